This design comes from an exercise in tuning for small area and a short achievable clock period on the open sky130 flow, not from production work. In this exercise RTL edits were held to simulation tests only and were not proved equivalent to the original. The runs stand in the order in which they began. Some may have run side by side, so a run need not build on the results above it, and the first need not be the original design. Some runs may be left out. An edit can pass the tests and still lose a function that they never use. Power and IR drop assume default switching activity.

File: config.mk
export PLATFORM = sky130hd
export DESIGN_NAME = MipsMain
export DESIGN_NICKNAME = MipsMain
export VERILOG_FILES = /design/flow/design.v
export SDC_FILE = /design/flow/constraint.sdc
export NUM_CORES = 4
export LEC_CHECK = 0
export CAP_MARGIN = 20
export CORE_MARGIN = 2
export CORE_UTILIZATION = 40
export SLEW_MARGIN = 20
File: constraint.sdc
create_clock -name core_clock -period 50.0 [get_ports {clk}]
set_input_delay 10.0000 -clock core_clock [delete_from_list [all_inputs] [get_ports {clk}]]
set_output_delay 10.0000 -clock core_clock [all_outputs]
set_load 0.01 [all_outputs]
File: design.v
`timescale 1ns / 1ps
module MUX(
		input [19:0] a,
		input [19:0] b,
		input sel,
		output reg [19:0] x
    );
	always @ (*)
	begin
		if (sel == 0)
			x = a;
		else
			x = b;
	end
endmodule
`timescale 1ns / 1ps
module Extend(
		input [7:0] unextended,
		output reg [19:0] extended
    );
	 always @ (*)
	 begin
		extended[19:0] <= { {12{unextended[7]}}, unextended[7:0] };
	 end
endmodule
`timescale 1ns / 1ps
module ZeroExtend(
		input [7:0] unextended,
		output reg [19:0] extended
    );
		always @ (*)
		begin
			extended[7:0] <= unextended[7:0];
			extended[19:8] <= 12'b0;
		end
endmodule
`timescale 1ns / 1ps
module AluCont(func, aluop, aluctr
    );
	 input [3:0] func;
	 input [2:0] aluop;
	 output reg [2:0]aluctr;
    always@(*)
	 begin
    if(aluop == 3'b 100)
		aluctr = func[2:0];
    else
		aluctr = aluop;    
	 end
endmodule
`timescale 1ns / 1ps
module contUnit(opcode, RegWrite, RegDst, AluSrc, MemToReg, MemWrite, MemRead, branch, extOp, AluOp
    );
		input [3:0]opcode;
		output reg RegWrite;
		output reg RegDst;
		output reg AluSrc;
		output reg MemToReg;
		output reg MemWrite;
		output reg MemRead;
		output reg branch;
		output reg extOp;
		output reg [2:0]AluOp;
		always@(*)
		begin
			case(opcode)
			4'b0000:     
			begin
				RegWrite = 1;
				RegDst = 1;
				AluSrc = 0;
				MemToReg = 0;
				MemWrite = 0;
				MemRead = 0;
				branch = 0;
				extOp = 0;
				AluOp = 3'b100;
			end
			4'b0001:    
			begin
				RegWrite = 1;
				RegDst = 0;
				AluSrc = 1;
				MemToReg = 1;
				MemWrite = 0;
				MemRead = 1;
				branch = 0;
				extOp = 1;
				AluOp = 3'b001;
			end
			4'b0010:    
			begin
				RegWrite = 0;
				RegDst = 0;
				AluSrc = 1;
				MemToReg = 0;
				MemWrite = 1;
				MemRead = 0;
				branch = 0;
				extOp = 1;
				AluOp = 3'b001;
			end
			4'b0011:    
			begin
				RegWrite = 0;
				RegDst = 0;
				AluSrc = 0;
				MemToReg = 0;
				MemWrite = 0;
				MemRead = 0;
				branch = 1;
				extOp = 0;
				AluOp = 3'b010;
			end
			default:    
			begin
				RegWrite = 0;
				RegDst = 0;
				AluSrc = 0;
				MemToReg = 0;
				MemWrite = 0;
				MemRead = 0;
				branch = 0;
				extOp = 0;
				AluOp = 3'b000;
			end
			endcase
		end
endmodule
`timescale 1ns / 1ps
module ALU(a, b, sel, c, zeroCheck
    );
	 input [19:0]a;
	 input [19:0]b;
	 input [2:0]sel;
	 output reg[19:0]c;
	 output reg zeroCheck;
	 always@(*)
	 begin
		case(sel)
		3'b001 : c = a + b;
		3'b010 : c = a - b;
		3'b011 : c = a * b;
		3'b100 : c = (b == 20'b0) ? 20'hFFFFF : a / b;
		3'b101 : c = a & b;
		3'b110 : c = a | b;
		3'b111 : c = a ^ b;
		default : c = 20'b0;
		endcase
		if (c == 0) 
		begin
			zeroCheck = 1;
		end
		else
		begin
			zeroCheck = 0;
		end
	 end
endmodule
`timescale 1ns / 1ps
module RegisterFile(
		reg1,
		reg2,
		regaddress,
		regwrite,
		writedata,
		clk,
		reset,
		reg1out,
		reg2out
    );
	 input [3:0] reg1;
	 input [3:0] reg2;
	 input [3:0] regaddress;
	 input regwrite;
	 input [19:0] writedata;
	 input clk;
	 input reset;
	 output reg [19:0] reg1out;
	 output reg [19:0] reg2out;
	 reg [19:0] register [15:0];
	 integer i;
	 always @ (posedge clk)
	 begin
		if (reset) begin
			for (i = 0; i < 16; i = i + 1) begin
				register[i] <= 20'b0;
			end
			reg1out <= 20'b0;
			reg2out <= 20'b0;
		end
		else begin
			if (regwrite) begin
				register[regaddress] <= writedata;
			end
			reg1out <= (regwrite && regaddress == reg1) ? writedata : register[reg1];
			reg2out <= (regwrite && regaddress == reg2) ? writedata : register[reg2];
		end
	 end
endmodule
`timescale 1ns / 1ps
module DataMemory(
		address, 
		writeData,
		memwrite,
		memread,
		memtoreg,
		clk,
		reset,
		readData
    );
	 input [19:0] address;
	 input wire [19:0] writeData;
	 input memwrite;
    input memread;
	 input memtoreg;
	 input clk;
	 input reset;
	 output reg [19:0] readData;
	 reg [19:0] mem [31:0];
	 integer i;
	 always @ (posedge clk)
	 begin
	 if (reset)
	 begin
		readData <= 20'b0;
		for (i = 0; i < 32; i = i + 1) begin
			mem[i] <= i[19:0];
		end
	 end
	 else
	 begin
	 if (memwrite)
	 begin
		mem[address[4:0]] <= writeData;
	 end
	 if (memread)
	 begin
		readData <= mem[address[4:0]];
	 end
	 if (memtoreg == 0)
	 begin
		readData <= address;
	 end
	 end
	 end
endmodule
`timescale 1ns / 1ps
module IFetch(
		pcSrc,
		clk,
		reset,
		extended,
		pc
    );
	 input pcSrc;
	 input clk;
	 input reset;
	 input [19:0] extended;
	 output reg [19:0] pc;
	 reg [19:0] inpc;
	 reg [19:0] nextpc;
	 reg [19:0] adderOut;
	 reg [19:0] extAdderOut;
	 always @ (*)
	 begin
		if (reset == 1)
		begin
			nextpc = 20'b0;
		end
		else
		begin
			nextpc = inpc;
		end
		adderOut = nextpc + 20'b000000000000000000001;
		extAdderOut = adderOut + extended;
	 end
	 always @ (posedge clk)
	 begin
		pc <= nextpc;
		if (pcSrc == 0) 
		begin
			inpc <= adderOut;
		end
		else
		begin
			inpc <= extAdderOut;
		end
	 end
endmodule
`timescale 1ns / 1ps
module MipsMain(
		clk,
		reset,
		instruction,
		pc,
		writedata
    );
	 input clk;
	 input reset;
	 input [19:0] instruction;
	 output wire [19:0] pc;
	 output wire [19:0] writedata;
	 wire pcSrc;
	 wire [19:0] extended;
	 IFetch ifetch1(pcSrc, clk, reset, extended, pc);
	 wire [3:0] opcode; 
	 wire RegWrite; 
	 wire RegDst;
    wire AluSrc; 
	 wire MemToReg;
	 wire MemWrite;
	 wire MemRead;
	 wire branch;
	 wire extOp; 
	 wire [2:0] AluOp;
	 contUnit controlunit1(instruction[19:16], RegWrite, RegDst, AluSrc, MemToReg, MemWrite, MemRead, branch, extOp, AluOp);
	 wire [3:0] regaddress;
	 assign regaddress = RegDst ? instruction[7:4] : instruction[11:8];
	 wire [19:0] reg1out;
	 wire [19:0] reg2out;
	 RegisterFile registerfile1(instruction[15:12], instruction[11:8], regaddress, RegWrite, writedata, clk, reset, reg1out, reg2out);
	 wire [2:0]aluctr;
	 AluCont alucontrol1(instruction[3:0], AluOp, aluctr);
	 wire [19:0] zeroExtended;
	 wire [19:0] signExtended;
	 ZeroExtend zeroExtend1(instruction[7:0], zeroExtended);
	 Extend extend1(instruction[7:0], signExtended);
	 MUX mux1(zeroExtended, signExtended, extOp, extended);
	 wire [19:0] b;
	 MUX mux2(reg2out, extended, AluSrc, b);
	 wire [19:0] result;
	 wire zeroCheck;
	 ALU alu1(reg1out, b, aluctr, result, zeroCheck);
	 assign pcSrc = zeroCheck & branch;
	 DataMemory dataMemory1(result, reg2out, MemWrite, MemRead, MemToReg, clk, reset, writedata);
endmodule
File: run.sh
#!/bin/bash
# synth_recipe.tcl (not shown) runs the flow's synth.tcl, then flattens the netlist and writes it again
# the make line also repeats each setting of config.mk as NAME=value (left out here)
make -C /OpenROAD-flow-scripts/flow DESIGN_CONFIG=/design/flow/config.mk WORK_HOME=/design/flow/orfs CLKGATE_MAP_FILE= SYNTH_SCRIPT=/design/flow/synth_recipe.tcl finish
==> flow_metrics.env, run 1 <==
export IMPL_cp_data_arrival_time_ns=48.44
export IMPL_yosysUniqueCellTypes=104
export IMPL_netlist_instances=6888
export IMPL_r2r_slack_ns=11.11
export IMPL_met2_usage_pct=42.9
export IMPL_syn2layout_area_growth_pct=11.7
export IMPL_yosysTopAreaCell="edfxtp_1"
export IMPL_ys_top_cells_by_count="960 x edfxtp_1, 902 x nand2_1, 875 x and2_1"
export IMPL_rows=154
export IMPL_final_area_um2=79500
export IMPL_synth_edf_count=960
export IMPL_grt_pass1_wl_um=375000
export IMPL_drc_errors=0
export IMPL_avgSynthCellArea_um2=10.3
export IMPL_cts_buffers=112
export IMPL_synth_top_cell_area_share_pct=40.5
export IMPL_post_synth_top_count_cell="edfxtp_1"
export IMPL_synth_area_leaders="edfxtp_1 41%, and2_1 7.7%, mux4_2 6.3%"
export IMPL_gp_congestion=0.967
export IMPL_min_path_cells=1
export IMPL_slew_headroom_pct=13.9
export IMPL_initial_core_util_pct=40.3
export IMPL_dp_slack_ns=-1.88
export IMPL_max_freq_ghz=0.0209
export IMPL_finalCritPeriodShare_pct=95.6
export IMPL_crit_required_ns=50.63
export IMPL_slew_violations=0
export IMPL_cts_sinks=1060
export IMPL_io_pins=62
export IMPL_wl_um=261000
export IMPL_cp_slowest_cell="clkdlybuf4s50_1"
export IMPL_fill_cells=16600
export IMPL_synth_main_ff_cell="edfxtp_1"
export IMPL_setup_ws_ns=2.19
export IMPL_die_x_um=426
export IMPL_worstSkewPairLatency_ns=0.79
export IMPL_vias=56600
export IMPL_fin_nets=7382
export IMPL_wl_per_cell_um=28.0
export IMPL_cts_root_buf="clkbuf_16"
export IMPL_end_kind="flip-flop"
export IMPL_overflow=0
export IMPL_critPathMaxStageDelay_ns=0.60
export IMPL_grt_max_degree=125
export IMPL_path_clk_slew_ns=0.06
export IMPL_grt_util_met3_pct=5.69
export IMPL_firstDrtPassIters=6
export IMPL_tightest_slew_ns=1.29
export IMPL_placedCellCount=9069
export IMPL_busiest_layer="met2"
export IMPL_ys_seq_area_share_pct=43.3
export IMPL_portBuffers=61
export IMPL_skew_ns=0.102
export IMPL_path_class="in -> reg"
export IMPL_drive_above_1_share_pct=13.2
export IMPL_path_common_cell="ha_1"
export IMPL_dp_hpwl_um=171000
export IMPL_ys_ff_latch=1060
export IMPL_r2r_end="dataMemory1.readData[3]"
export IMPL_start_kind="input port"
export IMPL_outcome="complete, no violations"
export IMPL_die_h_um=426
export IMPL_antenna_left=0
export IMPL_drtIter0Drc=7423
export IMPL_syn_nets=7405
export IMPL_min_to="ifetch1.pc[19]"
export IMPL_vias_per_cell=6.07
export IMPL_min_from="ifetch1.inpc[19]"
export IMPL_setup_viol=0
export IMPL_cts_tree="built"
export IMPL_met1_usage_pct=38.8
export IMPL_worst_r2r_path_depth=171
export IMPL_final_cells=9312
export IMPL_clockBufferDepth=3
export IMPL_maxCapViolations=0
export IMPL_r2r_start="registerfile1.reg2out[17]"
export IMPL_antenna_found_initial=17
export IMPL_ys_warn_count=9
export IMPL_first_global_vias=54200
export IMPL_core_area_um2=176000
export IMPL_hold_viol=0
export IMPL_htreeDepth=3
export IMPL_grtUsageTotal_pct=28.1
export IMPL_cp_max_fo=32
export IMPL_period_minus_slack_ns=47.81
export IMPL_placed_area_um2=74900
export IMPL_hold_ws_ns=0.488
export IMPL_synthArstFlopShare_pct=0
export IMPL_synth_cell_area_um2=71100
export IMPL_hold_class="reg -> reg"
export IMPL_dieArea_um2=181000
-- flip-flops by register name (all words and copies together) (netlist names) --
register and count:
ifetch1.pc 20, registerfile1.reg1out 20, registerfile1.reg2out 20, registerfile1.register 320
dataMemory1.readData 20, dataMemory1.mem 640, ifetch1.inpc 20
-- stage by stage --
stage               setup TNS, ns  utilization, %
global route                -7.01            45.0
global placement          -578.48            42.4
CTS                             0            44.6
detailed placement       -1320.59            42.4
floorplan                       0               -
finish                          0            45.0
-- critical path, delay by kind of cell --
kind            cells  cell delay, ns
compound gates     90           19.92
buf+inv            20            3.60
fa+ha+maj          20            5.86
simple gates       39            7.62
mux                 4            1.09
xor+xnor            1            0.22
-- logic make-up (layout without fill, tap and decap cells) --
group / count (synthesis) / after routing / share of synthesized area, %
compound gates: 980 / 982 / 9.40
xor+xnor: 221 / 221 / 2.77
fa+ha+maj: 495 / 495 / 10.2
buf+inv: 758 / 831 / 4.16
flops: 1060 / 1060 / 43.3
mux: 385 / 385 / 9.09
other cells: 0 / 8 / 0
simple gates: 2989 / 2990 / 21.1
-- cell type report --
type	instances	area (µm²)	area share, %
clock inverters	48	634	0.798
diodes	8	20.0	0.0252
repair buffers	327	2730	3.43
flip-flops and latches	1060	30800	38.8
inverters	291	1090	1.37
clock buffers	165	3180	4.00
well taps	2340	2930	3.68
multi-input cells	5073	38000	47.9
-- worst max path at each step --
stage | end | startpoint | slack, ns | cells after the start
2_1_floorplan | ifetch1.inpc[10] | instruction[16] | 1.92 | 176
3_3_place_gp | ifetch1.inpc[15] | instruction[7] | -1.23 | 170
3_5_place_dp | ifetch1.inpc[17] | instruction[7] | -1.88 | 170
4_1_cts | dataMemory1.mem[5][1] | instruction[19] | 0.001 | 169
5_1_grt | dataMemory1.readData[3] | instruction[17] | -0.14 | 179
6_report | dataMemory1.readData[3] | instruction[17] | 2.19 | 174
-- cell usage in the layout, fill, tap and decap left out, types with 114 or more instances in the layout --
cell type / n
edfxtp_1: 960
nand2_1: 900
and2_1: 874
nor2_1: 379
ha_1: 356
inv_1: 280
nand3_1: 272
buf_4: 252
a21oi_1: 221
mux4_2: 200
o21ai_0: 160
xnor2_1: 147
fa_1: 139
mux2i_1: 123
nor3_1: 121
clkbuf_16: 114
-- routing by layer --
layer / wire [µm] / up-vias
met5: 62 / -
met4: 12200 / 10
met3: 28300 / 630
met2: 116000 / 3209
met1: 105000 / 28200
li1: - / 24500
-- repair_timing --
action,CTS,global route
pin swaps,2,10
setup buffers,1,14
hold buffers,0,0
gates resized for setup,10,106
setup endpoints to repair,984,1320
endpoints found under the hold margin,0,0
cloned,2,3
Power of run 1 is not shown: default switching activity piles up to over one toggle a cycle in this logic, so the estimate is an artifact.
==> inputs of run 2 (changes only) <==
==> design.v (replaced) <==
module Divider #(parameter S1 = 8) (
    input clk,
    input [19:0] an,
    input [19:0] bn,
    input [19:0] a,
    input [19:0] b,
    output [19:0] quo
);
  wire [19:0] rem [0:20];
  wire [19:0] qb;
  reg  [S1-1:0] rem1_r;    
  reg  [S1-1:0] q1_r;
  assign rem[0] = 20'd0;
  genvar k;
  generate
    for (k = 1; k <= 20; k = k + 1) begin : row
      wire [19:0] a_s = (k <= S1) ? an : a;
      wire [19:0] b_s = (k <= S1) ? bn : b;
      wire [19:0] rprev = (k == S1 + 1) ? {{(20-S1){1'b0}}, rem1_r} : rem[k-1];
      wire [k-1:0] r2;
      if (k == 1) begin : r2a
        assign r2 = a_s[19];
      end else begin : r2b
        assign r2 = {rprev[k-2:0], a_s[20-k]};
      end
      wire hz;
      if (k == 20) begin : hza
        assign hz = 1'b1;
      end else begin : hzb
        assign hz = ~|b_s[19:k];
      end
      wire [k:0] diff = {1'b0, r2} - {1'b0, b_s[k-1:0]};
      wire ge = hz & ~diff[k];
      assign qb[20-k] = ge;
      assign rem[k] = ge ? diff[k-1:0] : r2;
    end
  endgenerate
  always @(posedge clk) begin
    rem1_r <= rem[S1][S1-1:0];
    q1_r   <= qb[19:20-S1];
  end
  assign quo = {q1_r, qb[19-S1:0]};
endmodule
module MipsMain(
    input clk,
    input reset,
    input [19:0] instruction,
    output [19:0] pc,
    output [19:0] writedata
);
  localparam S1 = 8;    
  wire [3:0] op  = instruction[19:16];
  wire [3:0] rs  = instruction[15:12];
  wire [3:0] rt  = instruction[11:8];
  wire [3:0] rd  = instruction[7:4];
  wire [2:0] fn  = instruction[2:0];
  wire [7:0] imm = instruction[7:0];
  wire isR   = (op == 4'd0);
  wire isLW  = (op == 4'd1);
  wire isSW  = (op == 4'd2);
  wire isBEQ = (op == 4'd3);
  wire regwrite = isR | isLW;
  wire [3:0] wa = isR ? rd : rt;
  reg [19:0] pc_r, npc, A, B, D;
  reg [19:0] R [0:15];
  reg [19:0] M [0:31];
  assign pc = pc_r;
  assign writedata = D;
  wire [19:0] simm = {{12{imm[7]}}, imm};
  wire [19:0] asum = A + simm;
  wire [19:0] add  = A + B;
  wire [19:0] sub  = A - B;
  wire [19:0] mul  = A * B;
  wire [19:0] quo;
  reg [19:0] rres;
  always @(*) begin
    case (fn)
      3'd1: rres = add;
      3'd2: rres = sub;
      3'd3: rres = mul;
      3'd4: rres = quo;
      3'd5: rres = A & B;
      3'd6: rres = A | B;
      3'd7: rres = A ^ B;
      default: rres = 20'd0;
    endcase
  end
  wire [4:0] maddr = A[4:0] + imm[4:0];
  wire [19:0] mrd = M[maddr];
  reg [19:0] dnext;
  always @(*) begin
    if (isR) dnext = rres;
    else if (isLW) dnext = mrd;
    else if (isSW) dnext = asum;
    else if (isBEQ) dnext = sub;
    else dnext = 20'd0;
  end
  wire taken = isBEQ & (A == B);
  wire [19:0] pcbase = reset ? 20'd0 : npc;
  always @(posedge clk) begin
    pc_r <= pcbase;
    npc  <= pcbase + 20'd1 + (taken ? {12'd0, imm} : 20'd0);
  end
  wire [19:0] rA = R[rs];
  wire [19:0] rB = R[rt];
  wire [19:0] An = reset ? 20'd0 : ((regwrite && wa == rs) ? D : rA);
  wire [19:0] Bn = reset ? 20'd0 : ((regwrite && wa == rt) ? D : rB);
  always @(posedge clk) begin
    A <= An;
    B <= Bn;
    D <= dnext & {20{~reset}};
  end
  wire [19:0] rwd = D & {20{~reset}};
  integer i;
  always @(posedge clk) begin
    for (i = 0; i < 16; i = i + 1)
      if (reset | (regwrite & (wa == i))) R[i] <= rwd;
  end
  wire [19:0] mw0 = B & {20{~reset}};
  wire [19:0] mw1 = B | {20{reset}};
  integer m;
  always @(posedge clk) begin
    for (m = 0; m < 32; m = m + 1)
      if (reset | (isSW & (asum[4:0] == m)))
        M[m] <= (mw1 & m) | (mw0 & ~m);
  end
  Divider #(.S1(S1)) div1 (.clk(clk), .an(An), .bn(Bn), .a(A), .b(B), .quo(quo));
endmodule
==> run 2 against run 1 <==
Effect of this change:
- clock skew down 0.0085 ns
- final cell count down 16%
- non-clock buffer count down 107
- die area down 11%
- register-to-register slack better by 5.9 ns
- critical path type is now reg -> reg
- fmax up 45%
- setup slack better by 15 ns
==> flow_metrics.env, run 2 <==
export IMPL_outcome="complete, no violations"
export IMPL_antenna_left=0
export IMPL_antenna_found_initial=13
export IMPL_dp_hpwl_um=151000
export IMPL_path_class="reg -> reg"
export IMPL_grt_max_degree=139
export IMPL_max_freq_ghz=0.0303
export IMPL_crit_start="B[19]"
export IMPL_skew_ns=0.0936
export IMPL_wl_per_cell_um=30.5
export IMPL_portBuffers=61
export IMPL_rows=146
export IMPL_rsz0062_at_grt="false"
export IMPL_synthArstFlopShare_pct=0
export IMPL_final_cell_mix="960 x edfxtp_1, 377 x nand2_1, 374 x ha_1, 366 x inv_1, 363 x nor2_1"
export IMPL_top_register="M"
export IMPL_synthAdderAreaFrac_pct=12.4
export IMPL_r2r_slack_ns=17.05
export IMPL_synth_main_ff_cell="edfxtp_1"
export IMPL_syn2layout_area_growth_pct=11.4
export IMPL_post_synth_top_count_cell="edfxtp_1"
export IMPL_vias=50000
export IMPL_die_x_um=402
export IMPL_cp_data_arrival_time_ns=33.57
export IMPL_netlist_instances=5602
export IMPL_drc_errors=0
export IMPL_final_area_um2=70500
export IMPL_path_clk_slew_ns=0.06
export IMPL_synth_area_mux_share_pct=3.13
export IMPL_core_area_um2=158000
export IMPL_clockBufferDepth=3
export IMPL_r2r_start="B[19]"
export IMPL_drive_above_1_share_pct=9.72
export IMPL_ys_top_cells_by_count="960 x edfxtp_1, 418 x nor2_1, 377 x nand2_1"
export IMPL_gp_congestion=0.933
export IMPL_synth_xor_area_share_pct=3.25
export IMPL_ys_seq_area_share_pct=49.2
export IMPL_post_cts_resized=0
export IMPL_tightest_slew_ns=1.26
export IMPL_syn_nets=6157
export IMPL_tns_ns=0
export IMPL_final_cells=7828
export IMPL_hold_viol=0
export IMPL_die_h_um=402
export IMPL_synth_area_leaders="edfxtp_1 46%, ha_1 7.4%, fa_1 5.0%"
export IMPL_period_minus_slack_ns=32.95
export IMPL_cp_slowest_cell="a41o_1"
export IMPL_dieArea_um2=162000
export IMPL_avgSynthCellArea_um2=11.3
export IMPL_hold_ws_ns=0.476
export IMPL_htreeDepth=3
export IMPL_crit_required_ns=50.62
export IMPL_synth_top_family_by_area="compound AO/OA/AOI/OAI gates"
export IMPL_setup_viol=0
export IMPL_cp_top_family="compound AO/OA/AOI/OAI gates"
export IMPL_first_global_vias=48100
export IMPL_slew_violations=0
export IMPL_yosys_area_share_simple_pct=10.6
export IMPL_cts_buffers=109
export IMPL_grtUsageTotal_pct=28.8
export IMPL_largest_reg_flops=640
export IMPL_worst_r2r_path_depth=122
export IMPL_cp_depth=122
export IMPL_r2r_end="D[0]"
export IMPL_hold_buffers=0
export IMPL_fin_nets=6215
export IMPL_synth_compound_area_share_pct=17.4
export IMPL_ys_warn_count=4
export IMPL_vias_per_cell=6.39
export IMPL_finalCritPeriodShare_pct=65.9
export IMPL_maxCapViolations=0
export IMPL_postCtsSetupBuffers=0
export IMPL_critPathMaxStageDelay_ns=0.77
export IMPL_cts_sinks=1076
export IMPL_synth_top_cell_area_share_pct=45.5
export IMPL_fill_cells=14600
export IMPL_yosysTopAreaCell="edfxtp_1"
export IMPL_firstDrtPassIters=6
export IMPL_cp_max_fo=23
export IMPL_final_common_cell="edfxtp_1"
export IMPL_slew_headroom_pct=16.1
export IMPL_start_kind="flip-flop"
export IMPL_placedCellCount=7618
export IMPL_cts_root_buf="clkbuf_16"
export IMPL_cp_buffers_inverters=7
export IMPL_path_common_cell="o21ai_0"
export IMPL_top_regs="M (640), R (320)"
export IMPL_ys_ff_latch=1076
export IMPL_overflow=0
export IMPL_initial_core_util_pct=40.1
export IMPL_io_pins=62
export IMPL_min_path_cells=1
export IMPL_synth_cell_area_um2=63300
export IMPL_cts_tree="built"
export IMPL_worstSkewPairLatency_ns=0.78
export IMPL_yosysUniqueCellTypes=94
export IMPL_hold_class="reg -> reg"
export IMPL_placed_area_um2=66800
export IMPL_synth_edf_count=960
export IMPL_wl_um=239000
export IMPL_critPathCapture="D[0]"
export IMPL_drtIter0Drc=7120
export IMPL_end_kind="flip-flop"
export IMPL_grt_pass1_wl_um=341000
[run 2: cell types whose count changed after synthesis, sizes merged, moves of 85 or more]
cell	previous run	this run
a221oi	18	174
a22o	9	155
a22oi	18	218
and2	875	28
clkbuf	349	201
inv	281	367
mux4	200	13
nand2	903	378
nand3	272	106
or3	109	24
[run 2: worst min path at each step]
stage,from,end,slack [ns]
2_1_floorplan,npc[0],pc_r[0],0.42
3_3_place_gp,npc[7],pc_r[7],0.47
3_5_place_dp,npc[3],pc_r[3],0.47
4_1_cts,npc[3],pc_r[3],0.48
5_1_grt,npc[5],pc_r[5],0.49
6_report,npc[3],pc_r[3],0.48
[run 2: cell type report]
cell class                      count  area [µm²]  area share [%]
Sequential cell                  1076       31100            44.2
Multi-Input combinational cell   3881       30000            42.5
Clock buffer                      139        2890            4.10
Tap cell                         2072        2590            3.68
Timing Repair Buffer              220        1790            2.54
Inverter                          372        1400            1.98
Clock inverter                     64         758            1.07
Antenna cell                        4        10.0          0.0142
[run 2: cell families after synthesis]
kind of cell,Yosys count
XOR/XNOR,235
buffers and inverters,645
flip-flops,1076
adder cells (fa/ha/maj),533
AND/OR/NAND/NOR,1412
multiplexers,173
AO/OA/AOI/OAI,1528
[run 2: layer usage]
layer / GRT usage [%] / up-vias / routed length, µm
met2: 44.6 / 3319 / 106000
met5: 0 / - / 103
met3: 5.71 / 679 / 27400
li1: - / 21200 / -
met1: 39.3 / 24800 / 93700
met4: 12.8 / 14 / 11900
[run 2: stage by stage]
stage	utilization (%)	worst slack, ns
3_3_place_gp	42.3	18.45
5_1_grt	44.7	13.84
6_report	44.7	17.05
2_1_floorplan	-	21.92
4_1_cts	44.6	17.47
3_5_place_dp	42.3	17.70
Power of run 2 is left out for the same reason.
==> inputs of run 3 (changes only) <==
--- a/config.mk
+++ b/config.mk
@@ -5,6 +5,7 @@
 export SDC_FILE = /design/flow/constraint.sdc
 export NUM_CORES = 4
 export LEC_CHECK = 0
+export ABC_CLOCK_PERIOD_IN_PS = 10000
 export CAP_MARGIN = 20
 export CORE_MARGIN = 2
 export CORE_UTILIZATION = 40
==> run 3 against run 2 <==
Effect of this change:
- non-clock buffer count unchanged
- utilization did not move
- still clean on timing, DRC and antenna
- setup slack stayed put
- routed wire length did not move
- clock-buffer cell count is the same
==> flow_metrics.env, run 3 <==
export IMPL_hold_viol=0
export IMPL_rows=146
export IMPL_r2r_end="D[0]"
export IMPL_drtIter0Drc=7120
export IMPL_final_cells=7828
export IMPL_outcome="complete, no violations"
export IMPL_placedCellCount=7618
export IMPL_min_from="npc[3]"
export IMPL_first_global_vias=48100
export IMPL_core_area_um2=158000
export IMPL_tns_ns=0
export IMPL_path_class="reg -> reg"
export IMPL_synth_cell_area_um2=63300
export IMPL_cp_top_family="compound AO/OA/AOI/OAI gates"
export IMPL_vias=50000
export IMPL_top_regs="M (640), R (320)"
export IMPL_skew_ns=0.0936
export IMPL_firstDrtPassIters=6
export IMPL_wl_per_cell_um=30.5
export IMPL_setup_viol=0
export IMPL_io_pins=62
export IMPL_drc_errors=0
export IMPL_dp_hpwl_um=151000
export IMPL_hold_buffers=0
export IMPL_largest_reg_flops=640
export IMPL_min_to="pc_r[3]"
export IMPL_vias_per_cell=6.39
export IMPL_grt_max_degree=139
export IMPL_syn2layout_area_growth_pct=11.4
export IMPL_fin_nets=6215
export IMPL_drive_above_1_share_pct=9.72
export IMPL_crit_start="B[19]"
export IMPL_slew_violations=0
export IMPL_rsz0062_at_grt="false"
export IMPL_die_h_um=402
export IMPL_cts_root_buf="clkbuf_16"
export IMPL_syn_nets=6157
export IMPL_cts_sinks=1076
export IMPL_worst_r2r_path_depth=122
export IMPL_cp_slowest_cell="a41o_1"
export IMPL_grtUsageTotal_pct=28.8
export IMPL_yosysUniqueCellTypes=94
export IMPL_synthArstFlopShare_pct=0
export IMPL_die_x_um=402
export IMPL_crit_required_ns=50.62
export IMPL_wl_um=239000
export IMPL_slew_headroom_pct=16.1
export IMPL_antenna_left=0
export IMPL_antenna_found_initial=13
export IMPL_ys_top_cells_by_count="960 x edfxtp_1, 418 x nor2_1, 377 x nand2_1"
export IMPL_synth_top_cell_area_share_pct=45.5
export IMPL_min_path_cells=1
export IMPL_fill_cells=14600
export IMPL_initial_core_util_pct=40.1
export IMPL_ys_warn_count=4
export IMPL_ys_ff_latch=1076
export IMPL_dieArea_um2=162000
export IMPL_end_kind="flip-flop"
export IMPL_cp_buffers_inverters=7
export IMPL_netlist_instances=5602
export IMPL_overflow=0
export IMPL_cts_tree="built"
export IMPL_cp_data_arrival_time_ns=33.57
export IMPL_postCtsSetupBuffers=0
export IMPL_grt_pass1_wl_um=341000
export IMPL_htreeDepth=3
export IMPL_critPathMaxStageDelay_ns=0.77
export IMPL_r2r_slack_ns=17.05
export IMPL_synth_main_ff_cell="edfxtp_1"
export IMPL_hold_class="reg -> reg"
export IMPL_period_minus_slack_ns=32.95
export IMPL_worstSkewPairLatency_ns=0.78
export IMPL_r2r_start="B[19]"
export IMPL_post_synth_top_count_cell="edfxtp_1"
export IMPL_post_cts_resized=0
export IMPL_start_kind="flip-flop"
export IMPL_final_cell_mix="960 x edfxtp_1, 377 x nand2_1, 374 x ha_1, 366 x inv_1, 363 x nor2_1"
export IMPL_cts_buffers=109
export IMPL_clockBufferDepth=3
export IMPL_cp_max_fo=23
export IMPL_maxCapViolations=0
export IMPL_finalCritPeriodShare_pct=65.9
export IMPL_path_common_cell="o21ai_0"
export IMPL_ys_seq_area_share_pct=49.2
export IMPL_avgSynthCellArea_um2=11.3
export IMPL_synth_area_leaders="edfxtp_1 46%, ha_1 7.4%, fa_1 5.0%"
export IMPL_synth_edf_count=960
export IMPL_tightest_slew_ns=1.26
export IMPL_max_freq_ghz=0.0303
export IMPL_yosysTopAreaCell="edfxtp_1"
export IMPL_final_common_cell="edfxtp_1"
export IMPL_top_register="M"
export IMPL_gp_congestion=0.933
export IMPL_portBuffers=61
export IMPL_path_clk_slew_ns=0.06
==> run 3: cell counts in the layout (fill, tap and decap cells not counted) <==
Identical to the previous run, type by type.
==> run 3: layout make-up <==
class	instances	area, µm²	share of cell area (%)
inverter	372	1400	1.98
sequential	1076	31100	44.2
tap	2072	2590	3.68
antenna	4	10.0	0.0142
clock inverter	64	758	1.07
multi-input combinational	3881	30000	42.5
timing repair buffer	220	1790	2.54
clock buffer	139	2890	4.10
==> run 3: cell families after synthesis <==
group,Yosys count,share of synthesized area (%)
simple gates,1412,10.6
compound gates,1528,17.4
fa+ha+maj,533,12.4
xor+xnor,235,3.25
flops,1076,49.2
mux,173,3.13
buf+inv,645,4.01
==> run 3: worst max-delay path by stage <==
stage | end | slack, ns | cells past startpoint
finish | D[0] | 17.05 | 122
CTS | D[0] | 17.47 | 122
detailed placement | D[0] | 17.70 | 122
global placement | D[0] | 18.45 | 121
floorplan | D[0] | 21.92 | 130
global route | D[0] | 13.84 | 121
==> run 3: stage by stage <==
stage	hold WS, ns	setup slack [ns]	area (µm²)	utilization [%]
CTS	0.476	17.47	70500	44.6
global route	0.492	13.84	70500	44.7
finish	0.476	17.05	70500	44.7
floorplan	0.421	21.92	63300	-
global placement	0.471	18.45	66800	42.3
detailed placement	0.468	17.70	66800	42.3
==> run 3: metal layers <==
metal  track usage, %  vias to the layer above  share of wire [%]
li1                 -                    21200                  -
met1             39.3                    24800                 39
met2             44.6                     3319                 44
met3             5.71                      679                 11
met4             12.8                       14                5.0
met5                0                        -              0.043
Power of run 3 is left out for the same reason.
==> inputs of run 4 (changes only) <==
==> design.v (replaced) <==
module Divider #(parameter P1 = 2, parameter P2 = 8) (
    input clk,
    input [19:0] an,
    input [19:0] bn,
    input [19:0] a,
    input [19:0] b,
    output [19:0] quo
);
  wire [19:0] rem [0:10];
  wire [19:0] qb;
  reg  [2*P1-1:0] rem1_r, q1_r;
  reg  [2*P2-1:0] rem2_r, q2_r;
  reg  [19-2*P2:0] alow_r;
  reg  [19:0] b2_r;
  reg  [21:0] b32_r;
  assign rem[0] = 20'd0;
  wire [21:0] bn3 = {2'b0, bn} + {1'b0, bn, 1'b0};
  wire [21:0] b3  = {2'b0, b} + {1'b0, b, 1'b0};
  genvar p;
  generate
    for (p = 1; p <= 10; p = p + 1) begin : pr
      localparam W = 2 * p;
      wire [19:0] a_s = (p <= P1) ? an : (p <= P2) ? a : {{(2*P2){1'b0}}, alow_r};
      wire [21:0] m1 = (p <= P1) ? {2'b0, bn} : (p <= P2) ? {2'b0, b} : {2'b0, b2_r};
      wire [21:0] m3 = (p <= P1) ? bn3 : (p <= P2) ? b3 : b32_r;
      wire [21:0] m2 = {m1[20:0], 1'b0};
      wire [19:0] rprev = (p == P1 + 1) ? {{(20-2*P1){1'b0}}, rem1_r} :
                          (p == P2 + 1) ? {{(20-2*P2){1'b0}}, rem2_r} : rem[p-1];
      wire [W-1:0] r4;
      if (p == 1) begin : ra
        assign r4 = a_s[19:18];
      end else begin : rb
        assign r4 = {rprev[W-3:0], a_s[21-W:20-W]};
      end
      wire [W:0] d1 = {1'b0, r4} - {1'b0, m1[W-1:0]};
      wire [W:0] d2 = {1'b0, r4} - {1'b0, m2[W-1:0]};
      wire [W:0] d3 = {1'b0, r4} - {1'b0, m3[W-1:0]};
      wire g1 = ~|m1[21:W] & ~d1[W];
      wire g2 = ~|m2[21:W] & ~d2[W];
      wire g3 = ~|m3[21:W] & ~d3[W];
      assign qb[21-W] = g2;
      assign qb[20-W] = g3 | (g1 & ~g2);
      assign rem[p] = g3 ? d3[W-1:0] : g2 ? d2[W-1:0] : g1 ? d1[W-1:0] : r4;
    end
  endgenerate
  always @(posedge clk) begin
    rem1_r <= rem[P1][2*P1-1:0];
    q1_r   <= qb[19:20-2*P1];
    rem2_r <= rem[P2][2*P2-1:0];
    q2_r   <= {q1_r, qb[19-2*P1:20-2*P2]};
    alow_r <= a[19-2*P2:0];
    b2_r   <= b;
    b32_r  <= b3;
  end
  assign quo = {q2_r, qb[19-2*P2:0]};
endmodule
module MipsMain(
    input clk,
    input reset,
    input [19:0] instruction,
    output [19:0] pc,
    output [19:0] writedata
);
  wire [3:0] op  = instruction[19:16];
  wire [3:0] rs  = instruction[15:12];
  wire [3:0] rt  = instruction[11:8];
  wire [3:0] rd  = instruction[7:4];
  wire [2:0] fn  = instruction[2:0];
  wire [7:0] imm = instruction[7:0];
  wire isR   = (op == 4'd0);
  wire isLW  = (op == 4'd1);
  wire isSW  = (op == 4'd2);
  wire isBEQ = (op == 4'd3);
  wire regwrite = isR | isLW;
  wire [3:0] wa = isR ? rd : rt;
  reg [19:0] pc_r, npc, A, B, D;
  reg isdiv;          
  wire [19:0] Dv = isdiv ? quo : D;
  reg [19:0] R [0:15];
  reg [19:0] M [0:31];
  assign pc = pc_r;
  assign writedata = Dv;
  wire [19:0] simm = {{12{imm[7]}}, imm};
  wire [19:0] asum = A + simm;
  wire [19:0] add  = A + B;
  wire [19:0] sub  = A - B;
  wire [19:0] mul  = A * B;
  wire [19:0] quo;
  reg [19:0] rres;
  always @(*) begin
    case (fn)
      3'd1: rres = add;
      3'd2: rres = sub;
      3'd3: rres = mul;
      3'd5: rres = A & B;
      3'd6: rres = A | B;
      3'd7: rres = A ^ B;
      default: rres = 20'd0;
    endcase
  end
  wire [4:0] maddr = A[4:0] + imm[4:0];
  wire [19:0] mrd = M[maddr];
  reg [19:0] dnext;
  always @(*) begin
    if (isR) dnext = rres;
    else if (isLW) dnext = mrd;
    else if (isSW) dnext = asum;
    else if (isBEQ) dnext = sub;
    else dnext = 20'd0;
  end
  wire taken = isBEQ & (A == B);
  wire [19:0] pcbase = reset ? 20'd0 : npc;
  always @(posedge clk) begin
    pc_r <= pcbase;
    npc  <= pcbase + 20'd1 + (taken ? {12'd0, imm} : 20'd0);
  end
  wire [19:0] rA = R[rs];
  wire [19:0] rB = R[rt];
  wire [19:0] An = reset ? 20'd0 : ((regwrite && wa == rs) ? Dv : rA);
  wire [19:0] Bn = reset ? 20'd0 : ((regwrite && wa == rt) ? Dv : rB);
  always @(posedge clk) begin
    A <= An;
    B <= Bn;
    D <= dnext & {20{~reset}};
    isdiv <= ~reset & isR & (fn == 3'd4);
  end
  wire [19:0] rwd = Dv & {20{~reset}};
  integer i;
  always @(posedge clk) begin
    for (i = 0; i < 16; i = i + 1)
      if (reset | (regwrite & (wa == i))) R[i] <= rwd;
  end
  wire [19:0] mw0 = B & {20{~reset}};
  wire [19:0] mw1 = B | {20{reset}};
  integer m;
  always @(posedge clk) begin
    for (m = 0; m < 32; m = m + 1)
      if (reset | (isSW & (asum[4:0] == m)))
        M[m] <= (mw1 & m) | (mw0 & ~m);
  end
  Divider div1 (.clk(clk), .an(An), .bn(Bn), .a(A), .b(B), .quo(quo));
endmodule
--- a/config.mk
+++ b/config.mk
@@ -5,7 +5,7 @@
 export SDC_FILE = /design/flow/constraint.sdc
 export NUM_CORES = 4
 export LEC_CHECK = 0
-export ABC_CLOCK_PERIOD_IN_PS = 10000
+export ABC_AREA = 1
 export CAP_MARGIN = 20
 export CORE_MARGIN = 2
 export CORE_UTILIZATION = 40
==> run 4 against run 3 <==
Effect of this change:
- synthesized cell count up 38%
- via count up 19%
- still clean
- global-route usage down 0.39 points
==> flow_metrics.env, run 4 <==
export IMPL_outcome="complete, no violations"
export IMPL_cp_cell_sequence="ha_1, a21o_1, a31oi_1, o21ai_0, nand3_1, o2111ai_1, a21oi_1, o21bai_1, nand2_1, inv_1, o21ai_1, nor2_1, a21oi_1, ha_1, o211ai_1, a21oi_1, a2111oi_0, o221ai_1, a21oi_1, o21ai_0, nand2_1, nand3_1, nand2_1, clkdlybuf4s50_1"
export IMPL_route_met2_wl_um=119000
export IMPL_slew_violations=0
export IMPL_critPathMaxStageDelay_ns=0.74
export IMPL_synth_top_cell_area_share_pct=40.3
export IMPL_die_h_um=427
export IMPL_firstDrtPassIters=7
export IMPL_skew_ns=0.0440
export IMPL_finalCritPeriodShare_pct=36.4
export IMPL_dp_slack_ns=32.33
export IMPL_crit_required_ns=40.00
export IMPL_worst_r2r_path_depth=90
export IMPL_final_cell_mix="1614 x nand2_1, 1056 x inv_1, 960 x edfxtp_1, 553 x ha_1, 515 x a21oi_1"
export IMPL_fin_nets=8647
export IMPL_path_class="reg -> out"
export IMPL_clockBufferDepth=3
export IMPL_netlist_instances=7752
export IMPL_hold_buffers=0
export IMPL_r2r_slack_ns=32.94
export IMPL_r2r_end="div1.rem2_r[6]"
export IMPL_core_area_um2=178000
export IMPL_cp_slowest_cell="o21ai_1"
export IMPL_gp_congestion=0.965
export IMPL_period_minus_slack_ns=18.19
export IMPL_r2r_start="B[9]"
export IMPL_dieArea_um2=182000
export IMPL_setup_viol=0
export IMPL_first_global_vias=57800
export IMPL_portBuffers=61
export IMPL_htreeDepth=4
export IMPL_overflow=0
export IMPL_hold_ws_ns=0.332
export IMPL_initial_core_util_pct=40.2
export IMPL_avgSynthCellArea_um2=9.23
export IMPL_path_clk_slew_ns=0.05
export IMPL_vias=59700
export IMPL_post_cts_resized=0
export IMPL_drive_above_1_share_pct=7.48
export IMPL_die_x_um=427
export IMPL_cts_sinks=1146
export IMPL_min_from="div1.q1_r[3]"
export IMPL_dr_max_layer_used="met5"
export IMPL_hold_class="reg -> reg"
export IMPL_maxCapViolations=0
export IMPL_path_common_cell="a21oi_1"
export IMPL_wl_um=263000
export IMPL_ys_seq_area_share_pct=45.5
export IMPL_rsz0062_at_grt="false"
export IMPL_min_path_cells=0
export IMPL_grt_max_degree=65
export IMPL_yosysUniqueCellTypes=77
export IMPL_yosysTopAreaCell="edfxtp_1"
export IMPL_met1Wirelength_um=107000
export IMPL_top_register="M"
export IMPL_min_to="div1.q2_r[15]"
export IMPL_synth_edf_count=960
export IMPL_synthArstFlopShare_pct=0
export IMPL_dp_hpwl_um=185000
export IMPL_ys_top_cells_by_count="1617 x nand2_1, 1059 x inv_1, 960 x edfxtp_1"
export IMPL_hold_viol=0
export IMPL_cp_data_arrival_time_ns=8.19
export IMPL_top_regs="M (640), R (320), div1.b32_r (22)"
export IMPL_syn2layout_area_growth_pct=11.9
export IMPL_post_synth_top_count_cell="nand2_1"
export IMPL_tightest_slew_ns=1.20
export IMPL_vias_per_cell=5.75
export IMPL_wl_per_cell_um=25.3
export IMPL_cp_max_fo=20
export IMPL_final_common_cell="nand2_1"
export IMPL_end_kind="primary output"
export IMPL_cts_buffers=130
export IMPL_worstSkewPairLatency_ns=0.80
export IMPL_io_pins=62
export IMPL_rows=155
export IMPL_ys_warn_count=4
export IMPL_max_freq_ghz=0.0550
export IMPL_setup_ws_ns=31.81
export IMPL_antenna_left=0
export IMPL_synth_cell_area_um2=71600
export IMPL_cts_root_buf="clkbuf_16"
export IMPL_antenna_found_initial=12
export IMPL_ys_ff_latch=1146
export IMPL_drc_errors=0
export IMPL_synth_area_leaders="edfxtp_1 40%, ha_1 9.7%, nand2_1 8.5%"
export IMPL_syn_nets=8496
export IMPL_grt_pass1_wl_um=383000
export IMPL_dr_wl_met3_um=23600
export IMPL_start_kind="flip-flop"
export IMPL_postCtsSetupBuffers=0
export IMPL_drtIter0Drc=7284
export IMPL_largest_reg_flops=640
export IMPL_tns_ns=0
export IMPL_slew_headroom_pct=19.4
export IMPL_synth_main_ff_cell="edfxtp_1"
export IMPL_grtUsageTotal_pct=28.4
export IMPL_cts_tree="built"
[run 4: logic make-up after synthesis]
group,after synthesis,share of synthesized area [%]
AO/OA/AOI/OAI,1467,12.8
XOR/XNOR,270,3.30
adder cells (fa/ha/maj),722,14.4
buffers and inverters,1326,7.07
flip-flops,1146,45.5
multiplexers,5,0.0699
AND/OR/NAND/NOR,2816,16.9
[run 4: worst max path at each step]
| stage | startpoint | end |
|---|---|---|
| after CTS | div1.rem2_r[1] | writedata[0] |
| after detailed placement | instruction[19] | div1.rem1_r[0] |
| after global routing | B[9] | div1.rem2_r[5] |
| after floorplan | instruction[19] | div1.rem1_r[0] |
| final | div1.rem2_r[1] | writedata[0] |
| after global placement | div1.rem2_r[1] | writedata[0] |
[run 4: per-stage QoR]
step	std cells	util, %	instance area, µm²
final	10400	45.0	80100
after global routing	10400	45.0	80100
after CTS	10400	44.9	80100
after detailed placement	10100	42.6	76000
after global placement	10100	42.6	75900
after floorplan	7752	-	71600
[run 4: layout make-up]
cell class	instances	area [µm²]
inverters	1100	4140
clock buffers	170	3520
well taps	2355	2950
clock inverters	65	617
fillers	16900	98100
flip-flops and latches	1146	32600
repair buffers	245	1990
diodes	7	17.5
multi-input cells	5280	34400
[run 4: critical path: cells and delay by family, from the launching register on]
kind	cells	cell delay, ns
buffers and inverters	2	1.19
and+or+nand+nor	6	1.52
DFF	1	0.48
adders and majority gates	2	0.63
AOI/OAI and AO/OA	14	3.59
[run 4: per-layer routing]
layer	vias to the layer above	GRT usage, %
met5	-	0
met4	4	12.5
met3	645	5.23
met2	2916	45.5
met1	29000	37.6
li1	27100	-
Power of run 4 is not shown: the default activity estimate is doubtful for this run.
==> inputs of run 5 (changes only) <==
--- a/design.v
+++ b/design.v
@@ -1,4 +1,27 @@
-module Divider #(parameter P1 = 2, parameter P2 = 8) (
+module Mul20(
+    input [19:0] a,
+    input [19:0] b,
+    output [19:0] p
+);
+  wire [20:0] bx = {b, 1'b0};
+  reg [19:0] acc;
+  integer i;
+  reg one, two, neg;
+  reg [20:0] m;
+  always @(*) begin
+    acc = 20'd0;
+    for (i = 0; i < 10; i = i + 1) begin
+      one = bx[2*i] ^ bx[2*i+1];
+      two = (bx[2*i+2] & ~bx[2*i+1] & ~bx[2*i]) | (~bx[2*i+2] & bx[2*i+1] & bx[2*i]);
+      neg = bx[2*i+2];
+      m = ({21{one}} & {1'b0, a}) | ({21{two}} & {a, 1'b0});
+      m = m ^ {21{neg}};
+      acc = acc + ((m[19:0] << (2*i)) + ({19'd0, neg} << (2*i)));
+    end
+  end
+  assign p = acc;
+endmodule
+module Divider #(parameter P1 = 1, parameter P2 = 8) (
     input clk,
     input [19:0] an,
     input [19:0] bn,
@@ -12,17 +35,16 @@
   reg  [2*P2-1:0] rem2_r, q2_r;
   reg  [19-2*P2:0] alow_r;
   reg  [19:0] b2_r;
-  reg  [21:0] b32_r;
+  reg  [21:0] b3_r, b32_r;    
   assign rem[0] = 20'd0;
   wire [21:0] bn3 = {2'b0, bn} + {1'b0, bn, 1'b0};
-  wire [21:0] b3  = {2'b0, b} + {1'b0, b, 1'b0};
   genvar p;
   generate
     for (p = 1; p <= 10; p = p + 1) begin : pr
       localparam W = 2 * p;
       wire [19:0] a_s = (p <= P1) ? an : (p <= P2) ? a : {{(2*P2){1'b0}}, alow_r};
       wire [21:0] m1 = (p <= P1) ? {2'b0, bn} : (p <= P2) ? {2'b0, b} : {2'b0, b2_r};
-      wire [21:0] m3 = (p <= P1) ? bn3 : (p <= P2) ? b3 : b32_r;
+      wire [21:0] m3 = (p <= P1) ? bn3 : (p <= P2) ? b3_r : b32_r;
       wire [21:0] m2 = {m1[20:0], 1'b0};
       wire [19:0] rprev = (p == P1 + 1) ? {{(20-2*P1){1'b0}}, rem1_r} :
                           (p == P2 + 1) ? {{(20-2*P2){1'b0}}, rem2_r} : rem[p-1];
@@ -37,7 +59,9 @@
       wire [W:0] d3 = {1'b0, r4} - {1'b0, m3[W-1:0]};
       wire g1 = ~|m1[21:W] & ~d1[W];
       wire g2 = ~|m2[21:W] & ~d2[W];
-      wire g3 = ~|m3[21:W] & ~d3[W];
+      wire [W+1:0] t3 = {2'b0, m1[W-1:0]} + {1'b0, m1[W-1:0], 1'b0};
+      wire h3 = (p <= P1) ? (~|m1[21:W] & ~|t3[W+1:W]) : ~|m3[21:W];
+      wire g3 = h3 & ~d3[W];
       assign qb[21-W] = g2;
       assign qb[20-W] = g3 | (g1 & ~g2);
       assign rem[p] = g3 ? d3[W-1:0] : g2 ? d2[W-1:0] : g1 ? d1[W-1:0] : r4;
@@ -50,7 +74,8 @@
     q2_r   <= {q1_r, qb[19-2*P1:20-2*P2]};
     alow_r <= a[19-2*P2:0];
     b2_r   <= b;
-    b32_r  <= b3;
+    b3_r   <= bn3;
+    b32_r  <= b3_r;
   end
   assign quo = {q2_r, qb[19-2*P2:0]};
 endmodule
@@ -84,7 +109,8 @@
   wire [19:0] asum = A + simm;
   wire [19:0] add  = A + B;
   wire [19:0] sub  = A - B;
-  wire [19:0] mul  = A * B;
+  wire [19:0] mul;
+  Mul20 mul1 (.a(A), .b(B), .p(mul));
   wire [19:0] quo;
   reg [19:0] rres;
   always @(*) begin
@@ -99,7 +125,14 @@
     endcase
   end
   wire [4:0] maddr = A[4:0] + imm[4:0];
-  wire [19:0] mrd = M[maddr];
+  wire [31:0] msel = 32'd1 << maddr;
+  reg [19:0] mrd;
+  integer j;
+  always @(*) begin
+    mrd = 20'd0;
+    for (j = 0; j < 32; j = j + 1)
+      mrd = mrd | (M[j] & {20{msel[j]}});
+  end
   reg [19:0] dnext;
   always @(*) begin
     if (isR) dnext = rres;
@@ -109,13 +142,26 @@
     else dnext = 20'd0;
   end
   wire taken = isBEQ & (A == B);
-  wire [19:0] pcbase = reset ? 20'd0 : npc;
+  wire [19:0] npc1 = npc + 20'd1;
+  wire [19:0] npcb = npc1 + {12'd0, imm};
+  wire [8:0]  rstb = {1'b0, imm} + 9'd1;
   always @(posedge clk) begin
-    pc_r <= pcbase;
-    npc  <= pcbase + 20'd1 + (taken ? {12'd0, imm} : 20'd0);
+    pc_r <= reset ? 20'd0 : npc;
+    if (reset) npc <= taken ? {11'd0, rstb} : 20'd1;
+    else       npc <= taken ? npcb : npc1;
   end
-  wire [19:0] rA = R[rs];
-  wire [19:0] rB = R[rt];
+  wire [15:0] sa = 16'd1 << rs;
+  wire [15:0] sb = 16'd1 << rt;
+  reg [19:0] rA, rB;
+  integer n;
+  always @(*) begin
+    rA = 20'd0;
+    rB = 20'd0;
+    for (n = 0; n < 16; n = n + 1) begin
+      rA = rA | (R[n] & {20{sa[n]}});
+      rB = rB | (R[n] & {20{sb[n]}});
+    end
+  end
   wire [19:0] An = reset ? 20'd0 : ((regwrite && wa == rs) ? Dv : rA);
   wire [19:0] Bn = reset ? 20'd0 : ((regwrite && wa == rt) ? Dv : rB);
   always @(posedge clk) begin
@@ -135,7 +181,7 @@
   integer m;
   always @(posedge clk) begin
     for (m = 0; m < 32; m = m + 1)
-      if (reset | (isSW & (asum[4:0] == m)))
+      if (reset | (isSW & msel[m]))
         M[m] <= (mw1 & m) | (mw0 & ~m);
   end
   Divider div1 (.clk(clk), .an(An), .bn(Bn), .a(A), .b(B), .quo(quo));
--- a/config.mk
+++ b/config.mk
@@ -9,4 +9,7 @@
 export CAP_MARGIN = 20
 export CORE_MARGIN = 2
 export CORE_UTILIZATION = 40
+export CTS_BUF_LIST = sky130_fd_sc_hd__clkbuf_8
+export CTS_CLUSTER_DIAMETER = 60
+export CTS_CLUSTER_SIZE = 20
 export SLEW_MARGIN = 20
==> run 5 against run 4 <==
Effect of this change:
- still clean on timing, DRC and antenna
- die area fell by 4.2%
- critical path depth increased by 65
- utilization shrank 0.80 points
- sequential share of layout area up 3.2 points
- non-clock buffer count fell by 9
- hold slack got worse by 0.0039 ns
- final cell count down 8.1%
- clock-buffer cell count decreased by 71
- fmax is 1.0% lower
- clock skew up 0.072 ns
==> flow_metrics.env, run 5 <==
export IMPL_outcome="complete, no violations"
export IMPL_hold_viol=0
export IMPL_htreeDepth=3
export IMPL_tns_ns=0
export IMPL_initial_core_util_pct=40.4
export IMPL_cts_root_buf="clkbuf_8"
export IMPL_grtUsageTotal_pct=28.4
export IMPL_maxCapViolations=0
export IMPL_synth_area_leaders="edfxtp_1 42%, ha_1 9.4%, nand2_1 6.7%"
export IMPL_post_cts_resized=0
export IMPL_slew_headroom_pct=14.2
export IMPL_finalCritPeriodShare_pct=36.7
export IMPL_start_kind="flip-flop"
export IMPL_postCtsSetupBuffers=0
export IMPL_dieArea_um2=175000
export IMPL_cp_buffers_inverters=9
export IMPL_synth_main_ff_cell="edfxtp_1"
export IMPL_avgSynthCellArea_um2=9.64
export IMPL_tightest_slew_ns=1.27
export IMPL_portBuffers=61
export IMPL_r2r_slack_ns=31.63
export IMPL_first_global_vias=53700
export IMPL_synth_cell_area_um2=68500
export IMPL_crit_required_ns=50.63
export IMPL_final_common_cell="nand2_1"
export IMPL_max_freq_ghz=0.0544
export IMPL_drc_errors=0
export IMPL_gp_congestion=0.994
export IMPL_hold_buffers=0
export IMPL_r2r_start="B[13]"
export IMPL_worst_r2r_path_depth=89
export IMPL_end_kind="flip-flop"
export IMPL_yosysUniqueCellTypes=73
export IMPL_syn_nets=7747
export IMPL_hold_ws_ns=0.328
export IMPL_setup_viol=0
export IMPL_ys_warn_count=5
export IMPL_worstSkewPairLatency_ns=0.93
export IMPL_cp_data_arrival_time_ns=19.00
export IMPL_syn2layout_area_growth_pct=9.44
export IMPL_cp_max_fo=16
export IMPL_r2r_end="div1.rem2_r[1]"
export IMPL_cts_tree="built"
export IMPL_ys_seq_area_share_pct=48.0
export IMPL_die_h_um=418
export IMPL_path_clk_slew_ns=0.10
export IMPL_path_class="reg -> reg"
export IMPL_vias_per_cell=5.94
export IMPL_synth_top_cell_area_share_pct=42.1
export IMPL_fin_nets=7862
export IMPL_critPathMaxStageDelay_ns=0.84
export IMPL_period_minus_slack_ns=18.37
export IMPL_final_cell_mix="1224 x nand2_1, 960 x edfxtp_1, 830 x inv_1, 514 x ha_1, 513 x a21oi_1"
export IMPL_antenna_left=0
export IMPL_overflow=0
export IMPL_firstDrtPassIters=7
export IMPL_grt_pass1_wl_um=366000
export IMPL_path_common_cell="nand2_1"
export IMPL_antenna_found_initial=13
export IMPL_netlist_instances=7113
export IMPL_slew_violations=0
export IMPL_rsz0062_at_grt="false"
export IMPL_cp_depth=89
export IMPL_skew_ns=0.116
export IMPL_min_from="div1.b3_r[18]"
export IMPL_synthArstFlopShare_pct=0
export IMPL_cts_sinks=1163
export IMPL_hold_class="reg -> reg"
export IMPL_core_area_um2=170000
export IMPL_dp_hpwl_um=178000
export IMPL_die_x_um=418
export IMPL_cp_top_family="simple AND/OR/NAND/NOR gates"
export IMPL_io_pins=62
export IMPL_top_register="M"
export IMPL_clockBufferDepth=3
export IMPL_min_path_cells=0
export IMPL_post_synth_top_count_cell="nand2_1"
export IMPL_drive_above_1_share_pct=6.98
export IMPL_cp_slowest_cell="inv_1"
export IMPL_wl_per_cell_um=26.7
export IMPL_largest_reg_flops=640
export IMPL_fill_cells=16300
export IMPL_wl_um=254000
export IMPL_drtIter0Drc=6450
export IMPL_min_to="div1.b32_r[18]"
export IMPL_yosysTopAreaCell="edfxtp_1"
export IMPL_ys_ff_latch=1163
export IMPL_grt_max_degree=47
export IMPL_top_regs="M (640), R (320)"
export IMPL_vias=56600
export IMPL_synth_edf_count=960
export IMPL_ys_top_cells_by_count="1225 x nand2_1, 960 x edfxtp_1, 824 x inv_1"
export IMPL_cts_buffers=95
export IMPL_rows=151
## run 5: final cells by class
class                      count  area [µm²]  share of cell area (%)
antenna                        8        20.0                  0.0267
clock buffer                  99        1360                    1.82
clock inverter                72         850                    1.13
inverter                     874        3290                    4.38
multi-input combinational   4858       31900                    42.5
sequential                  1163       32900                    43.9
tap                         2218        2780                    3.70
timing repair buffer         236        1940                    2.59
## run 5: layer usage
| metal | share of wire (%) | vias up | track usage (%) |
|---|---|---|---|
| met1 | 41 | 27600 | 38.5 |
| met4 | 5.0 | 6 | 12.7 |
| met2 | 44 | 2892 | 44.2 |
| li1 | - | 25500 | - |
| met5 | 0.016 | - | 0 |
| met3 | 9.5 | 607 | 5.49 |
## run 5: worst max path at each step
stage | slack (ns) | end | from
2_1_floorplan | 35.82 | div1.b3_r[19] | instruction[19]
3_3_place_gp | 32.22 | div1.rem2_r[1] | B[13]
3_5_place_dp | 31.86 | div1.rem2_r[1] | B[13]
4_1_cts | 31.84 | div1.rem2_r[1] | B[13]
5_1_grt | 29.85 | div1.rem2_r[1] | B[13]
6_report | 31.63 | div1.rem2_r[1] | B[13]
## run 5: metrics by stage
stage	setup slack (ns)	area (µm²)	util, %	std cells
finish	31.63	75000	44.2	9528
global route	29.85	75000	44.2	9526
global placement	32.22	72700	42.8	9346
detailed placement	31.86	72700	42.8	9347
CTS	31.84	74900	44.1	9518
floorplan	35.82	68500	-	7113
## run 5: cells by family after synthesis
logic type / Yosys count / share of synthesized area, %
fa+ha+maj: 612 / 12.2
flops: 1163 / 48.0
buf+inv: 1092 / 6.06
simple gates: 2215 / 13.7
mux: 2 / 0.0310
compound gates: 1700 / 15.7
xor+xnor: 329 / 4.20
Power of run 5 is not shown: the default activity estimate is doubtful for this run.
==> inputs of run 6 (changes only) <==
--- a/design.v
+++ b/design.v
@@ -21,7 +21,7 @@
   end
   assign p = acc;
 endmodule
-module Divider #(parameter P1 = 1, parameter P2 = 8) (
+module Divider #(parameter P1 = 1) (
     input clk,
     input [19:0] an,
     input [19:0] bn,
@@ -32,52 +32,83 @@
   wire [19:0] rem [0:10];
   wire [19:0] qb;
   reg  [2*P1-1:0] rem1_r, q1_r;
-  reg  [2*P2-1:0] rem2_r, q2_r;
-  reg  [19-2*P2:0] alow_r;
-  reg  [19:0] b2_r;
-  reg  [21:0] b3_r, b32_r;    
+  reg  [21:0] b3_r;           
   assign rem[0] = 20'd0;
   wire [21:0] bn3 = {2'b0, bn} + {1'b0, bn, 1'b0};
   genvar p;
   generate
     for (p = 1; p <= 10; p = p + 1) begin : pr
       localparam W = 2 * p;
-      wire [19:0] a_s = (p <= P1) ? an : (p <= P2) ? a : {{(2*P2){1'b0}}, alow_r};
-      wire [21:0] m1 = (p <= P1) ? {2'b0, bn} : (p <= P2) ? {2'b0, b} : {2'b0, b2_r};
-      wire [21:0] m3 = (p <= P1) ? bn3 : (p <= P2) ? b3_r : b32_r;
+      wire [19:0] a_s = (p <= P1) ? an : a;
+      wire [21:0] m1 = (p <= P1) ? {2'b0, bn} : {2'b0, b};
+      wire [21:0] m3 = (p <= P1) ? bn3 : b3_r;
       wire [21:0] m2 = {m1[20:0], 1'b0};
-      wire [19:0] rprev = (p == P1 + 1) ? {{(20-2*P1){1'b0}}, rem1_r} :
-                          (p == P2 + 1) ? {{(20-2*P2){1'b0}}, rem2_r} : rem[p-1];
+      wire [19:0] rprev = (p == P1 + 1) ? {{(20-2*P1){1'b0}}, rem1_r} : rem[p-1];
       wire [W-1:0] r4;
       if (p == 1) begin : ra
         assign r4 = a_s[19:18];
       end else begin : rb
         assign r4 = {rprev[W-3:0], a_s[21-W:20-W]};
       end
-      wire [W:0] d1 = {1'b0, r4} - {1'b0, m1[W-1:0]};
-      wire [W:0] d2 = {1'b0, r4} - {1'b0, m2[W-1:0]};
-      wire [W:0] d3 = {1'b0, r4} - {1'b0, m3[W-1:0]};
-      wire g1 = ~|m1[21:W] & ~d1[W];
-      wire g2 = ~|m2[21:W] & ~d2[W];
+      wire c1, c2, c3;
+      wire [W-1:0] d1, d2, d3;
+      Cmp #(.K(W)) cmp1 (.r(r4), .m(m1[W-1:0]), .ge(c1), .d(d1));
+      Cmp #(.K(W)) cmp2 (.r(r4), .m(m2[W-1:0]), .ge(c2), .d(d2));
+      Cmp #(.K(W)) cmp3 (.r(r4), .m(m3[W-1:0]), .ge(c3), .d(d3));
+      wire g1 = ~|m1[21:W] & c1;
+      wire g2 = ~|m2[21:W] & c2;
       wire [W+1:0] t3 = {2'b0, m1[W-1:0]} + {1'b0, m1[W-1:0], 1'b0};
       wire h3 = (p <= P1) ? (~|m1[21:W] & ~|t3[W+1:W]) : ~|m3[21:W];
-      wire g3 = h3 & ~d3[W];
+      wire g3 = h3 & c3;
       assign qb[21-W] = g2;
       assign qb[20-W] = g3 | (g1 & ~g2);
-      assign rem[p] = g3 ? d3[W-1:0] : g2 ? d2[W-1:0] : g1 ? d1[W-1:0] : r4;
+      assign rem[p] = g3 ? d3 : g2 ? d2 : g1 ? d1 : r4;
     end
   endgenerate
   always @(posedge clk) begin
     rem1_r <= rem[P1][2*P1-1:0];
     q1_r   <= qb[19:20-2*P1];
-    rem2_r <= rem[P2][2*P2-1:0];
-    q2_r   <= {q1_r, qb[19-2*P1:20-2*P2]};
-    alow_r <= a[19-2*P2:0];
-    b2_r   <= b;
     b3_r   <= bn3;
-    b32_r  <= b3_r;
-  end
-  assign quo = {q2_r, qb[19-2*P2:0]};
+  end
+  assign quo = {q1_r, qb[19-2*P1:0]};
+endmodule
+module Cmp #(parameter K = 4) (
+    input [K-1:0] r,
+    input [K-1:0] m,
+    output ge,
+    output [K-1:0] d
+);
+  localparam L = (K <= 2) ? 1 : (K <= 4) ? 2 : (K <= 8) ? 3 : (K <= 16) ? 4 : 5;
+  wire [K-1:0] G [0:L];
+  wire [K-1:0] P [0:L];
+  genvar i, l;
+  generate
+    for (i = 0; i < K; i = i + 1) begin : pg
+      if (i == 0) begin : c
+        assign G[0][i] = r[i] | ~m[i];    
+      end else begin : n
+        assign G[0][i] = r[i] & ~m[i];
+      end
+      assign P[0][i] = r[i] | ~m[i];
+    end
+    for (l = 0; l < L; l = l + 1) begin : lv
+      for (i = 0; i < K; i = i + 1) begin : bt
+        if ((i >> l) & 1) begin : cmb
+          localparam integer J = ((i >> l) << l) - 1;
+          assign G[l+1][i] = G[l][i] | (P[l][i] & G[l][J]);
+          assign P[l+1][i] = P[l][i] & P[l][J];
+        end else begin : pass
+          assign G[l+1][i] = G[l][i];
+          assign P[l+1][i] = P[l][i];
+        end
+      end
+    end
+    wire [K:0] C = {G[L], 1'b1};
+    assign ge = C[K];
+    for (i = 0; i < K; i = i + 1) begin : o
+      assign d[i] = r[i] ^ (~m[i] ^ C[i]);
+    end
+  endgenerate
 endmodule
 module MipsMain(
     input clk,
@@ -99,8 +130,7 @@
   wire regwrite = isR | isLW;
   wire [3:0] wa = isR ? rd : rt;
   reg [19:0] pc_r, npc, A, B, D;
-  reg isdiv;          
-  wire [19:0] Dv = isdiv ? quo : D;
+  wire [19:0] Dv = D;
   reg [19:0] R [0:15];
   reg [19:0] M [0:31];
   assign pc = pc_r;
@@ -118,6 +148,7 @@
       3'd1: rres = add;
       3'd2: rres = sub;
       3'd3: rres = mul;
+      3'd4: rres = quo;
       3'd5: rres = A & B;
       3'd6: rres = A | B;
       3'd7: rres = A ^ B;
@@ -168,7 +199,6 @@
     A <= An;
     B <= Bn;
     D <= dnext & {20{~reset}};
-    isdiv <= ~reset & isR & (fn == 3'd4);
   end
   wire [19:0] rwd = Dv & {20{~reset}};
   integer i;
--- a/config.mk
+++ b/config.mk
@@ -9,7 +9,7 @@
 export CAP_MARGIN = 20
 export CORE_MARGIN = 2
 export CORE_UTILIZATION = 40
-export CTS_BUF_LIST = sky130_fd_sc_hd__clkbuf_8
-export CTS_CLUSTER_DIAMETER = 60
-export CTS_CLUSTER_SIZE = 20
+export CTS_BUF_LIST = sky130_fd_sc_hd__clkbuf_16
+export CTS_CLUSTER_DIAMETER = 80
+export CTS_CLUSTER_SIZE = 24
 export SLEW_MARGIN = 20
==> run 6 against run 5 <==
Effect of this change:
- cell area down 3.3%
- non-clock buffer count shrank 21
- synthesized area fell by 1.5%
- hold slack gained 0.13 ns
- clock-buffer cell count shrank 46
- register-to-register slack improved by 1.6 ns
- largest cell class is now multi-input gates
- first-iteration DRC count up 2.7%
==> flow_metrics.env, run 6 <==
export IMPL_clockBufferDepth=3
export IMPL_wl_um=242000
export IMPL_portBuffers=61
export IMPL_rows=150
export IMPL_min_to="pc_r[19]"
export IMPL_crit_required_ns=50.59
export IMPL_cp_data_arrival_time_ns=18.14
export IMPL_tns_ns=0
export IMPL_synth_main_ff_cell="edfxtp_1"
export IMPL_multi_input_area_um2=31900
export IMPL_crit_start="instruction[19]"
export IMPL_fill_cells=16300
export IMPL_avgSynthCellArea_um2=8.79
export IMPL_yosys_area_share_simple_pct=23.4
export IMPL_first_global_vias=53900
export IMPL_utilization_pct=43.3
export IMPL_vias=56900
export IMPL_path_clk_slew_ns=0.11
export IMPL_htreeDepth=2
export IMPL_top_regs="M (640), R (320), div1.b3_r (22)"
export IMPL_hold_viol=0
export IMPL_grt_max_degree=65
export IMPL_p_per_area_nw_per_um2=61.3
export IMPL_io_pins=62
export IMPL_r2r_slack_ns=33.23
export IMPL_p_leak_nw=31.1
export IMPL_synthAdderAreaFrac_pct=7.85
export IMPL_cts_tree="built"
export IMPL_post_synth_top_count_cell="nand2_1"
export IMPL_max_freq_ghz=0.0570
export IMPL_largest_reg_flops=640
export IMPL_synth_area_mux_share_pct=0.0167
export IMPL_slew_violations=0
export IMPL_synth_top_family_by_area="simple AND/OR/NAND/NOR gates"
export IMPL_cp_max_fo=39
export IMPL_yosysUniqueCellTypes=77
export IMPL_die_x_um=415
export IMPL_cp_slowest_cell="a21oi_1"
export IMPL_dp_hpwl_um=169000
export IMPL_cts_buffers=51
export IMPL_critPathMaxStageDelay_ns=0.87
export IMPL_end_kind="flip-flop"
export IMPL_finalCritPeriodShare_pct=35.1
export IMPL_grtUsageTotal_pct=27.2
export IMPL_final_cell_mix="2048 x nand2_1, 960 x edfxtp_1, 789 x inv_1, 579 x nand3_1, 499 x nor2_1"
export IMPL_skew_ns=0.0440
export IMPL_period_minus_slack_ns=17.55
export IMPL_synth_top_cell_area_share_pct=42.7
export IMPL_synth_cell_area_um2=67500
export IMPL_antenna_found_initial=13
export IMPL_maxCapViolations=0
export IMPL_tightest_slew_ns=1.16
export IMPL_min_from="npc[19]"
export IMPL_syn2layout_area_growth_pct=7.47
export IMPL_worstSkewPairLatency_ns=0.68
export IMPL_ys_warn_count=15
export IMPL_syn_nets=8057
export IMPL_synth_edf_count=960
export IMPL_slew_headroom_pct=21.8
export IMPL_path_common_cell="inv_1"
export IMPL_vias_per_cell=5.74
export IMPL_r2r_end="D[1]"
export IMPL_post_cts_resized=0
export IMPL_regArea_um2=31300
export IMPL_drive_above_1_share_pct=8.00
export IMPL_synth_compound_area_share_pct=11.8
export IMPL_hold_buffers=0
export IMPL_rsz0062_at_grt="false"
export IMPL_worst_r2r_path_depth=103
export IMPL_antenna_left=0
export IMPL_min_path_cells=2
export IMPL_netlist_instances=7685
export IMPL_overflow=0
export IMPL_drtIter0Drc=6626
export IMPL_ys_seq_area_share_pct=46.4
export IMPL_start_kind="input port"
export IMPL_path_class="in -> reg"
export IMPL_firstDrtPassIters=6
export IMPL_setup_viol=0
export IMPL_postCtsSetupBuffers=0
export IMPL_die_h_um=415
export IMPL_core_area_um2=167000
export IMPL_ys_ff_latch=1085
export IMPL_synth_area_leaders="edfxtp_1 43%, nand2_1 11%, nand3_1 4.3%"
export IMPL_gp_congestion=0.965
export IMPL_outcome="complete, no violations"
export IMPL_ir_worst_vdd_uv=39.5
export IMPL_p_total_mw=4.45
export IMPL_hold_class="reg -> reg"
export IMPL_wl_per_cell_um=24.4
export IMPL_final_common_cell="nand2_1"
export IMPL_top_register="M"
export IMPL_synthArstFlopShare_pct=0
export IMPL_cts_root_buf="clkbuf_16"
export IMPL_r2r_start="B[17]"
export IMPL_fin_nets=8040
export IMPL_grt_pass1_wl_um=354000
export IMPL_initial_core_util_pct=40.3
export IMPL_dieArea_um2=172000
export IMPL_drc_errors=0
export IMPL_yosysTopAreaCell="edfxtp_1"
export IMPL_synth_xor_area_share_pct=3.81
export IMPL_ys_top_cells_by_count="2058 x nand2_1, 960 x edfxtp_1, 755 x inv_1"
export IMPL_cts_sinks=1085
==> run 6: cell types whose count changed after synthesis, moves of 42 or more <==
cell | previous run | this run
inv_1 | 824 | 755
a22oi_1 | 85 | 18
a221oi_1 | 145 | 238
nor2_1 | 396 | 532
ha_1 | 514 | 227
o21ai_0 | 348 | 230
inv_2 | 31 | 73
nand2_2 | 2 | 125
nand2_1 | 1225 | 2058
a21oi_1 | 514 | 248
nand3_1 | 273 | 579
dfxtp_1 | 203 | 125
==> run 6: cell type report <==
cell class | count | area share (%)
Clock inverter | 41 | 0.297
Antenna cell | 6 | 0.0207
Clock buffer | 53 | 1.83
Sequential cell | 1085 | 43.2
Inverter | 860 | 4.46
Tap cell | 2204 | 3.80
Timing Repair Buffer | 215 | 2.44
Multi-Input combinational cell | 5455 | 44.0
==> run 6: report_power, final <==
| part | switching, mW | internal [mW] |
|---|---|---|
| combinational | 1.94 | 0.930 |
| clock | 0.286 | 0.198 |
| sequential | 0.0446 | 1.05 |
==> run 6: how the worst max path moves through the flow <==
stage                         end  slack, ns
CTS                 div1.b3_r[19]      32.12
global route        div1.b3_r[19]      31.80
detailed placement  div1.b3_r[19]      31.44
finish              div1.b3_r[19]      32.45
global placement    div1.b3_r[19]      31.60
floorplan           div1.b3_r[19]      34.52
==> run 6: layer usage <==
metal	GRT usage (%)	wire, µm	up-vias
met2	43.6	110000	2520
met5	0	31	-
met3	3.48	18500	493
li1	-	-	26300
met1	36.8	101000	27600
met4	12.5	12300	6
==> run 6: per-stage QoR <==
step                      hold WS (ns)  instance area, µm²  worst slack (ns)  instances
after global routing             0.489               72600             31.80       9917
after CTS                        0.458               72500             32.12       9911
final                            0.455               72600             32.45       9919
after global placement           0.446               70900             31.60       9817
after detailed placement         0.439               70900             31.44       9817
after floorplan                  0.427               67500             34.52       7685
==> run 6: logic make-up after synthesis <==
family / count (synthesis)
and+or+nand+nor: 3627
buffers and inverters: 1145
DFF: 1085
AOI/OAI and AO/OA: 1183
xor gates and xnor gates: 294
adders and majority gates: 350
muxes: 1
==> run 6: critical path: cells and delay by family <==
| family | cells | cell delay [ns] |
|---|---|---|
| fa+ha+maj | 2 | 0.63 |
| simple gates | 10 | 1.75 |
| xor+xnor | 1 | 0.16 |
| compound gates | 13 | 3.15 |
| buf+inv | 9 | 2.41 |
==> inputs of run 7 (changes only) <==
==> flow/run.sh (new file) <==
#!/bin/bash
# The standard layout (standard.sh), with its timing repair steps aiming for
# a setup slack margin instead of zero slack.
set -uo pipefail
export SETUP_SLACK_MARGIN=36.5
bash standard.sh > standard.log 2>&1
status=$?
cp -r orfs/logs logs_orfs 2>/dev/null
exit $status
==> standard.sh (new file) <==
#!/bin/bash
# synth_recipe.tcl (not shown) runs the flow's synth.tcl, then flattens the netlist and writes it again
# the make line also repeats each setting of config.mk as NAME=value (left out here)
make -C /OpenROAD-flow-scripts/flow DESIGN_CONFIG=/design/flow/config.mk WORK_HOME=/design/flow/orfs CLKGATE_MAP_FILE= SYNTH_SCRIPT=/design/flow/synth_recipe.tcl "${@:-finish}"
removed: run.sh
==> run 7 against run 6 <==
Effect of this change:
- final cell count up 2.8%
- routed wire length up 4.7%
- sequential power about the same
- setup slack better by 3.1 ns
- register-to-register slack better by 3.3 ns
- sequential cell count unchanged
- cell area up 8.6%
- critical path type unchanged
- highest routed layer unchanged
==> flow_metrics.env, run 7 <==
export IMPL_first_global_vias=55200
export IMPL_top_regs="M (640), R (320), div1.b3_r (22)"
export IMPL_drive_above_1_share_pct=17.2
export IMPL_top_register="M"
export IMPL_firstDrtPassIters=8
export IMPL_end_kind="flip-flop"
export IMPL_hold_buffers=0
export IMPL_fin_nets=8308
export IMPL_drtIter0Drc=6699
export IMPL_grt_max_degree=66
export IMPL_overflow=0
export IMPL_ys_seq_area_share_pct=46.4
export IMPL_min_from="npc[19]"
export IMPL_final_common_cell="nand2_1"
export IMPL_slew_violations=0
export IMPL_placed_area_um2=71600
export IMPL_path_clk_slew_ns=0.09
export IMPL_syn2layout_area_growth_pct=16.7
export IMPL_r2r_start="B[17]"
export IMPL_outcome="complete, no violations"
export IMPL_dp_hpwl_um=170000
export IMPL_finalCritPeriodShare_pct=29.0
export IMPL_ir_worst_vdd_uv=45.8
export IMPL_io_pins=62
export IMPL_p_per_area_nw_per_um2=60.7
export IMPL_core_area_um2=167000
export IMPL_wl_per_cell_um=24.9
export IMPL_yosysTopAreaCell="edfxtp_1"
export IMPL_antenna_left=0
export IMPL_synth_top_cell_area_share_pct=42.7
export IMPL_antenna_found_initial=12
export IMPL_synth_edf_count=960
export IMPL_max_freq_ghz=0.0690
export IMPL_wl_um=253000
export IMPL_cp_buffers_inverters=4
export IMPL_cp_data_arrival_time_ns=15.06
export IMPL_hold_ws_ns=0.465
export IMPL_setup_viol=0
export IMPL_htreeDepth=2
export IMPL_cts_root_buf="clkbuf_16"
export IMPL_ys_top_cells_by_count="2058 x nand2_1, 960 x edfxtp_1, 755 x inv_1"
export IMPL_vias_per_cell=5.82
export IMPL_synth_area_leaders="edfxtp_1 43%, nand2_1 11%, nand3_1 4.3%"
export IMPL_clockBufferDepth=3
export IMPL_final_area_um2=78800
export IMPL_gp_congestion=0.988
export IMPL_portBuffers=61
export IMPL_skew_ns=0.0550
export IMPL_netlist_instances=7685
export IMPL_ys_warn_count=15
export IMPL_path_class="in -> reg"
export IMPL_start_kind="input port"
export IMPL_cts_buffers=53
export IMPL_largest_reg_flops=640
export IMPL_post_synth_top_count_cell="nand2_1"
export IMPL_syn_nets=8057
export IMPL_worstSkewPairLatency_ns=0.71
export IMPL_synth_main_ff_cell="edfxtp_1"
export IMPL_cp_max_fo=9
export IMPL_critPathMaxStageDelay_ns=0.29
export IMPL_p_total_mw=4.78
export IMPL_synth_cell_area_um2=67500
export IMPL_dieArea_um2=172000
export IMPL_utilization_pct=47.1
export IMPL_hold_class="reg -> reg"
export IMPL_crit_start="instruction[2]"
export IMPL_vias=59300
export IMPL_die_h_um=415
export IMPL_cp_slowest_cell="ha_4"
export IMPL_initial_core_util_pct=40.3
export IMPL_crit_required_ns=50.56
export IMPL_die_x_um=415
export IMPL_drc_errors=0
export IMPL_grt_pass1_wl_um=364000
export IMPL_period_minus_slack_ns=14.50
export IMPL_tns_ns=0
export IMPL_maxCapViolations=0
export IMPL_yosysUniqueCellTypes=77
export IMPL_slew_headroom_pct=19.7
export IMPL_cp_top_family="compound AO/OA/AOI/OAI gates"
export IMPL_cts_sinks=1085
export IMPL_path_common_cell="a221oi_2"
export IMPL_rows=150
export IMPL_final_cell_mix="1961 x nand2_1, 960 x edfxtp_1, 757 x inv_1, 524 x nand3_1, 454 x nor2_1"
export IMPL_tightest_slew_ns=1.19
export IMPL_grtUsageTotal_pct=28.0
export IMPL_hold_viol=0
export IMPL_synthArstFlopShare_pct=0
export IMPL_ys_ff_latch=1085
export IMPL_p_leak_nw=33.7
export IMPL_rsz0062_at_grt="true"
export IMPL_avgSynthCellArea_um2=8.79
export IMPL_cts_tree="built"
## run 7: cell counts after synthesis
Identical to the previous run, type by type.
## run 7: what timing repair did
| item | 4_1_cts | 5_1_grt |
|---|---|---|
| pin swaps | 146 | 192 |
| gates cloned | 12 | 11 |
| buffers inserted | 130 | 114 |
| endpoints found under the setup margin | 71 | 34 |
| gates resized for setup | 426 | 342 |
## run 7: routing by layer
| metal | GRT usage (%) | wire [µm] |
|---|---|---|
| met5 | 0 | 14 |
| met4 | 13.9 | 14200 |
| met3 | 3.52 | 21400 |
| met2 | 45.1 | 116000 |
| met1 | 37.2 | 102000 |
## run 7: final timing paths
| kind | endpoint | slack, ns | cells after the start |
|---|---|---|---|
| setup reg to reg | D[0] | 36.55 | 96 |
| setup / recovery | D[7] | 35.50 | 33 |
| hold / removal | pc_r[19] | 0.46 | 2 |
| hold reg to reg | pc_r[19] | 0.46 | 2 |
## run 7: final cells by class
class	count	area, µm²
Timing Repair Buffer	468	4480
Sequential cell	1085	31400
Multi-Input combinational cell	5467	35100
Clock buffer	54	1350
Inverter	860	3460
Fill cell	15700	88600
Timing Repair inverter	1	8.76
Clock inverter	46	274
Tap cell	2204	2760
Antenna cell	8	20.0
## run 7: where the power goes
group	leakage [nW]	switching (mW)	internal, mW
registers	10.9	0.0376	1.05
logic	21.9	2.13	1.07
clock network	0.921	0.297	0.203
total	33.7	2.46	2.32
## run 7: kinds of logic after synthesis
family	share of synthesized area, %
mux	0.0167
simple gates	23.4
fa+ha+maj	7.85
compound gates	11.8
buf+inv	6.78
xor+xnor	3.81
flops	46.4
## run 7: worst min-delay path: stages, from the launching register on
cell and delay (ns):
dfxtp_1 0.31, inv_1 0.08, nor2_1 0.05
## run 7: per-stage QoR
step                setup slack, ns  cells
floorplan                     35.57   7685
global placement              33.29   9813
finish                        35.50  10200
global route                  35.22  10200
CTS                           35.46  10100
detailed placement            33.25   9815
==> inputs of run 8 (changes only) <==
--- a/design.v
+++ b/design.v
@@ -32,16 +32,15 @@
   wire [19:0] rem [0:10];
   wire [19:0] qb;
   reg  [2*P1-1:0] rem1_r, q1_r;
-  reg  [21:0] b3_r;           
   assign rem[0] = 20'd0;
-  wire [21:0] bn3 = {2'b0, bn} + {1'b0, bn, 1'b0};
+  wire [21:0] b3 = {2'b0, b} + {1'b0, b, 1'b0};
   genvar p;
   generate
     for (p = 1; p <= 10; p = p + 1) begin : pr
       localparam W = 2 * p;
       wire [19:0] a_s = (p <= P1) ? an : a;
       wire [21:0] m1 = (p <= P1) ? {2'b0, bn} : {2'b0, b};
-      wire [21:0] m3 = (p <= P1) ? bn3 : b3_r;
+      wire [21:0] m3 = (p <= P1) ? 22'd0 : b3;    
       wire [21:0] m2 = {m1[20:0], 1'b0};
       wire [19:0] rprev = (p == P1 + 1) ? {{(20-2*P1){1'b0}}, rem1_r} : rem[p-1];
       wire [W-1:0] r4;
@@ -50,15 +49,15 @@
       end else begin : rb
         assign r4 = {rprev[W-3:0], a_s[21-W:20-W]};
       end
+      wire [W+1:0] t3 = (p <= P1) ? {2'b0, m1[W-1:0]} + {1'b0, m1[W-1:0], 1'b0} : {(W+2){1'b0}};
       wire c1, c2, c3;
       wire [W-1:0] d1, d2, d3;
       Cmp #(.K(W)) cmp1 (.r(r4), .m(m1[W-1:0]), .ge(c1), .d(d1));
       Cmp #(.K(W)) cmp2 (.r(r4), .m(m2[W-1:0]), .ge(c2), .d(d2));
-      Cmp #(.K(W)) cmp3 (.r(r4), .m(m3[W-1:0]), .ge(c3), .d(d3));
+      Cmp #(.K(W)) cmp3 (.r(r4), .m((p <= P1) ? t3[W-1:0] : m3[W-1:0]), .ge(c3), .d(d3));
       wire g1 = ~|m1[21:W] & c1;
       wire g2 = ~|m2[21:W] & c2;
-      wire [W+1:0] t3 = {2'b0, m1[W-1:0]} + {1'b0, m1[W-1:0], 1'b0};
-      wire h3 = (p <= P1) ? (~|m1[21:W] & ~|t3[W+1:W]) : ~|m3[21:W];
+      wire h3 = (p <= P1) ? (~|m1[21:W] & ~|t3[W+1:W]) : (~|m1[21:W-1] & ~m3[W]);
       wire g3 = h3 & c3;
       assign qb[21-W] = g2;
       assign qb[20-W] = g3 | (g1 & ~g2);
@@ -68,7 +67,6 @@
   always @(posedge clk) begin
     rem1_r <= rem[P1][2*P1-1:0];
     q1_r   <= qb[19:20-2*P1];
-    b3_r   <= bn3;
   end
   assign quo = {q1_r, qb[19-2*P1:0]};
 endmodule
@@ -157,13 +155,17 @@
   end
   wire [4:0] maddr = A[4:0] + imm[4:0];
   wire [31:0] msel = 32'd1 << maddr;
-  reg [19:0] mrd;
-  integer j;
-  always @(*) begin
-    mrd = 20'd0;
-    for (j = 0; j < 32; j = j + 1)
-      mrd = mrd | (M[j] & {20{msel[j]}});
-  end
+  wire [19:0] mrd;
+  genvar gj, gm;
+  generate
+    for (gj = 0; gj < 20; gj = gj + 1) begin : mcol
+      wire [31:0] t;
+      for (gm = 0; gm < 32; gm = gm + 1) begin : w
+        assign t[gm] = M[gm][gj] & msel[gm];
+      end
+      assign mrd[gj] = |t;     
+    end
+  endgenerate
   reg [19:0] dnext;
   always @(*) begin
     if (isR) dnext = rres;
@@ -183,16 +185,18 @@
   end
   wire [15:0] sa = 16'd1 << rs;
   wire [15:0] sb = 16'd1 << rt;
-  reg [19:0] rA, rB;
-  integer n;
-  always @(*) begin
-    rA = 20'd0;
-    rB = 20'd0;
-    for (n = 0; n < 16; n = n + 1) begin
-      rA = rA | (R[n] & {20{sa[n]}});
-      rB = rB | (R[n] & {20{sb[n]}});
-    end
-  end
+  wire [19:0] rA, rB;
+  generate
+    for (gj = 0; gj < 20; gj = gj + 1) begin : rcol
+      wire [15:0] ta, tb;
+      for (gm = 0; gm < 16; gm = gm + 1) begin : w
+        assign ta[gm] = R[gm][gj] & sa[gm];
+        assign tb[gm] = R[gm][gj] & sb[gm];
+      end
+      assign rA[gj] = |ta;
+      assign rB[gj] = |tb;
+    end
+  endgenerate
   wire [19:0] An = reset ? 20'd0 : ((regwrite && wa == rs) ? Dv : rA);
   wire [19:0] Bn = reset ? 20'd0 : ((regwrite && wa == rt) ? Dv : rB);
   always @(posedge clk) begin
==> flow/run.sh (replaced) <==
#!/bin/bash
# The standard layout (standard.sh), with its timing repair steps aiming for
# a setup slack margin instead of zero slack.
set -uo pipefail
export SETUP_SLACK_MARGIN=37
bash standard.sh > standard.log 2>&1
status=$?
cp -r orfs/logs logs_orfs 2>/dev/null
exit $status
--- a/config.mk
+++ b/config.mk
@@ -13,3 +13,4 @@
 export CTS_CLUSTER_DIAMETER = 80
 export CTS_CLUSTER_SIZE = 24
 export SLEW_MARGIN = 20
+export TNS_END_PERCENT = 0
==> run 8 against run 7 <==
Effect of this change:
- still clean on timing, DRC and antenna
- sequential share of layout area down 0.60 points
- cell area up 0.17%
- clock skew down 0.0057 ns
- final cell count down 0.43%
- sequential cell count down 21
==> flow_metrics.env, run 8 <==
export IMPL_clockBufferDepth=3
export IMPL_synth_area_mux_share_pct=0.149
export IMPL_antenna_found_initial=14
export IMPL_maxCapViolations=0
export IMPL_rsz0062_at_grt="true"
export IMPL_crit_required_ns=50.61
export IMPL_drc_errors=0
export IMPL_rows=152
export IMPL_fin_nets=8252
export IMPL_cp_max_fo=10
export IMPL_dp_slack_ns=34.34
export IMPL_syn_nets=7906
export IMPL_period_minus_slack_ns=13.27
export IMPL_r2r_slack_ns=37.14
export IMPL_critPathMaxStageDelay_ns=0.36
export IMPL_finalCritPeriodShare_pct=26.5
export IMPL_synth_edf_count=960
export IMPL_outcome="complete, no violations"
export IMPL_vias=59200
export IMPL_tightest_slew_ns=1.28
export IMPL_slew_headroom_pct=13.7
export IMPL_htreeDepth=2
export IMPL_portBuffers=61
export IMPL_largest_reg_flops=640
export IMPL_drtIter0Drc=6966
export IMPL_tns_ns=0
export IMPL_cts_tree="built"
export IMPL_avgSynthCellArea_um2=9.14
export IMPL_die_x_um=419
export IMPL_synth_area_leaders="edfxtp_1 42%, nand2_1 9.3%, inv_1 4.3%"
export IMPL_grt_pass1_wl_um=372000
export IMPL_antenna_left=0
export IMPL_ys_warn_count=15
export IMPL_worstSkewPairLatency_ns=0.69
export IMPL_yosys_area_share_simple_pct=23.4
export IMPL_cp_slowest_cell="nand4_1"
export IMPL_synth_xor_area_share_pct=3.90
export IMPL_crit_start="instruction[11]"
export IMPL_skew_ns=0.0493
export IMPL_path_class="in -> reg"
export IMPL_r2r_end="D[0]"
export IMPL_synth_top_cell_area_share_pct=41.9
export IMPL_first_global_vias=55500
export IMPL_wl_um=259000
export IMPL_end_kind="flip-flop"
export IMPL_start_kind="input port"
export IMPL_synth_cell_area_um2=68800
export IMPL_io_pins=62
export IMPL_post_synth_top_count_cell="nand2_1"
export IMPL_dieArea_um2=175000
export IMPL_vias_per_cell=5.83
export IMPL_netlist_instances=7527
export IMPL_drive_above_1_share_pct=20.5
export IMPL_synth_compound_area_share_pct=12.3
export IMPL_dp_hpwl_um=177000
export IMPL_grtUsageTotal_pct=28.6
export IMPL_hold_buffers=0
export IMPL_min_path_cells=2
export IMPL_cp_data_arrival_time_ns=13.87
export IMPL_final_common_cell="nand2_1"
export IMPL_grt_max_degree=52
export IMPL_gp_congestion=0.973
export IMPL_ys_ff_latch=1064
export IMPL_cp_cell_sequence="buf_2, inv_2, nand3_1, buf_4, clkinvlp_4, buf_4, buf_4, a221oi_1, nand4_1, o21ai_0, a21oi_1, nor4_2, nand4_1, nor3_2, nand2_1, nor2_2, buf_4, buf_4, buf_4"
export IMPL_overflow=0
export IMPL_cts_buffers=51
export IMPL_synth_top_family_by_area="simple AND/OR/NAND/NOR gates"
export IMPL_yosysUniqueCellTypes=97
export IMPL_setup_ws_ns=36.73
export IMPL_firstDrtPassIters=6
export IMPL_top_regs="M (640), R (320)"
export IMPL_worst_r2r_path_depth=95
export IMPL_yosysTopAreaCell="edfxtp_1"
export IMPL_hold_viol=0
export IMPL_synthAdderAreaFrac_pct=7.83
export IMPL_r2r_start="B[0]"
export IMPL_core_area_um2=171000
export IMPL_path_clk_slew_ns=0.09
export IMPL_synth_main_ff_cell="edfxtp_1"
export IMPL_min_from="npc[14]"
export IMPL_top_register="M"
export IMPL_synthArstFlopShare_pct=0
export IMPL_ys_seq_area_share_pct=44.9
export IMPL_die_h_um=419
export IMPL_syn2layout_area_growth_pct=14.7
export IMPL_final_cell_mix="1611 x nand2_1, 960 x edfxtp_1, 791 x inv_1, 413 x buf_4, 403 x nor2_1"
export IMPL_wl_per_cell_um=25.6
export IMPL_setup_viol=0
export IMPL_cts_sinks=1064
export IMPL_ys_top_cells_by_count="1702 x nand2_1, 960 x edfxtp_1, 784 x inv_1"
export IMPL_hold_class="reg -> reg"
export IMPL_cts_root_buf="clkbuf_16"
export IMPL_fill_cells=16200
export IMPL_min_to="pc_r[14]"
export IMPL_max_freq_ghz=0.0754
export IMPL_initial_core_util_pct=40.2
export IMPL_slew_violations=0
export IMPL_path_common_cell="buf_4"
run 8: cell families (layout without fill, tap and decap cells):
family                   after synthesis  after routing
AO/OA/AOI/OAI                       1241           1242
XOR/XNOR                             306            306
adder cells (fa/ha/maj)              357            357
buffers and inverters               1174           1543
flip-flops                          1064           1064
multiplexers                          10             10
other                                  0              2
AND/OR/NAND/NOR                     3375           3392
run 8: repair_timing:
action	in CTS	in global routing
gates resized for setup	333	312
hold endpoints to repair	0	0
pin swaps	71	151
setup buffers	132	131
endpoints found under the setup margin	826	34
gates cloned	14	8
run 8: critical path, delay by kind of cell:
kind            cells  cell delay [ns]
compound gates      3             0.64
buf+inv             9             1.75
simple gates        7             1.45
run 8: worst max-delay path by stage:
stage	endpoint	cells past startpoint
2_1_floorplan	div1.rem1_r[0]	22
3_3_place_gp	div1.rem1_r[0]	26
3_5_place_dp	div1.rem1_r[0]	26
4_1_cts	D[0]	105
5_1_grt	D[0]	105
6_report	div1.q1_r[1]	19
run 8: per-layer routing:
layer	GRT usage (%)	routed length (µm)
met3	4.88	25100
met5	0	84
met2	44.6	115000
met1	38.5	104000
met4	13.8	15800
run 8: stage by stage:
| stage | instance area (µm²) | cells | hold WS [ns] | util, % |
|---|---|---|---|---|
| global placement | 72400 | 9765 | 0.475 | 42.3 |
| global route | 78900 | 10100 | 0.523 | 46.1 |
| detailed placement | 72400 | 9768 | 0.470 | 42.3 |
| floorplan | 68800 | 7527 | 0.427 | - |
| CTS | 76500 | 10000 | 0.486 | 44.7 |
| finish | 78900 | 10100 | 0.484 | 46.1 |
run 8: final cells by class:
class | instances | area, µm² | area share, %
Clock buffer | 52 | 1300 | 1.65
Timing Repair Buffer | 531 | 4630 | 5.87
Sequential cell | 1064 | 30900 | 39.2
Tap cell | 2233 | 2790 | 3.54
Multi-Input combinational cell | 5307 | 35400 | 44.8
Clock inverter | 42 | 233 | 0.295
Inverter | 918 | 3640 | 4.61
Antenna cell | 2 | 5.00 | 0.00634
Power of run 8 is not shown: the default activity estimate is doubtful for this run.
==> inputs of run 9 (changes only) <==
--- a/config.mk
+++ b/config.mk
@@ -13,4 +13,4 @@
 export CTS_CLUSTER_DIAMETER = 80
 export CTS_CLUSTER_SIZE = 24
 export SLEW_MARGIN = 20
-export TNS_END_PERCENT = 0
+export TNS_END_PERCENT = 10
==> run 9 against run 8 <==
Effect of this change:
- final cell count barely moved
- register-to-register slack got worse by 0.03 ns
- clock skew fell by 0.0038 ns
- highest routed layer unchanged
==> flow_metrics.env, run 9 <==
export IMPL_wl_um=267000
export IMPL_top_register="M"
export IMPL_grt_max_degree=59
export IMPL_regArea_um2=30900
export IMPL_htreeDepth=2
export IMPL_antenna_found_initial=11
export IMPL_drc_errors=0
export IMPL_grtUsageTotal_pct=29.2
export IMPL_hold_class="reg -> reg"
export IMPL_fill_cells=16300
export IMPL_final_cell_mix="1550 x nand2_1, 960 x edfxtp_1, 766 x inv_1, 422 x buf_4, 387 x nor2_1"
export IMPL_cp_slowest_cell="a221o_1"
export IMPL_finalCritPeriodShare_pct=26.6
export IMPL_netlist_instances=7527
export IMPL_die_x_um=419
export IMPL_synth_cell_area_um2=68800
export IMPL_avgSynthCellArea_um2=9.14
export IMPL_overflow=0
export IMPL_core_area_um2=171000
export IMPL_dieArea_um2=175000
export IMPL_syn_nets=7906
export IMPL_start_kind="input port"
export IMPL_final_common_cell="nand2_1"
export IMPL_syn2layout_area_growth_pct=16.2
export IMPL_path_class="in -> reg"
export IMPL_skew_ns=0.0455
export IMPL_cp_cell_sequence="buf_2, inv_2, nand3_1, buf_4, clkinvlp_4, a221o_1, nor4_4, nand4_1, o211ai_1, inv_1, nor4_2, nand4_1, nor3_4, nand2_2, nand2_2, o21ai_2, o211ai_1, o21ai_1"
export IMPL_ys_top_cells_by_count="1702 x nand2_1, 960 x edfxtp_1, 784 x inv_1"
export IMPL_tns_ns=0
export IMPL_drive_above_1_share_pct=22.3
export IMPL_cts_buffers=52
export IMPL_cts_sinks=1064
export IMPL_slew_violations=0
export IMPL_critPathMaxStageDelay_ns=0.44
export IMPL_synthArstFlopShare_pct=0
export IMPL_dp_hpwl_um=179000
export IMPL_crit_required_ns=50.54
export IMPL_rows=152
export IMPL_post_synth_top_count_cell="nand2_1"
export IMPL_top_regs="M (640), R (320)"
export IMPL_first_global_vias=56300
export IMPL_synth_edf_count=960
export IMPL_vias_per_cell=5.94
export IMPL_path_clk_slew_ns=0.09
export IMPL_setup_ws_ns=36.71
export IMPL_ys_warn_count=15
export IMPL_maxCapViolations=0
export IMPL_ys_ff_latch=1064
export IMPL_setup_viol=0
export IMPL_cp_max_fo=10
export IMPL_worstSkewPairLatency_ns=0.70
export IMPL_period_minus_slack_ns=13.29
export IMPL_outcome="complete, no violations"
export IMPL_wl_per_cell_um=26.3
export IMPL_cp_data_arrival_time_ns=13.82
export IMPL_vias=60300
export IMPL_slew_headroom_pct=17.3
export IMPL_portBuffers=61
export IMPL_end_kind="flip-flop"
export IMPL_firstDrtPassIters=6
export IMPL_io_pins=62
export IMPL_max_freq_ghz=0.0753
export IMPL_grt_pass1_wl_um=379000
export IMPL_drtIter0Drc=7132
export IMPL_synth_main_ff_cell="edfxtp_1"
export IMPL_die_h_um=419
export IMPL_fin_nets=8269
export IMPL_clockBufferDepth=3
export IMPL_cts_root_buf="clkbuf_16"
export IMPL_multi_input_area_um2=36000
export IMPL_synth_area_leaders="edfxtp_1 42%, nand2_1 9.3%, inv_1 4.3%"
export IMPL_initial_core_util_pct=40.2
export IMPL_yosysTopAreaCell="edfxtp_1"
export IMPL_tightest_slew_ns=1.24
export IMPL_gp_congestion=0.952
export IMPL_largest_reg_flops=640
export IMPL_synth_top_cell_area_share_pct=41.9
export IMPL_cts_tree="built"
export IMPL_hold_viol=0
export IMPL_dp_slack_ns=34.26
export IMPL_rsz0062_at_grt="true"
export IMPL_yosysUniqueCellTypes=97
export IMPL_ys_seq_area_share_pct=44.9
export IMPL_antenna_left=0
==> run 9: cell counts after synthesis <==
No cell type changed its count.
==> run 9: cells by family after synthesis <==
logic type,after synthesis,share of synthesized area [%]
mux,10,0.149
fa+ha+maj,357,7.83
simple gates,3375,23.4
compound gates,1241,12.3
flops,1064,44.9
buf+inv,1174,7.43
xor+xnor,306,3.90
==> run 9: cell type report <==
cell class                      instances  share of cell area (%)
Tap cell                             2233                    3.49
Timing Repair inverter                  1                  0.0110
Timing Repair Buffer                  551                    6.17
Inverter                              918                    4.57
Sequential cell                      1064                    38.7
Multi-Input combinational cell       5302                    45.0
Clock inverter                         33                   0.374
Antenna cell                            5                  0.0156
Clock buffer                           52                    1.63
==> run 9: final timing paths <==
path	startpoint	end	slack [ns]	depth (start not counted)
worst max-delay path	instruction[11]	div1.rem1_r[1]	36.71	18
worst min-delay path	npc[11]	pc_r[11]	0.46	2
worst min register to register	npc[11]	pc_r[11]	0.46	2
worst max register to register	B[2]	D[0]	37.11	92
==> run 9: per-stage QoR <==
| step | util, % | area [µm²] | hold WS (ns) | instances |
|---|---|---|---|---|
| 3_5_place_dp | 42.3 | 72400 | 0.468 | 9756 |
| 3_3_place_gp | 42.3 | 72300 | 0.485 | 9755 |
| 4_1_cts | 44.6 | 76300 | 0.461 | 9979 |
| 5_1_grt | 46.7 | 80000 | 0.509 | 10200 |
| 6_report | 46.7 | 80000 | 0.457 | 10200 |
| 2_1_floorplan | - | 68800 | 0.427 | 7527 |
==> run 9: critical path, delay by kind of cell <==
kind                   cells  cell delay, ns
AO/OA/AOI/OAI              5            0.94
AND/OR/NAND/NOR            8            1.63
buffers and inverters      5            1.19
==> run 9: repair_timing <==
| action | in CTS | in global routing |
|---|---|---|
| resized for setup | 313 | 543 |
| pin swaps | 64 | 259 |
| hold buffers | 0 | 0 |
| gates cloned | 9 | 13 |
| endpoints found under the setup margin | 969 | 22 |
| setup buffers | 129 | 156 |
==> run 9: per-layer routing <==
layer / GRT usage (%) / vias up / routed length, µm
met5: 0 / - / 71
met4: 15.7 / 10 / 17000
met3: 4.72 / 760 / 26000
met2: 45.3 / 3410 / 118000
met1: 39.1 / 29500 / 106000
li1: - / 26700 / -
Power of run 9 is not shown: the default activity estimate is doubtful for this run.
==> inputs of run 10 (changes only) <==
--- a/design.v
+++ b/design.v
@@ -133,6 +133,7 @@
   reg [19:0] M [0:31];
   assign pc = pc_r;
   assign writedata = Dv;
+  genvar gj, gm;
   wire [19:0] simm = {{12{imm[7]}}, imm};
   wire [19:0] asum = A + simm;
   wire [19:0] add  = A + B;
@@ -140,23 +141,9 @@
   wire [19:0] mul;
   Mul20 mul1 (.a(A), .b(B), .p(mul));
   wire [19:0] quo;
-  reg [19:0] rres;
-  always @(*) begin
-    case (fn)
-      3'd1: rres = add;
-      3'd2: rres = sub;
-      3'd3: rres = mul;
-      3'd4: rres = quo;
-      3'd5: rres = A & B;
-      3'd6: rres = A | B;
-      3'd7: rres = A ^ B;
-      default: rres = 20'd0;
-    endcase
-  end
   wire [4:0] maddr = A[4:0] + imm[4:0];
   wire [31:0] msel = 32'd1 << maddr;
   wire [19:0] mrd;
-  genvar gj, gm;
   generate
     for (gj = 0; gj < 20; gj = gj + 1) begin : mcol
       wire [31:0] t;
@@ -166,14 +153,26 @@
       assign mrd[gj] = |t;     
     end
   endgenerate
-  reg [19:0] dnext;
-  always @(*) begin
-    if (isR) dnext = rres;
-    else if (isLW) dnext = mrd;
-    else if (isSW) dnext = asum;
-    else if (isBEQ) dnext = sub;
-    else dnext = 20'd0;
-  end
+  wire fR = isR & ~reset;
+  wire [8:0] dsel = {
+    isSW & ~reset,                             
+    isLW & ~reset,                             
+    fR & (fn == 3'd7),                         
+    fR & (fn == 3'd6),                         
+    fR & (fn == 3'd5),                         
+    fR & (fn == 3'd4),                         
+    fR & (fn == 3'd3),                         
+    (fR & (fn == 3'd2)) | (isBEQ & ~reset),    
+    fR & (fn == 3'd1)                          
+  };
+  wire [19:0] dnext;
+  generate
+    for (gj = 0; gj < 20; gj = gj + 1) begin : dcol
+      wire [8:0] t = dsel & {asum[gj], mrd[gj], A[gj] ^ B[gj], A[gj] | B[gj],
+                             A[gj] & B[gj], quo[gj], mul[gj], sub[gj], add[gj]};
+      assign dnext[gj] = |t;
+    end
+  endgenerate
   wire taken = isBEQ & (A == B);
   wire [19:0] npc1 = npc + 20'd1;
   wire [19:0] npcb = npc1 + {12'd0, imm};
@@ -197,18 +196,22 @@
       assign rB[gj] = |tb;
     end
   endgenerate
-  wire [19:0] An = reset ? 20'd0 : ((regwrite && wa == rs) ? Dv : rA);
-  wire [19:0] Bn = reset ? 20'd0 : ((regwrite && wa == rt) ? Dv : rB);
+  wire fwdA = (isR & (rd == rs)) | (isLW & (rt == rs));
+  wire fwdB = isR & (rd == rt) | isLW;
+  wire [19:0] An = (fwdA ? Dv : rA) & {20{~reset}};
+  wire [19:0] Bn = (fwdB ? Dv : rB) & {20{~reset}};
   always @(posedge clk) begin
     A <= An;
     B <= Bn;
-    D <= dnext & {20{~reset}};
+    D <= dnext;
   end
   wire [19:0] rwd = Dv & {20{~reset}};
+  wire [15:0] rdh = 16'd1 << rd;
+  wire [15:0] rth = sb;
   integer i;
   always @(posedge clk) begin
     for (i = 0; i < 16; i = i + 1)
-      if (reset | (regwrite & (wa == i))) R[i] <= rwd;
+      if (reset | (isR & rdh[i]) | (isLW & rth[i])) R[i] <= rwd;
   end
   wire [19:0] mw0 = B & {20{~reset}};
   wire [19:0] mw1 = B | {20{reset}};
--- a/config.mk
+++ b/config.mk
@@ -13,4 +13,4 @@
 export CTS_CLUSTER_DIAMETER = 80
 export CTS_CLUSTER_SIZE = 24
 export SLEW_MARGIN = 20
-export TNS_END_PERCENT = 10
+export TNS_END_PERCENT = 0
==> run 10 against run 9 <==
Effect of this change:
- still clean on timing, DRC and antenna
- final cell count fell by 1.8%
- routed wire length fell by 1.2%
- clock-buffer cell count fell by 2
- critical path type unchanged
==> flow_metrics.env, run 10 <==
export IMPL_outcome="complete, no violations"
export IMPL_dieArea_um2=170000
export IMPL_wl_per_cell_um=26.4
export IMPL_cts_tree="built"
export IMPL_multi_input_area_um2=34200
export IMPL_netlist_instances=7474
export IMPL_end_kind="flip-flop"
export IMPL_synth_top_cell_area_share_pct=43.2
export IMPL_antenna_left=0
export IMPL_slew_headroom_pct=13.5
export IMPL_fin_nets=8140
export IMPL_grt_max_degree=52
export IMPL_top_register="M"
export IMPL_setup_ws_ns=36.64
export IMPL_gp_congestion=0.992
export IMPL_min_to="pc_r[19]"
export IMPL_finalCritPeriodShare_pct=26.7
export IMPL_die_h_um=413
export IMPL_synth_edf_count=960
export IMPL_final_cell_mix="1677 x nand2_1, 960 x edfxtp_1, 785 x inv_1, 487 x nand3_1, 368 x nor2_1"
export IMPL_cts_root_buf="clkbuf_16"
export IMPL_regArea_um2=30900
export IMPL_skew_ns=0.0718
export IMPL_grt_pass1_wl_um=376000
export IMPL_start_kind="input port"
export IMPL_clockBufferDepth=3
export IMPL_cts_sinks=1064
export IMPL_synthArstFlopShare_pct=0
export IMPL_vias=59500
export IMPL_io_pins=62
export IMPL_r2r_end="D[0]"
export IMPL_final_area_um2=76900
export IMPL_dp_slack_ns=32.49
export IMPL_dp_hpwl_um=177000
export IMPL_firstDrtPassIters=6
export IMPL_yosysUniqueCellTypes=78
export IMPL_placed_area_um2=70800
export IMPL_ys_ff_latch=1064
export IMPL_critPathMaxStageDelay_ns=0.46
export IMPL_period_minus_slack_ns=13.36
export IMPL_largest_reg_flops=640
export IMPL_portBuffers=61
export IMPL_cts_buffers=50
export IMPL_tightest_slew_ns=1.29
export IMPL_drtIter0Drc=7924
export IMPL_syn2layout_area_growth_pct=15.2
export IMPL_yosysTopAreaCell="edfxtp_1"
export IMPL_hold_class="reg -> reg"
export IMPL_slew_violations=0
export IMPL_worst_r2r_path_depth=98
export IMPL_max_freq_ghz=0.0749
export IMPL_vias_per_cell=5.96
export IMPL_synth_cell_area_um2=66800
export IMPL_hold_ws_ns=0.456
export IMPL_r2r_slack_ns=37.13
export IMPL_synth_main_ff_cell="edfxtp_1"
export IMPL_fill_cells=15600
export IMPL_ys_top_cells_by_count="1852 x nand2_1, 960 x edfxtp_1, 772 x inv_1"
export IMPL_drive_above_1_share_pct=16.8
export IMPL_drc_errors=0
export IMPL_crit_required_ns=50.53
export IMPL_tns_ns=0
export IMPL_path_class="in -> reg"
export IMPL_first_global_vias=55300
export IMPL_overflow=0
export IMPL_ys_seq_area_share_pct=46.3
export IMPL_wl_um=264000
export IMPL_cp_data_arrival_time_ns=13.89
export IMPL_final_common_cell="nand2_1"
export IMPL_syn_nets=7867
export IMPL_post_synth_top_count_cell="nand2_1"
export IMPL_initial_core_util_pct=40.4
export IMPL_hold_viol=0
export IMPL_antenna_found_initial=11
export IMPL_maxCapViolations=0
export IMPL_top_regs="M (640), R (320)"
export IMPL_cp_cell_sequence="clkdlybuf4s50_1, buf_4, clkinv_2, nand3_2, clkinvlp_4, nand2_1, o21ai_0, a221oi_1, nand3_1, nor4_4, nor3_2, buf_4, fa_1, nand3_1, o21ai_0, nor2_1, a21oi_1"
export IMPL_htreeDepth=2
export IMPL_cp_slowest_cell="clkdlybuf4s50_1"
export IMPL_path_clk_slew_ns=0.09
export IMPL_rows=149
export IMPL_min_from="npc[19]"
export IMPL_cp_max_fo=24
export IMPL_worstSkewPairLatency_ns=0.72
export IMPL_min_path_cells=2
export IMPL_rsz0062_at_grt="true"
export IMPL_setup_viol=0
export IMPL_r2r_start="B[4]"
export IMPL_core_area_um2=165000
export IMPL_hold_buffers=0
export IMPL_die_x_um=413
export IMPL_synth_area_leaders="edfxtp_1 43%, nand2_1 10%, ha_1 4.4%"
export IMPL_grtUsageTotal_pct=29.8
export IMPL_ys_warn_count=15
export IMPL_avgSynthCellArea_um2=8.93
-- run 10: per-layer routing --
layer  vias to the layer above  wire, µm  global-route usage (%)  share of wire, %
li1                      26400         -                       -                 -
met1                     28700    105000                    41.1                40
met2                      3713    113000                    45.3                43
met3                       720     32200                    6.45                12
met4                         6     13400                    12.4               5.1
met5                         -        40                       0             0.015
-- run 10: cells by family after synthesis --
group	after synthesis	synth area share [%]
AND/OR/NAND/NOR	3344	22.1
flip-flops	1064	46.3
buffers and inverters	1156	6.85
adder cells (fa/ha/maj)	371	8.47
AO/OA/AOI/OAI	1247	12.5
XOR/XNOR	282	3.72
multiplexers	10	0.154
-- run 10: how the worst max path moves through the flow --
stage / start / end / slack [ns] / depth (start not counted)
after CTS: B[0] / D[0] / 36.81 / 107
final: instruction[15] / div1.rem1_r[0] / 36.64 / 17
after global routing: B[0] / D[0] / 36.36 / 102
after detailed placement: B[1] / D[0] / 32.49 / 106
after floorplan: instruction[0] / M[25][0] / 36.89 / 11
after global placement: B[1] / D[0] / 32.70 / 106
-- run 10: final cells by class --
cell class	count	share of cell area (%)
Clock buffer	50	1.63
Clock inverter	43	0.311
Timing Repair Buffer	463	5.32
Sequential cell	1064	40.2
Inverter	893	4.57
Timing Repair inverter	2	0.0228
Tap cell	2189	3.56
Antenna cell	3	0.00976
Multi-Input combinational cell	5273	44.4
-- run 10: what timing repair did --
item / 4_1_cts / 5_1_grt
pin swaps: 64 / 148
setup buffers: 87 / 113
cloned: 13 / 10
endpoints found under the setup margin: 612 / 44
hold endpoints to repair: 0 / 0
gates resized for setup: 319 / 366
-- run 10: critical path, delay by kind of cell --
kind	cells	cell delay [ns]
buffers and inverters	5	1.46
AO/OA/AOI/OAI	4	0.49
AND/OR/NAND/NOR	7	1.49
adder cells (fa/ha/maj)	1	0.42
-- run 10: stage by stage --
stage	util (%)	std cells
2_1_floorplan	-	7474
3_3_place_gp	42.8	9659
3_5_place_dp	42.8	9661
4_1_cts	45.1	9854
5_1_grt	46.5	9977
6_report	46.5	9980
Power of run 10 is not shown: the default activity estimate is doubtful for this run.
==> inputs of run 11 (changes only) <==
--- a/config.mk
+++ b/config.mk
@@ -8,7 +8,7 @@
 export ABC_AREA = 1
 export CAP_MARGIN = 20
 export CORE_MARGIN = 2
-export CORE_UTILIZATION = 40
+export CORE_UTILIZATION = 55
 export CTS_BUF_LIST = sky130_fd_sc_hd__clkbuf_16
 export CTS_CLUSTER_DIAMETER = 80
 export CTS_CLUSTER_SIZE = 24
==> run 11 against run 10 <==
Effect of this change:
- critical endpoint is now D[3]
- die area decreased by 27%
- first-iteration DRC count decreased by 2.7%
- utilization increased by 17 points
- sequential share of layout area increased by 0.15 points
- synthesized cell count unchanged
- clock-buffer cell count increased by 4
- critical path type unchanged
- critical path depth increased by 3
- still clean on timing, DRC and antenna
- sequential cell count unchanged
- final cell count decreased by 5.8%
==> flow_metrics.env, run 11 <==
export IMPL_min_path_cells=2
export IMPL_first_global_vias=55600
export IMPL_post_synth_top_count_cell="nand2_1"
export IMPL_vias=59300
export IMPL_drc_errors=0
export IMPL_syn_nets=7867
export IMPL_ys_warn_count=15
export IMPL_wl_per_cell_um=27.1
export IMPL_tns_ns=0
export IMPL_io_pins=62
export IMPL_skew_ns=0.0938
export IMPL_finalCritPeriodShare_pct=26.6
export IMPL_r2r_end="D[0]"
export IMPL_crit_required_ns=50.58
export IMPL_grt_pass1_wl_um=365000
export IMPL_die_h_um=352
export IMPL_fill_cells=10200
export IMPL_hold_class="reg -> reg"
export IMPL_final_common_cell="nand2_1"
export IMPL_top_register="M"
export IMPL_met1_usage_pct=52.9
export IMPL_vias_per_cell=6.31
export IMPL_wl_um=255000
export IMPL_end_kind="flip-flop"
export IMPL_cp_buffers_inverters=5
export IMPL_synth_area_leaders="edfxtp_1 43%, nand2_1 10%, ha_1 4.4%"
export IMPL_r2r_start="B[4]"
export IMPL_path_clk_slew_ns=0.10
export IMPL_dp_hpwl_um=173000
export IMPL_synth_top_cell_area_share_pct=43.2
export IMPL_setup_viol=0
export IMPL_ys_top_cells_by_count="1852 x nand2_1, 960 x edfxtp_1, 772 x inv_1"
export IMPL_hold_buffers=0
export IMPL_die_x_um=352
export IMPL_portBuffers=61
export IMPL_r2r_slack_ns=37.11
export IMPL_fin_nets=8140
export IMPL_critPathMaxStageDelay_ns=0.52
export IMPL_worst_r2r_path_depth=93
export IMPL_gp_congestion=0.977
export IMPL_antenna_found_initial=9
export IMPL_period_minus_slack_ns=13.29
export IMPL_cp_max_fo=7
export IMPL_worstSkewPairLatency_ns=0.76
export IMPL_avgSynthCellArea_um2=8.93
export IMPL_yosysUniqueCellTypes=78
export IMPL_grt_max_degree=44
export IMPL_slew_violations=0
export IMPL_final_cell_mix="1681 x nand2_1, 960 x edfxtp_1, 766 x inv_1, 477 x nand3_1, 368 x nor2_1"
export IMPL_outcome="complete, no violations"
export IMPL_drive_above_1_share_pct=17.0
export IMPL_htreeDepth=2
export IMPL_syn2layout_area_growth_pct=14.8
export IMPL_rsz0062_at_grt="true"
export IMPL_cts_tree="built"
export IMPL_ys_seq_area_share_pct=46.3
export IMPL_rows=127
export IMPL_hold_viol=0
export IMPL_synth_edf_count=960
export IMPL_min_from="npc[19]"
export IMPL_maxCapViolations=0
export IMPL_netlist_instances=7474
export IMPL_min_to="pc_r[19]"
export IMPL_grtUsageTotal_pct=39.6
export IMPL_slew_headroom_pct=16.8
export IMPL_regArea_um2=30900
export IMPL_overflow=0
export IMPL_initial_core_util_pct=55.6
export IMPL_tightest_slew_ns=1.24
export IMPL_cp_top_family="compound AO/OA/AOI/OAI gates"
export IMPL_cts_sinks=1064
export IMPL_cp_slowest_cell="nand4_1"
export IMPL_busiest_layer="met2"
export IMPL_met2_usage_pct=59.0
export IMPL_drtIter0Drc=7714
export IMPL_core_area_um2=120000
export IMPL_firstDrtPassIters=7
export IMPL_max_freq_ghz=0.0752
export IMPL_cp_cell_sequence="buf_12, ha_4, fa_2, nand2_2, o21ai_4, xor2_4, buf_6, clkinv_8, nor2_4, buf_12, a22o_1, a221oi_2, nand4_1, nor3_2, buf_4, nand4_1, a221oi_2, o221ai_1, a221oi_1, o21ai_1"
export IMPL_multi_input_area_um2=34100
export IMPL_yosysTopAreaCell="edfxtp_1"
export IMPL_path_class="in -> reg"
export IMPL_cts_buffers=54
export IMPL_cp_data_arrival_time_ns=13.87
export IMPL_grt_util_met3_pct=10.6
export IMPL_largest_reg_flops=640
export IMPL_clockBufferDepth=3
export IMPL_synthArstFlopShare_pct=0
export IMPL_synth_cell_area_um2=66800
export IMPL_synth_main_ff_cell="edfxtp_1"
export IMPL_start_kind="input port"
export IMPL_top_regs="M (640), R (320)"
export IMPL_antenna_left=0
export IMPL_dieArea_um2=124000
export IMPL_cts_root_buf="clkbuf_16"
export IMPL_ys_ff_latch=1064
## run 11: stage by stage
stage / cells / util [%] / cell area [µm²] / setup WS, ns / hold WS (ns)
after global placement: 9071 / 58.2 / 69900 / 33.08 / 0.435
after CTS: 9266 / 61.6 / 74000 / 36.88 / 0.446
after detailed placement: 9073 / 58.3 / 70000 / 32.99 / 0.429
after global routing: 9403 / 63.8 / 76700 / 36.39 / 0.469
final: 9406 / 63.8 / 76700 / 36.71 / 0.448
after floorplan: 7474 / - / 66800 / 36.89 / 0.415
## run 11: layout make-up
type | instances | share of cell area (%)
Antenna cell | 6 | 0.0196
Clock buffer | 54 | 1.76
Clock inverter | 43 | 0.437
Inverter | 893 | 4.67
Multi-Input combinational cell | 5272 | 44.5
Sequential cell | 1064 | 40.3
Tap cell | 1612 | 2.63
Timing Repair Buffer | 459 | 5.65
Timing Repair inverter | 3 | 0.0310
## run 11: worst reg2reg max path: cells and delay by family, from the launching register on
family	cells	cell delay, ns
compound gates	3	0.37
buf+inv	20	2.29
flops	1	0.47
fa+ha+maj	4	1.62
simple gates	62	6.93
xor+xnor	4	1.06
## run 11: per-layer routing
| metal | up-vias | routed length [µm] |
|---|---|---|
| met1 | 28300 | 97400 |
| met4 | 6 | 15900 |
| met2 | 3737 | 109000 |
| met5 | - | 37 |
| li1 | 26400 | - |
| met3 | 795 | 32400 |
## run 11: repair_timing
action | CTS | global route
setup endpoints to repair | 500 | 25
resized for setup | 361 | 381
pin swaps | 44 | 134
setup buffers | 82 | 117
cloned | 14 | 16
## run 11: how the worst max path moves through the flow
stage / start / cells after the start / slack (ns) / to
after detailed placement: B[1] / 107 / 32.99 / D[0]
after floorplan: instruction[0] / 11 / 36.89 / M[25][0]
after CTS: instruction[0] / 20 / 36.88 / D[3]
after global routing: B[1] / 105 / 36.39 / D[0]
after global placement: B[1] / 107 / 33.08 / D[0]
final: instruction[0] / 20 / 36.71 / D[3]
## run 11: logic make-up (layout without fill, tap and decap cells)
logic type	after synthesis	in the layout	synth area share, %
DFF	1064	1064	46.3
xor gates and xnor gates	282	283	3.72
other	0	6	0
buffers and inverters	1156	1452	6.85
AOI/OAI and AO/OA	1247	1248	12.5
adders and majority gates	371	371	8.47
and+or+nand+nor	3344	3360	22.1
muxes	10	10	0.154
Power of run 11 is not shown: the default activity estimate is doubtful for this run.
==> inputs of run 12 (changes only) <==
--- a/design.v
+++ b/design.v
@@ -79,6 +79,8 @@
   localparam L = (K <= 2) ? 1 : (K <= 4) ? 2 : (K <= 8) ? 3 : (K <= 16) ? 4 : 5;
   wire [K-1:0] G [0:L];
   wire [K-1:0] P [0:L];
+  wire [K-1:0] GD [0:L];
+  wire [K-1:0] PD [0:L];
   genvar i, l;
   generate
     for (i = 0; i < K; i = i + 1) begin : pg
@@ -89,19 +91,31 @@
       end
       assign P[0][i] = r[i] | ~m[i];
     end
-    for (l = 0; l < L; l = l + 1) begin : lv
+    for (l = 0; l < L; l = l + 1) begin : up
       for (i = 0; i < K; i = i + 1) begin : bt
-        if ((i >> l) & 1) begin : cmb
-          localparam integer J = ((i >> l) << l) - 1;
-          assign G[l+1][i] = G[l][i] | (P[l][i] & G[l][J]);
-          assign P[l+1][i] = P[l][i] & P[l][J];
+        if (((i + 1) % (2 << l)) == 0) begin : cmb
+          assign G[l+1][i] = G[l][i] | (P[l][i] & G[l][i - (1 << l)]);
+          assign P[l+1][i] = P[l][i] & P[l][i - (1 << l)];
         end else begin : pass
           assign G[l+1][i] = G[l][i];
           assign P[l+1][i] = P[l][i];
         end
       end
     end
-    wire [K:0] C = {G[L], 1'b1};
+    for (l = L - 1; l >= 0; l = l - 1) begin : dn
+      for (i = 0; i < K; i = i + 1) begin : bt
+        if ((((i + 1) % (2 << l)) == (1 << l)) && (i >= (2 << l))) begin : cmb
+          assign GD[l][i] = GD[l+1][i] | (PD[l+1][i] & GD[l+1][i - (1 << l)]);
+          assign PD[l][i] = PD[l+1][i] & PD[l+1][i - (1 << l)];
+        end else begin : pass
+          assign GD[l][i] = GD[l+1][i];
+          assign PD[l][i] = PD[l+1][i];
+        end
+      end
+    end
+    assign GD[L] = G[L];
+    assign PD[L] = P[L];
+    wire [K:0] C = {GD[0], 1'b1};
     assign ge = C[K];
     for (i = 0; i < K; i = i + 1) begin : o
       assign d[i] = r[i] ^ (~m[i] ^ C[i]);
@@ -127,7 +141,8 @@
   wire isBEQ = (op == 4'd3);
   wire regwrite = isR | isLW;
   wire [3:0] wa = isR ? rd : rt;
-  reg [19:0] pc_r, npc, A, B, D;
+  reg [19:0] pc_r, A, B, D;
+  reg [7:0] bofs;       
   wire [19:0] Dv = D;
   reg [19:0] R [0:15];
   reg [19:0] M [0:31];
@@ -174,13 +189,10 @@
     end
   endgenerate
   wire taken = isBEQ & (A == B);
-  wire [19:0] npc1 = npc + 20'd1;
-  wire [19:0] npcb = npc1 + {12'd0, imm};
-  wire [8:0]  rstb = {1'b0, imm} + 9'd1;
+  wire [19:0] npc = pc_r + 20'd1 + {12'd0, bofs};
   always @(posedge clk) begin
     pc_r <= reset ? 20'd0 : npc;
-    if (reset) npc <= taken ? {11'd0, rstb} : 20'd1;
-    else       npc <= taken ? npcb : npc1;
+    bofs <= taken ? imm : 8'd0;
   end
   wire [15:0] sa = 16'd1 << rs;
   wire [15:0] sb = 16'd1 << rt;
--- a/config.mk
+++ b/config.mk
@@ -8,7 +8,7 @@
 export ABC_AREA = 1
 export CAP_MARGIN = 20
 export CORE_MARGIN = 2
-export CORE_UTILIZATION = 55
+export CORE_UTILIZATION = 40
 export CTS_BUF_LIST = sky130_fd_sc_hd__clkbuf_16
 export CTS_CLUSTER_DIAMETER = 80
 export CTS_CLUSTER_SIZE = 24
==> run 12 against run 11 <==
Effect of this change:
- synthesized cell count down 7.2%
- die area increased by 36%
- first-iteration DRC count is 0.38% higher
- hold slack improved by 0.011 ns
- sequential share of layout area decreased by 0.87 points
- clock-buffer cell count fell by 2
- sequential cell count shrank 12
- critical endpoint is now div1.rem1_r[0]
- fmax decreased by 0.70%
- non-clock buffer count up 85
==> flow_metrics.env, run 12 <==
export IMPL_top_register="M"
export IMPL_clockBufferDepth=3
export IMPL_rsz0062_at_grt="true"
export IMPL_wl_per_cell_um=27.3
export IMPL_period_minus_slack_ns=13.39
export IMPL_synth_area_leaders="edfxtp_1 43%, nand2_1 8.2%, fa_1 5.4%"
export IMPL_cp_slowest_cell="a221oi_1"
export IMPL_min_from="pc_r[19]"
export IMPL_cp_buffers_inverters=6
export IMPL_final_cell_mix="1367 x nand2_1, 960 x edfxtp_1, 663 x inv_1, 398 x buf_4, 342 x nand3_1"
export IMPL_synth_main_ff_cell="edfxtp_1"
export IMPL_vias_per_cell=6.05
export IMPL_cts_root_buf="clkbuf_16"
export IMPL_syn_nets=7366
export IMPL_antenna_left=0
export IMPL_hold_buffers=0
export IMPL_diodes=0
export IMPL_crit_required_ns=50.56
export IMPL_cp_max_fo=12
export IMPL_hold_viol=0
export IMPL_tns_ns=0
export IMPL_cts_tree="built"
export IMPL_slew_headroom_pct=9.11
export IMPL_post_synth_top_count_cell="nand2_1"
export IMPL_final_common_cell="nand2_1"
export IMPL_yosysUniqueCellTypes=81
export IMPL_synth_cell_area_um2=66500
export IMPL_path_clk_slew_ns=0.09
export IMPL_finalCritPeriodShare_pct=26.8
export IMPL_synth_top_cell_area_share_pct=43.4
export IMPL_initial_core_util_pct=40.3
export IMPL_critPathMaxStageDelay_ns=0.78
export IMPL_max_freq_ghz=0.0747
export IMPL_path_common_cell="nand4_1"
export IMPL_fin_nets=7718
export IMPL_htreeDepth=2
export IMPL_synth_edf_count=960
export IMPL_core_area_um2=165000
export IMPL_yosysTopAreaCell="edfxtp_1"
export IMPL_vias=57600
export IMPL_firstDrtPassIters=9
export IMPL_grt_max_degree=51
export IMPL_portBuffers=61
export IMPL_die_x_um=412
export IMPL_largest_reg_flops=640
export IMPL_syn2layout_area_growth_pct=17.0
export IMPL_maxCapViolations=0
export IMPL_drc_errors=0
export IMPL_start_kind="input port"
export IMPL_fill_cells=15300
export IMPL_skew_ns=0.0412
export IMPL_cp_data_arrival_time_ns=13.95
export IMPL_top_regs="M (640), R (320)"
export IMPL_cp_cell_sequence="buf_2, clkinv_2, nand2_2, inv_1, buf_4, a221oi_1, nand4_1, nand3_1, nand4_1, nor3_1, nand4_1, buf_4, nor2_1, inv_1, o21ai_1, nor2_1, a21oi_2"
export IMPL_worstSkewPairLatency_ns=0.69
export IMPL_io_pins=62
export IMPL_die_h_um=412
export IMPL_overflow=0
export IMPL_avgSynthCellArea_um2=9.59
export IMPL_cts_buffers=51
export IMPL_first_global_vias=53400
export IMPL_ys_top_cells_by_count="1459 x nand2_1, 960 x edfxtp_1, 663 x inv_1"
export IMPL_grtUsageTotal_pct=29.3
export IMPL_cp_top_family="buffers and inverters"
export IMPL_hold_ws_ns=0.458
export IMPL_setup_viol=0
export IMPL_crit_start="instruction[11]"
export IMPL_tightest_slew_ns=1.35
export IMPL_ys_warn_count=15
export IMPL_synthArstFlopShare_pct=0
export IMPL_r2r_start="B[4]"
export IMPL_wl_um=260000
export IMPL_cts_sinks=1052
export IMPL_end_kind="flip-flop"
export IMPL_rows=149
export IMPL_path_class="in -> reg"
export IMPL_slew_violations=0
export IMPL_netlist_instances=6935
export IMPL_drtIter0Drc=7743
export IMPL_ys_ff_latch=1052
export IMPL_grt_pass1_wl_um=366000
export IMPL_ys_seq_area_share_pct=46.1
export IMPL_antenna_found_initial=12
export IMPL_outcome="complete, no violations"
export IMPL_gp_congestion=0.988
export IMPL_dp_hpwl_um=171000
export IMPL_drive_above_1_share_pct=21.1
export IMPL_hold_class="reg -> reg"
export IMPL_dieArea_um2=169000
-- run 12: cell count changes after synthesis, moves of 49 or more --
cell and delta:
a21oi_1 -63, nand2_1 -393, nand2_2 +56, nand3_2 +49, inv_1 -109, nand3_1 -152
nor2_1 -63, nand2_4 +49
-- run 12: layer usage --
layer / GRT usage, % / wire (µm)
met4: 13.5 / 14400
met1: 39.7 / 100000
met2: 45.1 / 114000
met3: 5.91 / 31400
met5: 0 / 94
-- run 12: final cells by class --
class / count / area, µm² / share of cell area, %
Inverter: 787 / 3240 / 4.16
Tap cell: 2189 / 2740 / 3.52
Clock buffer: 52 / 1300 / 1.67
Timing Repair inverter: 2 / 13.8 / 0.0177
Sequential cell: 1052 / 30700 / 39.5
Clock inverter: 44 / 295 / 0.380
Multi-Input combinational cell: 4849 / 34500 / 44.4
Timing Repair Buffer: 544 / 4960 / 6.37
-- run 12: through the flow --
stage	std cells	setup slack, ns	util, %	cell area, µm²
4_1_cts	9327	36.80	45.4	74900
3_5_place_dp	9111	32.81	42.7	70400
3_3_place_gp	9110	32.71	42.7	70400
5_1_grt	9519	36.28	47.1	77800
6_report	9519	36.61	47.1	77800
2_1_floorplan	6935	36.54	-	66500
-- run 12: path summary, 6_finish.rpt --
kind | end | slack (ns) | cells after the start
worst max register to register | D[0] | 37.09 | 98
worst min register to register | pc_r[19] | 0.46 | 1
worst max-delay path | div1.rem1_r[0] | 36.61 | 17
worst min-delay path | pc_r[19] | 0.46 | 1
-- run 12: repair_timing --
action,in CTS,in global routing
setup buffers,102,175
gates resized for setup,411,328
pin swaps,69,139
setup endpoints to repair,480,24
cloned,18,15
-- run 12: logic make-up after synthesis --
logic type                 count (synthesis)  share of synthesized area [%]
and+or+nand+nor                         2895                           20.8
muxes                                     10                          0.154
xor gates and xnor gates                 274                           3.61
AOI/OAI and AO/OA                       1242                           12.6
adders and majority gates                409                           9.73
buffers and inverters                   1053                           6.98
DFF                                     1052                           46.1
Power of run 12 is not shown: the default activity estimate is doubtful for this run.
==> inputs of run 13 (changes only) <==
--- a/design.v
+++ b/design.v
@@ -61,7 +61,8 @@
       wire g3 = h3 & c3;
       assign qb[21-W] = g2;
       assign qb[20-W] = g3 | (g1 & ~g2);
-      assign rem[p] = g3 ? d3 : g2 ? d2 : g1 ? d1 : r4;
+      wire [W-1:0] fl = ({W{g3}} & d3) | ({W{g2 & ~g3}} & d2) | ({W{g1 & ~g2}} & d1);
+      assign rem[p] = r4 ^ fl;
     end
   endgenerate
   always @(posedge clk) begin
@@ -118,7 +119,7 @@
     wire [K:0] C = {GD[0], 1'b1};
     assign ge = C[K];
     for (i = 0; i < K; i = i + 1) begin : o
-      assign d[i] = r[i] ^ (~m[i] ^ C[i]);
+      assign d[i] = ~m[i] ^ C[i];
     end
   endgenerate
 endmodule
==> run 13 against run 12 <==
Effect of this change:
- still clean on timing, DRC and antenna
- sequential share of layout area up 1.2 points
- hold slack better by 0.021 ns
- clock skew up 0.042 ns
- die area down 4.8%
- final cell count down 0.97%
- synthesized cell count up 1.0%
- utilization up 1.0 points
- via count about the same
- setup slack worse by 0.061 ns
- critical endpoint is now D[13]
- largest cell class unchanged
==> flow_metrics.env, run 13 <==
export IMPL_syn2layout_area_growth_pct=19.2
export IMPL_first_global_vias=52900
export IMPL_die_h_um=402
export IMPL_end_kind="flip-flop"
export IMPL_ys_top_cells_by_count="1665 x nand2_1, 960 x edfxtp_1, 647 x inv_1"
export IMPL_post_synth_top_count_cell="nand2_1"
export IMPL_ys_warn_count=15
export IMPL_drtIter0Drc=6892
export IMPL_synthAdderAreaFrac_pct=6.13
export IMPL_vias_per_cell=6.11
export IMPL_cp_data_arrival_time_ns=13.97
export IMPL_setup_viol=0
export IMPL_switchingPower_mw=2.27
export IMPL_top_register="M"
export IMPL_grtUsageTotal_pct=29.4
export IMPL_largest_reg_flops=640
export IMPL_drc_errors=0
export IMPL_synth_cell_area_um2=63300
export IMPL_synth_area_mux_share_pct=0.162
export IMPL_yosys_area_share_simple_pct=22.9
export IMPL_cts_root_buf="clkbuf_16"
export IMPL_cp_max_fo=21
export IMPL_vias=57600
export IMPL_syn_nets=7294
export IMPL_finalCritPeriodShare_pct=26.9
export IMPL_hold_buffers=0
export IMPL_synth_xor_area_share_pct=3.61
export IMPL_combinationalPowerShare_pct=66.6
export IMPL_synth_area_leaders="edfxtp_1 46%, nand2_1 9.9%, nand3_1 4.5%"
export IMPL_seq_power_share_pct=22.8
export IMPL_synth_top_family_by_area="simple AND/OR/NAND/NOR gates"
export IMPL_worstSkewPairLatency_ns=0.71
export IMPL_hold_viol=0
export IMPL_p_leak_nw=31.0
export IMPL_synth_top_cell_area_share_pct=45.5
export IMPL_p_sw_share_pct=49.4
export IMPL_die_x_um=402
export IMPL_clkPwrFrac_pct=10.6
export IMPL_wl_per_cell_um=26.6
export IMPL_netlist_instances=7005
export IMPL_cts_tree="built"
export IMPL_max_freq_ghz=0.0744
export IMPL_initial_core_util_pct=40.4
export IMPL_clockBufferDepth=3
export IMPL_overflow=0
export IMPL_ys_ff_latch=1052
export IMPL_fin_nets=7623
export IMPL_cts_buffers=52
export IMPL_grt_pass1_wl_um=356000
export IMPL_hold_class="reg -> reg"
export IMPL_firstDrtPassIters=7
export IMPL_antenna_left=0
export IMPL_grt_util_met3_pct=5.60
export IMPL_antenna_found_initial=9
export IMPL_slew_headroom_pct=19.1
export IMPL_yosysUniqueCellTypes=75
export IMPL_met1_usage_pct=39.6
export IMPL_skew_ns=0.0831
export IMPL_grt_max_degree=56
export IMPL_internal_power_mw=2.33
export IMPL_rsz0062_at_grt="true"
export IMPL_utilization_pct=48.1
export IMPL_hold_ws_ns=0.479
export IMPL_htreeDepth=2
export IMPL_wl_um=250000
export IMPL_path_class="in -> reg"
export IMPL_io_pins=62
export IMPL_busiest_layer="met2"
export IMPL_path_clk_slew_ns=0.10
export IMPL_avgSynthCellArea_um2=9.04
export IMPL_dp_hpwl_um=164000
export IMPL_gp_congestion=0.984
export IMPL_tightest_slew_ns=1.21
export IMPL_portBuffers=61
export IMPL_drive_above_1_share_pct=20.1
export IMPL_final_cell_mix="1406 x nand2_1, 960 x edfxtp_1, 630 x inv_1, 434 x nand3_1, 390 x buf_4"
export IMPL_dieArea_um2=161000
export IMPL_start_kind="input port"
export IMPL_crit_required_ns=50.53
export IMPL_fill_cells=14600
export IMPL_top_regs="M (640), R (320)"
export IMPL_period_minus_slack_ns=13.45
export IMPL_tns_ns=0
export IMPL_ys_seq_area_share_pct=48.5
export IMPL_rows=145
export IMPL_final_common_cell="nand2_1"
export IMPL_yosysTopAreaCell="edfxtp_1"
export IMPL_ir_worst_vdd_uv=51.5
export IMPL_met2_usage_pct=45.2
export IMPL_synth_main_ff_cell="edfxtp_1"
export IMPL_outcome="complete, no violations"
export IMPL_cts_sinks=1052
export IMPL_slew_violations=0
export IMPL_maxCapViolations=0
export IMPL_synth_edf_count=960
export IMPL_p_per_area_nw_per_um2=61.1
export IMPL_synthArstFlopShare_pct=0
export IMPL_synth_compound_area_share_pct=12.6
export IMPL_core_area_um2=157000
-- run 13: cell count changes in the layout (fill, tap and decap cells not counted), sizes merged, moves of 41 or more --
cell / previous run / this run
or2: 64 / 23
fa: 180 / 72
nand4: 117 / 261
nand2: 1723 / 1777
inv: 776 / 695
xnor2: 66 / 12
nor2: 408 / 466
nand3: 484 / 593
o21ai: 260 / 200
-- run 13: power by group through the flow --
| stage | Clock (mW) | Sequential, mW | Combinational [mW] |
|---|---|---|---|
| floorplan | 0 | 1.06 | 1.64 |
| global placement | 0 | 1.07 | 2.22 |
| detailed placement | 0 | 1.07 | 2.25 |
| CTS | 0.492 | 1.05 | 2.51 |
| global route | 0.521 | 1.06 | 3.33 |
| finish | 0.490 | 1.05 | 3.07 |
-- run 13: kinds of logic (layout without fill, tap and decap cells) --
logic type | count (synthesis) | count (layout)
DFF | 1052 | 1052
AOI/OAI and AO/OA | 1169 | 1169
xor gates and xnor gates | 259 | 259
muxes | 10 | 10
adders and majority gates | 267 | 267
other | 0 | 2
and+or+nand+nor | 3250 | 3261
buffers and inverters | 998 | 1349
-- run 13: area by class of cell --
cell class | count | area (µm²) | share of cell area [%]
Antenna cell | 2 | 5.00 | 0.00663
Multi-Input combinational cell | 4966 | 32500 | 43.0
Clock inverter | 34 | 279 | 0.370
Clock buffer | 53 | 1330 | 1.76
Tap cell | 2058 | 2570 | 3.41
Inverter | 708 | 2850 | 3.77
Timing Repair Buffer | 554 | 5280 | 6.99
Sequential cell | 1052 | 30700 | 40.7
-- run 13: through the flow --
step	std cells	cell area (µm²)	power, mW	worst slack (ns)
after global routing	9425	75500	4.91	36.30
after CTS	9226	71300	4.05	36.82
after floorplan	7005	63300	2.70	36.89
final	9427	75500	4.61	36.55
after global placement	9024	67100	3.29	32.84
after detailed placement	9027	67200	3.32	32.73
-- run 13: what timing repair did --
item / 4_1_cts / 5_1_grt
setup buffers: 101 / 187
resized for setup: 348 / 690
pin swaps: 78 / 341
gates cloned: 11 / 11
endpoints found under the setup margin: 664 / 26
-- run 13: worst paths after layout --
path                                      from  endpoint  slack [ns]  depth (start not counted)
worst max-delay path            instruction[0]     D[13]       36.55                         15
worst min-delay path              div1.q1_r[0]     D[18]        0.48                          2
worst max register to register           B[10]      D[1]       36.93                        107
worst min register to register    div1.q1_r[0]     D[18]        0.48                          2
-- run 13: worst max-delay path, cell delays in order --
cell     delay, ns
buf_6         0.12
ha_4          0.17
fa_2          0.39
nand2_4       0.09
o21ai_4       0.07
xor2_4        0.49
buf_6         0.21
nor2_1        0.05
buf_4         0.23
a22oi_1       0.21
nand4_1       0.40
nor4_4        0.86
o22ai_1       0.19
nor4_1        0.35
o31ai_1       0.11
-- run 13: metal layers --
layer,vias to the layer above,wire (µm),share of wire (%)
met5,-,26,0.010
met4,4,15800,6.3
met3,738,28300,11
met2,3486,108000,43
met1,27900,97900,39
li1,25400,-,-
==> inputs of run 14 (changes only) <==
--- a/config.mk
+++ b/config.mk
@@ -6,11 +6,11 @@
 export NUM_CORES = 4
 export LEC_CHECK = 0
 export ABC_AREA = 1
-export CAP_MARGIN = 20
+export CAP_MARGIN = 30
 export CORE_MARGIN = 2
 export CORE_UTILIZATION = 40
 export CTS_BUF_LIST = sky130_fd_sc_hd__clkbuf_16
 export CTS_CLUSTER_DIAMETER = 80
 export CTS_CLUSTER_SIZE = 24
-export SLEW_MARGIN = 20
+export SLEW_MARGIN = 30
 export TNS_END_PERCENT = 0
==> run 14 against run 13 <==
Effect of this change:
- still clean on timing, DRC and antenna
- sequential power about the same
- first-iteration DRC count is 5.0% higher
- synthesized area stayed put
- combinational power is 13% lower
- clock skew down 0.027 ns
- clock-buffer cell count decreased by 1
- via count is 1.9% lower
- sequential share of layout area rose by 1.5 points
- utilization shrank 1.8 points
- non-clock buffer count decreased by 118
- highest routed layer unchanged
==> flow_metrics.env, run 14 <==
export IMPL_outcome="complete, no violations"
export IMPL_crit_required_ns=50.53
export IMPL_path_clk_slew_ns=0.09
export IMPL_vias_per_cell=6.07
export IMPL_yosysUniqueCellTypes=75
export IMPL_synth_top_cell_area_share_pct=45.5
export IMPL_dp_slack_ns=32.65
export IMPL_ir_worst_vdd_uv=56.6
export IMPL_core_area_um2=157000
export IMPL_setup_ws_ns=36.63
export IMPL_initial_core_util_pct=40.4
export IMPL_hold_ws_ns=0.484
export IMPL_maxCapViolations=0
export IMPL_top_register="M"
export IMPL_hold_viol=0
export IMPL_firstDrtPassIters=6
export IMPL_ys_top_cells_by_count="1665 x nand2_1, 960 x edfxtp_1, 647 x inv_1"
export IMPL_synth_area_leaders="edfxtp_1 46%, nand2_1 9.9%, nand3_1 4.5%"
export IMPL_hold_class="reg -> reg"
export IMPL_first_global_vias=53200
export IMPL_setup_viol=0
export IMPL_antenna_left=0
export IMPL_grtUsageTotal_pct=29.6
export IMPL_final_common_cell="nand2_1"
export IMPL_top_regs="M (640), R (320)"
export IMPL_avgSynthCellArea_um2=9.04
export IMPL_post_synth_top_count_cell="nand2_1"
export IMPL_final_cell_mix="1575 x nand2_1, 960 x edfxtp_1, 651 x inv_1, 527 x nand3_1, 368 x nor2_1"
export IMPL_antenna_found_initial=4
export IMPL_dieArea_um2=161000
export IMPL_cp_max_fo=21
export IMPL_busiest_layer="met2"
export IMPL_wl_um=247000
export IMPL_utilization_pct=46.4
export IMPL_cts_root_buf="clkbuf_16"
export IMPL_yosysTopAreaCell="edfxtp_1"
export IMPL_worstSkewPairLatency_ns=0.70
export IMPL_placed_area_um2=67400
export IMPL_cp_data_arrival_time_ns=13.90
export IMPL_rows=145
export IMPL_die_x_um=402
export IMPL_p_per_area_nw_per_um2=58.0
export IMPL_period_minus_slack_ns=13.37
export IMPL_final_area_um2=72700
export IMPL_syn2layout_area_growth_pct=14.9
export IMPL_htreeDepth=2
export IMPL_ys_ff_latch=1052
export IMPL_slew_violations=0
export IMPL_drtIter0Drc=7239
export IMPL_drive_above_1_share_pct=14.1
export IMPL_largest_reg_flops=640
export IMPL_synth_cell_area_um2=63300
export IMPL_start_kind="input port"
export IMPL_synth_edf_count=960
export IMPL_ys_seq_area_share_pct=48.5
export IMPL_hold_buffers=0
export IMPL_fin_nets=7501
export IMPL_wl_per_cell_um=26.6
export IMPL_gp_congestion=0.984
export IMPL_netlist_instances=7005
export IMPL_portBuffers=61
export IMPL_finalCritPeriodShare_pct=26.7
export IMPL_grt_max_degree=56
export IMPL_vias=56500
export IMPL_cts_buffers=52
export IMPL_met1_usage_pct=40.0
export IMPL_slew_headroom_pct=25.9
export IMPL_grt_pass1_wl_um=358000
export IMPL_synthArstFlopShare_pct=0
export IMPL_met2_usage_pct=45.6
export IMPL_tightest_slew_ns=1.08
export IMPL_drc_errors=0
export IMPL_die_h_um=402
export IMPL_io_pins=62
export IMPL_end_kind="flip-flop"
export IMPL_dp_hpwl_um=166000
export IMPL_path_class="in -> reg"
export IMPL_synth_main_ff_cell="edfxtp_1"
export IMPL_clockBufferDepth=3
export IMPL_cts_tree="built"
export IMPL_grt_util_met3_pct=5.54
export IMPL_rsz0062_at_grt="true"
export IMPL_placedCellCount=9037
export IMPL_fill_cells=14900
export IMPL_skew_ns=0.0565
export IMPL_p_total_mw=4.22
export IMPL_ys_warn_count=15
export IMPL_max_freq_ghz=0.0748
export IMPL_overflow=0
export IMPL_tns_ns=0
export IMPL_final_cells=9306
export IMPL_p_leak_nw=30.0
export IMPL_cts_sinks=1052
export IMPL_syn_nets=7294
## run 14: cell counts after synthesis
No cell type changed its count.
## run 14: cell families (layout without fill, tap and decap cells)
group | after synthesis | in the layout | share of synthesized area (%)
adders and majority gates | 267 | 267 | 6.13
xor gates and xnor gates | 259 | 260 | 3.61
muxes | 10 | 10 | 0.162
DFF | 1052 | 1052 | 48.5
other | 0 | 2 | 0
AOI/OAI and AO/OA | 1169 | 1169 | 12.6
buffers and inverters | 998 | 1233 | 6.15
and+or+nand+nor | 3250 | 3255 | 22.9
## run 14: final timing paths
kind	from	cells after the start	slack (ns)	endpoint
setup / recovery	instruction[0]	17	36.63	D[13]
hold / removal	pc_r[19]	1	0.48	pc_r[19]
setup reg to reg	B[15]	109	36.67	D[0]
hold reg to reg	pc_r[19]	1	0.48	pc_r[19]
## run 14: layout make-up
class | count | area [µm²] | share of cell area, %
Inverter | 708 | 2770 | 3.81
Sequential cell | 1052 | 30700 | 42.2
Clock buffer | 52 | 1300 | 1.79
Clock inverter | 36 | 273 | 0.375
Tap cell | 2058 | 2570 | 3.54
Timing Repair inverter | 1 | 5.00 | 0.00688
Antenna cell | 2 | 5.00 | 0.00688
Timing Repair Buffer | 436 | 4300 | 5.92
Multi-Input combinational cell | 4961 | 30800 | 42.3
## run 14: report_power, final
part / switching, mW / internal [mW] / total, mW
Sequential: 0.0285 / 1.02 / 1.05
Combinational: 1.78 / 0.905 / 2.68
Clock: 0.286 / 0.198 / 0.484
## run 14: worst max-delay path, stage by stage
cell and delay [ns]:
buf_4 0.15, ha_2 0.20, fa_2 0.35, nand2_2 0.11, o21ai_4 0.08, buf_12 0.15
xor2_4 0.21, clkinv_2 0.15, buf_4 0.16, nor2_2 0.04, buf_4 0.24, a221oi_1 0.35
nand4_1 0.33, nor4_4 0.69, o22ai_1 0.19, nor4_1 0.33, o31ai_1 0.13
## run 14: what timing repair did
| item | in CTS | in global routing |
|---|---|---|
| gates resized for setup | 409 | 86 |
| pin swaps | 109 | 67 |
| setup endpoints to repair | 658 | 35 |
| setup buffers | 126 | 36 |
| cloned | 15 | 0 |
## run 14: per-layer routing
layer / wire length [µm] / share of wire, % / vias to the layer above
met5: 36 / 0.015 / -
met4: 14100 / 5.7 / 4
met2: 108000 / 44 / 3293
met3: 27000 / 11 / 676
li1: - / - / 25200
met1: 98500 / 40 / 27300
==> inputs of run 15 (changes only) <==
==> flow/run.sh (replaced) <==
#!/bin/bash
# The standard layout (standard.sh), with its timing repair steps aiming for
# a setup slack margin instead of zero slack.
set -uo pipefail
export SETUP_SLACK_MARGIN=36.5
bash standard.sh > standard.log 2>&1
status=$?
cp -r orfs/logs logs_orfs 2>/dev/null
exit $status
==> run 15 against run 14 <==
Effect of this change:
- routed wire length fell by 2.2%
- fmax fell by 2.7%
- largest cell class unchanged
- synthesized area did not move
- setup slack got worse by 0.38 ns
- still clean
- highest routed layer unchanged
- non-clock buffer count fell by 12
- clock skew fell by 0.0044 ns
- largest power group unchanged
==> flow_metrics.env, run 15 <==
export IMPL_cts_tree="built"
export IMPL_core_area_um2=157000
export IMPL_top_regs="M (640), R (320)"
export IMPL_slew_headroom_pct=32.6
export IMPL_grt_pass1_wl_um=347000
export IMPL_synth_main_ff_cell="edfxtp_1"
export IMPL_setup_ws_ns=36.25
export IMPL_largest_reg_flops=640
export IMPL_firstDrtPassIters=8
export IMPL_portBuffers=61
export IMPL_start_kind="input port"
export IMPL_final_common_cell="nand2_1"
export IMPL_ir_worst_vdd_uv=54.1
export IMPL_htreeDepth=2
export IMPL_synth_area_leaders="edfxtp_1 46%, nand2_1 9.9%, nand3_1 4.5%"
export IMPL_clockBufferDepth=3
export IMPL_dp_slack_ns=32.63
export IMPL_wl_per_cell_um=26.1
export IMPL_syn_nets=7294
export IMPL_slew_violations=0
export IMPL_yosysUniqueCellTypes=75
export IMPL_initial_core_util_pct=40.4
export IMPL_gp_congestion=0.994
export IMPL_ys_top_cells_by_count="1665 x nand2_1, 960 x edfxtp_1, 647 x inv_1"
export IMPL_wl_um=242000
export IMPL_p_leak_nw=29.8
export IMPL_worstSkewPairLatency_ns=0.70
export IMPL_synth_cell_area_um2=63300
export IMPL_ys_ff_latch=1052
export IMPL_end_kind="flip-flop"
export IMPL_yosysTopAreaCell="edfxtp_1"
export IMPL_post_synth_top_count_cell="nand2_1"
export IMPL_rsz0062_at_grt="true"
export IMPL_maxCapViolations=0
export IMPL_avgSynthCellArea_um2=9.04
export IMPL_top_register="M"
export IMPL_dieArea_um2=161000
export IMPL_hold_viol=0
export IMPL_die_x_um=402
export IMPL_final_cell_mix="1554 x nand2_1, 960 x edfxtp_1, 646 x inv_1, 499 x nand3_1, 363 x nor2_1"
export IMPL_cts_root_buf="clkbuf_16"
export IMPL_io_pins=62
export IMPL_seq_power_share_pct=24.7
export IMPL_max_freq_ghz=0.0727
export IMPL_tns_ns=0
export IMPL_drtIter0Drc=6808
export IMPL_cp_max_fo=20
export IMPL_switchingPower_mw=2.11
export IMPL_p_total_mw=4.26
export IMPL_tightest_slew_ns=0.985
export IMPL_netlist_instances=7005
export IMPL_grtUsageTotal_pct=28.7
export IMPL_dp_hpwl_um=165000
export IMPL_antenna_left=0
export IMPL_finalCritPeriodShare_pct=27.5
export IMPL_synth_edf_count=960
export IMPL_internal_power_mw=2.15
export IMPL_fin_nets=7489
export IMPL_overflow=0
export IMPL_outcome="complete, no violations"
export IMPL_p_sw_share_pct=49.5
export IMPL_cts_sinks=1052
export IMPL_syn2layout_area_growth_pct=14.2
export IMPL_period_minus_slack_ns=13.75
export IMPL_vias_per_cell=6.08
export IMPL_vias=56400
export IMPL_grt_max_degree=64
export IMPL_drc_errors=0
export IMPL_cts_buffers=51
export IMPL_combinationalPowerShare_pct=64.2
export IMPL_clkPwrFrac_pct=11.1
export IMPL_p_per_area_nw_per_um2=59.0
export IMPL_ys_warn_count=15
export IMPL_antenna_found_initial=5
export IMPL_first_global_vias=51800
export IMPL_path_clk_slew_ns=0.09
export IMPL_synthArstFlopShare_pct=0
export IMPL_setup_viol=0
export IMPL_skew_ns=0.0520
export IMPL_die_h_um=402
export IMPL_cp_data_arrival_time_ns=14.27
export IMPL_drive_above_1_share_pct=14.4
export IMPL_rows=145
export IMPL_ys_seq_area_share_pct=48.5
export IMPL_hold_class="reg -> reg"
export IMPL_crit_required_ns=50.53
export IMPL_synth_top_cell_area_share_pct=45.5
export IMPL_diodes=0
export IMPL_path_class="in -> reg"
[run 15: layer usage]
layer | vias up | global-route usage (%) | routed length [µm]
met5 | - | 0 | 46
met1 | 27300 | 39.3 | 96700
li1 | 25100 | - | -
met3 | 652 | 4.95 | 26100
met2 | 3344 | 44.4 | 106000
met4 | 6 | 12.9 | 12900
[run 15: cells by family (layout without fill, tap and decap cells)]
group | count (synthesis) | count (layout) | share of synthesized area [%]
mux | 10 | 10 | 0.162
simple gates | 3250 | 3257 | 22.9
compound gates | 1169 | 1169 | 12.6
xor+xnor | 259 | 259 | 3.61
buf+inv | 998 | 1211 | 6.15
fa+ha+maj | 267 | 267 | 6.13
flops | 1052 | 1052 | 48.5
[run 15: power by group through the flow]
stage	registers [mW]	clock network, mW	logic [mW]
2_1_floorplan	1.06	0	1.64
3_3_place_gp	1.07	0	2.21
3_5_place_dp	1.07	0	2.24
4_1_cts	1.05	0.478	2.46
5_1_grt	1.06	0.504	2.99
6_report	1.05	0.474	2.74
[run 15: layout make-up]
type | instances | area [µm²]
Clock buffer | 51 | 1280
Timing Repair Buffer | 424 | 3940
Sequential cell | 1052 | 30700
Tap cell | 2058 | 2570
Clock inverter | 27 | 215
Timing Repair inverter | 1 | 8.76
Inverter | 708 | 2780
Fill cell | 14800 | 84400
Multi-Input combinational cell | 4962 | 30800
[run 15: repair_timing]
action / 4_1_cts / 5_1_grt
cloned: 8 / 7
setup endpoints to repair: 431 / 17
setup buffers: 76 / 84
resized for setup: 210 / 300
hold buffers: 0 / 0
pin swaps: 53 / 134
endpoints found under the hold margin: 0 / 0
[run 15: critical path, cell delays in order]
cell,delay [ns]
clkdlybuf4s15_2,0.33
ha_1,0.28
a21o_1,0.18
a21oi_1,0.26
xor2_2,0.35
clkinv_2,0.23
nand2_1,0.16
nor2_1,0.09
buf_4,0.26
a22o_1,0.24
a221oi_1,0.22
nand4_1,0.38
o41ai_4,0.50
buf_4,0.17
o21ai_0,0.10
a2111oi_2,0.37
o31ai_1,0.13
[run 15: through the flow]
stage / hold WS [ns] / std cells / area [µm²] / utilization (%)
after global routing: 0.521 / 9283 / 72300 / 46.1
after detailed placement: 0.468 / 9027 / 67100 / 42.8
after CTS: 0.490 / 9189 / 70300 / 44.8
final: 0.484 / 9283 / 72300 / 46.1
after global placement: 0.444 / 9025 / 67000 / 42.7
after floorplan: 0.444 / 7005 / 63300 / -
[run 15: final timing paths]
kind,startpoint,end,slack (ns),cells past startpoint
min,pc_r[19],pc_r[19],0.48,1
max,instruction[1],D[8],36.25,17
min reg2reg,pc_r[19],pc_r[19],0.48,1
max reg2reg,B[13],D[0],36.72,109
==> inputs of run 16 (changes only) <==
==> flow/run.sh (replaced) <==
#!/bin/bash
# The standard layout (standard.sh), with its timing repair steps aiming for
# a setup slack margin instead of zero slack.
set -uo pipefail
export SETUP_SLACK_MARGIN=37.5
bash standard.sh > standard.log 2>&1
status=$?
cp -r orfs/logs logs_orfs 2>/dev/null
exit $status
==> run 16 against run 15 <==
Effect of this change:
- setup slack gained 0.46 ns
- still clean
- utilization grew 2.3 points
- largest cell class unchanged
- critical path depth is 1 lower
- hold slack worse by 0.012 ns
- final cell count grew 1.6%
- sequential cell count stayed put
- critical path type unchanged
==> flow_metrics.env, run 16 <==
export IMPL_initial_core_util_pct=40.4
export IMPL_hold_class="reg -> reg"
export IMPL_skew_ns=0.0612
export IMPL_post_synth_top_count_cell="nand2_1"
export IMPL_ir_worst_vdd_uv=60.9
export IMPL_p_per_area_nw_per_um2=60.5
export IMPL_cts_tree="built"
export IMPL_ys_seq_area_share_pct=48.5
export IMPL_cts_sinks=1052
export IMPL_dp_hpwl_um=165000
export IMPL_avgSynthCellArea_um2=9.04
export IMPL_antenna_left=0
export IMPL_dieArea_um2=161000
export IMPL_wl_um=251000
export IMPL_final_common_cell="nand2_1"
export IMPL_tns_ns=0
export IMPL_dr_max_layer_used="met5"
export IMPL_synthArstFlopShare_pct=0
export IMPL_final_cell_mix="1410 x nand2_1, 960 x edfxtp_1, 617 x inv_1, 439 x nand3_1, 404 x buf_4"
export IMPL_worstSkewPairLatency_ns=0.69
export IMPL_gp_congestion=0.979
export IMPL_cts_buffers=52
export IMPL_synth_area_leaders="edfxtp_1 46%, nand2_1 9.9%, nand3_1 4.5%"
export IMPL_path_class="in -> reg"
export IMPL_die_x_um=402
export IMPL_cts_root_buf="clkbuf_16"
export IMPL_vias=57800
export IMPL_wl_per_cell_um=26.6
export IMPL_cp_slowest_cell="a221oi_1"
export IMPL_diodes=0
export IMPL_synth_edf_count=960
export IMPL_r2r_slack_ns=37.09
export IMPL_syn_nets=7294
export IMPL_htreeDepth=2
export IMPL_setup_viol=0
export IMPL_end_kind="flip-flop"
export IMPL_cp_cell_sequence="clkdlybuf4s15_2, ha_1, xor2_4, buf_12, buf_8, clkinv_8, nor2_2, buf_4, a22o_1, a221oi_1, nand4_1, o41ai_2, buf_4, nand4_1, a21oi_1, o21ai_0"
export IMPL_fin_nets=7645
export IMPL_start_kind="input port"
export IMPL_final_area_um2=75800
export IMPL_final_cells=9436
export IMPL_drive_above_1_share_pct=20.7
export IMPL_netlist_instances=7005
export IMPL_syn2layout_area_growth_pct=19.8
export IMPL_antenna_found_initial=4
export IMPL_critPathMaxStageDelay_ns=0.60
export IMPL_rows=145
export IMPL_p_leak_nw=31.1
export IMPL_ys_ff_latch=1052
export IMPL_ys_top_cells_by_count="1665 x nand2_1, 960 x edfxtp_1, 647 x inv_1"
export IMPL_route_met2_wl_um=112000
export IMPL_overflow=0
export IMPL_top_regs="M (640), R (320)"
export IMPL_portBuffers=61
export IMPL_drtIter0Drc=7150
export IMPL_drc_errors=0
export IMPL_die_h_um=402
export IMPL_outcome="complete, no violations"
export IMPL_ys_warn_count=15
export IMPL_cp_max_fo=21
export IMPL_first_global_vias=52600
export IMPL_synth_top_cell_area_share_pct=45.5
export IMPL_grt_pass1_wl_um=355000
export IMPL_p_total_mw=4.59
export IMPL_synth_main_ff_cell="edfxtp_1"
export IMPL_rsz0062_at_grt="true"
export IMPL_top_register="M"
export IMPL_crit_required_ns=50.53
export IMPL_placedCellCount=9025
export IMPL_firstDrtPassIters=9
export IMPL_finalCritPeriodShare_pct=26.6
export IMPL_clockBufferDepth=3
export IMPL_slew_headroom_pct=27.7
export IMPL_yosysUniqueCellTypes=75
export IMPL_core_area_um2=157000
export IMPL_vias_per_cell=6.13
export IMPL_largest_reg_flops=640
export IMPL_hold_viol=0
export IMPL_path_clk_slew_ns=0.10
export IMPL_grt_max_degree=55
export IMPL_slew_violations=0
export IMPL_dr_wl_met3_um=25300
export IMPL_tightest_slew_ns=1.07
export IMPL_utilization_pct=48.4
export IMPL_synth_cell_area_um2=63300
export IMPL_maxCapViolations=0
export IMPL_cp_data_arrival_time_ns=13.81
export IMPL_met1Wirelength_um=100000
export IMPL_grtUsageTotal_pct=29.5
export IMPL_placed_area_um2=67300
export IMPL_max_freq_ghz=0.0753
export IMPL_io_pins=62
export IMPL_period_minus_slack_ns=13.29
export IMPL_yosysTopAreaCell="edfxtp_1"
run 16: cell count changes in the layout (fill, tap and decap cells not counted), moves of 29 or more:
cell	change
buf_4	+93
nand3_1	-60
nand2_2	+89
nand2_1	-144
inv_1	-29
nand3_2	+44
nand2_4	+53
nor2_1	-48
buf_6	+33
run 16: worst max-delay path, delay by kind of cell:
kind                       cells  cell delay (ns)
AOI/OAI and AO/OA              5             1.56
buffers and inverters          6             1.16
adders and majority gates      1             0.47
and+or+nand+nor                3             0.38
xor gates and xnor gates       1             0.22
run 16: layer usage:
metal  vias up  track usage [%]
li1      25500                -
met1     28300             39.7
met2      3344             46.6
met3       711             4.69
met4         2             13.6
met5         -                0
run 16: per-stage QoR:
stage	setup WS (ns)	hold WS (ns)
final	36.71	0.472
after global routing	36.41	0.510
after CTS	36.82	0.473
after detailed placement	32.42	0.451
after global placement	32.56	0.445
after floorplan	36.98	0.444
run 16: kinds of logic (layout without fill, tap and decap cells):
| group | Yosys count | in the layout | share of synthesized area [%] |
|---|---|---|---|
| AO/OA/AOI/OAI | 1169 | 1170 | 12.6 |
| adder cells (fa/ha/maj) | 267 | 267 | 6.13 |
| multiplexers | 10 | 10 | 0.162 |
| buffers and inverters | 998 | 1360 | 6.15 |
| flip-flops | 1052 | 1052 | 48.5 |
| XOR/XNOR | 259 | 259 | 3.61 |
| AND/OR/NAND/NOR | 3250 | 3260 | 22.9 |
run 16: area by class of cell:
class / count / area [µm²]
timing repair buffer: 574 / 5520
tap: 2058 / 2570
sequential: 1052 / 30700
inverter: 708 / 2850
timing repair inverter: 2 / 17.5
clock buffer: 53 / 1330
clock inverter: 23 / 184
fill: 14600 / 80900
multi-input combinational: 4966 / 32700
run 16: path summary, 6_finish.rpt:
check                 start  endpoint  depth (start not counted)
max          instruction[4]     D[11]                         16
max reg2reg           B[11]      D[1]                        102
min                pc_r[19]  pc_r[19]                          1
min reg2reg        pc_r[19]  pc_r[19]                          1
run 16: power by group:
| part | internal, mW | leakage (nW) | switching (mW) |
|---|---|---|---|
| logic | 1.10 | 19.7 | 1.96 |
| registers | 1.02 | 10.6 | 0.0271 |
| clock network | 0.196 | 0.789 | 0.282 |
run 16: timing repair:
action,in CTS,in global routing
setup endpoints to repair,819,515
hold buffers,0,0
pin swaps,104,326
setup buffers,126,180
cloned,15,8
resized for setup,403,641
==> inputs of run 17 (changes only) <==
==> run.sh (new file) <==
#!/bin/bash
# synth_recipe.tcl (not shown) runs the flow's synth.tcl, then flattens the netlist and writes it again
# the make line also repeats each setting of config.mk as NAME=value (left out here)
make -C /OpenROAD-flow-scripts/flow DESIGN_CONFIG=/design/flow/config.mk WORK_HOME=/design/flow/orfs CLKGATE_MAP_FILE= SYNTH_SCRIPT=/design/flow/synth_recipe.tcl finish
--- a/config.mk
+++ b/config.mk
@@ -13,4 +13,3 @@
 export CTS_CLUSTER_DIAMETER = 80
 export CTS_CLUSTER_SIZE = 24
 export SLEW_MARGIN = 30
-export TNS_END_PERCENT = 0
removed: flow/run.sh
removed: standard.sh
==> run 17 against run 16 <==
Effect of this change:
- sequential cell count stayed put
- largest power group unchanged
- clock power down 1%
- die area unchanged
- hold slack better by 0.012 ns
- still clean on timing, DRC and antenna
- critical endpoint is now D[0]
- via count decreased by 4.3%
==> flow_metrics.env, run 17 <==
export IMPL_top_regs="M (640), R (320)"
export IMPL_worstSkewPairLatency_ns=0.69
export IMPL_synthArstFlopShare_pct=0
export IMPL_firstDrtPassIters=9
export IMPL_vias_per_cell=6.08
export IMPL_ys_warn_count=15
export IMPL_ys_top_cells_by_count="1665 x nand2_1, 960 x edfxtp_1, 647 x inv_1"
export IMPL_grt_pass1_wl_um=344000
export IMPL_critPathMaxStageDelay_ns=1.07
export IMPL_vias=55300
export IMPL_ys_seq_area_share_pct=48.5
export IMPL_finalCritPeriodShare_pct=35.9
export IMPL_final_common_cell="nand2_1"
export IMPL_slew_violations=0
export IMPL_cp_slowest_cell="fa_1"
export IMPL_grt_max_degree=64
export IMPL_cp_max_fo=47
export IMPL_cts_tree="built"
export IMPL_tightest_slew_ns=1.09
export IMPL_maxCapViolations=0
export IMPL_drc_errors=0
export IMPL_postCtsSetupBuffers=0
export IMPL_end_kind="flip-flop"
export IMPL_slew_headroom_pct=26.7
export IMPL_largest_reg_flops=640
export IMPL_cts_sinks=1052
export IMPL_htreeDepth=2
export IMPL_diodes=0
export IMPL_post_cts_resized=0
export IMPL_drtIter0Drc=6744
export IMPL_skew_ns=0.0453
export IMPL_synth_main_ff_cell="edfxtp_1"
export IMPL_wl_um=237000
export IMPL_cp_data_arrival_time_ns=18.56
export IMPL_io_pins=62
export IMPL_p_per_area_nw_per_um2=55.8
export IMPL_ys_ff_latch=1052
export IMPL_dieArea_um2=161000
export IMPL_path_clk_slew_ns=0.10
export IMPL_setup_viol=0
export IMPL_die_h_um=402
export IMPL_final_cell_mix="1659 x nand2_1, 960 x edfxtp_1, 662 x inv_1, 568 x nand3_1, 391 x nor2_1"
export IMPL_overflow=0
export IMPL_max_freq_ghz=0.0557
export IMPL_hold_viol=0
export IMPL_dp_hpwl_um=165000
export IMPL_grtUsageTotal_pct=28.4
export IMPL_ir_worst_vdd_uv=44.2
export IMPL_synth_edf_count=960
export IMPL_tns_ns=0
export IMPL_start_kind="flip-flop"
export IMPL_syn_nets=7294
export IMPL_synth_top_cell_area_share_pct=45.5
export IMPL_cts_root_buf="clkbuf_16"
export IMPL_gp_congestion=0.994
export IMPL_synth_area_leaders="edfxtp_1 46%, nand2_1 9.9%, nand3_1 4.5%"
export IMPL_path_class="reg -> reg"
export IMPL_antenna_found_initial=6
export IMPL_first_global_vias=51200
export IMPL_avgSynthCellArea_um2=9.04
export IMPL_yosysTopAreaCell="edfxtp_1"
export IMPL_rows=145
export IMPL_yosysUniqueCellTypes=75
export IMPL_initial_core_util_pct=40.4
export IMPL_wl_per_cell_um=26.0
export IMPL_outcome="complete, no violations"
export IMPL_hold_ws_ns=0.484
export IMPL_drive_above_1_share_pct=8.30
export IMPL_path_common_cell="nand2_1"
export IMPL_synth_cell_area_um2=63300
export IMPL_portBuffers=61
export IMPL_die_x_um=402
export IMPL_period_minus_slack_ns=17.97
export IMPL_antenna_left=0
export IMPL_hold_buffers=0
export IMPL_cts_buffers=51
export IMPL_core_area_um2=157000
export IMPL_syn2layout_area_growth_pct=8.51
export IMPL_netlist_instances=7005
export IMPL_crit_required_ns=50.59
export IMPL_rsz0062_at_grt="false"
export IMPL_top_register="M"
export IMPL_clockBufferDepth=3
export IMPL_hold_class="reg -> reg"
export IMPL_post_synth_top_count_cell="nand2_1"
export IMPL_p_leak_nw=28.3
export IMPL_fin_nets=7314
-- run 17: cell counts after synthesis --
Identical to the previous run, type by type.
-- run 17: area by class of cell --
class	instances	area (µm²)
Fill cell	15200	88100
Sequential cell	1052	30700
Multi-Input combinational cell	4955	29100
Inverter	708	2660
Tap cell	2058	2570
Timing Repair Buffer	257	2150
Clock buffer	51	1280
Clock inverter	27	215
-- run 17: per-layer routing --
| metal | part of all wire (%) | global-route usage, % | vias to the layer above | wire [µm] |
|---|---|---|---|---|
| met5 | 0.013 | 0 | - | 32 |
| met4 | 5.2 | 12.7 | 4 | 12400 |
| met3 | 11 | 4.71 | 606 | 24900 |
| met2 | 44 | 43.9 | 3227 | 104000 |
| met1 | 41 | 39.1 | 26700 | 96200 |
| li1 | - | - | 24800 | - |
-- run 17: cell families after synthesis --
| family | synth area share (%) |
|---|---|
| AO/OA/AOI/OAI | 12.6 |
| XOR/XNOR | 3.61 |
| flip-flops | 48.5 |
| AND/OR/NAND/NOR | 22.9 |
| buffers and inverters | 6.15 |
| adder cells (fa/ha/maj) | 6.13 |
| multiplexers | 0.162 |
-- run 17: stage by stage --
step / worst slack [ns] / power (mW) / cells / area (µm²) / utilization [%]
after detailed placement: 32.63 / 3.31 / 9027 / 67100 / 42.8
after global routing: 30.91 / 4.12 / 9108 / 68700 / 43.8
after floorplan: 36.70 / 2.70 / 7005 / 63300 / -
final: 32.03 / 3.84 / 9108 / 68700 / 43.8
after CTS: 32.64 / 3.78 / 9105 / 68600 / 43.7
after global placement: 32.92 / 3.28 / 9025 / 67000 / 42.7
-- run 17: worst max-delay path, delay by kind of cell, from the launching register on --
kind	cells	cell delay (ns)
compound gates	5	1.43
xor+xnor	1	0.64
fa+ha+maj	2	1.37
buf+inv	7	1.75
flops	1	0.32
simple gates	86	12.25
-- run 17: path summary, 6_finish.rpt --
path         endpoint      from  slack [ns]  depth (start not counted)
max              D[0]      B[0]       32.03                        101
min          pc_r[19]  pc_r[19]        0.48                          1
max reg2reg      D[0]      B[0]       32.03                        101
min reg2reg  pc_r[19]  pc_r[19]        0.48                          1
-- run 17: where the power goes --
part	internal [mW]	switching, mW
combinational	0.695	1.61
sequential	1.02	0.0296
clock	0.193	0.281
total	1.91	1.92

-- what the ideal ports hide --
Ports are ideal in the flow. The routed layouts listed here were re-timed in OpenROAD. Step 1 (the two cells are an assumption about what drives the block):
set clk [get_ports {clk}]
set_driving_cell -lib_cell sky130_fd_sc_hd__clkbuf_16 $clk
set_driving_cell -lib_cell sky130_fd_sc_hd__buf_2 [delete_from_list [all_inputs] $clk]
Step 2 times the ports against the registers' clock, not the clock port: input delays grow and output delays shrink by t, the midpoint of the rising clock arrivals with the driver on. a / b / c = ideal / step 1 / step 2; a / b = the first two.
run	shift t [ns]	slack for setup (ns)	hold WS [ns]	slew at the worst register clock pin (ns)
run 1	0.817	2.194 / 2.090 / 1.273	0.488 / 0.488 / 0.488	0.07 / 0.07
run 2	0.814	17.047 / 17.047 / 17.047	0.476 / 0.476 / 0.476	0.07 / 0.07
run 3	0.814	17.047 / 17.047 / 17.047	0.476 / 0.476 / 0.476	0.07 / 0.07
run 4	0.860	31.814 / 31.736 / 32.212	0.332 / 0.332 / 0.332	0.07 / 0.07
run 5	0.944	31.627 / 31.627 / 31.627	0.328 / 0.328 / 0.328	0.12 / 0.12
run 6	0.730	32.448 / 32.498 / 31.768	0.455 / 0.455 / 0.455	0.11 / 0.11
run 7	0.754	35.499 / 35.467 / 34.713	0.465 / 0.465 / 0.465	0.11 / 0.11
run 8	0.738	36.735 / 36.783 / 36.045	0.484 / 0.484 / 0.484	0.11 / 0.11
run 9	0.746	36.712 / 36.761 / 36.015	0.457 / 0.457 / 0.457	0.11 / 0.11
run 10	0.748	36.641 / 36.685 / 35.937	0.456 / 0.456 / 0.456	0.11 / 0.11
run 11	0.791	36.708 / 36.706 / 35.915	0.448 / 0.448 / 0.448	0.10 / 0.10
run 12	0.737	36.614 / 36.650 / 35.913	0.458 / 0.458 / 0.458	0.11 / 0.11
run 13	0.740	36.553 / 36.574 / 35.834	0.479 / 0.479 / 0.479	0.10 / 0.10
run 14	0.747	36.631 / 36.658 / 35.911	0.484 / 0.484 / 0.484	0.11 / 0.11
run 15	0.745	36.254 / 36.277 / 35.532	0.484 / 0.484 / 0.484	0.11 / 0.11
run 16	0.726	36.715 / 36.755 / 36.029	0.472 / 0.472 / 0.472	0.11 / 0.11
run 17	0.734	32.032 / 32.032 / 32.032	0.484 / 0.484 / 0.484	0.11 / 0.11
After both steps every run listed still meets setup and hold. The setup slack of run 1, which loses most, moves by -0.104 ns with the drivers and by -0.921 ns with both steps.
